Source: an optimization exercise on an open RTL-to-GDS flow (aim: small area). Production flows keep margins and buffers that such runs may drop.
RTL that was checked went through simulation tests only; none was proved equivalent to the original.
Order is by start time. A run may have started before the one above it ended, and the first run may already hold edits.
Not every run is shown, and edits may drop behaviour that the tests do not exercise.
For runs 1, 11 and 12, only the layout was checked, not whether the RTL still works.
In runs 6 to 13 the design's own scripts or RTL, not TritonCTS, make the clock network.
The flow treats the clock pin as an ideal source. Dropping or thinning the clock tree relies on that and would not hold on a real chip.
Power is estimated from default activity; no workload was simulated.

[config.mk]
export PLATFORM = sky130hd
export DESIGN_NAME = top
export DESIGN_NICKNAME = top
export VERILOG_FILES = /design/flow/design.v
export SDC_FILE = /design/flow/constraint.sdc
export NUM_CORES = 4
export LEC_CHECK = 0
export CAP_MARGIN = 20
export CORE_MARGIN = 2
export CORE_UTILIZATION = 40
export SLEW_MARGIN = 20
[constraint.sdc]
create_clock -name core_clock -period 10.0 [get_ports {clk_i}]
set_input_delay 2.0000 -clock core_clock [delete_from_list [all_inputs] [get_ports {clk_i}]]
set_output_delay 2.0000 -clock core_clock [all_outputs]
set_load 0.01 [all_outputs]
[design.v]
`timescale 1ns/1ps
module ascii_to_morse_code
    (
        input wire [7:0] ascii_i,  
        output reg [3:0] len_o,    
        output reg [5:0] morse_o   
    );
    always @* begin
        morse_o = 6'bxxxxxx;
        len_o = 0;
        casex (ascii_i)
            8'b01x00001:  begin  morse_o = 6'bxxxx01;  len_o = 2;  end  
            8'b01x00010:  begin  morse_o = 6'bxx1110;  len_o = 4;  end  
            8'b01x00011:  begin  morse_o = 6'bxx1010;  len_o = 4;  end  
            8'b01x00100:  begin  morse_o = 6'bxxx110;  len_o = 3;  end  
            8'b01x00101:  begin  morse_o = 6'bxxxxx1;  len_o = 1;  end  
            8'b01x00110:  begin  morse_o = 6'bxx1011;  len_o = 4;  end  
            8'b01x00111:  begin  morse_o = 6'bxxx100;  len_o = 3;  end  
            8'b01x01000:  begin  morse_o = 6'bxx1111;  len_o = 4;  end  
            8'b01x01001:  begin  morse_o = 6'bxxxx11;  len_o = 2;  end  
            8'b01x01010:  begin  morse_o = 6'bxx0001;  len_o = 4;  end  
            8'b01x01011:  begin  morse_o = 6'bxxx010;  len_o = 3;  end  
            8'b01x01100:  begin  morse_o = 6'bxx1101;  len_o = 4;  end  
            8'b01x01101:  begin  morse_o = 6'bxxxx00;  len_o = 2;  end  
            8'b01x01110:  begin  morse_o = 6'bxxxx10;  len_o = 2;  end  
            8'b01x01111:  begin  morse_o = 6'bxxx000;  len_o = 3;  end  
            8'b01x10000:  begin  morse_o = 6'bxx1001;  len_o = 4;  end  
            8'b01x10001:  begin  morse_o = 6'bxx0100;  len_o = 4;  end  
            8'b01x10010:  begin  morse_o = 6'bxxx101;  len_o = 3;  end  
            8'b01x10011:  begin  morse_o = 6'bxxx111;  len_o = 3;  end  
            8'b01x10100:  begin  morse_o = 6'bxxxxx0;  len_o = 1;  end  
            8'b01x10101:  begin  morse_o = 6'bxxx011;  len_o = 3;  end  
            8'b01x10110:  begin  morse_o = 6'bxx0111;  len_o = 4;  end  
            8'b01x10111:  begin  morse_o = 6'bxxx001;  len_o = 3;  end  
            8'b01x11000:  begin  morse_o = 6'bxx0110;  len_o = 4;  end  
            8'b01x11001:  begin  morse_o = 6'bxx0010;  len_o = 4;  end  
            8'b01x11010:  begin  morse_o = 6'bxx1100;  len_o = 4;  end  
            8'b00110000:  begin  morse_o = 6'bx00000;  len_o = 5;  end  
            8'b00110001:  begin  morse_o = 6'bx00001;  len_o = 5;  end  
            8'b00110010:  begin  morse_o = 6'bx00011;  len_o = 5;  end  
            8'b00110011:  begin  morse_o = 6'bx00111;  len_o = 5;  end  
            8'b00110100:  begin  morse_o = 6'bx01111;  len_o = 5;  end  
            8'b00110101:  begin  morse_o = 6'bx11111;  len_o = 5;  end  
            8'b00110110:  begin  morse_o = 6'bx11110;  len_o = 5;  end  
            8'b00110111:  begin  morse_o = 6'bx11100;  len_o = 5;  end  
            8'b00111000:  begin  morse_o = 6'bx11000;  len_o = 5;  end  
            8'b00111001:  begin  morse_o = 6'bx10000;  len_o = 5;  end  
            8'b00101110:  begin  morse_o = 6'b010101;  len_o = 6;  end  
            8'b00101100:  begin  morse_o = 6'b001100;  len_o = 6;  end  
            8'b00111111:  begin  morse_o = 6'b110011;  len_o = 6;  end  
            8'b00100111:  begin  morse_o = 6'b100001;  len_o = 6;  end  
            8'b00101111:  begin  morse_o = 6'bx10110;  len_o = 5;  end  
            8'b00101000:  begin  morse_o = 6'bx10010;  len_o = 5;  end  
            8'b00101001:  begin  morse_o = 6'b010010;  len_o = 6;  end  
            8'b00111010:  begin  morse_o = 6'b111000;  len_o = 6;  end  
            8'b00111101:  begin  morse_o = 6'bx01110;  len_o = 5;  end  
            8'b00101011:  begin  morse_o = 6'bx10101;  len_o = 5;  end  
            8'b00101101:  begin  morse_o = 6'b011110;  len_o = 6;  end  
            8'b00100010:  begin  morse_o = 6'b101101;  len_o = 6;  end  
            8'b01000000:  begin  morse_o = 6'b101001;  len_o = 6;  end  
            default:      begin  morse_o = 6'bxxxxxx;  len_o = 0;  end  
        endcase
    end
endmodule
`timescale 1ns/1ps
module morse_generator
    #(
        parameter MORSE_CYCLES = 10  
    )
    (
        input wire clk_i,          
        input wire reset_i,        
        input wire [7:0] ascii_i,  
        input wire en_i,           
        output reg morse_o,        
        output wire done_o         
    );
    localparam DOT_CYCLES = 1 * MORSE_CYCLES;     
    localparam DASH_CYCLES = 3 * MORSE_CYCLES;    
    localparam SYMBOL_CYCLES = 1 * MORSE_CYCLES;  
    localparam WORD_CYCLES = 7 * MORSE_CYCLES;    
    localparam COUNTER_BITS = $clog2(7 * MORSE_CYCLES) + 1;
    localparam [2:0] STATE_IDLE   = 3'b000,
                     STATE_DOT    = 3'b001,
                     STATE_DASH   = 3'b010,
                     STATE_SYMBOL = 3'b011,
                     STATE_WORD   = 3'b100,
                     STATE_DONE   = 3'b101;
    wire [3:0] morse_len;
    wire [5:0] morse_symbols;
    reg [2:0] state_curr, state_next;
    reg [2:0] symbol_curr, symbol_next;
    reg done_curr, done_next;
    reg [COUNTER_BITS-1:0] count_curr, count_next;
    reg [7:0] char_curr, char_next;  
    wire [7:0] char_lookup;
    ascii_to_morse_code ascii_to_morse (
        .ascii_i(char_lookup),
        .len_o(morse_len),
        .morse_o(morse_symbols)
    );
    assign char_lookup = (state_curr == STATE_IDLE) ? ascii_i : char_curr;
    assign done_o = done_curr;
    always @(posedge clk_i or posedge reset_i) begin
        if (reset_i) begin
            state_curr <= STATE_IDLE;
            count_curr <= 0;
            symbol_curr <= 0;
            done_curr <= 1;
            char_curr <= 0;
        end else begin
            state_curr <= state_next;
            count_curr <= count_next;
            symbol_curr <= symbol_next;
            done_curr <= done_next;
            char_curr <= char_next;
        end
    end
    always @(*) begin
        state_next = state_curr;
        count_next = count_curr;
        symbol_next = symbol_curr;
        done_next = done_curr;
        char_next = char_curr;
        case (state_curr)
            STATE_IDLE: begin
                symbol_next = 0;
                count_next = 0;
                done_next = 1'b0;
                morse_o = 1'b0;
                char_next = ascii_i;
                if (en_i) begin
                    if (ascii_i == 8'h20) begin
                        state_next = STATE_WORD;
                    end else if (morse_len > 0) begin
                        state_next = (morse_symbols[symbol_curr] == 1'b1) ? STATE_DOT : STATE_DASH;
                    end
                end
            end
            STATE_DOT: begin
                morse_o = 1'b1;
                done_next = 1'b0;
                if (count_curr < DOT_CYCLES) begin
                    count_next = count_curr + 1;
                end else begin
                    count_next = 0;
                    state_next = STATE_SYMBOL;
                end
            end
            STATE_DASH: begin
                morse_o = 1'b1;
                done_next = 1'b0;
                if (count_curr < DASH_CYCLES) begin
                    count_next = count_curr + 1;
                end else begin
                    count_next = 0;
                    state_next = STATE_SYMBOL;
                end
            end
            STATE_SYMBOL: begin
                morse_o = 1'b0;
                done_next = 1'b0;
                if (count_curr < SYMBOL_CYCLES) begin
                    count_next = count_curr + 1;
                end else begin
                    count_next = 0;
                    symbol_next = symbol_curr + 1;
                    if ((symbol_curr + 1) < morse_len) begin
                        state_next = (morse_symbols[symbol_curr + 1] == 1'b1) ? STATE_DOT : STATE_DASH;
                    end else begin
                        state_next = STATE_DONE;
                    end
                end
            end
            STATE_WORD: begin
                morse_o = 1'b0;
                symbol_next = 0;
                done_next = 1'b0;
                if (count_curr < WORD_CYCLES) begin
                    count_next = count_curr + 1;
                end else begin
                    count_next = 0;
                    state_next = STATE_DONE;
                end
            end
            STATE_DONE: begin
                morse_o = 1'b0;
                symbol_next = 0;
                done_next = 1'b1;
                if (!en_i) begin
                    state_next = STATE_IDLE;
                end
            end
            default: begin
                morse_o = 1'b0;
                symbol_next = 0;
                state_next = STATE_IDLE;
                done_next = 1'b0;
            end
        endcase
    end
endmodule
`timescale 1ns/1ps
module baud_generator
    #(
        parameter N = 10,  
        parameter M = 651  
    )
    (
        input wire clk_i,            
        input wire reset_i,          
        output wire tick_o,          
        output wire [N-1:0] count_o  
    );
    reg [N-1:0] count_curr;
    wire [N-1:0] count_next;
    always @(posedge clk_i, posedge reset_i) begin
        if (reset_i) begin
            count_curr <= 0;
        end else begin
            count_curr <= count_next;
        end
    end
    assign count_next = (count_curr == (M - 1)) ? 0 : count_curr + 1;
    assign tick_o = (count_curr == (M - 1)) ? 1'b1 : 1'b0;
    assign count_o = count_curr;
endmodule
`timescale 1ns/1ps
module fifo
    #(
        parameter WORD_BITS = 8,  
        parameter ADDR_BITS = 2  
    )
    (
        input wire clk_i,                     
        input wire reset_i,                   
        input wire read_i,                    
        input wire write_i,                   
        input wire [WORD_BITS-1:0] wdata_i,   
        output wire [WORD_BITS-1:0] rdata_o,  
        output wire empty_o,                  
        output wire full_o                    
    );
    localparam BUFFER_SIZE = (2**ADDR_BITS);
    reg [WORD_BITS-1:0] buffer [BUFFER_SIZE-1:0];        
    wire write_en;                                        
    reg [ADDR_BITS-1:0] wptr_curr, wptr_buff, wptr_next;  
    reg [ADDR_BITS-1:0] rptr_curr, rptr_buff, rptr_next;  
    reg fifo_full, full_buff;                             
    reg fifo_empty, empty_buff;                           
    integer i;
    assign rdata_o = buffer[rptr_curr];
    assign write_en = write_i & ~fifo_full;
    always @(posedge clk_i, posedge reset_i) begin
        if (reset_i) begin
            wptr_curr <= 0;
            rptr_curr <= 0;
            fifo_full <= 1'b0;
            fifo_empty <= 1'b1;
            for (i = 0; i < (BUFFER_SIZE-1); i = i + 1) begin
                buffer[i] <= 0;
            end
        end else begin
            if (write_en) begin
                buffer[wptr_curr] <= wdata_i;
            end
            wptr_curr <= wptr_buff;
            rptr_curr <= rptr_buff;
            fifo_full <= full_buff;
            fifo_empty <= empty_buff;
        end
    end
    always @* begin
        wptr_next = wptr_curr + 1;
        rptr_next = rptr_curr + 1;
        wptr_buff = wptr_curr;
        rptr_buff = rptr_curr;
        full_buff = fifo_full;
        empty_buff = fifo_empty;
        case ({write_i, read_i})
            2'b00:  begin
                wptr_buff = wptr_curr;
                rptr_buff = rptr_curr;
                full_buff = fifo_full;
                empty_buff = fifo_empty;
            end
            2'b01: 
                if (~fifo_empty) begin
                    rptr_buff = rptr_next;
                    full_buff = 1'b0;  
                    if (rptr_next == wptr_curr) begin
                        empty_buff = 1'b1;
                    end
                end
            2'b10:
                if (~fifo_full) begin
                    wptr_buff = wptr_next;
                    empty_buff = 1'b0;  
                    if (wptr_next == rptr_curr) begin
                        full_buff = 1'b1;
                    end
                end
            2'b11:
                begin
                    wptr_buff = wptr_next;  
                    rptr_buff = rptr_next;  
                end
        endcase
    end
    assign full_o = fifo_full;
    assign empty_o = fifo_empty;
endmodule
`timescale 1ns/1ps
module uart_receiver
    #(
        parameter WORD_BITS = 8,     
        parameter SAMPLE_TICKS = 16  
    )
    (
        input wire clk_i,                   
        input wire reset_i,                 
        input wire rx_i,                    
        input wire baud_i,                  
        output reg rx_done_o,               
        output wire [WORD_BITS-1:0] data_o  
    );
    localparam [1:0] STATE_IDLE  = 2'b00,
                     STATE_START = 2'b01,
                     STATE_DATA  = 2'b10,
                     STATE_STOP  = 2'b11;
    reg [1:0] state_curr, state_next;          
    reg [3:0] tick_curr, tick_next;            
    reg [2:0] len_curr, len_next;              
    reg [WORD_BITS-1:0] data_curr, data_next;  
    always @(posedge clk_i, posedge reset_i) begin
        if (reset_i) begin
            state_curr <= STATE_IDLE;
            tick_curr <= 0;
            len_curr <= 0;
            data_curr <= 0;
        end else begin
            state_curr <= state_next;
            tick_curr <= tick_next;
            len_curr <= len_next;
            data_curr <= data_next;
        end
    end
    always @* begin
        state_next = state_curr;
        tick_next = tick_curr;
        len_next = len_curr;
        data_next = data_curr;
        rx_done_o = 1'b0;
        case (state_curr)
            STATE_IDLE: begin
                if (~rx_i) begin
                    state_next = STATE_START;
                    tick_next = 0;
                end
            end
            STATE_START: begin
                if (baud_i) begin
                    if (tick_curr == (SAMPLE_TICKS/2)-1) begin
                        state_next = STATE_DATA;
                        tick_next = 0;
                        len_next = 0;
                    end else begin
                        tick_next = tick_curr + 1;
                    end
                end
            end
            STATE_DATA: begin
                if (baud_i) begin
                    if (tick_curr == SAMPLE_TICKS-1) begin
                        tick_next = 0;
                        data_next = {rx_i, data_curr[WORD_BITS-1:1]};
                        if (len_curr == WORD_BITS-1) begin
                            state_next = STATE_STOP;
                        end else begin
                            len_next = len_curr + 1;
                        end
                    end else begin
                        tick_next = tick_curr + 1;
                    end
                end
            end
            STATE_STOP: begin
                if (baud_i) begin
                    if (tick_curr == SAMPLE_TICKS-1) begin
                        state_next = STATE_IDLE;
                        rx_done_o = 1'b1;
                    end else begin
                        tick_next = tick_curr + 1;
                    end
                end
            end
        endcase
    end
    assign data_o = data_curr;
endmodule
`timescale 1ns/1ps
module uart_transmitter
    #(
        parameter WORD_BITS = 8,     
        parameter SAMPLE_TICKS = 16  
    )
    (
        input wire clk_i,                   
        input wire reset_i,                 
        input wire tx_start_i,              
        input wire baud_i,                  
        input wire [WORD_BITS-1:0] data_i,  
        output reg tx_done_o,               
        output wire tx_o                    
    );
    localparam [1:0] STATE_IDLE  = 2'b00,
                     STATE_START = 2'b01,
                     STATE_DATA  = 2'b10,
                     STATE_STOP  = 2'b11;
    reg [1:0] state_curr, state_next;          
    reg [3:0] tick_curr, tick_next;            
    reg [2:0] nbits_curr, nbits_next;          
    reg [WORD_BITS-1:0] data_curr, data_next;  
    reg tx_curr, tx_next;                      
    always @(posedge clk_i, posedge reset_i) begin
        if (reset_i) begin
            state_curr <= STATE_IDLE;
            tick_curr <= 0;
            nbits_curr <= 0;
            data_curr <= 0;
            tx_curr <= 0;
        end else begin
            state_curr <= state_next;
            tick_curr <= tick_next;
            nbits_curr <= nbits_next;
            data_curr <= data_next;
            tx_curr <= tx_next;
        end
    end
    always @* begin
        state_next = state_curr;
        tick_next = tick_curr;
        nbits_next = nbits_curr;
        data_next = data_curr;
        tx_next = tx_curr;
        tx_done_o = 1'b0;
        case (state_curr)
            STATE_IDLE: begin
                tx_next = 1'b1;
                if (tx_start_i) begin
                    state_next = STATE_START;
                    tick_next = 0;
                    data_next = data_i;
                end
            end
            STATE_START: begin
                tx_next = 1'b0;  
                if (baud_i) begin
                    if (tick_curr == SAMPLE_TICKS-1) begin
                        state_next = STATE_DATA;
                        tick_next = 0;
                        nbits_next = 0;
                    end else begin
                        tick_next = tick_curr + 1;
                    end
                end
            end
            STATE_DATA: begin
                tx_next = data_curr[0];
                if (baud_i) begin
                    if (tick_curr == SAMPLE_TICKS-1) begin
                        tick_next = 0;
                        data_next = data_curr >> 1;
                        if (nbits_curr == WORD_BITS-1) begin
                            state_next = STATE_STOP;
                        end else begin
                            nbits_next = nbits_curr + 1;
                        end
                    end else begin
                        tick_next = tick_curr + 1;
                    end
                end
            end
            STATE_STOP: begin
                tx_next = 1'b1;  
                if (baud_i) begin
                    if (tick_curr == SAMPLE_TICKS-1) begin
                        tick_next = 0;
                        state_next = STATE_IDLE;
                        tx_done_o = 1'b1;
                    end else begin
                        tick_next = tick_curr + 1;
                    end
                end
            end
        endcase
    end
    assign tx_o = tx_curr;
endmodule
`timescale 1ns/1ps
module uart_echo
    #(
        parameter WORD_BITS = 8,      
        parameter SAMPLE_TICKS = 16,  
        parameter BAUD_LIMIT = 651,   
        parameter BAUD_BITS = 10,     
        parameter FIFO_ADDR_BITS = 4  
    )
    (
        input wire clk_i,                       
        input wire reset_i,                     
        input wire rx_i,                        
        output wire tx_o,                       
        output wire [WORD_BITS-1:0] tx_data_o,  
        output wire [WORD_BITS-1:0] rx_data_o,  
        output wire baud_tick_o,                
        output wire fifo_empty_o,               
        output wire fifo_full_o,                
        output wire tx_done_o,                  
        output wire rx_done_o                   
    );
    wire [WORD_BITS-1:0] rx_to_fifo;
    wire [WORD_BITS-1:0] fifo_to_tx;
    wire fifo_read, fifo_write;
    reg tx_start;
    baud_generator #(.M(BAUD_LIMIT), .N(BAUD_BITS)) baud (
        .clk_i(clk_i),
        .reset_i(reset_i),
        .tick_o(baud_tick_o),
        .count_o()  
    );
    uart_receiver #(.WORD_BITS(WORD_BITS), .SAMPLE_TICKS(SAMPLE_TICKS)) uart_rx (
        .clk_i(clk_i),
        .reset_i(reset_i),
        .rx_i(rx_i),
        .baud_i(baud_tick_o),
        .rx_done_o(rx_done_o),
        .data_o(rx_to_fifo)
    );
    fifo #(.WORD_BITS(WORD_BITS), .ADDR_BITS(FIFO_ADDR_BITS)) fifo_rx (
        .clk_i(clk_i),
        .reset_i(reset_i),
        .read_i(fifo_read),
        .write_i(fifo_write),
        .wdata_i(rx_to_fifo),
        .rdata_o(fifo_to_tx),
        .empty_o(fifo_empty_o),
        .full_o(fifo_full_o)
    );
    uart_transmitter #(.WORD_BITS(WORD_BITS), .SAMPLE_TICKS(SAMPLE_TICKS)) uart_tx (
        .clk_i(clk_i),
        .reset_i(reset_i),
        .tx_start_i(tx_start),
        .baud_i(baud_tick_o),
        .data_i(fifo_to_tx),
        .tx_done_o(tx_done_o),
        .tx_o(tx_o)
    );
    always @(posedge clk_i or posedge reset_i) begin
        if (reset_i) begin
            tx_start <= 0;
        end else if (rx_done_o && !fifo_full_o) begin
            tx_start <= 1;  
        end else if (tx_done_o) begin
            tx_start <= 0;  
        end
    end
    assign fifo_write = rx_done_o && !fifo_full_o;
    assign fifo_read = tx_done_o && !fifo_empty_o;
    assign rx_data_o = rx_to_fifo;
    assign tx_data_o = fifo_to_tx;
endmodule
`timescale 1ns/1ps
module seven_seg_controller
    #(
        parameter REFRESH_FREQ = 1000,    
        parameter CLK_FREQ = 100_000_000  
    )
    (
        input wire clk_i,          
        input wire reset_i,        
        input wire [15:0] data_i,  
        output reg [6:0] segs_o,   
        output reg [3:0] anodes_o  
    );
    localparam MAX_COUNT = (CLK_FREQ / REFRESH_FREQ) / 4;  
    localparam COUNTER_BITS = $clog2(MAX_COUNT);           
    reg [COUNTER_BITS-1:0] refresh_counter;  
    reg [1:0] digit_sel;                     
    reg [3:0] digit_val;                     
    always @(posedge clk_i or posedge reset_i) begin
        if (reset_i) begin
            refresh_counter <= 0;
            digit_sel <= 0;
        end else if (refresh_counter >= MAX_COUNT) begin
            refresh_counter <= 0;
            digit_sel <= digit_sel + 1;
        end else begin
            refresh_counter <= refresh_counter + 1;
        end
    end
    always @(posedge clk_i or posedge reset_i) begin
        if (reset_i) begin
            anodes_o <= 4'b1111;   
            digit_val <= 0;
        end else begin
            case (digit_sel)
                2'b00: begin
                    anodes_o <= 4'b1110;
                    digit_val <= data_i[3:0];
                end
                2'b01: begin
                    anodes_o <= 4'b1101;
                    digit_val <= data_i[7:4];
                end
                2'b10: begin
                    anodes_o <= 4'b1011;
                    digit_val <= data_i[11:8];
                end
                2'b11: begin
                    anodes_o <= 4'b0111;
                    digit_val <= data_i[15:12];
                end
            endcase
        end
    end
    always @* begin
        case (digit_val)
            4'h0:    segs_o = 7'b1000000;
            4'h1:    segs_o = 7'b1111001;
            4'h2:    segs_o = 7'b0100100;
            4'h3:    segs_o = 7'b0110000;
            4'h4:    segs_o = 7'b0011001;
            4'h5:    segs_o = 7'b0010010;
            4'h6:    segs_o = 7'b0000010;
            4'h7:    segs_o = 7'b1111000;
            4'h8:    segs_o = 7'b0000000;
            4'h9:    segs_o = 7'b0010000;
            4'hA:    segs_o = 7'b0001000;
            4'hB:    segs_o = 7'b0000011;
            4'hC:    segs_o = 7'b1000110;
            4'hD:    segs_o = 7'b0100001;
            4'hE:    segs_o = 7'b0000110;
            4'hF:    segs_o = 7'b0001110;
        endcase
    end
endmodule
`timescale 1ns/1ps
module top
    (
        input wire clk_i,                     
        input wire reset_i,                   
        input wire rx_i,                      
        output wire tx_o,                     
        output wire [6:0] sev_seg_encoded_o,  
        output wire [3:0] sev_seg_anodes_o,   
        output wire morse_o                   
    );
    localparam CLK_FREQ = 100 * (10**6);
    localparam WORD_BITS = 8;
    localparam SAMPLE_TICKS = 16;
    localparam BAUD_RATE = 9600;
    localparam BAUD_DIV = CLK_FREQ / BAUD_RATE / SAMPLE_TICKS;
    localparam BAUD_BITS = $clog2(BAUD_DIV);
    localparam UART_FIFO_ADDR_BITS = 3;  
    localparam SEV_SEG_REFRESH = 1000;
    localparam MORSE_CYCLES = 8_000;  
    wire [WORD_BITS-1:0] rx_data;  
    wire [WORD_BITS-1:0] tx_data;  
    wire rx_done, tx_done;
    wire uart_fifo_empty, uart_fifo_full;
    uart_echo #(
        .WORD_BITS(WORD_BITS),
        .SAMPLE_TICKS(SAMPLE_TICKS),
        .BAUD_LIMIT(BAUD_DIV),
        .BAUD_BITS(BAUD_BITS),
        .FIFO_ADDR_BITS(UART_FIFO_ADDR_BITS)
    ) uart (
        .clk_i(clk_i),
        .reset_i(reset_i),
        .rx_i(rx_i),
        .tx_o(tx_o),
        .tx_data_o(tx_data),
        .rx_data_o(rx_data),
        .rx_done_o(rx_done),
        .tx_done_o(tx_done),
        .fifo_empty_o(uart_fifo_empty),
        .fifo_full_o(uart_fifo_full),
        .baud_tick_o()
    );
    seven_seg_controller #(
        .REFRESH_FREQ(SEV_SEG_REFRESH),
        .CLK_FREQ(CLK_FREQ)
    ) display (
        .clk_i(clk_i),
        .reset_i(reset_i),
        .data_i({8'b0, rx_data}),
        .segs_o(sev_seg_encoded_o),
        .anodes_o(sev_seg_anodes_o)
    );
    morse_generator #(
        .MORSE_CYCLES(MORSE_CYCLES)
    ) morse (
        .clk_i(clk_i),
        .reset_i(reset_i),
        .ascii_i(rx_data),
        .en_i(rx_done),
        .morse_o(morse_o),
        .done_o()
    );
endmodule
[run.sh]
#!/bin/bash
# synth_recipe.tcl (not shown) runs the flow's synth.tcl, then flattens the netlist and writes it again
# the make line also repeats each setting of config.mk as NAME=value (left out here)
make -C /OpenROAD-flow-scripts/flow DESIGN_CONFIG=/design/flow/config.mk WORK_HOME=/design/flow/orfs CLKGATE_MAP_FILE= SYNTH_SCRIPT=/design/flow/synth_recipe.tcl finish
==> results of run 1 <==
-- layer usage --
layer / share of wire, % / up-vias
met1: 46 / 4295
met2: 47 / 237
li1: - / 4216
met5: 0 / -
met4: 3.0 / 0
met3: 4.6 / 68
-- Yosys cell counts (10+ instances only) --
cell / n
a211oi_1: 10
a21oi_1: 45
a221oi_1: 17
a31oi_1: 12
and3_1: 18
buf_2: 11
clkbuf_1: 58
dfrtp_1: 161
ha_1: 50
inv_1: 42
mux2_2: 72
mux2i_1: 11
nand2_1: 125
nand2b_1: 27
nand3_1: 45
nand3b_1: 11
nor2_1: 65
nor2b_1: 18
nor3_1: 28
nor4_1: 13
o211ai_1: 10
o21ai_0: 87
o22ai_1: 13
xnor2_1: 23
xor2_1: 17
-- area by class of cell --
| cell class | instances | area [um^2] |
|---|---|---|
| sequential | 174 | 4400 |
| fill | 2560 | 15000 |
| inverter | 43 | 166 |
| multi-input combinational | 879 | 6090 |
| clock inverter | 15 | 166 |
| clock buffer | 17 | 425 |
| tap | 341 | 427 |
| timing repair buffer | 28 | 251 |
-- critical path, stage by stage, from the launching register on --
cell      delay (ns)
dfrtp_1         0.86
or3_4           0.67
mux2i_1         0.67
o21ai_1         0.14
a211o_1         0.33
o211ai_1        0.10
nor3_1          0.09
ha_1            0.31
a21oi_1         0.12
o21ai_0         0.10
a31oi_1         0.16
o21a_1          0.19
o211ai_2        0.10
a211o_1         0.31
o31ai_2         0.06
-- flip-flops by register name (all words and copies together), names as in the netlist, 2 cells and up --
| name | flops |
|---|---|
| morse.count_curr | 17 |
| display.anodes_o | 4 |
| uart.uart_tx.nbits_curr | 3 |
| uart.uart_tx.data_curr | 8 |
| morse.char_curr | 8 |
| morse.symbol_curr | 3 |
| uart.fifo_rx.rptr_curr | 3 |
| uart.fifo_rx.wptr_curr | 3 |
| uart.uart_rx.state_curr | 2 |
| uart.uart_tx.state_curr | 2 |
| morse.state_curr | 3 |
| uart.baud.count_curr | 10 |
| display.digit_sel | 2 |
| display.digit_val | 4 |
| uart.uart_tx.tick_curr | 4 |
| uart.uart_rx.tick_curr | 4 |
| uart.uart_rx.len_curr | 3 |
| uart.fifo_rx.buffer | 64 |
| uart.uart_rx.data_curr | 8 |
| display.refresh_counter | 15 |
-- stage by stage --
stage,util (%),area (um^2)
global placement,42.1,11300
floorplan,-,11000
detailed placement,42.1,11300
global route,44.3,11900
CTS,44.3,11900
finish,44.3,11900
-- how the worst min path moves through the flow --
| stage | depth (start not counted) | start | slack [ns] | end |
|---|---|---|---|---|
| after floorplan | 0 | uart.uart_rx.data_curr[5]$_DFFE_PP0P_ | 0.43 | uart.fifo_rx.buffer[7][5]$_DFFE_PP_ |
| final | 2 | uart.tx_start$_DFFE_PP0P_ | 0.47 | uart.tx_start$_DFFE_PP0P_ |
| after detailed placement | 2 | uart.tx_start$_DFFE_PP0P_ | 0.46 | uart.tx_start$_DFFE_PP0P_ |
| after global placement | 2 | uart.tx_start$_DFFE_PP0P_ | 0.46 | uart.tx_start$_DFFE_PP0P_ |
| after CTS | 2 | uart.tx_start$_DFFE_PP0P_ | 0.47 | uart.tx_start$_DFFE_PP0P_ |
| after global routing | 2 | uart.tx_start$_DFFE_PP0P_ | 0.50 | uart.tx_start$_DFFE_PP0P_ |
-- cell families after synthesis --
| family | Yosys count | synth area share [%] |
|---|---|---|
| buffers and inverters | 122 | 4.70 |
| AND/OR/NAND/NOR | 414 | 19.7 |
| flip-flops | 174 | 40.0 |
| adder cells (fa/ha/maj) | 50 | 5.69 |
| AO/OA/AOI/OAI | 289 | 17.7 |
| XOR/XNOR | 40 | 3.18 |
| multiplexers | 86 | 8.98 |
==> results.py, run 1 <==
metrics = {
    "cts": {
        "cts_tree": "built",
        "cts_sinks": 174,
        "cts_made_buffers": 17,
        "hold_buffers": 0,
        "post_cts_buffers": 0,
        "clk_pin_slew_ns": 0.08,
        "cts_resized": 0,
        "cts.root.buffer_cell": "clkbuf_16",
        "htree_levels": 4,
        "clockBufferDepth": 2,
        "clkLatencyLatePin_ns": 0.45,
    },
    "global_routing": {
        "grt_pass1_vias": 8728,
        "antenna_found_initial": 0,
        "busiest_layer": "met2",
        "grtUsageTotal_pct": 20.0,
        "met2_usage_pct": 31.8,
        "met1_usage_pct": 27.4,
        "use_met3_pct": 2.98,
        "grt_pass1_wl_mm": 46.0,
        "grt_max_degree": 89,
        "gr-total-overflow": 0,
    },
    "setup_path": {
        "cp-startpoint": "morse.state_curr[1]$_DFFE_PP0P_",
        "crit_end": "morse.state_curr[1]$_DFFE_PP0P_",
        "reg2reg_to": "morse.state_curr[1]$_DFFE_PP0P_",
        "cp-start-kind": "register",
        "required_ns": 10.36,
        "r2r_slack_ns": 5.69,
        "crit_type": "register to register",
        "r2r_start": "morse.state_curr[1]$_DFFE_PP0P_",
        "rr_worst_depth": 14,
        "end_kind": "register",
        "critical_path_arrival_ns": 4.66,
        "crit_path_max_fanout": 47,
    },
    "floorplan": {
        "die_w_um": 170,
        "fp.dieArea_mm2": 0.0288,
        "io_pins": 16,
        "die_h_um": 170,
        "start_util_pct": 40.8,
        "core_mm2": 0.0270,
        "rows": 60,
    },
    "sta": {
        "final.setup.tns_ns": 0,
        "relSlewSlack_pct": 36.0,
        "hold_ws_ns": 0.467,
        "skew_ns": 0.0148,
        "tightest_slew_ns": 0.955,
        "fmax_mhz": 232,
        "rsz0062_at_grt": "false",
        "min_period_ns": 4.31,
        "hold_viol": 0,
        "setup_viol": 0,
        "worst_slack_ns": 5.69,
        "min_period_over_period_pct": 43.1,
        "slew_viol_final": 0,
    },
    "logic_synthesis": {
        "ys_seq_elements": 174,
        "synth_area_leaders": "dfrtp_1 37%, mux2_2 7.4%, ha_1 5.7%",
        "synth_area_mm2": 0.0110,
        "synth_top_area_share_pct": 36.6,
        "syn_nets": 1228,
        "yosysSeqAreaShare_pct": 40.0,
        "ys_warn_count": 9,
        "async_flop_share_pct": 95.4,
        "ys.flop_type": "dfrtp_1",
        "synth_top_area_cell": "dfrtp_1",
        "syn-instance-count": 1175,
        "synth_area_per_cell_um2": 9.36,
        "synthDistinctLibCells": 85,
        "synth-edff-count": 8,
    },
    "cells_and_area": {
        "fin_cells": 1497,
        "layout-drive-gt1-share_pct": 13.4,
        "n_antenna_cell": 0,
        "layout.nets": 1196,
        "layout_commonest_cell": "dfrtp_1",
        "syn_to_final_growth_pct": 8.45,
        "final_cell_mix": "161 x dfrtp_1, 125 x nand2_1, 87 x o21ai_0",
    },
    "route": {
        "via_count": 8816,
        "drt_iter0_markers": 906,
        "firstDrtPassIters": 6,
        "wire_per_inst_um": 18.6,
        "drc": 0,
        "final_antenna_net_count": 0,
        "wl_mm": 27.8,
        "vias_per_cell": 5.89,
    },
    "placement": {
        "hpwl_mm": 18.5,
        "io_buffers": 15,
        "gp_congestion": 0.965,
        "dp.cells": 1465,
        "post-place-ws_ns": 5.78,
    },
    "outcome": {
        "outcome": "finished clean",
    },
    "flow_run": {
        "drv_cap": 0,
    },
    "worst_hold_path": {
        "min_path_type": "register to register",
    },
}
Power of run 1 is not shown: the default activity estimate is doubtful for this run.
==> run 2, diff against run 1 <==
==> design.v (replaced) <==
`timescale 1ns/1ps
module ascii_to_morse_code
    (
        input wire [7:0] ascii_i,  
        output reg [6:0] code_o    
    );
    always @* begin
        casez (ascii_i)
            8'b01?00001: code_o = 7'b0000101;  
            8'b01?00010: code_o = 7'b0011110;  
            8'b01?00011: code_o = 7'b0011010;  
            8'b01?00100: code_o = 7'b0001110;  
            8'b01?00101: code_o = 7'b0000011;  
            8'b01?00110: code_o = 7'b0011011;  
            8'b01?00111: code_o = 7'b0001100;  
            8'b01?01000: code_o = 7'b0011111;  
            8'b01?01001: code_o = 7'b0000111;  
            8'b01?01010: code_o = 7'b0010001;  
            8'b01?01011: code_o = 7'b0001010;  
            8'b01?01100: code_o = 7'b0011101;  
            8'b01?01101: code_o = 7'b0000100;  
            8'b01?01110: code_o = 7'b0000110;  
            8'b01?01111: code_o = 7'b0001000;  
            8'b01?10000: code_o = 7'b0011001;  
            8'b01?10001: code_o = 7'b0010100;  
            8'b01?10010: code_o = 7'b0001101;  
            8'b01?10011: code_o = 7'b0001111;  
            8'b01?10100: code_o = 7'b0000010;  
            8'b01?10101: code_o = 7'b0001011;  
            8'b01?10110: code_o = 7'b0010111;  
            8'b01?10111: code_o = 7'b0001001;  
            8'b01?11000: code_o = 7'b0010110;  
            8'b01?11001: code_o = 7'b0010010;  
            8'b01?11010: code_o = 7'b0011100;  
            8'b00110000: code_o = 7'b0100000;  
            8'b00110001: code_o = 7'b0100001;  
            8'b00110010: code_o = 7'b0100011;  
            8'b00110011: code_o = 7'b0100111;  
            8'b00110100: code_o = 7'b0101111;  
            8'b00110101: code_o = 7'b0111111;  
            8'b00110110: code_o = 7'b0111110;  
            8'b00110111: code_o = 7'b0111100;  
            8'b00111000: code_o = 7'b0111000;  
            8'b00111001: code_o = 7'b0110000;  
            8'b00101110: code_o = 7'b1010101;  
            8'b00101100: code_o = 7'b1001100;  
            8'b00111111: code_o = 7'b1110011;  
            8'b00100111: code_o = 7'b1100001;  
            8'b00101111: code_o = 7'b0110110;  
            8'b00101000: code_o = 7'b0110010;  
            8'b00101001: code_o = 7'b1010010;  
            8'b00111010: code_o = 7'b1111000;  
            8'b00111101: code_o = 7'b0101110;  
            8'b00101011: code_o = 7'b0110101;  
            8'b00101101: code_o = 7'b1011110;  
            8'b00100010: code_o = 7'b1101101;  
            8'b01000000: code_o = 7'b1101001;  
            default:      code_o = 7'b0000000;  
        endcase
    end
endmodule
`timescale 1ns/1ps
module morse_generator
    (
        input wire clk_i,          
        input wire reset_i,        
        input wire [7:0] ascii_i,  
        input wire en_i,           
        output wire morse_o        
    );
    localparam [15:0] SEED = 16'h300c;
    localparam [15:0] T1 = 16'h66ec;  
    localparam [15:0] T3 = 16'hee4c;  
    localparam [15:0] T7 = 16'hee6c;  
    localparam [1:0] IDLE = 2'b00, ON = 2'b01, OFF = 2'b10, DONE = 2'b11;
    reg [1:0] state;
    reg [6:0] m;
    reg [15:0] cnt;
    wire [6:0] code;
    ascii_to_morse_code ascii_to_morse (.ascii_i(ascii_i), .code_o(code));
    wire word = ~(|m);           
    wire last = ~(|m[6:1]);      
    wire finish = (state == ON)  ? (m[0] ? (cnt == T1) : (cnt == T3)) :
                  (state == OFF) ? (word ? (cnt == T7) : (cnt == T1)) : 1'b0;
    assign morse_o = (state == ON);
    always @(posedge clk_i) begin
        if (state == IDLE || state == DONE || finish) cnt <= SEED;
        else cnt <= {cnt[14:0], cnt[15] ^ cnt[6]};
        if (state == IDLE) m <= (ascii_i == 8'h20) ? 7'd0 : code;
        else if (state == ON && finish) m <= {1'b0, m[6:1]};
    end
    always @(posedge clk_i or posedge reset_i) begin
        if (reset_i) begin
            state <= IDLE;
        end else begin
            case (state)
                IDLE: if (en_i) begin
                    if (ascii_i == 8'h20) state <= OFF;
                    else if (|code) state <= ON;
                end
                ON:   if (finish) state <= OFF;
                OFF:  if (finish) state <= last ? DONE : ON;
                DONE: if (!en_i) state <= IDLE;
            endcase
        end
    end
endmodule
`timescale 1ns/1ps
module baud_generator
    (
        input wire clk_i,    
        input wire reset_i,  
        output wire tick_o   
    );
    localparam [9:0] SEED = 10'h3e6;  
    localparam [9:0] LAST = 10'h1f3;  
    reg [9:0] s;
    assign tick_o = (s == LAST);
    always @(posedge clk_i, posedge reset_i) begin
        if (reset_i) s <= SEED;
        else         s <= {s[8:0], s[9] ^ s[6] ^ tick_o};
    end
endmodule
`timescale 1ns/1ps
module fifo
    (
        input wire clk_i,            
        input wire reset_i,          
        input wire read_i,           
        input wire write_i,          
        input wire [7:0] wdata_i,    
        input wire [2:0] rbit_i,     
        output wire rbit_o,          
        output reg empty_o,          
        output reg full_o            
    );
    reg [7:0] buffer [0:7];
    reg [2:0] wptr, rptr;
    wire [7:0] head = buffer[rptr];
    assign rbit_o = head[rbit_i];
    wire [2:0] wptr_next = wptr + 3'd1;
    wire [2:0] rptr_next = rptr + 3'd1;
    always @(posedge clk_i) begin
        if (write_i) buffer[wptr] <= wdata_i;
    end
    always @(posedge clk_i, posedge reset_i) begin
        if (reset_i) begin
            wptr <= 3'd0;
            rptr <= 3'd0;
            full_o <= 1'b0;
            empty_o <= 1'b1;
        end else begin
            if (write_i) wptr <= wptr_next;
            if (read_i)  rptr <= rptr_next;
            if (write_i & ~read_i) begin
                empty_o <= 1'b0;
                full_o <= (wptr_next == rptr);
            end else if (read_i & ~write_i) begin
                full_o <= 1'b0;
                empty_o <= (rptr_next == wptr);
            end
        end
    end
endmodule
`timescale 1ns/1ps
module uart_receiver
    (
        input wire clk_i,         
        input wire reset_i,       
        input wire rx_i,          
        input wire baud_i,        
        output wire rx_done_o,    
        output reg [7:0] data_o   
    );
    reg [7:0] c;
    wire idle = c[7] & c[5];                     
    wire last = baud_i & (&c[3:0]);              
    wire data_slot = (~c[7] & (|c[6:4])) | (c[7] & ~c[4]);  
    assign rx_done_o = last & c[7] & c[4];       
    always @(posedge clk_i, posedge reset_i) begin
        if (reset_i) begin
            c <= 8'ha0;
            data_o <= 8'h00;
        end else begin
            if (idle) begin
                if (~rx_i) c <= 8'h08;
            end else if (baud_i) begin
                c <= c + 8'd1;
            end
            if (last & data_slot)
                data_o <= {rx_i, data_o[7:1]};
        end
    end
endmodule
`timescale 1ns/1ps
module uart_transmitter
    (
        input wire clk_i,           
        input wire reset_i,         
        input wire tx_start_i,      
        input wire baud_i,          
        output wire [2:0] bit_o,    
        input wire bit_i,           
        output wire tx_done_o,      
        output reg tx_o             
    );
    reg [7:0] c;
    wire idle = c[7] & c[5];                     
    wire start = ~(|c[7:4]);                     
    wire stop = c[7] & c[4];                     
    assign bit_o = c[6:4] - 3'd1;                
    assign tx_done_o = baud_i & stop & (&c[3:0]);
    always @(posedge clk_i, posedge reset_i) begin
        if (reset_i) begin
            c <= 8'ha0;
            tx_o <= 1'b0;
        end else begin
            if (idle) begin
                if (tx_start_i) c <= 8'h00;
            end else if (baud_i) begin
                c <= c + 8'd1;
            end
            tx_o <= (idle | stop) ? 1'b1 : (start ? 1'b0 : bit_i);
        end
    end
endmodule
`timescale 1ns/1ps
module uart_echo
    (
        input wire clk_i,              
        input wire reset_i,            
        input wire rx_i,               
        output wire tx_o,              
        output wire [7:0] rx_data_o,   
        output wire rx_done_o          
    );
    wire baud, tx_done, empty, full, rbit;
    wire [2:0] rbit_sel;
    reg tx_start;
    wire fifo_write = rx_done_o & ~full;
    wire fifo_read = tx_done & ~empty;
    baud_generator baud_gen (
        .clk_i(clk_i), .reset_i(reset_i), .tick_o(baud)
    );
    uart_receiver uart_rx (
        .clk_i(clk_i), .reset_i(reset_i), .rx_i(rx_i), .baud_i(baud),
        .rx_done_o(rx_done_o), .data_o(rx_data_o)
    );
    fifo fifo_rx (
        .clk_i(clk_i), .reset_i(reset_i), .read_i(fifo_read), .write_i(fifo_write),
        .wdata_i(rx_data_o), .rbit_i(rbit_sel), .rbit_o(rbit),
        .empty_o(empty), .full_o(full)
    );
    uart_transmitter uart_tx (
        .clk_i(clk_i), .reset_i(reset_i), .tx_start_i(tx_start), .baud_i(baud),
        .bit_o(rbit_sel), .bit_i(rbit), .tx_done_o(tx_done), .tx_o(tx_o)
    );
    always @(posedge clk_i, posedge reset_i) begin
        if (reset_i)         tx_start <= 1'b0;
        else if (fifo_write) tx_start <= 1'b1;
        else if (tx_done)    tx_start <= 1'b0;
    end
endmodule
`timescale 1ns/1ps
module seven_seg_controller
    (
        input wire clk_i,          
        input wire reset_i,        
        input wire [7:0] data_i,   
        output reg [6:0] segs_o,   
        output reg [3:0] anodes_o  
    );
    localparam [14:0] LAST = 15'h46c5;  
    reg [14:0] s;
    reg [3:0] digit_val;
    wire step = (s == LAST);
    wire [3:0] anodes_next = step ? {anodes_o[2:0], anodes_o[3] & ~(&anodes_o[2:0])} : anodes_o;
    always @(posedge clk_i or posedge reset_i) begin
        if (reset_i) begin
            s <= LAST;
            anodes_o <= 4'b1111;
            digit_val <= 4'h0;
        end else begin
            s <= {s[13:0], s[14] ^ s[13] ^ step};
            anodes_o <= anodes_next;
            digit_val <= ~anodes_next[0] ? data_i[3:0] :
                         ~anodes_next[1] ? data_i[7:4] : 4'h0;
        end
    end
    always @* begin
        case (digit_val)
            4'h0:    segs_o = 7'b1000000;
            4'h1:    segs_o = 7'b1111001;
            4'h2:    segs_o = 7'b0100100;
            4'h3:    segs_o = 7'b0110000;
            4'h4:    segs_o = 7'b0011001;
            4'h5:    segs_o = 7'b0010010;
            4'h6:    segs_o = 7'b0000010;
            4'h7:    segs_o = 7'b1111000;
            4'h8:    segs_o = 7'b0000000;
            4'h9:    segs_o = 7'b0010000;
            4'hA:    segs_o = 7'b0001000;
            4'hB:    segs_o = 7'b0000011;
            4'hC:    segs_o = 7'b1000110;
            4'hD:    segs_o = 7'b0100001;
            4'hE:    segs_o = 7'b0000110;
            4'hF:    segs_o = 7'b0001110;
        endcase
    end
endmodule
`timescale 1ns/1ps
module top
    (
        input wire clk_i,                     
        input wire reset_i,                   
        input wire rx_i,                      
        output wire tx_o,                     
        output wire [6:0] sev_seg_encoded_o,  
        output wire [3:0] sev_seg_anodes_o,   
        output wire morse_o                   
    );
    wire [7:0] rx_data;
    wire rx_done;
    uart_echo uart (
        .clk_i(clk_i),
        .reset_i(reset_i),
        .rx_i(rx_i),
        .tx_o(tx_o),
        .rx_data_o(rx_data),
        .rx_done_o(rx_done)
    );
    seven_seg_controller display (
        .clk_i(clk_i),
        .reset_i(reset_i),
        .data_i(rx_data),
        .segs_o(sev_seg_encoded_o),
        .anodes_o(sev_seg_anodes_o)
    );
    morse_generator morse (
        .clk_i(clk_i),
        .reset_i(reset_i),
        .ascii_i(rx_data),
        .en_i(rx_done),
        .morse_o(morse_o)
    );
endmodule
==> results.py, run 2 <==
metrics = {
    "cells_and_area": {
        "stdcell_area_mm2": 0.00841,
        "final_cell_mix": "71 x edfxtp_1, 46 x dfrtp_1, 41 x nand2_1",
        "layout_commonest_cell": "edfxtp_1",
        "layout.nets": 653,
        "n_fill_cell": 1629,
        "regMostFlops": "uart.fifo_rx.buffer",
        "multiInputGateArea_mm2": 0.00301,
        "fin_cells": 874,
        "n_antenna_cell": 0,
        "largest_reg_flops": 64,
        "ff_latch_area_mm2": 0.00421,
        "layout-drive-gt1-share_pct": 15.8,
        "syn_to_final_growth_pct": 12.7,
        "top_regs": "uart.fifo_rx.buffer: 64 flops, morse.cnt: 16 flops, display.s: 15 flops",
    },
    "outcome": {
        "outcome": "finished clean",
    },
    "global_routing": {
        "gr-total-overflow": 0,
        "antenna_found_initial": 0,
        "grt_max_degree": 70,
        "grt_pass1_vias": 4798,
        "grt_pass1_wl_mm": 24.7,
        "grtUsageTotal_pct": 15.7,
    },
    "placement": {
        "placed_cell_area_mm2": 0.00782,
        "dp.cells": 842,
        "io_buffers": 15,
        "hpwl_mm": 9.74,
        "gp_congestion": 0.851,
    },
    "floorplan": {
        "die_h_um": 141,
        "fp.dieArea_mm2": 0.0198,
        "io_pins": 16,
        "rows": 49,
        "die_w_um": 141,
        "start_util_pct": 41.1,
        "core_mm2": 0.0181,
    },
    "route": {
        "final_antenna_net_count": 0,
        "wire_per_inst_um": 16.9,
        "drt_iter0_markers": 283,
        "via_count": 4850,
        "firstDrtPassIters": 4,
        "wl_mm": 14.7,
        "drc": 0,
        "vias_per_cell": 5.55,
    },
    "logic_synthesis": {
        "synth_top_area_share_pct": 28.6,
        "ys_seq_elements": 156,
        "syn_nets": 642,
        "synth_area_per_cell_um2": 12.0,
        "synthDistinctLibCells": 71,
        "ys.flop_type": "edfxtp_1",
        "yosysSeqAreaShare_pct": 56.4,
        "synth_top_area_cell": "edfxtp_1",
        "yosys-top-cells-count": "71 x edfxtp_1, 46 x dfrtp_1, 41 x nand2_1",
        "synth-edff-count": 71,
        "async_flop_share_pct": 44.2,
        "yosysMostFrequentCell": "edfxtp_1",
        "syn-instance-count": 621,
        "synth_area_leaders": "edfxtp_1 29%, dfrtp_1 15%, dfstp_2 8.1%",
        "ys_warn_count": 8,
        "synth_area_mm2": 0.00747,
    },
    "setup_path": {
        "r2r_slack_ns": 6.86,
        "r2r_start": "uart.baud_gen.s[6]$_DFF_PP1_",
        "critical_path.most_common_cell": "inv_1",
        "reg2reg_to": "uart.fifo_rx.buffer[3][1]$_DFFE_PP_",
        "crit_end": "sev_seg_encoded_o[3]",
        "required_ns": 8.00,
        "critical-path-slowest-cell": "clkdlybuf4s50_1",
        "end_kind": "output pin",
        "critical_path_arrival_ns": 2.29,
        "crit_cells": 5,
        "cpPeakStageDelay_ns": 0.50,
        "crit_type": "register to output pin",
        "cp-start-kind": "register",
        "critical_path_buf_inv_count": 3,
        "path_delay_family": "buffers and inverters",
        "rr_worst_depth": 8,
        "cp-startpoint": "display.digit_val[0]$_DFF_PP0_",
        "path_cells": "inv_1 > ha_1 > inv_1 > mux4_2 > clkdlybuf4s50_1",
        "crit_path_max_fanout": 5,
    },
    "worst_hold_path": {
        "min_path_type": "register to register",
    },
    "sta": {
        "skew_ns": 0.0159,
        "slew_viol_final": 0,
        "rsz0062_at_grt": "false",
        "tightest_slew_ns": 1.07,
        "fmax_mhz": 233,
        "relSlewSlack_pct": 28.6,
        "min_period_ns": 4.29,
        "final.setup.tns_ns": 0,
        "min_period_over_period_pct": 42.9,
        "setup_viol": 0,
        "hold_viol": 0,
    },
    "cts": {
        "cts.root.buffer_cell": "clkbuf_16",
        "cts_made_buffers": 17,
        "clkLatencyLatePin_ns": 0.43,
        "cts_sinks": 156,
        "htree_levels": 4,
        "clk_pin_slew_ns": 0.07,
        "cts_tree": "built",
        "post_cts_buffers": 0,
        "cts_resized": 0,
        "hold_buffers": 0,
        "clockBufferDepth": 2,
    },
    "flow_run": {
        "drv_cap": 0,
    },
    "pwr": {
        "power.density_mw_per_mm2": 158,
        "p_leak_nw": 2.99,
        "peakVddDrop_mv": 0.104,
    },
}
run 2: cell count changes in the layout (fill, tap and decap cells not counted), sizes merged, moves of 18 or more:
| cell | previous run | this run |
|---|---|---|
| a21oi | 47 | 18 |
| dfrtp | 161 | 46 |
| dfstp | 5 | 23 |
| edfxtp | 8 | 71 |
| ha | 50 | 18 |
| inv | 52 | 31 |
| mux2 | 72 | 13 |
| nand2 | 125 | 41 |
| nand3 | 45 | 24 |
| nor2 | 65 | 28 |
| o21ai | 89 | 31 |
run 2: cells by family (layout without fill, tap and decap cells):
group | after synthesis | in the layout | synth area share (%)
simple gates | 211 | 211 | 16.0
flops | 156 | 156 | 56.4
compound gates | 115 | 115 | 10.5
buf+inv | 55 | 79 | 3.35
mux | 40 | 40 | 7.76
xor+xnor | 26 | 26 | 3.05
fa+ha+maj | 18 | 18 | 3.02
run 2: area by class of cell:
cell class / count / area share [%]
sequential: 156 / 50.0
multi-input combinational: 410 / 35.8
clock buffer: 18 / 5.35
tap: 229 / 3.41
timing repair buffer: 25 / 2.68
clock inverter: 14 / 1.74
inverter: 22 / 0.982
run 2: how the worst min path moves through the flow:
stage | startpoint | end | slack, ns | cells after the start
global route | uart.baud_gen.s[1]$_DFF_PP1_ | uart.baud_gen.s[2]$_DFF_PP1_ | 0.37 | 0
detailed placement | display.s[6]$_DFF_PP1_ | display.s[7]$_DFF_PP1_ | 0.36 | 0
floorplan | uart.baud_gen.s[3]$_DFF_PP0_ | uart.baud_gen.s[4]$_DFF_PP0_ | 0.35 | 0
finish | display.s[6]$_DFF_PP1_ | display.s[7]$_DFF_PP1_ | 0.36 | 0
global placement | uart.baud_gen.s[3]$_DFF_PP0_ | uart.baud_gen.s[4]$_DFF_PP0_ | 0.36 | 0
CTS | display.s[6]$_DFF_PP1_ | display.s[7]$_DFF_PP1_ | 0.36 | 0
run 2: where the power goes:
group / switching, mW / internal (mW)
combinational: 0.00817 / 0.00450
sequential: 0.00538 / 0.670
clock: 0.274 / 0.367
run 2: metrics by stage:
stage	hold slack (ns)	power, mW	worst slack, ns	utilization (%)
final	0.359	1.33	5.71	46.4
after global routing	0.366	1.37	5.62	46.4
after detailed placement	0.356	0.701	6.15	43.1
after global placement	0.356	0.700	6.23	43.1
after floorplan	0.345	0.696	6.30	-
after CTS	0.361	1.34	5.69	46.4
run 2: layer usage:
| layer | vias to the layer above | GRT usage [%] | share of wire [%] |
|---|---|---|---|
| li1 | 2344 | - | - |
| met1 | 2414 | 21.0 | 47 |
| met2 | 77 | 25.4 | 49 |
| met3 | 15 | 3.16 | 2.7 |
| met4 | 0 | 5.79 | 1.4 |
| met5 | - | 0 | 0 |
==> run 3, diff against run 2 <==
--- a/design.v
+++ b/design.v
@@ -130,26 +130,37 @@
         input wire write_i,          
         input wire [7:0] wdata_i,    
         input wire [2:0] rbit_i,     
-        output wire rbit_o,          
+        output reg rbit_o,           
         output reg empty_o,          
         output reg full_o            
     );
-    reg [7:0] buffer [0:7];
+    reg [7:0] ring [0:7];
+    reg [2:0] k;
     reg [2:0] wptr, rptr;
-    wire [7:0] head = buffer[rptr];
-    assign rbit_o = head[rbit_i];
+    reg pend;                        
+    wire store = pend & (k == wptr);
     wire [2:0] wptr_next = wptr + 3'd1;
     wire [2:0] rptr_next = rptr + 3'd1;
+    wire [7:0] out = ring[7];
+    integer i;
     always @(posedge clk_i) begin
-        if (write_i) buffer[wptr] <= wdata_i;
+        ring[0] <= ring[7];
+        for (i = 1; i < 7; i = i + 1) ring[i] <= ring[i-1];
+        ring[7] <= store ? wdata_i : ring[6];
+        if (k == rptr) rbit_o <= out[rbit_i];
     end
     always @(posedge clk_i, posedge reset_i) begin
         if (reset_i) begin
+            k <= 3'd0;
+            pend <= 1'b0;
             wptr <= 3'd0;
             rptr <= 3'd0;
             full_o <= 1'b0;
             empty_o <= 1'b1;
         end else begin
+            k <= k - 3'd1;
+            if (write_i) pend <= 1'b1;
+            else if (store) pend <= 1'b0;
             if (write_i) wptr <= wptr_next;
             if (read_i)  rptr <= rptr_next;
             if (write_i & ~read_i) begin
@@ -205,11 +216,16 @@
         output reg tx_o             
     );
     reg [7:0] c;
+    reg cur;
     wire idle = c[7] & c[5];                     
     wire start = ~(|c[7:4]);                     
     wire stop = c[7] & c[4];                     
-    assign bit_o = c[6:4] - 3'd1;                
-    assign tx_done_o = baud_i & stop & (&c[3:0]);
+    wire last = baud_i & (&c[3:0]);              
+    assign bit_o = c[6:4];
+    assign tx_done_o = last & stop;
+    always @(posedge clk_i) begin
+        if (last & ~c[7]) cur <= bit_i;          
+    end
     always @(posedge clk_i, posedge reset_i) begin
         if (reset_i) begin
             c <= 8'ha0;
@@ -220,7 +236,7 @@
             end else if (baud_i) begin
                 c <= c + 8'd1;
             end
-            tx_o <= (idle | stop) ? 1'b1 : (start ? 1'b0 : bit_i);
+            tx_o <= (idle | stop) ? 1'b1 : (start ? 1'b0 : cur);
         end
     end
 endmodule
==> results.py, run 3 <==
metrics = {
    "outcome": {
        "outcome": "finished clean",
    },
    "cts": {
        "cts_made_buffers": 17,
        "cts_resized": 0,
        "htree_levels": 4,
        "cts_tree": "built",
        "clkLatencyLatePin_ns": 0.42,
        "hold_buffers": 0,
        "clk_pin_slew_ns": 0.07,
        "cts_sinks": 162,
        "post_cts_buffers": 0,
        "clockBufferDepth": 2,
        "cts.root.buffer_cell": "clkbuf_16",
    },
    "cells_and_area": {
        "regMostFlops": "uart.fifo_rx.ring",
        "multiInputGateArea_mm2": 0.00272,
        "ff_latch_area_mm2": 0.00373,
        "top_regs": "uart.fifo_rx.ring: 64 flops, morse.cnt: 16 flops, display.s: 15 flops",
        "final_cell_mix": "80 x dfxtp_1, 50 x dfrtp_1, 44 x nand2_1",
        "layout_commonest_cell": "dfxtp_1",
        "fin_util_pct": 46.0,
        "layout-drive-gt1-share_pct": 14.9,
        "n_antenna_cell": 0,
        "syn_to_final_growth_pct": 12.9,
        "n_fill_cell": 1486,
        "largest_reg_flops": 64,
        "stdcell_area_mm2": 0.00760,
        "layout.nets": 636,
    },
    "logic_synthesis": {
        "synthDistinctLibCells": 79,
        "async_flop_share_pct": 45.1,
        "yosys-top-cells-count": "80 x dfxtp_1, 50 x dfrtp_1, 44 x nand2_1",
        "yosysMostFrequentCell": "dfxtp_1",
        "synth_top_area_cell": "dfxtp_1",
        "synth_top_area_share_pct": 23.8,
        "synth_area_per_cell_um2": 11.0,
        "yosysSeqAreaShare_pct": 55.4,
        "ys_warn_count": 9,
        "synth-edff-count": 9,
        "syn-instance-count": 612,
        "synth_area_mm2": 0.00673,
        "syn_nets": 631,
        "ys.flop_type": "dfxtp_1",
        "ys_seq_elements": 162,
        "synth_area_leaders": "dfxtp_1 24%, dfrtp_1 19%, dfstp_2 9.0%",
    },
    "worst_hold_path": {
        "hp-start": "uart.fifo_rx.ring[2][0]$_DFF_P_",
        "min_path_type": "register to register",
    },
    "floorplan": {
        "io_pins": 16,
        "die_w_um": 134,
        "rows": 47,
        "core_mm2": 0.0165,
        "fp.dieArea_mm2": 0.0179,
        "die_h_um": 134,
        "start_util_pct": 40.7,
    },
    "placement": {
        "gp_congestion": 0.873,
        "io_buffers": 15,
        "placed_cell_area_mm2": 0.00699,
        "hpwl_mm": 7.98,
        "post-place-ws_ns": 6.04,
    },
    "global_routing": {
        "busiest_layer": "met2",
        "met2_usage_pct": 21.5,
        "use_met3_pct": 4.38,
        "antenna_found_initial": 0,
        "met1_usage_pct": 19.5,
        "grt_max_degree": 74,
        "grt_pass1_wl_mm": 20.7,
        "gr-total-overflow": 0,
        "grtUsageTotal_pct": 14.4,
        "grt_pass1_vias": 4194,
    },
    "setup_path": {
        "r2r_start": "uart.uart_rx.data_o[1]$_DFFE_PP0P_",
        "crit_path_max_fanout": 5,
        "end_kind": "output pin",
        "cp-startpoint": "display.digit_val[1]$_DFF_PP0_",
        "critical_path_arrival_ns": 2.39,
        "required_ns": 8.00,
        "crit_type": "register to output pin",
        "cp-start-kind": "register",
    },
    "sta": {
        "hold_viol": 0,
        "min_period_ns": 4.39,
        "slew_viol_final": 0,
        "fmax_mhz": 228,
        "rsz0062_at_grt": "false",
        "setup_viol": 0,
        "hold_ws_ns": 0.321,
        "tightest_slew_ns": 1.01,
        "final.setup.tns_ns": 0,
        "min_period_over_period_pct": 43.9,
        "worst_slack_ns": 5.61,
        "skew_ns": 0.0115,
        "relSlewSlack_pct": 32.5,
    },
    "pwr": {
        "p_clk_share_pct": 48.2,
        "p_int_mw": 1.07,
        "pwr-share-seq_pct": 50.2,
        "peakVddDrop_mv": 0.132,
        "p_comb_share_pct": 1.6,
        "switching_share_pct": 20.4,
        "p_sw_mw": 0.275,
        "p_leak_nw": 3.02,
        "power.density_mw_per_mm2": 177,
    },
    "route": {
        "final_antenna_net_count": 0,
        "wl_mm": 12.2,
        "firstDrtPassIters": 8,
        "via_count": 4503,
        "wire_per_inst_um": 14.4,
        "vias_per_cell": 5.30,
        "drt_iter0_markers": 507,
        "drc": 0,
    },
    "flow_run": {
        "drv_cap": 0,
    },
}
[run 3: cell families after synthesis]
family	count (synthesis)	share of synthesized area (%)
AND/OR/NAND/NOR	210	17.5
multiplexers	29	5.30
XOR/XNOR	23	3.10
AO/OA/AOI/OAI	117	11.6
flip-flops	162	55.4
buffers and inverters	55	4.15
adder cells (fa/ha/maj)	16	2.97
[run 3: cell type report]
cell class / instances / share of cell area [%]
clock buffers: 24 / 6.90
clock inverters: 8 / 1.19
inverters: 23 / 1.14
multi-input cells: 395 / 35.8
flip-flops and latches: 162 / 49.0
well taps: 220 / 3.62
repair buffers: 18 / 2.27
[run 3: power groups by stage]
stage / Sequential (mW) / Combinational (mW) / Clock, mW
detailed placement: 0.688 / 0.0223 / 0
global route: 0.676 / 0.0256 / 0.698
floorplan: 0.685 / 0.0186 / 0
finish: 0.675 / 0.0216 / 0.647
global placement: 0.688 / 0.0213 / 0
CTS: 0.675 / 0.0222 / 0.666
[run 3: final timing paths]
| path | cells after the start | endpoint | slack [ns] |
|---|---|---|---|
| worst max register to register | 7 | morse.state[0]$_DFFE_PP0P_ | 6.62 |
| max in group asynchronous | 3 | uart.fifo_rx.k[1]$_DFF_PP0_ | 7.23 |
| worst min-delay path | 0 | uart.fifo_rx.ring[3][0]$_DFF_P_ | 0.32 |
| worst max-delay path | 6 | sev_seg_encoded_o[0] | 5.61 |
| min in group asynchronous | 3 | display.s[5]$_DFF_PP0_ | 2.17 |
| worst min register to register | 0 | uart.fifo_rx.ring[3][0]$_DFF_P_ | 0.32 |
[run 3: worst max-delay path, cell delays in order (launching register included)]
cell and delay [ns]:
dfrtp_1 0.43, inv_1 0.14, ha_1 0.24, nor2b_1 0.08
or3b_2 0.45, o21ai_0 0.08, clkdlybuf4s50_1 0.55
[run 3: through the flow]
stage | power, mW | instances
final | 1.34 | 850
after global routing | 1.40 | 850
after CTS | 1.36 | 850
after detailed placement | 0.710 | 818
after global placement | 0.709 | 818
after floorplan | 0.703 | 612
[run 3: per-layer routing]
metal | vias up | wire (um)
met5 | - | 0
li1 | 2181 | -
met1 | 2155 | 5870
met4 | 0 | 239
met3 | 26 | 654
met2 | 141 | 5440
==> run 4, diff against run 3 <==
--- a/design.v
+++ b/design.v
@@ -2,62 +2,27 @@
 module ascii_to_morse_code
     (
         input wire [7:0] ascii_i,  
-        output reg [6:0] code_o    
+        output wire [6:0] code_o,  
+        output wire valid_o        
     );
-    always @* begin
-        casez (ascii_i)
-            8'b01?00001: code_o = 7'b0000101;  
-            8'b01?00010: code_o = 7'b0011110;  
-            8'b01?00011: code_o = 7'b0011010;  
-            8'b01?00100: code_o = 7'b0001110;  
-            8'b01?00101: code_o = 7'b0000011;  
-            8'b01?00110: code_o = 7'b0011011;  
-            8'b01?00111: code_o = 7'b0001100;  
-            8'b01?01000: code_o = 7'b0011111;  
-            8'b01?01001: code_o = 7'b0000111;  
-            8'b01?01010: code_o = 7'b0010001;  
-            8'b01?01011: code_o = 7'b0001010;  
-            8'b01?01100: code_o = 7'b0011101;  
-            8'b01?01101: code_o = 7'b0000100;  
-            8'b01?01110: code_o = 7'b0000110;  
-            8'b01?01111: code_o = 7'b0001000;  
-            8'b01?10000: code_o = 7'b0011001;  
-            8'b01?10001: code_o = 7'b0010100;  
-            8'b01?10010: code_o = 7'b0001101;  
-            8'b01?10011: code_o = 7'b0001111;  
-            8'b01?10100: code_o = 7'b0000010;  
-            8'b01?10101: code_o = 7'b0001011;  
-            8'b01?10110: code_o = 7'b0010111;  
-            8'b01?10111: code_o = 7'b0001001;  
-            8'b01?11000: code_o = 7'b0010110;  
-            8'b01?11001: code_o = 7'b0010010;  
-            8'b01?11010: code_o = 7'b0011100;  
-            8'b00110000: code_o = 7'b0100000;  
-            8'b00110001: code_o = 7'b0100001;  
-            8'b00110010: code_o = 7'b0100011;  
-            8'b00110011: code_o = 7'b0100111;  
-            8'b00110100: code_o = 7'b0101111;  
-            8'b00110101: code_o = 7'b0111111;  
-            8'b00110110: code_o = 7'b0111110;  
-            8'b00110111: code_o = 7'b0111100;  
-            8'b00111000: code_o = 7'b0111000;  
-            8'b00111001: code_o = 7'b0110000;  
-            8'b00101110: code_o = 7'b1010101;  
-            8'b00101100: code_o = 7'b1001100;  
-            8'b00111111: code_o = 7'b1110011;  
-            8'b00100111: code_o = 7'b1100001;  
-            8'b00101111: code_o = 7'b0110110;  
-            8'b00101000: code_o = 7'b0110010;  
-            8'b00101001: code_o = 7'b1010010;  
-            8'b00111010: code_o = 7'b1111000;  
-            8'b00111101: code_o = 7'b0101110;  
-            8'b00101011: code_o = 7'b0110101;  
-            8'b00101101: code_o = 7'b1011110;  
-            8'b00100010: code_o = 7'b1101101;  
-            8'b01000000: code_o = 7'b1101001;  
-            default:      code_o = 7'b0000000;  
-        endcase
-    end
+    wire [7:0] a = ascii_i;
+    wire [6:0] L, B;               
+    assign L[0] = (~a[0] & a[1] & a[2] & ~a[3]) | (~a[1] & ~a[2] & ~a[4]) | (~a[0] & ~a[2] & a[3] & ~a[4]) | (a[1] & ~a[3] & a[4]) | (a[0] & ~a[1] & a[2] & ~a[3]) | (~a[0] & ~a[1] & a[3] & ~a[4]) | (~a[0] & ~a[2] & ~a[3] & a[4]);
+    assign L[1] = (~a[1] & a[2] & ~a[3]) | (~a[1] & ~a[2] & a[3]) | (~a[0] & a[1] & a[2]) | (a[0] & a[1] & ~a[2]) | (~a[0] & a[1] & ~a[3] & ~a[4]);
+    assign L[2] = (~a[0] & a[1] & ~a[2] & ~a[3]) | (~a[0] & ~a[1] & a[2] & ~a[4]) | (a[0] & a[1] & a[2] & ~a[3] & ~a[4]) | (~a[0] & a[2] & a[3]) | (~a[0] & a[1] & a[4]) | (~a[1] & a[3] & ~a[4]) | (a[0] & ~a[2] & ~a[3] & a[4]) | (~a[0] & a[3] & a[4]) | (a[0] & ~a[1] & ~a[2] & ~a[4]);
+    assign L[3] = (~a[0] & ~a[1] & ~a[4]) | (a[0] & a[1]) | (~a[0] & ~a[2] & ~a[3]) | (a[0] & a[2] & a[4]) | (a[1] & ~a[2] & a[4]) | (~a[0] & ~a[3] & ~a[4]);
+    assign L[4] = (a[1] & ~a[2] & ~a[3] & ~a[4]) | (~a[0] & ~a[1] & a[3]) | (~a[1] & ~a[2] & a[4]) | (~a[0] & ~a[2] & a[3]) | (~a[0] & a[1] & a[2] & ~a[3]);
+    assign L[5] = (~a[0] & ~a[1] & ~a[2] & ~a[3] & ~a[4]);
+    assign L[6] = (~a[0] & ~a[1] & ~a[2] & ~a[3] & ~a[4]);
+    assign B[0] = (~a[3] & ~a[4]) | (a[1] & ~a[2] & ~a[3]) | (a[0] & ~a[1] & ~a[3]) | (a[1] & ~a[2] & ~a[4]) | (~a[1] & a[2] & ~a[3]) | (~a[0] & a[1] & ~a[4]) | (a[1] & a[2] & a[3] & a[4]);
+    assign B[1] = (a[0] & a[2] & a[3]) | (~a[0] & a[2] & a[4]) | (~a[1] & ~a[2] & a[3] & ~a[4]) | (a[1] & ~a[2] & ~a[3] & a[4]) | (~a[1] & a[2] & ~a[3]);
+    assign B[2] = (~a[1] & a[2]) | (a[1] & a[3] & ~a[4]) | (a[2] & ~a[3] & a[4]) | (a[1] & ~a[2] & ~a[4]) | (a[0] & a[1] & ~a[2]);
+    assign B[3] = (~a[1] & a[2]) | (a[2] & ~a[3] & a[4]) | (~a[0] & a[3] & a[4]) | (~a[0] & a[1] & ~a[3] & ~a[4]);
+    assign B[4] = (~a[2] & a[3]) | (a[1] & a[3]) | (a[1] & a[2] & a[4]) | (a[0] & a[3] & ~a[4]) | (a[0] & ~a[1] & a[2] & ~a[3]);
+    assign B[5] = (~a[0] & ~a[2] & a[3]) | (a[0] & a[1]) | (a[4]) | (a[1] & ~a[2]);
+    assign B[6] = (a[0] & ~a[1] & ~a[4]) | (a[1] & a[3] & a[4]) | (~a[0] & a[2] & a[3]) | (a[1] & ~a[3] & ~a[4]);
+    assign code_o = a[6] ? L : B;
+    assign valid_o = (a[0] & a[3] & ~a[4] & a[5] & ~a[7]) | (a[2] & a[3] & ~a[4] & a[5] & ~a[7]) | (~a[3] & a[4] & a[5] & ~a[7]) | (~a[0] & ~a[2] & a[4] & a[5] & ~a[7]) | (~a[4] & ~a[5] & a[6] & ~a[7]) | (a[0] & ~a[3] & a[6] & ~a[7]) | (a[1] & ~a[3] & a[6] & ~a[7]) | (~a[1] & ~a[2] & a[3] & a[6] & ~a[7]) | (a[2] & ~a[3] & a[6] & ~a[7]) | (~a[1] & ~a[2] & a[3] & a[5] & ~a[7]) | (~a[0] & ~a[2] & a[3] & a[6] & ~a[7]) | (a[0] & a[2] & a[4] & a[5] & ~a[6] & ~a[7]) | (~a[0] & ~a[2] & ~a[3] & a[5] & ~a[6] & ~a[7]) | (~a[3] & ~a[5] & a[6] & ~a[7]) | (a[0] & a[1] & a[2] & ~a[3] & a[5] & ~a[7]);
 endmodule
 `timescale 1ns/1ps
 module morse_generator
@@ -77,27 +42,25 @@
     reg [6:0] m;
     reg [15:0] cnt;
     wire [6:0] code;
-    ascii_to_morse_code ascii_to_morse (.ascii_i(ascii_i), .code_o(code));
-    wire word = ~(|m);           
-    wire last = ~(|m[6:1]);      
+    wire valid;
+    ascii_to_morse_code ascii_to_morse (.ascii_i(ascii_i), .code_o(code), .valid_o(valid));
+    wire last = ~(|m[6:2]);      
+    wire word = last & ~m[1];    
     wire finish = (state == ON)  ? (m[0] ? (cnt == T1) : (cnt == T3)) :
                   (state == OFF) ? (word ? (cnt == T7) : (cnt == T1)) : 1'b0;
     assign morse_o = (state == ON);
     always @(posedge clk_i) begin
         if (state == IDLE || state == DONE || finish) cnt <= SEED;
         else cnt <= {cnt[14:0], cnt[15] ^ cnt[6]};
-        if (state == IDLE) m <= (ascii_i == 8'h20) ? 7'd0 : code;
-        else if (state == ON && finish) m <= {1'b0, m[6:1]};
+        if (state == IDLE) m <= code;
+        else if (state == OFF && finish) m <= {1'b0, m[6:1]};
     end
     always @(posedge clk_i or posedge reset_i) begin
         if (reset_i) begin
             state <= IDLE;
         end else begin
             case (state)
-                IDLE: if (en_i) begin
-                    if (ascii_i == 8'h20) state <= OFF;
-                    else if (|code) state <= ON;
-                end
+                IDLE: if (en_i & valid) state <= (|code[6:1]) ? ON : OFF;
                 ON:   if (finish) state <= OFF;
                 OFF:  if (finish) state <= last ? DONE : ON;
                 DONE: if (!en_i) state <= IDLE;
@@ -131,16 +94,17 @@
         input wire [7:0] wdata_i,    
         input wire [2:0] rbit_i,     
         output reg rbit_o,           
-        output reg empty_o,          
-        output reg full_o            
+        output wire empty_o,         
+        output wire full_o           
     );
     reg [7:0] ring [0:7];
     reg [2:0] k;
     reg [2:0] wptr, rptr;
     reg pend;                        
+    reg lastw;                       
+    assign full_o = (wptr == rptr) & lastw;
+    assign empty_o = (wptr == rptr) & ~lastw;
     wire store = pend & (k == wptr);
-    wire [2:0] wptr_next = wptr + 3'd1;
-    wire [2:0] rptr_next = rptr + 3'd1;
     wire [7:0] out = ring[7];
     integer i;
     always @(posedge clk_i) begin
@@ -155,21 +119,14 @@
             pend <= 1'b0;
             wptr <= 3'd0;
             rptr <= 3'd0;
-            full_o <= 1'b0;
-            empty_o <= 1'b1;
+            lastw <= 1'b0;
         end else begin
             k <= k - 3'd1;
             if (write_i) pend <= 1'b1;
             else if (store) pend <= 1'b0;
-            if (write_i) wptr <= wptr_next;
-            if (read_i)  rptr <= rptr_next;
-            if (write_i & ~read_i) begin
-                empty_o <= 1'b0;
-                full_o <= (wptr_next == rptr);
-            end else if (read_i & ~write_i) begin
-                full_o <= 1'b0;
-                empty_o <= (rptr_next == wptr);
-            end
+            if (write_i) wptr <= wptr + 3'd1;
+            if (read_i)  rptr <= rptr + 3'd1;
+            if (write_i ^ read_i) lastw <= write_i;
         end
     end
 endmodule
@@ -184,22 +141,27 @@
         output reg [7:0] data_o   
     );
     reg [7:0] c;
+    reg rx_q, baud_q;
     wire idle = c[7] & c[5];                     
-    wire last = baud_i & (&c[3:0]);              
+    wire last = baud_q & (&c[3:0]);              
     wire data_slot = (~c[7] & (|c[6:4])) | (c[7] & ~c[4]);  
-    assign rx_done_o = last & c[7] & c[4];       
+    assign rx_done_o = baud_i & c[7] & c[4] & (&c[3:0]);
     always @(posedge clk_i, posedge reset_i) begin
         if (reset_i) begin
+            rx_q <= 1'b1;
+            baud_q <= 1'b0;
             c <= 8'ha0;
             data_o <= 8'h00;
         end else begin
+            rx_q <= rx_i;
+            baud_q <= baud_i;
             if (idle) begin
-                if (~rx_i) c <= 8'h08;
-            end else if (baud_i) begin
+                if (~rx_q) c <= 8'h08;
+            end else if (baud_q) begin
                 c <= c + 8'd1;
             end
             if (last & data_slot)
-                data_o <= {rx_i, data_o[7:1]};
+                data_o <= {rx_q, data_o[7:1]};
         end
     end
 endmodule
@@ -288,21 +250,19 @@
     );
     localparam [14:0] LAST = 15'h46c5;  
     reg [14:0] s;
-    reg [3:0] digit_val;
     wire step = (s == LAST);
     wire [3:0] anodes_next = step ? {anodes_o[2:0], anodes_o[3] & ~(&anodes_o[2:0])} : anodes_o;
     always @(posedge clk_i or posedge reset_i) begin
         if (reset_i) begin
             s <= LAST;
             anodes_o <= 4'b1111;
-            digit_val <= 4'h0;
         end else begin
             s <= {s[13:0], s[14] ^ s[13] ^ step};
             anodes_o <= anodes_next;
-            digit_val <= ~anodes_next[0] ? data_i[3:0] :
-                         ~anodes_next[1] ? data_i[7:4] : 4'h0;
         end
     end
+    wire [3:0] digit_val = ~anodes_o[0] ? data_i[3:0] :
+                           ~anodes_o[1] ? data_i[7:4] : 4'h0;
     always @* begin
         case (digit_val)
             4'h0:    segs_o = 7'b1000000;
==> flow/run.sh (new file) <==
#!/bin/bash
# Standard layout, with clock tree synthesis told not to add dummy loads.
set -o pipefail
cp standard.sh standard_copy.txt
export CTS_ARGS="-sink_clustering_enable -repair_clock_nets -buf_list sky130_fd_sc_hd__clkbuf_8 -dont_use_dummy_load"
bash standard.sh > standard.log 2>&1
==> standard.sh (new file) <==
#!/bin/bash
# synth_recipe.tcl (not shown) runs the flow's synth.tcl, then flattens the netlist and writes it again
# the make line also repeats each setting of config.mk as NAME=value (left out here)
make -C /OpenROAD-flow-scripts/flow DESIGN_CONFIG=/design/flow/config.mk WORK_HOME=/design/flow/orfs CLKGATE_MAP_FILE= SYNTH_SCRIPT=/design/flow/synth_recipe.tcl "${@:-finish}"
--- a/config.mk
+++ b/config.mk
@@ -7,5 +7,5 @@
 export LEC_CHECK = 0
 export CAP_MARGIN = 20
 export CORE_MARGIN = 2
-export CORE_UTILIZATION = 40
+export CORE_UTILIZATION = 70
 export SLEW_MARGIN = 20
removed: run.sh
==> results.py, run 4 <==
metrics = {
    "setup_path": {
        "critical_path_buf_inv_count": 2,
        "path_delay_family": "buffers and inverters",
        "end_kind": "output pin",
        "critical_path_arrival_ns": 3.06,
        "crit_type": "register to output pin",
        "crit_path_max_fanout": 20,
        "cpPeakStageDelay_ns": 0.72,
        "critical-path-slowest-cell": "dfrtp_1",
        "path_cells": "inv_1 > o21a_1 > ha_1 > a21oi_1 > nor2_1 > a31oi_1 > clkdlybuf4s50_1",
        "cp-start-kind": "register",
        "required_ns": 8.00,
    },
    "global_routing": {
        "grt_max_degree": 71,
        "grt_pass1_vias": 3894,
        "gr-total-overflow": 0,
        "antenna_found_initial": 0,
        "grt_pass1_wl_mm": 18.4,
        "grtUsageTotal_pct": 24.3,
    },
    "sta": {
        "hold_viol": 0,
        "relSlewSlack_pct": 44.5,
        "min_period_over_period_pct": 50.6,
        "fmax_mhz": 198,
        "rsz0062_at_grt": "false",
        "final.setup.tns_ns": 0,
        "setup_viol": 0,
        "slew_viol_final": 0,
        "min_period_ns": 5.06,
        "hold_ws_ns": 0.302,
        "skew_ns": 0.0390,
        "tightest_slew_ns": 0.833,
    },
    "cells_and_area": {
        "fin_util_pct": 76.1,
        "n_fill_cell": 553,
        "layout.nets": 577,
        "final_cell_mix": "80 x dfxtp_1, 48 x nor2_1, 47 x dfrtp_1",
        "syn_to_final_growth_pct": 6.72,
        "fin_cells": 665,
        "ff_latch_area_mm2": 0.00365,
        "multiInputGateArea_mm2": 0.00232,
        "top_regs": "uart.fifo_rx.ring: 64 flops, morse.cnt: 16 flops, display.s: 15 flops",
        "regMostFlops": "uart.fifo_rx.ring",
        "largest_reg_flops": 64,
        "layout-drive-gt1-share_pct": 12.9,
        "n_antenna_cell": 0,
        "layout_commonest_cell": "dfxtp_1",
    },
    "route": {
        "via_count": 4007,
        "firstDrtPassIters": 7,
        "wire_per_inst_um": 16.2,
        "drt_iter0_markers": 168,
        "final_antenna_net_count": 0,
        "vias_per_cell": 6.03,
        "wl_mm": 10.7,
        "drc": 0,
    },
    "outcome": {
        "outcome": "finished clean",
    },
    "logic_synthesis": {
        "synth_area_per_cell_um2": 11.2,
        "synthDistinctLibCells": 69,
        "ys.flop_type": "dfxtp_1",
        "ys_seq_elements": 159,
        "async_flop_share_pct": 44.0,
        "yosysSeqAreaShare_pct": 59.3,
        "synth_top_area_cell": "dfxtp_1",
        "syn_nets": 568,
        "syn-instance-count": 550,
        "synth_area_mm2": 0.00616,
        "ys_warn_count": 8,
        "synth-edff-count": 9,
        "synth_area_leaders": "dfxtp_1 26%, dfrtp_1 19%, dfstp_2 9.8%",
        "yosysMostFrequentCell": "dfxtp_1",
        "synth_top_area_share_pct": 26.0,
        "yosys-top-cells-count": "80 x dfxtp_1, 48 x nor2_1, 47 x dfrtp_1",
    },
    "cts": {
        "post_cts_buffers": 0,
        "clkLatencyLatePin_ns": 0.44,
        "cts_sinks": 159,
        "cts_made_buffers": 17,
        "cts.root.buffer_cell": "clkbuf_8",
        "hold_buffers": 0,
        "cts_tree": "built",
        "cts_resized": 0,
        "clk_pin_slew_ns": 0.09,
        "htree_levels": 4,
        "clockBufferDepth": 2,
    },
    "placement": {
        "gp_congestion": 0.838,
        "dp.cells": 648,
        "io_buffers": 15,
        "hpwl_mm": 7.39,
    },
    "floorplan": {
        "core_mm2": 0.00864,
        "start_util_pct": 71.3,
        "io_pins": 16,
        "die_h_um": 97.8,
        "die_w_um": 97.8,
        "fp.dieArea_mm2": 0.00957,
        "rows": 34,
    },
    "worst_hold_path": {
        "min_path_type": "register to register",
    },
    "flow_run": {
        "drv_cap": 0,
    },
}
-- run 4: cells by family (layout without fill, tap and decap cells) --
family          Yosys count  after routing  share of synthesized area, %
xor+xnor                 27             27                          3.84
mux                      21             21                          4.22
fa+ha+maj                15             15                          3.05
simple gates            173            173                          14.7
compound gates          108            108                          11.8
flops                   159            159                          59.3
buf+inv                  47             54                          3.11
-- run 4: cell type report --
cell class	count	share of cell area (%)
flip-flops and latches	159	55.6
multi-input cells	344	35.2
clock buffers	17	3.56
repair buffers	16	2.40
well taps	108	2.06
inverters	21	1.20
-- run 4: stage by stage --
stage / cell area (um^2) / setup slack (ns)
detailed placement: 6340 / 5.42
CTS: 6570 / 4.96
floorplan: 6160 / 6.11
global placement: 6340 / 5.56
global route: 6570 / 4.75
finish: 6570 / 4.94
-- run 4: final timing paths --
path | depth (start not counted) | slack [ns] | startpoint | end
worst max-delay path | 7 | 4.94 | uart.uart_rx.data_o[1]$_DFFE_PP0P_ | sev_seg_encoded_o[3]
worst min-delay path | 0 | 0.30 | uart.fifo_rx.ring[5][2]$_DFF_P_ | uart.fifo_rx.ring[6][2]$_DFF_P_
worst max register to register | 6 | 7.47 | uart.uart_rx.data_o[1]$_DFFE_PP0P_ | morse.state[1]$_DFFE_PP0P_
worst min register to register | 0 | 0.30 | uart.fifo_rx.ring[5][2]$_DFF_P_ | uart.fifo_rx.ring[6][2]$_DFF_P_
max in group asynchronous | 3 | 7.30 | reset_i | uart.fifo_rx.lastw$_DFFE_PP0P_
min in group asynchronous | 3 | 2.12 | reset_i | display.s[3]$_DFF_PP0_
-- run 4: per-layer routing --
| layer | wire length, um | track usage (%) |
|---|---|---|
| met1 | 4800 | 31.8 |
| met2 | 5380 | 39.9 |
| met3 | 379 | 5.94 |
| met4 | 189 | 9.29 |
| met5 | 0 | 0 |
Power of run 4 is not shown: the default activity estimate is doubtful for this run.
==> run 5, diff against run 4 <==
==> run.sh (new file) <==
#!/bin/bash
# synth_recipe.tcl (not shown) runs the flow's synth.tcl, then flattens the netlist and writes it again
# the make line also repeats each setting of config.mk as NAME=value (left out here)
make -C /OpenROAD-flow-scripts/flow DESIGN_CONFIG=/design/flow/config.mk WORK_HOME=/design/flow/orfs CLKGATE_MAP_FILE= SYNTH_SCRIPT=/design/flow/synth_recipe.tcl finish
--- a/config.mk
+++ b/config.mk
@@ -8,4 +8,5 @@
 export CAP_MARGIN = 20
 export CORE_MARGIN = 2
 export CORE_UTILIZATION = 70
+export CTS_BUF_LIST = sky130_fd_sc_hd__clkbuf_8
 export SLEW_MARGIN = 20
removed: flow/run.sh
removed: standard.sh
==> results.py, run 5 <==
metrics = {
    "outcome": {
        "outcome": "finished clean",
    },
    "flow_run": {
        "drv_cap": 0,
    },
    "cells_and_area": {
        "layout-drive-gt1-share_pct": 15.0,
        "n_antenna_cell": 0,
        "stdcell_area_mm2": 0.00672,
        "top_regs": "uart.fifo_rx.ring: 64 flops, morse.cnt: 16 flops, display.s: 15 flops",
        "layout.nets": 577,
        "final_cell_mix": "80 x dfxtp_1, 48 x nor2_1, 47 x dfrtp_1",
        "layout_commonest_cell": "dfxtp_1",
        "largest_reg_flops": 64,
        "syn_to_final_growth_pct": 9.14,
        "regMostFlops": "uart.fifo_rx.ring",
    },
    "setup_path": {
        "required_ns": 8.00,
        "critical_path_arrival_ns": 3.10,
        "rr_worst_depth": 6,
        "end_kind": "output pin",
        "crit_path_max_fanout": 20,
        "cp-start-kind": "register",
        "crit_type": "register to output pin",
    },
    "sta": {
        "rsz0062_at_grt": "false",
        "hold_viol": 0,
        "slew_viol_final": 0,
        "skew_ns": 0.0147,
        "final.setup.tns_ns": 0,
        "tightest_slew_ns": 0.825,
        "min_period_ns": 5.10,
        "min_period_over_period_pct": 51.0,
        "relSlewSlack_pct": 45.0,
        "fmax_mhz": 196,
        "setup_viol": 0,
    },
    "cts": {
        "post_cts_buffers": 0,
        "htree_levels": 4,
        "clk_pin_slew_ns": 0.10,
        "hold_buffers": 0,
        "cts_tree": "built",
        "cts_made_buffers": 17,
        "cts_resized": 0,
        "clkLatencyLatePin_ns": 0.44,
        "cts.root.buffer_cell": "clkbuf_8",
        "cts_sinks": 159,
        "clockBufferDepth": 2,
    },
    "global_routing": {
        "grt_pass1_wl_mm": 18.6,
        "grt_pass1_vias": 3915,
        "grtUsageTotal_pct": 24.4,
        "gr-total-overflow": 0,
        "grt_max_degree": 71,
        "antenna_found_initial": 0,
    },
    "route": {
        "wl_mm": 10.9,
        "firstDrtPassIters": 8,
        "drc": 0,
        "vias_per_cell": 5.96,
        "drt_iter0_markers": 201,
        "final_antenna_net_count": 0,
        "wire_per_inst_um": 16.0,
        "via_count": 4054,
    },
    "logic_synthesis": {
        "synth_top_area_cell": "dfxtp_1",
        "yosysSeqAreaShare_pct": 59.3,
        "synth_area_per_cell_um2": 11.2,
        "synth_top_area_share_pct": 26.0,
        "yosysMostFrequentCell": "dfxtp_1",
        "synth_area_leaders": "dfxtp_1 26%, dfrtp_1 19%, dfstp_2 9.8%",
        "synth_area_mm2": 0.00616,
        "ys_warn_count": 8,
        "synthDistinctLibCells": 69,
        "ys.flop_type": "dfxtp_1",
        "yosys-top-cells-count": "80 x dfxtp_1, 48 x nor2_1, 47 x dfrtp_1",
        "async_flop_share_pct": 44.0,
        "synth-edff-count": 9,
        "syn-instance-count": 550,
        "syn_nets": 568,
        "ys_seq_elements": 159,
    },
    "placement": {
        "io_buffers": 15,
        "hpwl_mm": 7.39,
        "gp_congestion": 0.838,
        "placed_cell_area_mm2": 0.00634,
    },
    "floorplan": {
        "fp.dieArea_mm2": 0.00957,
        "start_util_pct": 71.3,
        "die_h_um": 97.8,
        "io_pins": 16,
        "die_w_um": 97.8,
        "core_mm2": 0.00864,
        "rows": 34,
    },
    "worst_hold_path": {
        "min_path_type": "register to register",
        "holdPathStages": 0,
    },
}
-- run 5: cell counts after synthesis --
Identical to the previous run, type by type.
-- run 5: routing by layer --
| metal | vias up | part of all wire (%) | track usage (%) |
|---|---|---|---|
| met5 | - | 0 | 0 |
| met4 | 0 | 1.9 | 8.44 |
| met3 | 25 | 3.4 | 5.87 |
| met2 | 99 | 50 | 40.1 |
| met1 | 1984 | 45 | 32.4 |
| li1 | 1946 | - | - |
-- run 5: final timing paths --
kind,from,endpoint,slack (ns)
worst max-delay path,uart.uart_rx.data_o[1]$_DFFE_PP0P_,sev_seg_encoded_o[3],4.90
worst min-delay path,uart.fifo_rx.ring[5][2]$_DFF_P_,uart.fifo_rx.ring[6][2]$_DFF_P_,0.32
worst max register to register,uart.uart_rx.data_o[3]$_DFFE_PP0P_,morse.state[1]$_DFFE_PP0P_,7.42
worst min register to register,uart.fifo_rx.ring[5][2]$_DFF_P_,uart.fifo_rx.ring[6][2]$_DFF_P_,0.32
max in group asynchronous,reset_i,uart.uart_rx.data_o[2]$_DFFE_PP0P_,7.34
min in group asynchronous,reset_i,display.s[3]$_DFF_PP0_,2.14
-- run 5: final cells by class --
type / count / area [um^2]
clock buffer: 17 / 234
clock inverter: 15 / 149
fill: 538 / 1910
inverter: 21 / 78.8
multi-input combinational: 344 / 2320
sequential: 159 / 3650
tap: 108 / 135
timing repair buffer: 16 / 158
-- run 5: critical path, cell delays in order, from the launching register on --
cell	delay, ns
dfrtp_1	0.72
inv_1	0.31
o21a_1	0.32
ha_1	0.33
a21oi_1	0.15
nor2_1	0.07
a31oi_1	0.20
clkdlybuf4s50_1	0.57
-- run 5: through the flow --
step,hold slack [ns],utilization [%],std cells,setup WS (ns)
final,0.316,77.8,680,4.90
after global routing,0.321,77.8,680,4.72
after CTS,0.314,77.8,680,4.93
after detailed placement,0.312,73.4,648,5.42
after global placement,0.311,73.4,648,5.56
after floorplan,0.310,-,550,6.11
-- run 5: cells by family (layout without fill, tap and decap cells) --
group,after synthesis,count (layout),share of synthesized area (%)
buf+inv,47,69,3.11
xor+xnor,27,27,3.84
fa+ha+maj,15,15,3.05
flops,159,159,59.3
simple gates,173,173,14.7
mux,21,21,4.22
compound gates,108,108,11.8
Power of run 5 is not shown: the default activity estimate is doubtful for this run.
==> run 6, diff against run 5 <==
--- a/design.v
+++ b/design.v
@@ -94,7 +94,6 @@
         input wire [7:0] wdata_i,    
         input wire [2:0] rbit_i,     
         output reg rbit_o,           
-        output wire empty_o,         
         output wire full_o           
     );
     reg [7:0] ring [0:7];
@@ -103,7 +102,6 @@
     reg pend;                        
     reg lastw;                       
     assign full_o = (wptr == rptr) & lastw;
-    assign empty_o = (wptr == rptr) & ~lastw;
     wire store = pend & (k == wptr);
     wire [7:0] out = ring[7];
     integer i;
@@ -138,10 +136,11 @@
         input wire rx_i,          
         input wire baud_i,        
         output wire rx_done_o,    
+        output reg baud_q,        
         output reg [7:0] data_o   
     );
     reg [7:0] c;
-    reg rx_q, baud_q;
+    reg rx_q;
     wire idle = c[7] & c[5];                     
     wire last = baud_q & (&c[3:0]);              
     wire data_slot = (~c[7] & (|c[6:4])) | (c[7] & ~c[4]);  
@@ -172,22 +171,19 @@
         input wire reset_i,         
         input wire tx_start_i,      
         input wire baud_i,          
+        input wire baud_q_i,        
         output wire [2:0] bit_o,    
         input wire bit_i,           
         output wire tx_done_o,      
         output reg tx_o             
     );
     reg [7:0] c;
-    reg cur;
     wire idle = c[7] & c[5];                     
     wire start = ~(|c[7:4]);                     
     wire stop = c[7] & c[4];                     
-    wire last = baud_i & (&c[3:0]);              
+    wire first = baud_q_i & ~(|c[3:0]);          
     assign bit_o = c[6:4];
-    assign tx_done_o = last & stop;
-    always @(posedge clk_i) begin
-        if (last & ~c[7]) cur <= bit_i;          
-    end
+    assign tx_done_o = baud_i & stop & (&c[3:0]);
     always @(posedge clk_i, posedge reset_i) begin
         if (reset_i) begin
             c <= 8'ha0;
@@ -198,7 +194,9 @@
             end else if (baud_i) begin
                 c <= c + 8'd1;
             end
-            tx_o <= (idle | stop) ? 1'b1 : (start ? 1'b0 : cur);
+            if (idle | stop) tx_o <= 1'b1;
+            else if (start) tx_o <= 1'b0;
+            else if (first) tx_o <= bit_i;
         end
     end
 endmodule
@@ -212,31 +210,29 @@
         output wire [7:0] rx_data_o,   
         output wire rx_done_o          
     );
-    wire baud, tx_done, empty, full, rbit;
+    wire baud, baud_q, tx_done, full, rbit;
     wire [2:0] rbit_sel;
     reg tx_start;
     wire fifo_write = rx_done_o & ~full;
-    wire fifo_read = tx_done & ~empty;
+    wire fifo_read = tx_done;
     baud_generator baud_gen (
         .clk_i(clk_i), .reset_i(reset_i), .tick_o(baud)
     );
     uart_receiver uart_rx (
         .clk_i(clk_i), .reset_i(reset_i), .rx_i(rx_i), .baud_i(baud),
-        .rx_done_o(rx_done_o), .data_o(rx_data_o)
+        .rx_done_o(rx_done_o), .baud_q(baud_q), .data_o(rx_data_o)
     );
     fifo fifo_rx (
         .clk_i(clk_i), .reset_i(reset_i), .read_i(fifo_read), .write_i(fifo_write),
-        .wdata_i(rx_data_o), .rbit_i(rbit_sel), .rbit_o(rbit),
-        .empty_o(empty), .full_o(full)
+        .wdata_i(rx_data_o), .rbit_i(rbit_sel), .rbit_o(rbit), .full_o(full)
     );
     uart_transmitter uart_tx (
         .clk_i(clk_i), .reset_i(reset_i), .tx_start_i(tx_start), .baud_i(baud),
-        .bit_o(rbit_sel), .bit_i(rbit), .tx_done_o(tx_done), .tx_o(tx_o)
+        .baud_q_i(baud_q), .bit_o(rbit_sel), .bit_i(rbit), .tx_done_o(tx_done), .tx_o(tx_o)
     );
     always @(posedge clk_i, posedge reset_i) begin
-        if (reset_i)         tx_start <= 1'b0;
-        else if (fifo_write) tx_start <= 1'b1;
-        else if (tx_done)    tx_start <= 1'b0;
+        if (reset_i) tx_start <= 1'b0;
+        else         tx_start <= fifo_write;
     end
 endmodule
 `timescale 1ns/1ps
==> flow/run.sh (new file) <==
#!/bin/bash
# Own layout flow: the standard ORFS flow (standard.sh) run with a copy of the
# ORFS scripts in which
#  - synthesis maps the logic with an area-oriented ABC script (abc_area.script);
#    the flip-flops are mapped before ABC runs, so they are the standard ones;
#  - clock tree synthesis builds a small balanced buffer tree (manual_tree.tcl:
#    a clkbuf_16 root driving 16 clkbuf_4 leaves, each leaf upsized to clkbuf_8
#    if its estimated slew is over 110 ps) instead of running TritonCTS.
# Each tool's output goes to the ORFS logs under orfs/logs; make's output to standard.log.
set -euo pipefail
HERE=$PWD
rm -rf myscripts
cp -r "$FLOW_HOME/scripts" myscripts
cp flow/abc_area.script myscripts/abc_speed.script
python3 - "$HERE" <<'PY'
import sys
here = sys.argv[1]
p = 'myscripts/cts.tcl'
s = open(p).read()
old = 'log_cmd clock_tree_synthesis {*}$cts_args'
assert old in s
s = s.replace(old, 'source %s/flow/manual_tree.tcl\nmanual_clock_tree clk_i 4 sky130_fd_sc_hd__clkbuf_4 sky130_fd_sc_hd__clkbuf_16\nset_propagated_clock [all_clocks]\nmanual_clock_tree_upsize 0.110 sky130_fd_sc_hd__clkbuf_8' % here)
open(p, 'w').write(s)
PY
SCRIPTS_DIR=$HERE/myscripts bash standard.sh > standard.log 2>&1
==> flow/abc_area.script (new file) <==
strash
&get -n
&deepsyn -T 90
&put
dch -f
map -a
amap
topo
==> flow/manual_tree.tcl (new file) <==
proc mct_split {sinks levels axis} {
  if {$levels == 0} { return [list $sinks] }
  set s [lsort -integer -index $axis $sinks]
  set h [expr {[llength $s] / 2}]
  set a [lrange $s 0 [expr {$h - 1}]]
  set b [lrange $s $h end]
  set nx [expr {1 - $axis}]
  return [concat [mct_split $a [expr {$levels - 1}] $nx] [mct_split $b [expr {$levels - 1}] $nx]]
}
proc mct_connect_buf {buf innet outnet} {
  foreach it [$buf getITerms] {
    set mt [$it getMTerm]
    if {[$mt getSigType] != "SIGNAL"} { continue }
    if {[$mt getIoType] == "INPUT"} { $it connect $innet }
    if {[$mt getIoType] == "OUTPUT"} { $it connect $outnet }
  }
}
proc manual_clock_tree {clk_port levels leaf_master root_master} {
  set block [ord::get_db_block]
  set db [ord::get_db]
  set lm [$db findMaster $leaf_master]
  set rm [$db findMaster $root_master]
  set clknet [$block findNet $clk_port]
  set sinks {}
  foreach it [$clknet getITerms] {
    set inst [$it getInst]
    lassign [$inst getLocation] x y
    lappend sinks [list $x $y $it]
  }
  set clusters [mct_split $sinks $levels 0]
  set nleaf [llength $clusters]
  set src $clknet
  if {$nleaf > 4} {
    set src [odb::dbNet_create $block "clknet_root"]
    $src setSigType CLOCK
    set root [odb::dbInst_create $block $rm "clkbuf_root"]
    mct_connect_buf $root $clknet $src
  }
  set b 0; set rx 0; set ry 0
  foreach grp $clusters {
    set net [odb::dbNet_create $block "clknet_leaf_$b"]
    $net setSigType CLOCK
    set buf [odb::dbInst_create $block $lm "clkbuf_leaf_$b"]
    set sx 0; set sy 0
    foreach s $grp {
      lassign $s x y it
      $it disconnect
      $it connect $net
      set sx [expr {$sx + $x}]; set sy [expr {$sy + $y}]
    }
    set cnt [llength $grp]
    set bx [expr {$sx / $cnt}]; set by [expr {$sy / $cnt}]
    $buf setLocation $bx $by
    $buf setPlacementStatus PLACED
    mct_connect_buf $buf $src $net
    set rx [expr {$rx + $bx}]; set ry [expr {$ry + $by}]
    incr b
  }
  if {$nleaf > 4} {
    $root setLocation [expr {$rx / $nleaf}] [expr {$ry / $nleaf}]
    $root setPlacementStatus PLACED
  }
}

# Upsize leaf buffers whose clock pins' estimated slew (placement parasitics)
# is above limit_ns to big_master.
proc manual_clock_tree_upsize {limit_ns big_master} {
  set db [ord::get_db]
  set block [ord::get_db_block]
  set bm [$db findMaster $big_master]
  estimate_parasitics -placement
  set changed 0
  foreach inst [$block getInsts] {
    if {![string match "clkbuf_leaf_*" [$inst getName]]} { continue }
    set name [$inst getName]
    set w [get_property [get_pins $name/X] slew_max]
    if {$w > $limit_ns} {
      $inst swapMaster $bm
      incr changed
    }
  }
  puts "manual_clock_tree_upsize: $changed leaf buffers upsized"
}
==> standard.sh (new file) <==
#!/bin/bash
# synth_recipe.tcl (not shown) runs the flow's synth.tcl, then flattens the netlist and writes it again
# the make line also repeats each setting of config.mk as NAME=value (left out here)
make -C /OpenROAD-flow-scripts/flow DESIGN_CONFIG=/design/flow/config.mk WORK_HOME=/design/flow/orfs CLKGATE_MAP_FILE= SYNTH_SCRIPT=/design/flow/synth_recipe.tcl "${@:-finish}"
--- a/config.mk
+++ b/config.mk
@@ -8,5 +8,4 @@
 export CAP_MARGIN = 20
 export CORE_MARGIN = 2
 export CORE_UTILIZATION = 70
-export CTS_BUF_LIST = sky130_fd_sc_hd__clkbuf_8
 export SLEW_MARGIN = 20
removed: run.sh
==> results.py, run 6 <==
metrics = {
    "outcome": {
        "outcome": "finished clean",
    },
    "floorplan": {
        "die_h_um": 94.5,
        "die_w_um": 94.5,
        "rows": 33,
        "io_pins": 16,
        "start_util_pct": 70.8,
        "fp.dieArea_mm2": 0.00893,
        "core_mm2": 0.00809,
    },
    "cells_and_area": {
        "final_cell_mix": "80 x dfxtp_1, 71 x clkinv_1, 62 x nor2_1",
        "regMostFlops": "uart.fifo_rx.ring",
        "layout-drive-gt1-share_pct": 7.50,
        "layout.nets": 594,
        "top_regs": "uart.fifo_rx.ring: 64 flops, morse.cnt: 16 flops, display.s: 15 flops",
        "syn_to_final_growth_pct": 7.71,
        "n_antenna_cell": 0,
        "layout_commonest_cell": "dfxtp_1",
        "largest_reg_flops": 64,
        "n_fill_cell": 519,
    },
    "setup_path": {
        "rr_worst_depth": 12,
        "required_ns": 8.00,
        "crit_path_max_fanout": 9,
        "r2r_start": "uart.uart_rx.data_o[2]$_DFFE_PP0P_",
        "end_kind": "output pin",
        "reg2reg_to": "morse.state[1]$_DFFE_PP0P_",
        "critical_path_arrival_ns": 3.18,
        "crit_type": "register to output pin",
        "r2r_slack_ns": 6.75,
        "cp-start-kind": "register",
        "cp-startpoint": "uart.uart_rx.data_o[1]$_DFFE_PP0P_",
    },
    "logic_synthesis": {
        "synth_area_mm2": 0.00573,
        "synth_area_per_cell_um2": 10.6,
        "yosys-top-cells-count": "80 x dfxtp_1, 72 x clkinv_1, 62 x nor2_1",
        "synth-edff-count": 8,
        "ys_warn_count": 8,
        "synth_top_area_share_pct": 27.9,
        "async_flop_share_pct": 44.3,
        "syn_nets": 558,
        "ys_seq_elements": 158,
        "syn-instance-count": 539,
        "synth_top_area_cell": "dfxtp_1",
        "synth_area_leaders": "dfxtp_1 28%, dfrtp_1 21%, dfstp_2 11%",
        "synthDistinctLibCells": 42,
        "ys.flop_type": "dfxtp_1",
        "yosysMostFrequentCell": "dfxtp_1",
        "yosysSeqAreaShare_pct": 63.2,
    },
    "sta": {
        "fmax_mhz": 193,
        "setup_viol": 0,
        "slew_viol_final": 0,
        "min_period_ns": 5.18,
        "relSlewSlack_pct": 36.1,
        "final.setup.tns_ns": 0,
        "tightest_slew_ns": 0.956,
        "rsz0062_at_grt": "false",
        "hold_viol": 0,
        "skew_ns": 0.0201,
        "min_period_over_period_pct": 51.8,
    },
    "route": {
        "final_antenna_net_count": 0,
        "via_count": 4139,
        "wl_mm": 11.6,
        "drt_iter0_markers": 265,
        "drc": 0,
        "wire_per_inst_um": 17.1,
        "vias_per_cell": 6.10,
        "firstDrtPassIters": 5,
    },
    "global_routing": {
        "grt_pass1_wl_mm": 19.2,
        "antenna_found_initial": 0,
        "grtUsageTotal_pct": 26.7,
        "gr-total-overflow": 0,
        "grt_max_degree": 71,
        "grt_pass1_vias": 4066,
    },
    "cts": {
        "post_cts_buffers": 0,
        "clk_pin_slew_ns": 0.11,
        "cts_resized": 0,
        "clkLatencyLatePin_ns": 0.37,
        "hold_buffers": 0,
    },
    "worst_hold_path": {
        "min_to": "uart.fifo_rx.ring[5][0]$_DFF_P_",
        "holdPathStages": 0,
        "min_path_type": "register to register",
        "hp-start": "uart.fifo_rx.ring[4][0]$_DFF_P_",
    },
    "placement": {
        "gp_congestion": 0.932,
        "hpwl_mm": 8.36,
        "io_buffers": 15,
    },
    "flow_run": {
        "drv_cap": 0,
    },
}
## run 6: cell count changes after synthesis, moves of 10 or more
cell      previous run  this run
and3_1              15         0
clkbuf_1            15         0
clkinv_1             0        72
inv_1               19         0
mux2_2              13         0
nor2_1              48        62
nor3_1               7        17
o21ai_1             15         0
o22ai_1              5        20
xor2_1              19         1
## run 6: cells by family after synthesis
logic type	synth area share, %
AO/OA/AOI/OAI	15.1
buffers and inverters	4.72
XOR/XNOR	0.153
flip-flops	63.2
adder cells (fa/ha/maj)	3.49
AND/OR/NAND/NOR	13.3
## run 6: worst max-delay path by stage
stage	end	slack (ns)	cells past startpoint
after CTS	sev_seg_encoded_o[3]	4.83	8
after floorplan	sev_seg_encoded_o[3]	6.02	7
after global routing	sev_seg_encoded_o[3]	4.61	8
after detailed placement	sev_seg_encoded_o[3]	5.26	8
after global placement	sev_seg_encoded_o[3]	5.36	8
final	sev_seg_encoded_o[3]	4.82	8
## run 6: worst max-delay path: stages, from the launching register on
cell and delay, ns:
dfrtp_1 0.53, clkinv_1 0.31, o22ai_1 0.50, clkinv_1 0.24
ha_1 0.34, nand3_1 0.11, o21ai_0 0.09, nor3_1 0.14
clkdlybuf4s50_1 0.56
## run 6: final cells by class
type	instances	area, um^2	area share, %
timing repair buffer	17	165	2.68
inverter	72	270	4.38
buffer	17	145	2.35
sequential	158	3620	58.7
multi-input combinational	309	1840	29.8
tap	105	131	2.13
## run 6: layer usage
layer,vias up,global-route usage (%),wire [um]
li1,1967,-,-
met1,1962,34.9,4710
met2,169,48.1,5890
met3,41,2.15,629
met4,0,7.61,360
met5,-,0,0
## run 6: through the flow
stage | hold WS [ns] | instances | setup WS [ns] | instance area [um^2] | utilization (%)
3_3_place_gp | 0.310 | 661 | 5.36 | 6030 | 74.5
4_1_cts | 0.321 | 678 | 4.83 | 6170 | 76.3
5_1_grt | 0.335 | 678 | 4.61 | 6170 | 76.3
2_1_floorplan | 0.310 | 539 | 6.02 | 5730 | -
3_5_place_dp | 0.312 | 661 | 5.26 | 6030 | 74.5
6_report | 0.309 | 678 | 4.82 | 6170 | 76.3
Power of run 6 is not shown: the default activity estimate is doubtful for this run.
==> run 7, diff against run 6 <==
--- a/design.v
+++ b/design.v
@@ -97,33 +97,30 @@
         output wire full_o           
     );
     reg [7:0] ring [0:7];
-    reg [2:0] k;
-    reg [2:0] wptr, rptr;
+    reg [2:0] dw, dr;
     reg pend;                        
     reg lastw;                       
-    assign full_o = (wptr == rptr) & lastw;
-    wire store = pend & (k == wptr);
+    assign full_o = (dw == dr) & lastw;
+    wire store = pend & (dw == 3'd0);
     wire [7:0] out = ring[7];
     integer i;
     always @(posedge clk_i) begin
         ring[0] <= ring[7];
         for (i = 1; i < 7; i = i + 1) ring[i] <= ring[i-1];
         ring[7] <= store ? wdata_i : ring[6];
-        if (k == rptr) rbit_o <= out[rbit_i];
+        if (dr == 3'd0) rbit_o <= out[rbit_i];
     end
     always @(posedge clk_i, posedge reset_i) begin
         if (reset_i) begin
-            k <= 3'd0;
+            dw <= 3'd0;
+            dr <= 3'd0;
             pend <= 1'b0;
-            wptr <= 3'd0;
-            rptr <= 3'd0;
             lastw <= 1'b0;
         end else begin
-            k <= k - 3'd1;
+            dw <= dw + {1'b0, write_i, ~write_i};
+            dr <= dr + {1'b0, read_i, ~read_i};
             if (write_i) pend <= 1'b1;
             else if (store) pend <= 1'b0;
-            if (write_i) wptr <= wptr + 3'd1;
-            if (read_i)  rptr <= rptr + 3'd1;
             if (write_i ^ read_i) lastw <= write_i;
         end
     end
@@ -139,25 +136,32 @@
         output reg baud_q,        
         output reg [7:0] data_o   
     );
-    reg [7:0] c;
+    reg [7:4] slot;
+    reg [3:0] tick;
+    wire [7:0] c = {slot, tick};
+    wire [7:0] c_inc = c + 8'd1;
     reg rx_q;
     wire idle = c[7] & c[5];                     
     wire last = baud_q & (&c[3:0]);              
-    wire data_slot = (~c[7] & (|c[6:4])) | (c[7] & ~c[4]);  
+    wire data_slot = (~c[7] & (|c[6:4])) | (c[7] & ~c[5] & ~c[4]);  
     assign rx_done_o = baud_i & c[7] & c[4] & (&c[3:0]);
+    always @(posedge clk_i) begin
+        if (idle) tick <= 4'h8;
+        else if (baud_q) tick <= c_inc[3:0];
+    end
     always @(posedge clk_i, posedge reset_i) begin
         if (reset_i) begin
             rx_q <= 1'b1;
             baud_q <= 1'b0;
-            c <= 8'ha0;
+            slot <= 4'ha;
             data_o <= 8'h00;
         end else begin
             rx_q <= rx_i;
             baud_q <= baud_i;
             if (idle) begin
-                if (~rx_q) c <= 8'h08;
+                if (~rx_q) slot <= 4'h0;
             end else if (baud_q) begin
-                c <= c + 8'd1;
+                slot <= c_inc[7:4];
             end
             if (last & data_slot)
                 data_o <= {rx_q, data_o[7:1]};
@@ -177,22 +181,29 @@
         output wire tx_done_o,      
         output reg tx_o             
     );
-    reg [7:0] c;
+    reg [7:4] slot;
+    reg [3:0] tick;
+    wire [7:0] c = {slot, tick};
+    wire [7:0] c_inc = c + 8'd1;
     wire idle = c[7] & c[5];                     
     wire start = ~(|c[7:4]);                     
     wire stop = c[7] & c[4];                     
     wire first = baud_q_i & ~(|c[3:0]);          
     assign bit_o = c[6:4];
     assign tx_done_o = baud_i & stop & (&c[3:0]);
+    always @(posedge clk_i) begin
+        if (idle) tick <= 4'h0;
+        else if (baud_i) tick <= c_inc[3:0];
+    end
     always @(posedge clk_i, posedge reset_i) begin
         if (reset_i) begin
-            c <= 8'ha0;
+            slot <= 4'ha;
             tx_o <= 1'b0;
         end else begin
             if (idle) begin
-                if (tx_start_i) c <= 8'h00;
+                if (tx_start_i) slot <= 4'h0;
             end else if (baud_i) begin
-                c <= c + 8'd1;
+                slot <= c_inc[7:4];
             end
             if (idle | stop) tx_o <= 1'b1;
             else if (start) tx_o <= 1'b0;
@@ -242,23 +253,29 @@
         input wire reset_i,        
         input wire [7:0] data_i,   
         output reg [6:0] segs_o,   
-        output reg [3:0] anodes_o  
+        output wire [3:0] anodes_o  
     );
     localparam [14:0] LAST = 15'h46c5;  
     reg [14:0] s;
+    reg blank;                          
+    reg [1:0] sel;                      
     wire step = (s == LAST);
-    wire [3:0] anodes_next = step ? {anodes_o[2:0], anodes_o[3] & ~(&anodes_o[2:0])} : anodes_o;
+    assign anodes_o = {blank | ~(sel == 2'd3), blank | ~(sel == 2'd2),
+                       blank | ~(sel == 2'd1), blank | ~(sel == 2'd0)};
     always @(posedge clk_i or posedge reset_i) begin
         if (reset_i) begin
             s <= LAST;
-            anodes_o <= 4'b1111;
+            blank <= 1'b1;
+            sel <= 2'd0;
         end else begin
             s <= {s[13:0], s[14] ^ s[13] ^ step};
-            anodes_o <= anodes_next;
+            if (step) begin
+                blank <= 1'b0;
+                if (!blank) sel <= sel + 2'd1;
+            end
         end
     end
-    wire [3:0] digit_val = ~anodes_o[0] ? data_i[3:0] :
-                           ~anodes_o[1] ? data_i[7:4] : 4'h0;
+    wire [3:0] digit_val = (blank | sel[1]) ? 4'h0 : (sel[0] ? data_i[7:4] : data_i[3:0]);
     always @* begin
         case (digit_val)
             4'h0:    segs_o = 7'b1000000;
--- a/flow/run.sh
+++ b/flow/run.sh
@@ -6,6 +6,7 @@
 #  - clock tree synthesis builds a small balanced buffer tree (manual_tree.tcl:
 #    a clkbuf_16 root driving 16 clkbuf_4 leaves, each leaf upsized to clkbuf_8
 #    if its estimated slew is over 110 ps) instead of running TritonCTS.
+#  - the ports are buffered with buf_1 (the standard flow picks clkdlybuf4s50_1).
 # Each tool's output goes to the ORFS logs under orfs/logs; make's output to standard.log.
 set -euo pipefail
 HERE=$PWD
@@ -22,4 +23,5 @@
 s = s.replace(old, 'source %s/flow/manual_tree.tcl\nmanual_clock_tree clk_i 4 sky130_fd_sc_hd__clkbuf_4 sky130_fd_sc_hd__clkbuf_16\nset_propagated_clock [all_clocks]\nmanual_clock_tree_upsize 0.110 sky130_fd_sc_hd__clkbuf_8' % here)
 open(p, 'w').write(s)
 PY
+export BUFFER_PORTS_ARGS="-buffer_cell sky130_fd_sc_hd__buf_1"
 SCRIPTS_DIR=$HERE/myscripts bash standard.sh > standard.log 2>&1
==> results.py, run 7 <==
metrics = {
    "floorplan": {
        "core_mm2": 0.00769,
        "fp.dieArea_mm2": 0.00866,
        "die_w_um": 93.1,
        "rows": 32,
        "die_h_um": 93.1,
        "io_pins": 16,
        "start_util_pct": 72.2,
    },
    "logic_synthesis": {
        "synth-compound-area-share_pct": 13.8,
        "yosysSeqAreaShare_pct": 62.6,
        "synth_area_leaders": "dfxtp_1 32%, dfrtp_1 17%, dfstp_2 9.5%",
        "ys_seq_elements": 154,
        "synth_top_family_by_area": "compound AO/OA/AOI/OAI gates",
        "synth-edff-count": 8,
        "yosysMostFrequentCell": "dfxtp_1",
        "ys.flop_type": "dfxtp_1",
        "synth_top_area_cell": "dfxtp_1",
        "syn_nets": 550,
        "yosys-top-cells-count": "88 x dfxtp_1, 72 x clkinv_1, 56 x nor2_1",
        "synthDistinctLibCells": 42,
        "async_flop_share_pct": 37.7,
        "synth_area_per_cell_um2": 10.6,
        "synth_area_mm2": 0.00555,
        "synthSimpleGateAreaFrac_pct": 13.6,
        "synth.mux.area_fraction_pct": 0,
        "syn-instance-count": 526,
        "ys_warn_count": 8,
        "synthAdderAreaFrac_pct": 5.00,
        "synth_top_area_share_pct": 31.7,
        "synth_xor_area_share_pct": 0.158,
    },
    "setup_path": {
        "rr_worst_depth": 12,
        "required_ns": 8.00,
        "r2r_slack_ns": 6.64,
        "cp-start-kind": "register",
        "r2r_start": "uart.baud_gen.s[6]$_DFF_PP1_",
        "critical_path_arrival_ns": 2.99,
        "crit_path_max_fanout": 11,
        "crit_type": "register to output pin",
        "reg2reg_to": "uart.fifo_rx.dw[2]$_DFF_PP0_",
        "end_kind": "output pin",
    },
    "placement": {
        "gp_congestion": 0.912,
        "io_buffers": 15,
        "dp.cells": 646,
        "hpwl_mm": 7.68,
    },
    "cts": {
        "clkLatencyLatePin_ns": 0.37,
        "hold_buffers": 0,
        "clk_pin_slew_ns": 0.10,
        "post_cts_buffers": 0,
        "cts_resized": 0,
    },
    "worst_hold_path": {
        "min_to": "uart.fifo_rx.ring[4][1]$_DFF_P_",
        "min_path_type": "register to register",
        "holdPathStages": 0,
        "hp-start": "uart.fifo_rx.ring[3][1]$_DFF_P_",
    },
    "global_routing": {
        "met1_usage_pct": 35.5,
        "met2_usage_pct": 44.0,
        "grt_max_degree": 59,
        "busiest_layer": "met2",
        "grt_pass1_vias": 3817,
        "gr-total-overflow": 0,
        "grtUsageTotal_pct": 25.4,
        "use_met3_pct": 2.82,
        "antenna_found_initial": 0,
        "grt_pass1_wl_mm": 18.0,
    },
    "route": {
        "firstDrtPassIters": 5,
        "wire_per_inst_um": 16.0,
        "wl_mm": 10.6,
        "vias_per_cell": 5.83,
        "final_antenna_net_count": 0,
        "drt_iter0_markers": 270,
        "drc": 0,
        "via_count": 3873,
    },
    "cells_and_area": {
        "syn_to_final_growth_pct": 6.53,
        "largest_reg_flops": 64,
        "ff_latch_area_mm2": 0.00348,
        "n_fill_cell": 517,
        "regMostFlops": "uart.fifo_rx.ring",
        "layout.nets": 588,
        "fin_cells": 664,
        "layout_commonest_cell": "dfxtp_1",
        "n_antenna_cell": 0,
        "multiInputGateArea_mm2": 0.00181,
        "final_cell_mix": "88 x dfxtp_1, 71 x clkinv_1, 56 x nor2_1",
        "top_regs": "uart.fifo_rx.ring: 64 flops, morse.cnt: 16 flops, display.s: 15 flops",
        "layout-drive-gt1-share_pct": 7.47,
    },
    "outcome": {
        "outcome": "finished clean",
    },
    "sta": {
        "relSlewSlack_pct": 51.8,
        "slew_viol_final": 0,
        "hold_viol": 0,
        "skew_ns": 0.0237,
        "min_period_ns": 4.99,
        "fmax_mhz": 200,
        "setup_viol": 0,
        "final.setup.tns_ns": 0,
        "rsz0062_at_grt": "false",
        "tightest_slew_ns": 0.716,
        "min_period_over_period_pct": 49.9,
    },
    "flow_run": {
        "drv_cap": 0,
    },
}
[run 7: cell count changes in the layout (fill, tap and decap cells not counted), moves of 6 or more]
| cell | delta |
|---|---|
| buf_1 | +15 |
| clkdlybuf4s50_1 | -15 |
| dfrtp_1 | -9 |
| dfxtp_1 | +8 |
| nand2_1 | +8 |
| nor2_1 | -6 |
| o21ai_0 | -6 |
[run 7: critical path: stages, from the launching register on]
cell and delay [ns]:
dfrtp_1 0.56, clkinv_1 0.34, o22ai_1 0.44, clkinv_1 0.26, ha_1 0.32, and3_1 0.18, a2111oi_0 0.32, buf_1 0.20
[run 7: per-stage QoR]
step | util (%) | area (um^2) | setup slack [ns] | hold slack (ns)
floorplan | - | 5550 | 5.71 | 0.310
CTS | 76.9 | 5910 | 5.05 | 0.324
finish | 77.0 | 5920 | 5.01 | 0.322
global placement | 74.9 | 5760 | 5.59 | 0.310
detailed placement | 74.9 | 5760 | 5.47 | 0.312
global route | 77.0 | 5920 | 4.78 | 0.338
[run 7: worst max path at each step]
| stage | from | to | slack, ns | cells past startpoint |
|---|---|---|---|---|
| final | uart.uart_rx.data_o[4]$_DFFE_PP0P_ | sev_seg_encoded_o[3] | 5.01 | 7 |
| after global routing | uart.uart_rx.data_o[0]$_DFFE_PP0P_ | sev_seg_encoded_o[3] | 4.78 | 7 |
| after CTS | uart.uart_rx.data_o[4]$_DFFE_PP0P_ | sev_seg_encoded_o[3] | 5.05 | 7 |
| after detailed placement | uart.uart_rx.data_o[4]$_DFFE_PP0P_ | sev_seg_encoded_o[3] | 5.47 | 7 |
| after global placement | uart.uart_rx.data_o[0]$_DFFE_PP0P_ | sev_seg_encoded_o[3] | 5.59 | 7 |
| after floorplan | uart.uart_rx.data_o[0]$_DFFE_PP0P_ | sev_seg_encoded_o[3] | 5.71 | 6 |
[run 7: cell type report]
cell class	count	share of cell area, %
plain buffers	17	2.56
well taps	102	2.16
flip-flops and latches	154	58.8
repair buffers	19	1.42
multi-input cells	300	30.5
inverters	72	4.57
[run 7: per-layer routing]
layer	vias to the layer above	part of all wire, %
li1	1917	-
met1	1839	44
met2	91	50
met3	26	4.1
met4	0	2.3
met5	-	0
[run 7: cell families after synthesis]
family | after synthesis
xor+xnor | 1
compound gates | 114
buf+inv | 72
fa+ha+maj | 21
flops | 154
simple gates | 164
Power of run 7 is not shown: the default activity estimate is doubtful for this run.
==> run 8, diff against run 7 <==
--- a/design.v
+++ b/design.v
@@ -33,25 +33,30 @@
         input wire en_i,           
         output wire morse_o        
     );
-    localparam [15:0] SEED = 16'h300c;
-    localparam [15:0] T1 = 16'h66ec;  
-    localparam [15:0] T3 = 16'hee4c;  
-    localparam [15:0] T7 = 16'hee6c;  
     localparam [1:0] IDLE = 2'b00, ON = 2'b01, OFF = 2'b10, DONE = 2'b11;
     reg [1:0] state;
     reg [6:0] m;
-    reg [15:0] cnt;
+    reg [12:0] p;
+    reg [2:0] u;
     wire [6:0] code;
     wire valid;
     ascii_to_morse_code ascii_to_morse (.ascii_i(ascii_i), .code_o(code), .valid_o(valid));
     wire last = ~(|m[6:2]);      
     wire word = last & ~m[1];    
-    wire finish = (state == ON)  ? (m[0] ? (cnt == T1) : (cnt == T3)) :
-                  (state == OFF) ? (word ? (cnt == T7) : (cnt == T1)) : 1'b0;
+    wire active = (state == ON) | (state == OFF);
+    wire start = (state == IDLE) & en_i & valid;
+    wire last_unit = (state == ON) ? (m[0] ? (u == 3'd0) : (u == 3'd2)) :
+                                     (word ? (u == 3'd6) : (u == 3'd0));
+    wire at_j = (p == 13'h0fff);
+    wire at_e = (p == 13'h1000);
+    wire finish = active & at_e & last_unit;
+    wire to_done = (state == OFF) & last;
+    wire fb = active ? (p[12] ^ p[2] ^ (at_j & ~last_unit) ^ (at_e & last_unit & to_done)) : start;
     assign morse_o = (state == ON);
     always @(posedge clk_i) begin
-        if (state == IDLE || state == DONE || finish) cnt <= SEED;
-        else cnt <= {cnt[14:0], cnt[15] ^ cnt[6]};
+        p <= {p[11:0], fb};
+        if (!active) u <= 3'd0;
+        else if (at_e) u <= last_unit ? 3'd0 : u + 3'd1;
         if (state == IDLE) m <= code;
         else if (state == OFF && finish) m <= {1'b0, m[6:1]};
     end
@@ -60,7 +65,7 @@
             state <= IDLE;
         end else begin
             case (state)
-                IDLE: if (en_i & valid) state <= (|code[6:1]) ? ON : OFF;
+                IDLE: if (start) state <= (|code[6:1]) ? ON : OFF;
                 ON:   if (finish) state <= OFF;
                 OFF:  if (finish) state <= last ? DONE : ON;
                 DONE: if (!en_i) state <= IDLE;
==> results.py, run 8 <==
metrics = {
    "cts": {
        "post_cts_buffers": 0,
        "cts_resized": 0,
        "hold_buffers": 0,
        "clk_pin_slew_ns": 0.09,
        "clkLatencyLatePin_ns": 0.37,
    },
    "sta": {
        "tightest_slew_ns": 1.02,
        "relSlewSlack_pct": 31.7,
        "skew_ns": 0.0301,
        "hold_viol": 0,
        "setup_viol": 0,
        "rsz0062_at_grt": "false",
        "final.setup.tns_ns": 0,
        "min_period_ns": 4.90,
        "fmax_mhz": 204,
        "min_period_over_period_pct": 49.0,
        "slew_viol_final": 0,
    },
    "logic_synthesis": {
        "ys_warn_count": 8,
        "synthDistinctLibCells": 44,
        "yosysMostFrequentCell": "dfxtp_1",
        "synth_area_mm2": 0.00555,
        "synth_top_area_share_pct": 31.7,
        "ys_seq_elements": 154,
        "synth-edff-count": 8,
        "yosys-top-cells-count": "88 x dfxtp_1, 68 x clkinv_1, 62 x nor2_1",
        "synth_top_area_cell": "dfxtp_1",
        "synth_area_leaders": "dfxtp_1 32%, dfrtp_1 17%, dfstp_2 9.5%",
        "yosysSeqAreaShare_pct": 62.6,
        "ys.flop_type": "dfxtp_1",
        "syn_nets": 543,
        "syn-instance-count": 516,
        "synth_area_per_cell_um2": 10.8,
        "async_flop_share_pct": 37.7,
    },
    "route": {
        "firstDrtPassIters": 5,
        "routed.top_layer": "met4",
        "final_antenna_net_count": 0,
        "via_count": 3955,
        "wl_met1_mm": 4.74,
        "wl_met3_um": 465,
        "vias_per_cell": 6.08,
        "wire_per_inst_um": 16.8,
        "drt_iter0_markers": 446,
        "wl_mm": 11.0,
        "dr_wl_met2_mm": 5.43,
        "drc": 0,
    },
    "cells_and_area": {
        "final_cell_mix": "88 x dfxtp_1, 67 x clkinv_1, 62 x nor2_1",
        "n_antenna_cell": 0,
        "syn_to_final_growth_pct": 6.29,
        "layout_commonest_cell": "dfxtp_1",
        "largest_reg_flops": 64,
        "regMostFlops": "uart.fifo_rx.ring",
        "fin_util_pct": 76.8,
        "layout.nets": 578,
        "layout-drive-gt1-share_pct": 7.10,
        "multiInputGateArea_mm2": 0.00182,
        "ff_latch_area_mm2": 0.00348,
        "n_fill_cell": 505,
        "top_regs": "uart.fifo_rx.ring: 64 flops, display.s: 15 flops, morse.p: 13 flops",
        "fin_cells": 651,
    },
    "setup_path": {
        "end_kind": "output pin",
        "critical_path_arrival_ns": 2.90,
        "crit_path_max_fanout": 11,
        "cpPeakStageDelay_ns": 0.53,
        "path_cells": "clkinv_1 > o22ai_1 > clkinv_1 > nor2_1 > clkinv_1 > o21ai_0 > a221o_1 > buf_1",
        "crit_type": "register to output pin",
        "critical-path-slowest-cell": "dfrtp_1",
        "critical_path.most_common_cell": "clkinv_1",
        "cp-start-kind": "register",
        "required_ns": 8.00,
    },
    "global_routing": {
        "grt_pass1_wl_mm": 18.5,
        "antenna_found_initial": 0,
        "grtUsageTotal_pct": 26.1,
        "grt_max_degree": 59,
        "gr-total-overflow": 0,
        "grt_pass1_vias": 3945,
    },
    "floorplan": {
        "fp.dieArea_mm2": 0.00866,
        "core_mm2": 0.00769,
        "start_util_pct": 72.2,
        "die_h_um": 93.1,
        "io_pins": 16,
        "rows": 32,
        "die_w_um": 93.1,
    },
    "placement": {
        "hpwl_mm": 7.85,
        "gp_congestion": 1.04,
        "dp.cells": 634,
        "io_buffers": 15,
    },
    "flow_run": {
        "drv_cap": 0,
    },
    "outcome": {
        "outcome": "finished clean",
    },
    "worst_hold_path": {
        "min_path_type": "register to register",
    },
}
==> run 8: changes by cell type after synthesis, sizes merged, moves of 4 or more <==
cell,before,now
a31oi,8,3
or2,7,1
nand2,43,35
o211ai,0,4
nor2,56,62
a22oi,0,7
clkinv,72,68
==> run 8: through the flow <==
stage | instance area (um^2) | hold WS, ns | setup WS (ns)
4_1_cts | 5900 | 0.317 | 5.19
2_1_floorplan | 5550 | 0.310 | 6.10
3_3_place_gp | 5740 | 0.310 | 5.80
3_5_place_dp | 5740 | 0.312 | 5.59
5_1_grt | 5900 | 0.322 | 4.89
6_report | 5900 | 0.325 | 5.10
==> run 8: worst paths after layout <==
path | slack (ns) | start | cells past startpoint | endpoint
max in group asynchronous | 7.70 | reset_i | 3 | display.sel[1]$_DFFE_PP0P_
setup / recovery | 5.10 | uart.uart_rx.data_o[6]$_DFFE_PP0P_ | 8 | sev_seg_encoded_o[3]
setup reg to reg | 6.11 | uart.baud_gen.s[6]$_DFF_PP1_ | 9 | uart.fifo_rx.dw[2]$_DFF_PP0_
min in group asynchronous | 1.80 | reset_i | 3 | uart.fifo_rx.dr[0]$_DFF_PP0_
hold reg to reg | 0.32 | uart.fifo_rx.ring[0][7]$_DFF_P_ | 0 | uart.fifo_rx.ring[1][7]$_DFF_P_
hold / removal | 0.32 | uart.fifo_rx.ring[0][7]$_DFF_P_ | 0 | uart.fifo_rx.ring[1][7]$_DFF_P_
==> run 8: layout make-up <==
cell class | instances | area share, %
Buffer | 17 | 2.67
Multi-Input combinational cell | 294 | 30.8
Tap cell | 102 | 2.16
Inverter | 68 | 4.32
Sequential cell | 154 | 58.9
Timing Repair Buffer | 16 | 1.08
==> run 8: logic make-up after synthesis <==
group	after synthesis	synth area share, %
adder cells (fa/ha/maj)	24	5.68
flip-flops	154	62.6
XOR/XNOR	1	0.158
AND/OR/NAND/NOR	150	12.1
buffers and inverters	68	4.60
AO/OA/AOI/OAI	119	14.8
==> run 8: layer usage <==
layer  GRT usage (%)  up-vias
li1                -     1890
met1            34.3     1904
met2            45.7      124
met3            3.06       37
met4            8.33        0
met5               0        -
==> run 8: critical path, delay by kind of cell, from the launching register on <==
family                 cells  cell delay, ns
buffers and inverters      4            0.91
AO/OA/AOI/OAI              3            0.78
flip-flops                 1            0.53
AND/OR/NAND/NOR            1            0.34
Power of run 8 is not shown: the default activity estimate is doubtful for this run.
==> run 9, diff against run 8 <==
--- a/design.v
+++ b/design.v
@@ -33,30 +33,25 @@
         input wire en_i,           
         output wire morse_o        
     );
+    localparam [15:0] SEED = 16'h300c;
+    localparam [15:0] T1 = 16'h66ec;  
+    localparam [15:0] T3 = 16'hee4c;  
+    localparam [15:0] T7 = 16'hee6c;  
     localparam [1:0] IDLE = 2'b00, ON = 2'b01, OFF = 2'b10, DONE = 2'b11;
     reg [1:0] state;
     reg [6:0] m;
-    reg [12:0] p;
-    reg [2:0] u;
+    reg [15:0] cnt;
     wire [6:0] code;
     wire valid;
     ascii_to_morse_code ascii_to_morse (.ascii_i(ascii_i), .code_o(code), .valid_o(valid));
     wire last = ~(|m[6:2]);      
     wire word = last & ~m[1];    
-    wire active = (state == ON) | (state == OFF);
-    wire start = (state == IDLE) & en_i & valid;
-    wire last_unit = (state == ON) ? (m[0] ? (u == 3'd0) : (u == 3'd2)) :
-                                     (word ? (u == 3'd6) : (u == 3'd0));
-    wire at_j = (p == 13'h0fff);
-    wire at_e = (p == 13'h1000);
-    wire finish = active & at_e & last_unit;
-    wire to_done = (state == OFF) & last;
-    wire fb = active ? (p[12] ^ p[2] ^ (at_j & ~last_unit) ^ (at_e & last_unit & to_done)) : start;
+    wire finish = (state == ON)  ? (m[0] ? (cnt == T1) : (cnt == T3)) :
+                  (state == OFF) ? (word ? (cnt == T7) : (cnt == T1)) : 1'b0;
     assign morse_o = (state == ON);
     always @(posedge clk_i) begin
-        p <= {p[11:0], fb};
-        if (!active) u <= 3'd0;
-        else if (at_e) u <= last_unit ? 3'd0 : u + 3'd1;
+        if (state == IDLE || state == DONE || finish) cnt <= SEED;
+        else cnt <= {cnt[14:0], cnt[15] ^ cnt[6]};
         if (state == IDLE) m <= code;
         else if (state == OFF && finish) m <= {1'b0, m[6:1]};
     end
@@ -65,7 +60,7 @@
             state <= IDLE;
         end else begin
             case (state)
-                IDLE: if (start) state <= (|code[6:1]) ? ON : OFF;
+                IDLE: if (en_i & valid) state <= (|code[6:1]) ? ON : OFF;
                 ON:   if (finish) state <= OFF;
                 OFF:  if (finish) state <= last ? DONE : ON;
                 DONE: if (!en_i) state <= IDLE;
--- a/flow/run.sh
+++ b/flow/run.sh
@@ -3,6 +3,8 @@
 # ORFS scripts in which
 #  - synthesis maps the logic with an area-oriented ABC script (abc_area.script);
 #    the flip-flops are mapped before ABC runs, so they are the standard ones;
+#    adders are not extracted into ha/fa cells first (ADDER_MAP_FILE empty), so
+#    ABC optimises all of the logic; this does not touch the flip-flops;
 #  - clock tree synthesis builds a small balanced buffer tree (manual_tree.tcl:
 #    a clkbuf_16 root driving 16 clkbuf_4 leaves, each leaf upsized to clkbuf_8
 #    if its estimated slew is over 110 ps) instead of running TritonCTS.
@@ -23,5 +25,6 @@
 s = s.replace(old, 'source %s/flow/manual_tree.tcl\nmanual_clock_tree clk_i 4 sky130_fd_sc_hd__clkbuf_4 sky130_fd_sc_hd__clkbuf_16\nset_propagated_clock [all_clocks]\nmanual_clock_tree_upsize 0.110 sky130_fd_sc_hd__clkbuf_8' % here)
 open(p, 'w').write(s)
 PY
+export ADDER_MAP_FILE=
 export BUFFER_PORTS_ARGS="-buffer_cell sky130_fd_sc_hd__buf_1"
 SCRIPTS_DIR=$HERE/myscripts bash standard.sh > standard.log 2>&1
==> results.py, run 9 <==
metrics = {
    "outcome": {
        "outcome": "finished clean",
    },
    "logic_synthesis": {
        "synth_top_area_share_pct": 33.6,
        "synth-edff-count": 8,
        "synth_area_leaders": "dfxtp_1 34%, dfrtp_1 18%, dfstp_2 10%",
        "synth_top_area_cell": "dfxtp_1",
        "yosysSeqAreaShare_pct": 66.4,
        "syn-instance-count": 501,
        "yosys-top-cells-count": "88 x dfxtp_1, 77 x nor2_1, 75 x clkinv_1",
        "synthDistinctLibCells": 41,
        "synth_area_per_cell_um2": 10.5,
        "ys_warn_count": 8,
        "synth_area_mm2": 0.00524,
        "yosysMostFrequentCell": "dfxtp_1",
        "syn_nets": 504,
        "async_flop_share_pct": 37.7,
        "ys.flop_type": "dfxtp_1",
        "ys_seq_elements": 154,
    },
    "setup_path": {
        "rr_worst_depth": 10,
        "end_kind": "output pin",
        "cp-startpoint": "uart.uart_rx.data_o[1]$_DFFE_PP0P_",
        "path_cells": "clkinv_1 > o22ai_1 > clkinv_1 > o21ai_0 > o221ai_1 > o21a_1 > nor2_1 > o21a_1 > buf_1",
        "crit_type": "register to output pin",
        "critical-path-slowest-cell": "dfrtp_1",
        "required_ns": 8.00,
        "critical_path_arrival_ns": 3.02,
        "r2r_start": "uart.baud_gen.s[6]$_DFF_PP1_",
        "reg2reg_to": "morse.state[1]$_DFFE_PP0P_",
        "r2r_slack_ns": 6.55,
        "crit_cells": 9,
        "critical_path_buf_inv_count": 3,
        "cp-start-kind": "register",
        "cpPeakStageDelay_ns": 0.48,
        "path_delay_family": "compound AO/OA/AOI/OAI gates",
        "crit_end": "sev_seg_encoded_o[2]",
        "crit_path_max_fanout": 13,
    },
    "sta": {
        "skew_ns": 0.0261,
        "final.setup.tns_ns": 0,
        "hold_viol": 0,
        "relSlewSlack_pct": 39.2,
        "fmax_mhz": 199,
        "tightest_slew_ns": 0.906,
        "slew_viol_final": 0,
        "setup_viol": 0,
        "min_period_over_period_pct": 50.2,
        "rsz0062_at_grt": "false",
        "min_period_ns": 5.02,
    },
    "route": {
        "firstDrtPassIters": 8,
        "wl_mm": 10.2,
        "drt_iter0_markers": 350,
        "final_antenna_net_count": 0,
        "drc": 0,
        "wire_per_inst_um": 16.1,
        "vias_per_cell": 5.90,
        "via_count": 3738,
    },
    "worst_hold_path": {
        "min_path_type": "register to register",
        "holdPathStages": 0,
        "hp-start": "uart.fifo_rx.ring[1][6]$_DFF_P_",
    },
    "cells_and_area": {
        "layout-drive-gt1-share_pct": 7.85,
        "ff_latch_area_mm2": 0.00348,
        "final_cell_mix": "88 x dfxtp_1, 77 x nor2_1, 74 x clkinv_1",
        "layout_commonest_cell": "dfxtp_1",
        "regMostFlops": "uart.fifo_rx.ring",
        "syn_to_final_growth_pct": 6.97,
        "stdcell_area_mm2": 0.00560,
        "n_fill_cell": 504,
        "top_regs": "uart.fifo_rx.ring: 64 flops, morse.cnt: 16 flops, display.s: 15 flops",
        "largest_reg_flops": 64,
        "n_antenna_cell": 0,
        "multiInputGateArea_mm2": 0.00149,
        "layout.nets": 540,
    },
    "global_routing": {
        "grt_pass1_vias": 3686,
        "grtUsageTotal_pct": 25.6,
        "gr-total-overflow": 0,
        "grt_pass1_wl_mm": 17.4,
        "antenna_found_initial": 0,
        "grt_max_degree": 59,
    },
    "cts": {
        "hold_buffers": 0,
        "cts_resized": 0,
        "post_cts_buffers": 0,
        "clk_pin_slew_ns": 0.10,
        "clkLatencyLatePin_ns": 0.36,
    },
    "placement": {
        "hpwl_mm": 7.16,
        "io_buffers": 15,
        "placed_cell_area_mm2": 0.00545,
        "gp_congestion": 0.949,
    },
    "floorplan": {
        "die_w_um": 90.5,
        "io_pins": 16,
        "die_h_um": 90.5,
        "start_util_pct": 72.2,
        "fp.dieArea_mm2": 0.00819,
        "core_mm2": 0.00725,
        "rows": 31,
    },
    "flow_run": {
        "drv_cap": 0,
    },
}
[run 9: logic make-up after synthesis]
| kind of cell | count (synthesis) | synth area share, % |
|---|---|---|
| compound gates | 120 | 14.8 |
| buf+inv | 75 | 5.37 |
| flops | 154 | 66.4 |
| simple gates | 152 | 13.4 |
[run 9: worst min-delay path by stage]
stage | to | slack, ns
after floorplan | uart.fifo_rx.ring[1][0]$_DFF_P_ | 0.31
after global placement | uart.fifo_rx.ring[2][4]$_DFF_P_ | 0.31
after detailed placement | uart.fifo_rx.ring[2][6]$_DFF_P_ | 0.31
after CTS | uart.fifo_rx.ring[2][6]$_DFF_P_ | 0.33
after global routing | uart.fifo_rx.ring[3][2]$_DFF_P_ | 0.33
final | uart.fifo_rx.ring[2][6]$_DFF_P_ | 0.33
[run 9: area by class of cell]
type / count / share of cell area, %
timing repair buffer: 17 / 1.27
sequential: 154 / 62.1
buffer: 17 / 2.81
tap: 99 / 2.21
inverter: 75 / 5.02
multi-input combinational: 272 / 26.6
[run 9: layer usage]
metal	track usage [%]	up-vias	wire, um	part of all wire [%]
met5	0	-	0	0
met1	35.1	1760	4270	42
met4	5.51	0	229	2.2
li1	-	1812	-	-
met3	2.67	25	596	5.9
met2	44.5	141	5080	50
[run 9: stage by stage]
stage | hold WS, ns | cells | setup WS [ns] | util [%]
floorplan | 0.310 | 501 | 5.98 | -
global route | 0.327 | 634 | 4.87 | 77.3
global placement | 0.310 | 617 | 5.78 | 75.0
finish | 0.326 | 634 | 4.98 | 77.3
CTS | 0.326 | 634 | 5.12 | 77.3
detailed placement | 0.312 | 617 | 5.51 | 75.1
[run 9: worst register-to-register path: cells and delay by family, from the launching register on]
family	cells	cell delay, ns
and+or+nand+nor	3	1.55
buffers and inverters	4	0.65
AOI/OAI and AO/OA	3	0.63
DFF	1	0.54
Power of run 9 is not shown: the default activity estimate is doubtful for this run.
==> run 10, diff against run 9 <==
--- a/design.v
+++ b/design.v
@@ -33,25 +33,30 @@
         input wire en_i,           
         output wire morse_o        
     );
-    localparam [15:0] SEED = 16'h300c;
-    localparam [15:0] T1 = 16'h66ec;  
-    localparam [15:0] T3 = 16'hee4c;  
-    localparam [15:0] T7 = 16'hee6c;  
     localparam [1:0] IDLE = 2'b00, ON = 2'b01, OFF = 2'b10, DONE = 2'b11;
     reg [1:0] state;
     reg [6:0] m;
-    reg [15:0] cnt;
+    reg [12:0] p;
+    reg [2:0] u;
     wire [6:0] code;
     wire valid;
     ascii_to_morse_code ascii_to_morse (.ascii_i(ascii_i), .code_o(code), .valid_o(valid));
     wire last = ~(|m[6:2]);      
     wire word = last & ~m[1];    
-    wire finish = (state == ON)  ? (m[0] ? (cnt == T1) : (cnt == T3)) :
-                  (state == OFF) ? (word ? (cnt == T7) : (cnt == T1)) : 1'b0;
+    wire active = (state == ON) | (state == OFF);
+    wire start = (state == IDLE) & en_i & valid;
+    wire last_unit = (state == ON) ? (m[0] ? (u == 3'd0) : (u == 3'd2)) :
+                                     (word ? (u == 3'd6) : (u == 3'd0));
+    wire at_j = (p == 13'h0fff);
+    wire at_e = (p == 13'h1000);
+    wire finish = active & at_e & last_unit;
+    wire to_done = (state == OFF) & last;
+    wire fb = active ? (p[12] ^ p[2] ^ (at_j & ~last_unit) ^ (at_e & last_unit & to_done)) : start;
     assign morse_o = (state == ON);
     always @(posedge clk_i) begin
-        if (state == IDLE || state == DONE || finish) cnt <= SEED;
-        else cnt <= {cnt[14:0], cnt[15] ^ cnt[6]};
+        p <= {p[11:0], fb};
+        if (!active) u <= 3'd0;
+        else if (at_e) u <= last_unit ? 3'd0 : u + 3'd1;
         if (state == IDLE) m <= code;
         else if (state == OFF && finish) m <= {1'b0, m[6:1]};
     end
@@ -60,7 +65,7 @@
             state <= IDLE;
         end else begin
             case (state)
-                IDLE: if (en_i & valid) state <= (|code[6:1]) ? ON : OFF;
+                IDLE: if (start) state <= (|code[6:1]) ? ON : OFF;
                 ON:   if (finish) state <= OFF;
                 OFF:  if (finish) state <= last ? DONE : ON;
                 DONE: if (!en_i) state <= IDLE;
==> results.py, run 10 <==
metrics = {
    "setup_path": {
        "critical_path_arrival_ns": 2.73,
        "crit_path_max_fanout": 11,
        "path_cells": "clkinv_1 > o22ai_1 > nor2b_1 > o31ai_1 > clkinv_1 > o21ai_0 > buf_1",
        "reg2reg_to": "uart.fifo_rx.lastw$_DFFE_PP0P_",
        "critical_path.most_common_cell": "clkinv_1",
        "crit_type": "register to output pin",
        "cpPeakStageDelay_ns": 0.51,
        "rr_worst_depth": 8,
        "r2r_start": "uart.baud_gen.s[6]$_DFF_PP1_",
        "cp-start-kind": "register",
        "critical-path-slowest-cell": "dfrtp_1",
        "path_delay_family": "compound AO/OA/AOI/OAI gates",
        "r2r_slack_ns": 6.67,
        "critical_path_buf_inv_count": 3,
        "required_ns": 8.00,
        "end_kind": "output pin",
    },
    "sta": {
        "skew_ns": 0.0271,
        "rsz0062_at_grt": "false",
        "final.setup.tns_ns": 0,
        "relSlewSlack_pct": 49.6,
        "min_period_over_period_pct": 47.3,
        "min_period_ns": 4.73,
        "fmax_mhz": 212,
        "slew_viol_final": 0,
        "setup_viol": 0,
        "hold_viol": 0,
        "tightest_slew_ns": 0.751,
    },
    "worst_hold_path": {
        "min_to": "uart.fifo_rx.ring[3][2]$_DFF_P_",
        "holdPathStages": 0,
        "hp-start": "uart.fifo_rx.ring[2][2]$_DFF_P_",
        "min_path_type": "register to register",
    },
    "floorplan": {
        "core_mm2": 0.00721,
        "fp.dieArea_mm2": 0.00814,
        "start_util_pct": 72.1,
        "die_w_um": 90.2,
        "die_h_um": 90.2,
        "io_pins": 16,
        "rows": 31,
    },
    "logic_synthesis": {
        "ys_seq_elements": 154,
        "synth_area_per_cell_um2": 10.6,
        "synth_area_leaders": "dfxtp_1 34%, dfrtp_1 18%, dfstp_2 10%",
        "synth_top_area_share_pct": 33.9,
        "syn-instance-count": 491,
        "yosys-top-cells-count": "88 x dfxtp_1, 73 x nor2_1, 57 x clkinv_1",
        "async_flop_share_pct": 37.7,
        "syn_nets": 494,
        "ys.flop_type": "dfxtp_1",
        "synthDistinctLibCells": 43,
        "yosysMostFrequentCell": "dfxtp_1",
        "synth-edff-count": 8,
        "yosysSeqAreaShare_pct": 66.8,
        "synth_area_mm2": 0.00520,
        "synth_top_area_cell": "dfxtp_1",
        "ys_warn_count": 8,
    },
    "cells_and_area": {
        "layout-drive-gt1-share_pct": 7.63,
        "final_cell_mix": "88 x dfxtp_1, 73 x nor2_1, 56 x clkinv_1",
        "regMostFlops": "uart.fifo_rx.ring",
        "n_antenna_cell": 0,
        "stdcell_area_mm2": 0.00555,
        "syn_to_final_growth_pct": 6.64,
        "top_regs": "uart.fifo_rx.ring: 64 flops, display.s: 15 flops, morse.p: 13 flops",
        "largest_reg_flops": 64,
        "fin_util_pct": 76.9,
        "layout_commonest_cell": "dfxtp_1",
        "layout.nets": 529,
    },
    "global_routing": {
        "gr-total-overflow": 0,
        "grtUsageTotal_pct": 24.8,
        "grt_max_degree": 59,
        "grt_pass1_wl_mm": 16.8,
        "grt_pass1_vias": 3609,
        "antenna_found_initial": 0,
    },
    "cts": {
        "cts_resized": 0,
        "hold_buffers": 0,
        "clkLatencyLatePin_ns": 0.37,
        "clk_pin_slew_ns": 0.10,
        "post_cts_buffers": 0,
    },
    "route": {
        "wl_mm": 9.99,
        "final_antenna_net_count": 0,
        "firstDrtPassIters": 5,
        "vias_per_cell": 5.94,
        "drt_iter0_markers": 210,
        "drc": 0,
        "wire_per_inst_um": 16.0,
        "via_count": 3700,
    },
    "placement": {
        "gp_congestion": 0.943,
        "io_buffers": 15,
        "hpwl_mm": 7.00,
        "placed_cell_area_mm2": 0.00539,
    },
    "flow_run": {
        "drv_cap": 0,
    },
    "outcome": {
        "outcome": "finished clean",
    },
}
-- run 10: changes by cell type after synthesis, sizes merged, moves of 3 or more --
cell,change
clkinv,-18
nand2,+14
a21oi,-13
nor3,+7
a211oi,-6
o21ai,+6
nor2,-4
a31oi,-3
o221a,+3
or4,-3
-- run 10: logic make-up after synthesis --
logic type             after synthesis  share of synthesized area (%)
AND/OR/NAND/NOR                    172                           15.4
flip-flops                         154                           66.8
AO/OA/AOI/OAI                      108                           13.7
buffers and inverters               57                           4.11
-- run 10: routing by layer --
layer | GRT usage [%] | share of wire, % | up-vias
li1 | - | - | 1782
met1 | 34.4 | 44 | 1742
met2 | 42.4 | 48 | 146
met3 | 2.60 | 5.4 | 30
met4 | 6.79 | 2.9 | 0
met5 | 0 | 0 | -
-- run 10: area by class of cell --
class                   count  area, um^2
multi-input cells         280        1520
flip-flops and latches    154        3480
fillers                   502        1670
repair buffers             16        63.8
inverters                  57         214
plain buffers              17         151
well taps                  99         124
-- run 10: how the worst max path moves through the flow --
stage | from | endpoint | slack, ns | cells past startpoint
3_5_place_dp | uart.uart_rx.data_o[6]$_DFFE_PP0P_ | sev_seg_encoded_o[3] | 5.76 | 7
2_1_floorplan | display.blank$_DFFE_PP1N_ | sev_seg_encoded_o[3] | 6.11 | 7
3_3_place_gp | uart.uart_rx.data_o[6]$_DFFE_PP0P_ | sev_seg_encoded_o[3] | 5.96 | 7
5_1_grt | uart.uart_rx.data_o[1]$_DFFE_PP0P_ | sev_seg_encoded_o[3] | 5.14 | 7
4_1_cts | uart.uart_rx.data_o[6]$_DFFE_PP0P_ | sev_seg_encoded_o[3] | 5.36 | 7
6_report | uart.uart_rx.data_o[6]$_DFFE_PP0P_ | sev_seg_encoded_o[3] | 5.27 | 7
-- run 10: worst reg2reg max path: stages, from the launching register on --
cell and delay, ns:
dfstp_2 0.56, or4b_1 0.44, nor3_1 0.63, clkinv_1 0.25
or2_0 0.38, a31oi_1 0.42, clkinv_1 0.22, o21ai_0 0.23
o21a_1 0.14
-- run 10: per-stage QoR --
stage	hold WS (ns)	instances	setup WS (ns)
floorplan	0.310	491	6.11
global placement	0.309	606	5.96
detailed placement	0.312	606	5.76
CTS	0.325	623	5.36
global route	0.332	623	5.14
finish	0.324	623	5.27
Power of run 10 is not shown: the default activity estimate is doubtful for this run.
==> run 11, diff against run 10 <==
--- a/design.v
+++ b/design.v
@@ -261,23 +261,21 @@
         output wire [3:0] anodes_o  
     );
     localparam [14:0] LAST = 15'h46c5;  
+    localparam [14:0] PRE = 15'h06c5;   
     reg [14:0] s;
-    reg blank;                          
     reg [1:0] sel;                      
-    wire step = (s == LAST);
+    wire low = (s[13:0] == LAST[13:0]);
+    wire step = low & s[14];            
+    wire blank = low & ~s[14];          
     assign anodes_o = {blank | ~(sel == 2'd3), blank | ~(sel == 2'd2),
                        blank | ~(sel == 2'd1), blank | ~(sel == 2'd0)};
     always @(posedge clk_i or posedge reset_i) begin
         if (reset_i) begin
-            s <= LAST;
-            blank <= 1'b1;
+            s <= PRE;
             sel <= 2'd0;
         end else begin
             s <= {s[13:0], s[14] ^ s[13] ^ step};
-            if (step) begin
-                blank <= 1'b0;
-                if (!blank) sel <= sel + 2'd1;
-            end
+            if (step) sel <= sel + 2'd1;
         end
     end
     wire [3:0] digit_val = (blank | sel[1]) ? 4'h0 : (sel[0] ? data_i[7:4] : data_i[3:0]);
==> results.py, run 11 <==
metrics = {
    "sta": {
        "worst_slack_ns": 4.79,
        "hold_ws_ns": 0.326,
        "relSlewSlack_pct": 34.6,
        "skew_ns": 0.0133,
        "min_period_over_period_pct": 52.1,
        "hold_viol": 0,
        "fmax_mhz": 192,
        "rsz0062_at_grt": "false",
        "tightest_slew_ns": 0.976,
        "setup_viol": 0,
        "min_period_ns": 5.21,
        "slew_viol_final": 0,
        "final.setup.tns_ns": 0,
    },
    "route": {
        "wl_mm": 9.77,
        "vias_per_cell": 5.96,
        "firstDrtPassIters": 5,
        "drc": 0,
        "final_antenna_net_count": 0,
        "drt_iter0_markers": 218,
        "wire_per_inst_um": 15.4,
        "via_count": 3789,
    },
    "logic_synthesis": {
        "synth.mux.area_fraction_pct": 0,
        "synth_top_area_share_pct": 33.7,
        "synth_area_leaders": "dfxtp_1 34%, dfrtp_1 19%, dfstp_2 9.1%",
        "synth-compound-area-share_pct": 14.1,
        "synth_xor_area_share_pct": 0,
        "ys.flop_type": "dfxtp_1",
        "synthDistinctLibCells": 40,
        "synth_area_per_cell_um2": 10.4,
        "synth_top_family_by_area": "simple AND/OR/NAND/NOR gates",
        "ys_warn_count": 8,
        "synthAdderAreaFrac_pct": 0,
        "synth_area_mm2": 0.00522,
        "syn-instance-count": 502,
        "synth-edff-count": 8,
        "synthSimpleGateAreaFrac_pct": 15.8,
        "yosysSeqAreaShare_pct": 66.1,
        "ys_seq_elements": 153,
        "yosys-top-cells-count": "88 x dfxtp_1, 78 x nor2_1, 57 x clkinv_1",
        "yosysMostFrequentCell": "dfxtp_1",
        "syn_nets": 505,
        "async_flop_share_pct": 37.3,
        "synth_top_area_cell": "dfxtp_1",
    },
    "setup_path": {
        "r2r_slack_ns": 6.93,
        "rr_worst_depth": 12,
        "end_kind": "output pin",
        "required_ns": 8.00,
        "r2r_start": "uart.uart_rx.data_o[2]$_DFFE_PP0P_",
        "crit_path_max_fanout": 5,
        "path_cells": "or4b_1 > or3b_1 > nor4_1 > nor2_1 > clkinv_1 > or3_1 > o21ai_0 > o22ai_1 > clkinv_1 > o32ai_1 > buf_1",
        "critical_path_buf_inv_count": 3,
        "critical_path_arrival_ns": 3.21,
        "critical_path.most_common_cell": "clkinv_1",
        "crit_type": "register to output pin",
        "cp-start-kind": "register",
        "reg2reg_to": "morse.state[1]$_DFFE_PP0P_",
        "cpPeakStageDelay_ns": 0.54,
        "path_delay_family": "simple AND/OR/NAND/NOR gates",
        "critical-path-slowest-cell": "dfstp_2",
    },
    "cts": {
        "clkLatencyLatePin_ns": 0.35,
        "post_cts_buffers": 0,
        "cts_resized": 0,
        "clk_pin_slew_ns": 0.09,
        "hold_buffers": 0,
    },
    "floorplan": {
        "die_w_um": 90.4,
        "io_pins": 16,
        "core_mm2": 0.00725,
        "die_h_um": 90.4,
        "rows": 31,
        "fp.dieArea_mm2": 0.00817,
        "start_util_pct": 72.0,
    },
    "worst_hold_path": {
        "min_to": "uart.fifo_rx.ring[3][4]$_DFF_P_",
        "hp-start": "uart.fifo_rx.ring[2][4]$_DFF_P_",
        "holdPathStages": 0,
        "min_path_type": "register to register",
    },
    "global_routing": {
        "grt_pass1_vias": 3704,
        "antenna_found_initial": 0,
        "grt_pass1_wl_mm": 16.6,
        "grtUsageTotal_pct": 24.4,
        "grt_max_degree": 58,
        "gr-total-overflow": 0,
    },
    "placement": {
        "hpwl_mm": 6.98,
        "gp_congestion": 0.943,
        "io_buffers": 15,
        "post-place-ws_ns": 5.22,
        "placed_cell_area_mm2": 0.00543,
    },
    "cells_and_area": {
        "regMostFlops": "uart.fifo_rx.ring",
        "stdcell_area_mm2": 0.00558,
        "layout_commonest_cell": "dfxtp_1",
        "layout-drive-gt1-share_pct": 7.45,
        "n_fill_cell": 484,
        "largest_reg_flops": 64,
        "layout.nets": 542,
        "n_antenna_cell": 0,
        "syn_to_final_growth_pct": 6.78,
        "final_cell_mix": "88 x dfxtp_1, 78 x nor2_1, 56 x clkinv_1",
        "top_regs": "uart.fifo_rx.ring: 64 flops, display.s: 15 flops, morse.p: 13 flops",
    },
    "outcome": {
        "outcome": "finished clean",
    },
    "flow_run": {
        "drv_cap": 0,
    },
}
==> run 11: changes by cell type in the layout (fill, tap and decap cells not counted), moves of 3 or more <==
| cell | before | now |
|---|---|---|
| a2111oi_0 | 0 | 3 |
| a211oi_1 | 2 | 5 |
| a21oi_1 | 13 | 21 |
| a221oi_1 | 3 | 0 |
| nand2_1 | 33 | 30 |
| nand3_1 | 12 | 7 |
| nand4_1 | 4 | 11 |
| nor2_1 | 73 | 78 |
| nor2b_1 | 6 | 1 |
| nor3_1 | 19 | 23 |
| nor4_1 | 5 | 9 |
| o32a_1 | 0 | 3 |
==> run 11: how the worst max path moves through the flow <==
| stage | slack, ns | from | endpoint | cells after the start |
|---|---|---|---|---|
| finish | 4.79 | display.s[2]$_DFF_PP1_ | sev_seg_encoded_o[2] | 11 |
| global route | 4.52 | display.s[2]$_DFF_PP1_ | sev_seg_encoded_o[2] | 11 |
| CTS | 4.81 | display.s[2]$_DFF_PP1_ | sev_seg_encoded_o[2] | 11 |
| detailed placement | 5.22 | display.s[2]$_DFF_PP1_ | sev_seg_encoded_o[2] | 11 |
| global placement | 5.35 | display.s[2]$_DFF_PP1_ | sev_seg_encoded_o[2] | 11 |
| floorplan | 5.24 | display.s[2]$_DFF_PP1_ | sev_seg_encoded_o[2] | 10 |
==> run 11: per-layer routing <==
metal	track usage, %	wire length, um	vias to the layer above
met5	0	0	-
met4	7.05	166	0
met3	2.92	499	20
met2	41.9	4790	132
met1	33.1	4320	1787
li1	-	-	1850
==> run 11: stage by stage <==
stage	util [%]	instances
final	76.9	636
after detailed placement	74.9	619
after CTS	76.9	636
after global routing	76.9	636
after floorplan	-	502
after global placement	74.9	619
==> run 11: cell type report <==
cell class	instances	area, um^2	share of cell area, %
inverters	57	214	3.84
repair buffers	18	78.8	1.41
plain buffers	17	145	2.60
well taps	99	124	2.22
flip-flops and latches	153	3450	61.9
multi-input cells	292	1570	28.1
==> run 11: cells by family (layout without fill, tap and decap cells) <==
kind of cell / after synthesis / after routing
AO/OA/AOI/OAI: 114 / 114
buffers and inverters: 57 / 92
flip-flops: 153 / 153
AND/OR/NAND/NOR: 178 / 178
==> run 11: worst register-to-register path, cell delays in order, from the launching register on <==
cell      delay [ns]
dfrtp_1         0.46
clkinv_1        0.40
nor2_1          0.45
clkinv_1        0.16
o21ai_0         0.28
nor2_1          0.11
a211oi_1        0.19
nor2_1          0.07
nor4_1          0.42
nand2_1         0.13
nand3_1         0.12
nand2_1         0.07
a31oi_1         0.15
Power of run 11 is not shown: the default activity estimate is doubtful for this run.
==> run 12, diff against run 11 <==
--- a/config.mk
+++ b/config.mk
@@ -7,5 +7,5 @@
 export LEC_CHECK = 0
 export CAP_MARGIN = 20
 export CORE_MARGIN = 2
-export CORE_UTILIZATION = 70
+export CORE_UTILIZATION = 80
 export SLEW_MARGIN = 20
==> results.py, run 12 <==
metrics = {
    "outcome": {
        "outcome": "finished clean",
    },
    "cells_and_area": {
        "layout_commonest_cell": "dfxtp_1",
        "n_fill_cell": 275,
        "ff_latch_area_mm2": 0.00345,
        "multiInputGateArea_mm2": 0.00157,
        "layout.nets": 541,
        "layout-drive-gt1-share_pct": 7.28,
        "syn_to_final_growth_pct": 6.16,
        "n_antenna_cell": 0,
        "largest_reg_flops": 64,
        "final_cell_mix": "88 x dfxtp_1, 78 x nor2_1, 56 x clkinv_1",
        "regMostFlops": "uart.fifo_rx.ring",
        "top_regs": "uart.fifo_rx.ring: 64 flops, display.s: 15 flops, morse.p: 13 flops",
    },
    "floorplan": {
        "rows": 29,
        "die_w_um": 84.8,
        "core_mm2": 0.00635,
        "start_util_pct": 82.3,
        "die_h_um": 84.8,
        "fp.dieArea_mm2": 0.00719,
        "io_pins": 16,
    },
    "sta": {
        "slew_viol_final": 0,
        "fmax_mhz": 184,
        "min_period_ns": 5.43,
        "min_period_over_period_pct": 54.3,
        "skew_ns": 0.0203,
        "hold_viol": 0,
        "relSlewSlack_pct": 29.8,
        "setup_viol": 0,
        "tightest_slew_ns": 1.05,
        "rsz0062_at_grt": "false",
        "final.setup.tns_ns": 0,
    },
    "logic_synthesis": {
        "synth_area_leaders": "dfxtp_1 34%, dfrtp_1 19%, dfstp_2 9.1%",
        "async_flop_share_pct": 37.3,
        "synth_top_area_cell": "dfxtp_1",
        "ys_seq_elements": 153,
        "synth_area_mm2": 0.00522,
        "ys_warn_count": 8,
        "syn-instance-count": 502,
        "synth-edff-count": 8,
        "synth_area_per_cell_um2": 10.4,
        "synth_top_area_share_pct": 33.7,
        "yosys-top-cells-count": "88 x dfxtp_1, 78 x nor2_1, 57 x clkinv_1",
        "ys.flop_type": "dfxtp_1",
        "syn_nets": 505,
        "synthDistinctLibCells": 40,
        "yosysMostFrequentCell": "dfxtp_1",
        "yosysSeqAreaShare_pct": 66.1,
    },
    "route": {
        "wire_per_inst_um": 21.8,
        "drt_iter0_markers": 488,
        "wl_mm": 13.4,
        "vias_per_cell": 6.86,
        "drc": 0,
        "final_antenna_net_count": 0,
        "via_count": 4207,
        "firstDrtPassIters": 5,
    },
    "global_routing": {
        "grtUsageTotal_pct": 38.1,
        "grt_pass1_vias": 4251,
        "antenna_found_initial": 0,
        "grt_pass1_wl_mm": 21.4,
        "gr-total-overflow": 0,
        "grt_max_degree": 58,
    },
    "setup_path": {
        "path_cells": "or4b_1 > or3b_1 > nor4_1 > nor2_1 > clkinv_1 > or3_1 > o21ai_0 > o22ai_1 > clkinv_1 > o32ai_1 > buf_1",
        "cp-start-kind": "register",
        "critical-path-slowest-cell": "dfstp_2",
        "cpPeakStageDelay_ns": 0.54,
        "crit_path_max_fanout": 5,
        "end_kind": "output pin",
        "required_ns": 8.00,
        "critical_path.most_common_cell": "clkinv_1",
        "critical_path_arrival_ns": 3.43,
        "crit_type": "register to output pin",
    },
    "placement": {
        "gp_congestion": 0.923,
        "hpwl_mm": 8.27,
        "io_buffers": 15,
    },
    "cts": {
        "hold_buffers": 0,
        "clk_pin_slew_ns": 0.10,
        "post_cts_buffers": 0,
        "cts_resized": 0,
        "clkLatencyLatePin_ns": 0.36,
    },
    "flow_run": {
        "drv_cap": 0,
    },
    "worst_hold_path": {
        "min_path_type": "register to register",
    },
}
==> run 12: cell types whose count changed in the layout (fill, tap and decap cells not counted), sizes merged <==
cell	delta
buf	-1
==> run 12: layout make-up <==
class                   instances  share of cell area, %
inverters                      57                   3.90
flip-flops and latches        153                   62.2
well taps                      77                   1.74
multi-input cells             292                   28.2
plain buffers                  17                   2.62
repair buffers                 17                   1.29
==> run 12: path summary, 6_finish.rpt <==
path                                                 startpoint                            endpoint  slack [ns]  cells after the start
worst max register to register     uart.baud_gen.s[6]$_DFF_PP1_    uart.uart_tx.slot[7]$_DFFE_PP1P_        6.90                     11
max in group asynchronous                               reset_i              display.s[8]$_DFF_PP0_        7.80                      2
worst min register to register  uart.fifo_rx.ring[1][7]$_DFF_P_     uart.fifo_rx.ring[2][7]$_DFF_P_        0.33                      0
worst max-delay path                     display.s[2]$_DFF_PP1_                sev_seg_encoded_o[2]        4.57                     11
worst min-delay path            uart.fifo_rx.ring[1][7]$_DFF_P_     uart.fifo_rx.ring[2][7]$_DFF_P_        0.33                      0
min in group asynchronous                               reset_i  uart.uart_rx.data_o[7]$_DFFE_PP0P_        1.75                      2
==> run 12: per-layer routing <==
layer	wire, um	part of all wire, %	up-vias	global-route usage, %
met2	6720	50	283	67.2
met1	5030	38	2001	46.6
met5	0	0	-	0
met3	956	7.2	80	5.51
met4	670	5.0	0	17.5
li1	-	-	1843	-
==> run 12: kinds of logic (layout without fill, tap and decap cells) <==
group                  after synthesis  after routing  synth area share, %
buffers and inverters               57             91                 4.10
flip-flops                         153            153                 66.1
AND/OR/NAND/NOR                    178            178                 15.8
AO/OA/AOI/OAI                      114            114                 14.1
==> run 12: critical path: cells and delay by family, from the launching register on <==
kind	cells	cell delay (ns)
AND/OR/NAND/NOR	5	1.58
flip-flops	1	0.54
AO/OA/AOI/OAI	3	0.54
buffers and inverters	3	0.42
==> run 12: stage by stage <==
| stage | utilization, % | area, um^2 | cells | setup slack [ns] | hold slack (ns) |
|---|---|---|---|---|---|
| final | 87.3 | 5550 | 613 | 4.57 | 0.330 |
| after global routing | 87.3 | 5550 | 613 | 4.46 | 0.328 |
| after CTS | 87.3 | 5540 | 613 | 4.61 | 0.315 |
| after detailed placement | 85.0 | 5400 | 596 | 5.11 | 0.312 |
| after global placement | 85.0 | 5400 | 596 | 5.33 | 0.310 |
| after floorplan | - | 5220 | 502 | 5.24 | 0.310 |
Power of run 12 is not shown: the default activity estimate is doubtful for this run.
==> run 13, diff against run 12 <==
--- a/design.v
+++ b/design.v
@@ -99,13 +99,15 @@
         input wire [7:0] wdata_i,    
         input wire [2:0] rbit_i,     
         output reg rbit_o,           
-        output wire full_o           
+        input wire busy_i,           
+        output wire full_o,          
+        output wire pend_o           
     );
+    reg pend;
+    assign pend_o = pend;
     reg [7:0] ring [0:7];
     reg [2:0] dw, dr;
-    reg pend;                        
-    reg lastw;                       
-    assign full_o = (dw == dr) & lastw;
+    assign full_o = (dw == dr) & busy_i;
     wire store = pend & (dw == 3'd0);
     wire [7:0] out = ring[7];
     integer i;
@@ -120,13 +122,11 @@
             dw <= 3'd0;
             dr <= 3'd0;
             pend <= 1'b0;
-            lastw <= 1'b0;
         end else begin
             dw <= dw + {1'b0, write_i, ~write_i};
             dr <= dr + {1'b0, read_i, ~read_i};
             if (write_i) pend <= 1'b1;
             else if (store) pend <= 1'b0;
-            if (write_i ^ read_i) lastw <= write_i;
         end
     end
 endmodule
@@ -138,6 +138,7 @@
         input wire rx_i,          
         input wire baud_i,        
         output wire rx_done_o,    
+        output wire rx_done_q_o,  
         output reg baud_q,        
         output reg [7:0] data_o   
     );
@@ -150,6 +151,7 @@
     wire last = baud_q & (&c[3:0]);              
     wire data_slot = (~c[7] & (|c[6:4])) | (c[7] & ~c[5] & ~c[4]);  
     assign rx_done_o = baud_i & c[7] & c[4] & (&c[3:0]);
+    assign rx_done_q_o = last & c[7] & c[4];
     always @(posedge clk_i) begin
         if (idle) tick <= 4'h8;
         else if (baud_q) tick <= c_inc[3:0];
@@ -184,6 +186,7 @@
         output wire [2:0] bit_o,    
         input wire bit_i,           
         output wire tx_done_o,      
+        output wire busy_o,         
         output reg tx_o             
     );
     reg [7:4] slot;
@@ -195,6 +198,7 @@
     wire stop = c[7] & c[4];                     
     wire first = baud_q_i & ~(|c[3:0]);          
     assign bit_o = c[6:4];
+    assign busy_o = ~idle;
     assign tx_done_o = baud_i & stop & (&c[3:0]);
     always @(posedge clk_i) begin
         if (idle) tick <= 4'h0;
@@ -226,9 +230,9 @@
         output wire [7:0] rx_data_o,   
         output wire rx_done_o          
     );
-    wire baud, baud_q, tx_done, full, rbit;
+    wire baud, baud_q, rx_done_q, tx_done, tx_busy, full, rbit, pend;
     wire [2:0] rbit_sel;
-    reg tx_start;
+    wire tx_start = rx_done_q & pend;
     wire fifo_write = rx_done_o & ~full;
     wire fifo_read = tx_done;
     baud_generator baud_gen (
@@ -236,20 +240,16 @@
     );
     uart_receiver uart_rx (
         .clk_i(clk_i), .reset_i(reset_i), .rx_i(rx_i), .baud_i(baud),
-        .rx_done_o(rx_done_o), .baud_q(baud_q), .data_o(rx_data_o)
+        .rx_done_o(rx_done_o), .rx_done_q_o(rx_done_q), .baud_q(baud_q), .data_o(rx_data_o)
     );
     fifo fifo_rx (
         .clk_i(clk_i), .reset_i(reset_i), .read_i(fifo_read), .write_i(fifo_write),
-        .wdata_i(rx_data_o), .rbit_i(rbit_sel), .rbit_o(rbit), .full_o(full)
+        .wdata_i(rx_data_o), .rbit_i(rbit_sel), .rbit_o(rbit), .busy_i(tx_busy), .full_o(full), .pend_o(pend)
     );
     uart_transmitter uart_tx (
         .clk_i(clk_i), .reset_i(reset_i), .tx_start_i(tx_start), .baud_i(baud),
-        .baud_q_i(baud_q), .bit_o(rbit_sel), .bit_i(rbit), .tx_done_o(tx_done), .tx_o(tx_o)
+        .baud_q_i(baud_q), .bit_o(rbit_sel), .bit_i(rbit), .tx_done_o(tx_done), .busy_o(tx_busy), .tx_o(tx_o)
     );
-    always @(posedge clk_i, posedge reset_i) begin
-        if (reset_i) tx_start <= 1'b0;
-        else         tx_start <= fifo_write;
-    end
 endmodule
 `timescale 1ns/1ps
 module seven_seg_controller
@@ -261,21 +261,23 @@
         output wire [3:0] anodes_o  
     );
     localparam [14:0] LAST = 15'h46c5;  
-    localparam [14:0] PRE = 15'h06c5;   
     reg [14:0] s;
+    reg blank;                          
     reg [1:0] sel;                      
-    wire low = (s[13:0] == LAST[13:0]);
-    wire step = low & s[14];            
-    wire blank = low & ~s[14];          
+    wire step = (s == LAST);
     assign anodes_o = {blank | ~(sel == 2'd3), blank | ~(sel == 2'd2),
                        blank | ~(sel == 2'd1), blank | ~(sel == 2'd0)};
     always @(posedge clk_i or posedge reset_i) begin
         if (reset_i) begin
-            s <= PRE;
+            s <= LAST;
+            blank <= 1'b1;
             sel <= 2'd0;
         end else begin
             s <= {s[13:0], s[14] ^ s[13] ^ step};
-            if (step) sel <= sel + 2'd1;
+            if (step) begin
+                blank <= 1'b0;
+                if (!blank) sel <= sel + 2'd1;
+            end
         end
     end
     wire [3:0] digit_val = (blank | sel[1]) ? 4'h0 : (sel[0] ? data_i[7:4] : data_i[3:0]);
--- a/config.mk
+++ b/config.mk
@@ -7,5 +7,5 @@
 export LEC_CHECK = 0
 export CAP_MARGIN = 20
 export CORE_MARGIN = 2
-export CORE_UTILIZATION = 80
+export CORE_UTILIZATION = 70
 export SLEW_MARGIN = 20
==> results.py, run 13 <==
metrics = {
    "outcome": {
        "outcome": "finished clean",
    },
    "global_routing": {
        "grtUsageTotal_pct": 24.1,
        "grt_pass1_vias": 3543,
        "grt_pass1_wl_mm": 16.5,
        "grt_max_degree": 57,
        "gr-total-overflow": 0,
        "antenna_found_initial": 0,
    },
    "logic_synthesis": {
        "synth_top_area_cell": "dfxtp_1",
        "synthDistinctLibCells": 47,
        "synth-edff-count": 8,
        "synth.mux.area_fraction_pct": 0,
        "yosysSeqAreaShare_pct": 66.6,
        "synth_area_mm2": 0.00515,
        "ys.flop_type": "dfxtp_1",
        "syn_nets": 483,
        "ys_warn_count": 7,
        "synth_xor_area_share_pct": 0,
        "yosys-top-cells-count": "88 x dfxtp_1, 75 x nor2_1, 59 x clkinv_1",
        "synth_area_per_cell_um2": 10.7,
        "synth_top_family_by_area": "compound AO/OA/AOI/OAI gates",
        "synth_top_area_share_pct": 34.2,
        "async_flop_share_pct": 36.8,
        "synthAdderAreaFrac_pct": 0,
        "yosysMostFrequentCell": "dfxtp_1",
        "syn-instance-count": 480,
        "synth_area_leaders": "dfxtp_1 34%, dfrtp_1 17%, dfstp_2 10%",
        "ys_seq_elements": 152,
        "synthSimpleGateAreaFrac_pct": 14.1,
        "synth-compound-area-share_pct": 15.0,
    },
    "worst_hold_path": {
        "min_to": "uart.fifo_rx.ring[2][6]$_DFF_P_",
        "holdPathStages": 0,
        "min_path_type": "register to register",
        "hp-start": "uart.fifo_rx.ring[1][6]$_DFF_P_",
    },
    "floorplan": {
        "start_util_pct": 71.8,
        "rows": 31,
        "fp.dieArea_mm2": 0.00806,
        "core_mm2": 0.00718,
        "io_pins": 16,
        "die_h_um": 89.8,
        "die_w_um": 89.8,
    },
    "cts": {
        "post_cts_buffers": 0,
        "clk_pin_slew_ns": 0.09,
        "hold_buffers": 0,
        "cts_resized": 0,
        "clkLatencyLatePin_ns": 0.36,
    },
    "sta": {
        "slew_viol_final": 0,
        "skew_ns": 0.0277,
        "fmax_mhz": 205,
        "final.setup.tns_ns": 0,
        "tightest_slew_ns": 0.911,
        "rsz0062_at_grt": "false",
        "hold_viol": 0,
        "min_period_over_period_pct": 48.9,
        "hold_ws_ns": 0.331,
        "relSlewSlack_pct": 39.2,
        "setup_viol": 0,
        "min_period_ns": 4.89,
    },
    "setup_path": {
        "end_kind": "output pin",
        "rr_worst_depth": 12,
        "crit_type": "register to output pin",
        "crit_path_max_fanout": 14,
        "cp-start-kind": "register",
        "cpPeakStageDelay_ns": 0.52,
        "reg2reg_to": "uart.fifo_rx.dr[2]$_DFF_PP0_",
        "critical-path-slowest-cell": "o22ai_1",
        "r2r_slack_ns": 7.18,
        "required_ns": 8.00,
        "r2r_start": "uart.baud_gen.s[6]$_DFF_PP1_",
        "path_cells": "clkinv_1 > o22ai_1 > nor2_1 > a21oi_1 > nor2_1 > o21ai_0 > clkinv_1 > o21a_1 > buf_1",
        "critical_path_arrival_ns": 2.89,
    },
    "route": {
        "drc": 0,
        "via_count": 3581,
        "wl_mm": 9.56,
        "drt_iter0_markers": 339,
        "wire_per_inst_um": 15.6,
        "vias_per_cell": 5.85,
        "firstDrtPassIters": 5,
        "final_antenna_net_count": 0,
    },
    "cells_and_area": {
        "regMostFlops": "uart.fifo_rx.ring",
        "fin_cells": 612,
        "fin_util_pct": 76.6,
        "final_cell_mix": "88 x dfxtp_1, 75 x nor2_1, 58 x clkinv_1",
        "layout.nets": 518,
        "n_antenna_cell": 0,
        "syn_to_final_growth_pct": 6.73,
        "layout_commonest_cell": "dfxtp_1",
        "largest_reg_flops": 64,
        "top_regs": "uart.fifo_rx.ring: 64 flops, display.s: 15 flops, morse.p: 13 flops",
        "layout-drive-gt1-share_pct": 7.80,
    },
    "flow_run": {
        "drv_cap": 0,
    },
    "placement": {
        "io_buffers": 15,
        "hpwl_mm": 6.75,
        "gp_congestion": 1.00,
        "dp.cells": 595,
    },
}
run 13: metal layers:
metal | track usage [%] | up-vias | share of wire (%)
met5 | 0 | - | 0
met4 | 5.26 | 0 | 2.1
met3 | 2.60 | 19 | 4.7
met2 | 42.2 | 101 | 49
met1 | 33.0 | 1684 | 44
li1 | - | 1777 | -
run 13: critical path: cells and delay by family (launching register included):
family | cells | cell delay, ns
buffers and inverters | 3 | 0.63
and+or+nand+nor | 2 | 0.24
AOI/OAI and AO/OA | 4 | 1.16
DFF | 1 | 0.50
run 13: how the worst max path moves through the flow:
stage                                                  start                   end  slack [ns]  depth (start not counted)
after global placement    uart.uart_rx.data_o[6]$_DFFE_PP0P_  sev_seg_encoded_o[2]        5.75                          9
after global routing      uart.uart_rx.data_o[6]$_DFFE_PP0P_  sev_seg_encoded_o[2]        4.82                          9
final                     uart.uart_rx.data_o[6]$_DFFE_PP0P_  sev_seg_encoded_o[2]        5.12                          9
after CTS                 uart.uart_rx.data_o[6]$_DFFE_PP0P_  sev_seg_encoded_o[2]        5.18                          9
after detailed placement  uart.uart_rx.data_o[6]$_DFFE_PP0P_  sev_seg_encoded_o[2]        5.61                          9
after floorplan                   display.sel[0]$_DFFE_PP0P_  sev_seg_encoded_o[2]        5.97                          9
run 13: logic make-up (layout without fill, tap and decap cells):
| kind of cell | Yosys count | in the layout |
|---|---|---|
| DFF | 152 | 152 |
| AOI/OAI and AO/OA | 115 | 115 |
| buffers and inverters | 59 | 92 |
| and+or+nand+nor | 154 | 154 |
run 13: cell type report:
class | count | area, um^2
Inverter | 59 | 223
Fill cell | 475 | 1680
Timing Repair Buffer | 16 | 63.8
Tap cell | 99 | 124
Sequential cell | 152 | 3430
Buffer | 17 | 151
Multi-Input combinational cell | 269 | 1510
run 13: metrics by stage:
step | area, um^2 | setup WS [ns]
5_1_grt | 5500 | 4.82
2_1_floorplan | 5150 | 5.97
3_3_place_gp | 5340 | 5.75
3_5_place_dp | 5340 | 5.61
6_report | 5500 | 5.12
4_1_cts | 5490 | 5.18
Power of run 13 is not shown: the default activity estimate is doubtful for this run.

re-timing with driven ports:
No port has a modelled driver above. Below, the same layouts with a new extraction and two added sets of constraints.
Step 1 sets driving cells, clkbuf_16 on the clock port and buf_2 on the other inputs (assumed; they add their load-dependent delay and slew).
Step 2 moves the port delays by t, midway between the first and last clock arrival at a register: inputs arrive t later, outputs are due t later. That takes back most of the time a late clock gives input paths.
Slacks: ideal ports / drivers / drivers and shift; pairs: ideal ports / drivers.
| run | shift t [ns] | setup slack, ns | cell pins on the clock port's net |
|---|---|---|---|
| run 1 | 0.484 | 5.694 / 5.682 / 5.694 | 1 |
| run 2 | 0.469 | 5.711 / 5.664 / 6.133 | 1 |
| run 3 | 0.450 | 5.608 / 5.568 / 6.017 | 1 |
| run 4 | 0.456 | 4.943 / 4.908 / 5.364 | 1 |
| run 5 | 0.462 | 4.901 / 4.870 / 5.332 | 1 |
| run 6 | 0.392 | 4.819 / 4.785 / 5.177 | 1 |
| run 7 | 0.391 | 5.007 / 4.972 / 5.363 | 1 |
| run 8 | 0.391 | 5.100 / 5.063 / 5.454 | 1 |
| run 9 | 0.380 | 4.981 / 4.949 / 5.328 | 1 |
| run 10 | 0.390 | 5.273 / 5.237 / 5.627 | 1 |
| run 11 | 0.378 | 4.789 / 4.756 / 5.134 | 1 |
| run 12 | 0.395 | 4.568 / 4.528 / 4.923 | 1 |
| run 13 | 0.383 | 5.115 / 5.082 / 5.465 | 1 |
After both steps every run listed still meets setup and hold.
